What follows belongs to an exercise in optimizing a design on an open flow for small area; a production flow would make more cautious choices. RTL that was checked went through simulation tests only; none was proved equivalent to the original. Order is by start time. A run may have started before the one above it ended, and the first run may already hold edits. Some runs may be left out. An edit can pass the tests and still lose a function that they never use. Function not checked in runs 22 to 24: the RTL went through the layout flow alone. Power figures rest on the tool's default switching activity, not on a simulated workload.

===== flow/config.mk =====
export PLATFORM = sky130hd
export DESIGN_NAME = TOP_MODULE
export DESIGN_NICKNAME = TOP_MODULE
export VERILOG_FILES = /design/flow/design.v
export SDC_FILE = /design/flow/constraint.sdc
export NUM_CORES = 4
export LEC_CHECK = 0
export CAP_MARGIN = 20
export CORE_MARGIN = 2
export CORE_UTILIZATION = 40
export SLEW_MARGIN = 20

===== flow/constraint.sdc =====
create_clock -name core_clock -period 10.0 [get_ports {CLK_100MHz}]
set_input_delay 2.0000 -clock core_clock [delete_from_list [all_inputs] [get_ports {CLK_100MHz}]]
set_output_delay 2.0000 -clock core_clock [all_outputs]
set_load 0.01 [all_outputs]

===== flow/design.v =====
module TOP_MODULE#(
    parameter NUM_DUT = 2,
    parameter UART_CNT_BAUDRATE = 216,
    parameter UART_FIFO_BYTE_SIZE = 3,
    parameter TEST_ENV_CMDS_BITWIDTH = 2,
    parameter TEST_ENV_ADR_WIDTH = 6,
    parameter TEST_ENV_DATA_BITWIDTH = 16
)(
    input wire          CLK_100MHz,
    input wire          RSTN,
    output wire [3:0]   LED,
    output wire         UART_TX,
    input wire          UART_RX
);
    localparam TEST_HEAD_BITWIDTH = 32;
    localparam UART_BITWIDTH = 8;
    wire uart_mod_rdy, uart_mod_start;
    wire [UART_BITWIDTH-'d1:0] data_uart_to_fifo, data_fifo_to_uart;
    wire uart_fifo_rdy;
    wire [UART_BITWIDTH*UART_FIFO_BYTE_SIZE -'d1:0] data_fifo_to_mid, data_mid_to_fifo;
    wire dut_start_flag, dut_rdy, dut_rnw;  
    wire [$clog2(NUM_DUT):0] dut_sel;
    wire [TEST_ENV_ADR_WIDTH-'d1:0] dut_adr;
    wire [TEST_ENV_DATA_BITWIDTH-'d1:0] dut_din, dut_dout;
    wire [TEST_HEAD_BITWIDTH-'d1:0] dut_header;
    assign LED[3:1] = {dut_rdy, dut_sel[0], dut_start_flag};
    TEST_ENVIRONMENT#(
        .NUM_DUT(NUM_DUT),
        .BITWIDTH_DATA(TEST_ENV_DATA_BITWIDTH), 
        .BITWIDTH_ADR(TEST_ENV_ADR_WIDTH),
        .NUM_BITS_HEADER(TEST_HEAD_BITWIDTH), 
        .UINT_DATATYPE(1'd1)
    ) DUT(
        .CLK(CLK_100MHz),
        .RSTN(RSTN),
        .START_FLAG(dut_start_flag),
        .SEL(dut_sel),
        .ADR(dut_adr),
        .RnW(dut_rnw),
        .DATA_IN(dut_din),
        .DATA_OUT(dut_dout),
        .HEAD_INFO(dut_header),
        .RDY_FLAG(dut_rdy)    
    );
    UART_COM#(
        .BITRATE(UART_CNT_BAUDRATE),
        .BITWIDTH(UART_BITWIDTH),
        .NSAMP(4)
    ) UART_MOD (
        .CLK_SYS(CLK_100MHz),
        .RSTN(RSTN),
        .RX(UART_RX),
        .TX(UART_TX),
        .UART_START_FLAG(uart_mod_start),
        .UART_DIN(data_fifo_to_uart),
        .UART_DOUT(data_uart_to_fifo),
        .UART_RDY(uart_mod_rdy)
    );
    UART_FIFO#(
        .FIFO_SIZE(UART_FIFO_BYTE_SIZE),
        .BITWIDTH(UART_BITWIDTH)
    ) UART_FIFO(
        .CLK_SYS(CLK_100MHz),
        .RSTN(RSTN),
        .START_FLAG(1'd0),
        .UART_START_FLAG(uart_mod_start),
        .UART_RDY_FLAG(uart_mod_rdy),
        .UART_DIN(data_uart_to_fifo),
        .UART_DOUT(data_fifo_to_uart),
        .FIFO_IN(data_mid_to_fifo),
        .FIFO_OUT(data_fifo_to_mid),
        .FIFO_RDY(uart_fifo_rdy)  
    );
    UART_MIDDLEWARE#(
        .FIFO_SIZE(UART_FIFO_BYTE_SIZE),
        .BITWIDTH(UART_BITWIDTH),
        .BITWIDTH_CMDS(TEST_ENV_CMDS_BITWIDTH),
        .BITWIDTH_DATA(TEST_ENV_DATA_BITWIDTH),
        .BITWIDTH_ADR(TEST_ENV_ADR_WIDTH),
        .BITWIDTH_HEAD(TEST_HEAD_BITWIDTH),
        .NUM_DUT(NUM_DUT)
    ) MIDDLEWARE(
        .CLK_SYS(CLK_100MHz),
        .RSTN(RSTN),
        .FIFO_RDY(uart_fifo_rdy),
        .FIFO_DIN(data_fifo_to_mid),
        .FIFO_DOUT(data_mid_to_fifo),
        .LED_CONTROL(LED[0]),
        .DUT_DO_TEST(dut_start_flag),
        .DUT_SEL(dut_sel),
        .DUT_DIN(dut_din),
        .DUT_DOUT(dut_dout),
        .DUT_ADR(dut_adr),
        .DUT_RnW(dut_rnw),
        .DUT_HEADER(dut_header)
    );
endmodule
module UART_COM#(
    parameter BITRATE = 'd26,
    parameter BITWIDTH = 'd8,
    parameter NSAMP = 'd4
)(
    input wire CLK_SYS,
    input wire RSTN,
    input wire RX,
    output reg TX,
    input wire UART_START_FLAG,
    input wire [BITWIDTH-'d1:0] UART_DIN,
    output reg [BITWIDTH-'d1:0] UART_DOUT,
    output wire UART_RDY
);
    localparam STATE_IDLE = 2'd0, STATE_START = 2'd1, STATE_RW = 2'd2, STATE_STOP = 2'd3;
    reg [1:0] state;
    reg [BITWIDTH-'d1:0] bufferUART;
    reg [$clog2(BITWIDTH)+'d1:0] bit_transfer;
    reg [$clog2(NSAMP)-'d1:0] valRX, cnt_ovs;
    reg [$clog2(BITRATE)-'d1:0] cnt_dt;
    wire ovs_done_flag, cnt_done_flag, uart_done_flag;
    assign UART_RDY = (state == STATE_IDLE);
    assign cnt_done_flag = (cnt_dt == BITRATE-'d1);
    assign ovs_done_flag = (cnt_ovs == NSAMP-'d1);
    assign uart_done_flag = (bit_transfer == BITWIDTH);
    always@(posedge CLK_SYS) begin
        if(!RSTN) begin
            bufferUART <= 'd0;
            UART_DOUT <= 'd0;
            state <= STATE_IDLE;
            cnt_dt <= 'd0;
            cnt_ovs <= 'd0;
            bit_transfer <= 'd0;
            TX <= 1'd1;
            valRX <= 'd0;
        end else begin
            case(state)
                STATE_IDLE: begin
                    state <= (UART_START_FLAG || !RX) ? STATE_START : STATE_IDLE;
                end
                STATE_START: begin
                    TX <= 1'd0;
                    bufferUART <= UART_DIN;
                    if(cnt_done_flag) begin
                        cnt_dt <= 'd0;
                        cnt_ovs <= (ovs_done_flag) ? 'd0 : cnt_ovs + 'd1;
                        state <= (ovs_done_flag) ? STATE_RW : STATE_START;
                        bit_transfer <= bit_transfer + ((ovs_done_flag) ? 'd1 : 'd0);
                    end else begin
                        cnt_dt <= cnt_dt + 'd1;
                        cnt_ovs <= cnt_ovs;
                        state <= STATE_START;
                        bit_transfer <= bit_transfer;
                    end
                end
                STATE_RW: begin
                    TX <= bufferUART[0];
                    if(cnt_done_flag) begin
                        cnt_dt <= 'd0;
                        cnt_ovs <= (ovs_done_flag) ? 'd0 : cnt_ovs + 'd1;
                        state <= (uart_done_flag && ovs_done_flag) ? STATE_STOP : STATE_RW; 
                        bit_transfer <= bit_transfer + ((ovs_done_flag) ? 'd1 : 'd0);
                        valRX <= (ovs_done_flag) ? 'd0 : valRX + RX;
                        bufferUART <= (ovs_done_flag) ? {valRX[1], bufferUART[BITWIDTH-'d1:1]} : bufferUART;
                    end else begin
                        cnt_dt <= cnt_dt + 'd1;
                        cnt_ovs <= cnt_ovs;
                        state <= state; 
                        bit_transfer <= bit_transfer;
                        valRX <= valRX;
                        bufferUART <= bufferUART;
                    end
                end
                STATE_STOP: begin
                    TX <= 1'd1;
                    if(cnt_done_flag) begin
                        cnt_dt <= 'd0;
                        cnt_ovs <= (ovs_done_flag) ? 'd0 : cnt_ovs + 'd1;
                        state <= (ovs_done_flag) ? STATE_IDLE : STATE_STOP;
                        UART_DOUT <= bufferUART;
                        bit_transfer <= 'd0;
                    end else begin
                        cnt_dt <= cnt_dt + 'd1;
                        cnt_ovs <= cnt_ovs;
                        state <= STATE_STOP;
                        UART_DOUT <= UART_DOUT;
                        bit_transfer <= bit_transfer;
                    end
                end  
            endcase
        end
    end
endmodule
module UART_FIFO#(
    parameter FIFO_SIZE = 'd4,
    parameter BITWIDTH = 'd8
)(
    input wire CLK_SYS,
    input wire RSTN,
    input wire UART_RDY_FLAG,
    input wire START_FLAG,
    input wire [BITWIDTH-'d1:0] UART_DIN,
    output wire [BITWIDTH-'d1:0] UART_DOUT,
    output wire UART_START_FLAG,
    input wire [BITWIDTH*FIFO_SIZE-'d1:0] FIFO_IN,
    output reg [BITWIDTH*FIFO_SIZE-'d1:0] FIFO_OUT,
    output wire FIFO_RDY
);
localparam STATE_IDLE = 2'd0, STATE_START = 2'd1, STATE_FIFO = 2'd2, STATE_STOP = 2'd3;
reg [1:0] state;
reg int_trigger;
reg [$clog2(FIFO_SIZE+'d1)-'d1:0] cnt_uart;
reg [2:0] shift_uart;
reg [1:0] shift_start;
wire do_flag_pos, do_flag_neg;
assign FIFO_RDY = (state == STATE_IDLE);
assign UART_START_FLAG = int_trigger && ((state == STATE_START) || (do_flag_pos && (cnt_uart < FIFO_SIZE-'d1)));
assign UART_DOUT = FIFO_OUT[(FIFO_SIZE-'d1)*BITWIDTH+:'d8];
assign do_flag_pos = (&shift_uart[1:0] && !shift_uart[2]);
assign do_flag_neg = (~&shift_uart[1:0] && shift_uart[1]);
assign do_start = (shift_start[0] && !shift_start[1]);
always@(posedge CLK_SYS) begin
    if(!RSTN) begin
        shift_uart <= 3'b111;
        shift_start <= 2'd0;
        state <= STATE_IDLE;
        cnt_uart <= 'd0;
        FIFO_OUT <= 'd0;
        int_trigger <= 1'd0;
    end else begin
        shift_uart <= {shift_uart[1:0], UART_RDY_FLAG};
        shift_start <= {shift_start[0], START_FLAG};
        case(state)
            STATE_IDLE: begin
                state <= (do_flag_neg ^ do_start) ? STATE_START : STATE_IDLE;
                int_trigger <= do_start;
            end
            STATE_START: begin
                state <= STATE_FIFO;
                FIFO_OUT <= FIFO_IN;
            end
            STATE_FIFO: begin
                if(cnt_uart == FIFO_SIZE) begin
                    state <= STATE_STOP;
                    cnt_uart <= 'd0;
                    FIFO_OUT <= FIFO_OUT;
                end else begin
                    state <= STATE_FIFO;
                    cnt_uart <= cnt_uart + ((do_flag_pos) ? 'd1 : 'd0);
                    FIFO_OUT <= (do_flag_pos) ? {FIFO_OUT[0+:(FIFO_SIZE-'d1)*BITWIDTH], UART_DIN} : FIFO_OUT;
                end
            end
            STATE_STOP: begin
                state <= STATE_IDLE;
            end
        endcase
    end
end
endmodule
module UART_MIDDLEWARE#(
    parameter NUM_DUT = 5,
    parameter FIFO_SIZE = 3,
    parameter BITWIDTH = 8,
    parameter BITWIDTH_CMDS = 2,
    parameter BITWIDTH_ADR = 6,
    parameter BITWIDTH_DATA = 16,
    parameter BITWIDTH_HEAD = 32
)(
    input wire                              CLK_SYS,
    input wire                              RSTN,
    input wire                              FIFO_RDY,
    input wire [BITWIDTH* FIFO_SIZE-'d1:0]  FIFO_DIN,
    output reg [BITWIDTH* FIFO_SIZE-'d1:0]  FIFO_DOUT,
    output reg                              LED_CONTROL,
    output wire                             DUT_DO_TEST,
    output reg [$clog2(NUM_DUT):0]          DUT_SEL,
    output reg [BITWIDTH_DATA-'d1:0]        DUT_DIN,
    input wire [BITWIDTH_DATA-'d1:0]        DUT_DOUT,
    output reg [BITWIDTH_ADR-'d1:0]         DUT_ADR,
    output reg                              DUT_RnW,
    input wire [BITWIDTH_HEAD-'d1:0]        DUT_HEADER
);
    localparam REG_DUT_CNTL = 2'd0, REG_DUT_WR = 2'd1, REG_DUT_RD = 2'd2, REG_HEADER = 2'd3;
    reg [1:0] shift_drdy;
    reg [1:0] shift_test;
    reg trigger_test;
    wire do_update_data;
    wire [BITWIDTH_CMDS-'d1:0] sel_cmds;
    wire [BITWIDTH_ADR-'d1:0] sel_adr;
    wire [BITWIDTH_DATA-'d1:0] sel_data;
    localparam NUM_HEAD_TRANSMISSION = 2**($clog2(BITWIDTH_HEAD) - $clog2(BITWIDTH_DATA));
    wire [BITWIDTH_DATA-'d1:0] data_head_send [NUM_HEAD_TRANSMISSION-'d1:0];
    genvar i1;
    for(i1 = 'd0; i1 < NUM_HEAD_TRANSMISSION; i1 = i1 + 'd1) begin
        assign data_head_send[i1] = DUT_HEADER[i1* BITWIDTH_DATA+:BITWIDTH_DATA];
    end
    assign do_update_data = shift_drdy[0] && ~shift_drdy[1];
    assign DUT_DO_TEST = shift_test[0] ^ shift_test[1];
    assign sel_cmds = (FIFO_RDY) ? FIFO_DIN[(BITWIDTH_DATA+BITWIDTH_ADR)+:BITWIDTH_CMDS] : 'd0;
    assign sel_adr = (FIFO_RDY) ? FIFO_DIN[BITWIDTH_DATA+:BITWIDTH_ADR] : 'd0;
    assign sel_data = (FIFO_RDY) ? FIFO_DIN[0+:BITWIDTH_DATA] : 'd0;
    always@(posedge CLK_SYS) begin
        if(~RSTN) begin
            shift_drdy <= 2'd3;
            shift_test <= 2'd0;
            FIFO_DOUT <= 'd0;
            LED_CONTROL <= 1'd0;
            trigger_test <= 1'd0;
            DUT_SEL <= 'd0;
            DUT_RnW <= 1'd1;
            DUT_ADR <= 'd0;
            DUT_DIN <= 'd0;
        end else begin
            shift_drdy <= {shift_drdy[0], FIFO_RDY};
            shift_test <= {shift_test[0], trigger_test};
            FIFO_DOUT <= (do_update_data) ? {sel_cmds, sel_adr, ((sel_cmds == REG_HEADER) ? data_head_send[sel_adr] : DUT_DOUT)} : FIFO_DOUT;
            LED_CONTROL     <= (do_update_data && sel_cmds == REG_DUT_CNTL && |sel_adr[3:2])    ? ((sel_adr[3]) ? ~LED_CONTROL : sel_data[0])  : LED_CONTROL;
            trigger_test    <= (do_update_data && sel_cmds == REG_DUT_CNTL && sel_adr[0])       ? ~trigger_test : trigger_test;
            DUT_SEL         <= (do_update_data && sel_cmds == REG_DUT_CNTL && sel_adr[1])       ? sel_data[$clog2(NUM_DUT)+'d1:1] : DUT_SEL;
            DUT_RnW         <= (do_update_data)                                                 ? ~(sel_cmds == REG_DUT_WR) : DUT_RnW;
            DUT_ADR         <= (do_update_data)                                                 ? sel_adr : DUT_ADR;
            DUT_DIN         <= (do_update_data && sel_cmds == REG_DUT_WR)                       ? sel_data : DUT_DIN;
        end
    end
endmodule
module TEST_ENVIRONMENT#(
    parameter BITWIDTH_DATA = 16,
    parameter BITWIDTH_ADR = 6,
    parameter NUM_DUT = 2,
    parameter NUM_BITS_HEADER = 32,
    parameter UINT_DATATYPE = 1
)(
    input wire CLK,
    input wire RSTN,
    input wire START_FLAG,
    input wire [$clog2(NUM_DUT):0] SEL,
    input wire [BITWIDTH_ADR-'d1:0] ADR,
    input wire RnW,
    input wire [BITWIDTH_DATA-'d1:0] DATA_IN,
    output wire [BITWIDTH_DATA-'d1:0] DATA_OUT,
    output wire [NUM_BITS_HEADER-'d1:0] HEAD_INFO, 
    output wire RDY_FLAG
);
    localparam BITWIDTH_HEAD = NUM_BITS_HEADER - 'd6;
    wire [BITWIDTH_DATA-'d1:0] dout [NUM_DUT:0];
    assign DATA_OUT = dout[SEL]; 
    wire [NUM_DUT:0] rdy_filt;
    assign RDY_FLAG = rdy_filt[SEL];
    wire [NUM_BITS_HEADER-'d7:0] head_array [NUM_DUT:0];
    assign HEAD_INFO = {NUM_DUT[5:0], head_array[SEL]};
    assign dout[0] = 'd0123;
    assign head_array[0] = {4'd0, 6'd0, 6'd1, 5'd0, BITWIDTH_DATA[4:0]};
    assign rdy_filt[0] = 1'd0; 
    SKELETON_ECHO#(
        .BITWIDTH_SYS(BITWIDTH_DATA),
        .BITWIDTH_HEAD(BITWIDTH_HEAD)
    ) DUT_01 (
        .CLK_SYS(CLK),
        .RSTN(RSTN),
        .EN(SEL == 'd1),
        .TRGG_START_CALC(START_FLAG),
        .DATA_IN(DATA_IN),
        .DATA_OUT(dout[1]),
        .DATA_HEAD(head_array[1]),
        .DATA_VALID(rdy_filt[1])
    );    
    SKELETON_RAM#(
        .BITWIDTH_IN('d16),
        .BITWIDTH_SYS(BITWIDTH_DATA),
        .BITWIDTH_HEAD(BITWIDTH_HEAD)
    ) DUT_02 (
        .CLK_SYS(CLK),
        .RSTN(RSTN),
		.EN(SEL == 'd2),
		.TRGG_START_CALC(START_FLAG),
		.RnW(RnW),
		.ADR(ADR),
		.DATA_IN(DATA_IN),
		.DATA_OUT(dout[2]),
		.DATA_HEAD(head_array[2]),
		.RDY(rdy_filt[2])
    );  
endmodule
module SKELETON_ECHO#(
    parameter BITWIDTH_SYS = 16,
    parameter BITWIDTH_HEAD = 26
)(
    input wire CLK_SYS,
    input wire RSTN,
    input wire EN,
    input wire TRGG_START_CALC,
    input wire [BITWIDTH_SYS-'d1:0] DATA_IN,
    output reg [BITWIDTH_SYS-'d1:0] DATA_OUT,
    output wire [BITWIDTH_HEAD-'d1:0] DATA_HEAD,
    output wire DATA_VALID
);
    reg first_run_done;
    assign DATA_HEAD = {4'd1, 6'd1, 6'd1, BITWIDTH_SYS[4:0], BITWIDTH_SYS[4:0]};
    assign DATA_VALID = first_run_done && !TRGG_START_CALC;
    always@(posedge CLK_SYS) begin
        if(~(RSTN && EN)) begin
            first_run_done <= 1'd0;
            DATA_OUT <= 'd0;
        end else begin
            first_run_done <= (TRGG_START_CALC) ? 1'd1 : first_run_done;
            DATA_OUT <= (TRGG_START_CALC) ? DATA_IN : DATA_OUT;
        end
    end
endmodule
module SKELETON_RAM#(
    parameter BITWIDTH_IN = 5'd12,
    parameter BITWIDTH_SYS = 5'd16,
    parameter BITWIDTH_HEAD = 6'd26,
	parameter BITWIDTH_ADR = 6'd6
)(
    input wire CLK_SYS,
    input wire RSTN,
    input wire EN,
    input wire TRGG_START_CALC,
    input wire RnW,
    input wire [BITWIDTH_ADR-'d1:0] ADR,
    input wire [BITWIDTH_SYS-'d1:0] DATA_IN,
    output wire [BITWIDTH_SYS-'d1:0] DATA_OUT,
    output wire [BITWIDTH_HEAD-'d1:0] DATA_HEAD,
    output wire RDY
);
localparam BITWIDTH_OFFSET = BITWIDTH_SYS - BITWIDTH_IN;
localparam NUM_POSITIONS = 2**BITWIDTH_ADR-'d4;
assign DATA_HEAD = {4'd3, NUM_POSITIONS[5:0], NUM_POSITIONS[5:0], BITWIDTH_IN[4:0], BITWIDTH_IN[4:0]};
wire en_module, we_module;
wire [BITWIDTH_IN-'d1:0] ram_din, ram_dout; 
assign en_module = EN && RSTN && ~TRGG_START_CALC;
assign we_module = ~RnW;
assign ram_din = DATA_IN[(BITWIDTH_SYS-'d1)-:BITWIDTH_IN];
assign DATA_OUT = {ram_dout, {BITWIDTH_OFFSET{1'd0}}};
assign RDY = 1'd1;
BRAM_SINGLE#(
    BITWIDTH_IN,
    NUM_POSITIONS,
    ""
) DUT (
    .CLK_RAM(CLK_SYS),
    .EN(en_module),
    .WE(we_module),
    .ADR(ADR),
    .DIN(ram_din),
    .DOUT(ram_dout)
);
endmodule
module BRAM_SINGLE#(
    parameter BITWIDTH = 12,
    parameter RAMWIDTH = 16,
    parameter DATAFILE = "bram_preload.mem"
)(
    input wire CLK_RAM,
    input wire EN,
    input wire WE,
    input wire [$clog2(RAMWIDTH)-'d1:'d0] ADR,
    input wire [BITWIDTH-'d1:'d0] DIN,
    output reg [BITWIDTH-'d1:'d0] DOUT
);
    (* ram_style = "block" *)
    reg [BITWIDTH-'d1:'d0] bram_block ['d0:RAMWIDTH-'d1];
    integer i0;
    always @(posedge CLK_RAM) begin
        if (EN) begin
            if (WE) begin
                bram_block[ADR] = DIN;
            end else begin
                DOUT = bram_block[ADR];
            end
        end
    end
endmodule

===== flow/run.sh =====
#!/bin/bash
# synth_recipe.tcl (not shown) runs the flow's synth.tcl, then flattens the netlist and writes it again
# the make line also repeats each setting of config.mk as NAME=value (left out here)
make -C /OpenROAD-flow-scripts/flow DESIGN_CONFIG=/design/flow/config.mk WORK_HOME=/design/flow/orfs CLKGATE_MAP_FILE= SYNTH_SCRIPT=/design/flow/synth_recipe.tcl finish

==> results of run 1 <==
layer usage:
metal | track usage [%] | vias up
li1 | - | 10900
met1 | 41.6 | 14400
met2 | 46.4 | 2438
met3 | 11.2 | 433
met4 | 16.1 | 6
met5 | 0 | -
worst max-delay path: cells and delay by family, from the launching register on:
| kind | cells | cell delay, ns |
|---|---|---|
| XOR/XNOR | 1 | 0.68 |
| AO/OA/AOI/OAI | 1 | 0.28 |
| flip-flops | 1 | 0.32 |
| buffers and inverters | 2 | 1.28 |
area by class of cell:
class / instances / area (um^2) / share of cell area [%]
flip-flops and latches: 1109 / 32000 / 66.5
diodes: 5 / 12.5 / 0.0260
repair buffers: 162 / 1230 / 2.55
inverters: 13 / 48.8 / 0.101
clock buffers: 133 / 2880 / 5.99
clock inverters: 75 / 696 / 1.45
well taps: 1380 / 1730 / 3.59
multi-input cells: 1394 / 9540 / 19.8
Yosys cell counts (all sizes together) (13+ instances only):
library cell,number,area (um^2)
nor3,66,330
nand2,219,825
a21boi,45,338
a21oi,44,224
o211a,34,340
ha,17,213
and3,37,231
nor2,125,528
a22o,18,158
a31oi,14,87.6
mux2i,46,460
nand4,56,357
nand2b,15,93.8
nor2b,13,81.3
buf,75,429
nand3,55,275
edfxtp,976,29300
dfxtp,133,2660
clkbuf,89,334
a2111oi,14,123
o21ai,21,105
nor4,26,163
a22oi,385,2900
cell families after synthesis:
logic type / Yosys count / synth area share (%)
adder cells (fa/ha/maj): 17 / 0.508
AND/OR/NAND/NOR: 666 / 8.01
buffers and inverters: 177 / 1.94
flip-flops: 1109 / 76.3
AO/OA/AOI/OAI: 641 / 11.5
XOR/XNOR: 12 / 0.269
multiplexers: 58 / 1.42
path summary, 6_finish.rpt:
path	from	end	slack [ns]
max	MIDDLEWARE.shift_test[1]$_SDFF_PN0_	LED[3]	4.77
min	DUT.DUT_01.DATA_OUT[6]$_SDFFE_PN0P_	DUT.DUT_01.DATA_OUT[6]$_SDFFE_PN0P_	0.45
max reg2reg	MIDDLEWARE.DUT_ADR[1]$_SDFFE_PN0P_	DUT.DUT_02.DUT.DOUT[1]$_DFFE_PP_	5.52
min reg2reg	DUT.DUT_01.DATA_OUT[6]$_SDFFE_PN0P_	DUT.DUT_01.DATA_OUT[6]$_SDFFE_PN0P_	0.45
through the flow:
| stage | cells | setup WS (ns) | util (%) |
|---|---|---|---|
| after floorplan | 2680 | 5.96 | - |
| after global placement | 4058 | 4.95 | 42.9 |
| after detailed placement | 4058 | 4.88 | 42.9 |
| after CTS | 4266 | 4.75 | 46.4 |
| after global routing | 4266 | 4.54 | 46.4 |
| final | 4271 | 4.77 | 46.4 |
flip-flops by register name, indices dropped and copies added, names as in the netlist, 3 cells and up:
register	flops
UART_MOD.UART_DOUT	8
DUT.DUT_02.DUT.DOUT	16
MIDDLEWARE.FIFO_DOUT	19
UART_MOD.cnt_dt	8
UART_MOD.bit_transfer	5
UART_FIFO.FIFO_OUT	24
DUT.DUT_02.DUT.bram_block	960
MIDDLEWARE.DUT_DIN	16
MIDDLEWARE.DUT_ADR	5
DUT.DUT_01.DATA_OUT	16
UART_FIFO.shift_uart	3
UART_MOD.bufferUART	8
==> impl_metrics.csv, run 1 <==
group,metric,value,unit
timing,drv_slew,0,
critical_path,cp_cell_sequence,"xnor2_2, clkinv_1, o22ai_1, clkdlybuf4s50_1",
logic_synthesis,syn_inst,2680,
critical_path,criticalPathCategory,"flop to output port",
critical_path,cp-end-kind,"output port",
placement,place_area,44500,um^2
critical_path,slowest_delay,0.71,ns
placement,gp_congestion,1.04,
timing,tns,0,ns
timing,clock.fmax,191,MHz
logic_synthesis,async_flop_share,0,%
critical_path,crit_fanout,19,
timing,min_period,5.23,ns
clock_network,cts-hold-fix-buffers,0,
detailed_routing,dr.pass1.iters,6,
die,rows,118,
logic_synthesis,netlist_area,41900,um^2
detailed_routing,routed_wl,172000,um
detailed_routing,avgViaCountPerCell,6.62,
die,core,104000,um^2
timing,hold-worst-slack,0.452,ns
detailed_routing,wl_per_cell,40.2,um
critical_path,reg2reg_depth,8,
detailed_routing,dr_wl_met2,73800,um
clock_network,clk_latency,0.73,ns
global_route,grt_pass1_vias,26200,
logic_synthesis,yosysWarnings,8,
logic_synthesis,ys_ff_latch,1109,
final_layout,nets,2811,
critical_path,worst_ep_required_time,8.00,ns
logic_synthesis,synth_area_per_cell,15.6,um^2
timing,finClkSkew,0.0645,ns
logic_synthesis,synth_edf_count,976,
hold_path,hold_depth,2,
clock_network,cts_resized,0,
timing,rsz0062_at_grt,"no",
critical_path,cp-start-kind,"flop",
clock_network,cts_tree,"done",
clock_network,htreeDepth,3,
status,status,"complete, no violations",
clock_network,cts_root_buf,"clkbuf_16",
detailed_routing,wl_met3,25200,um
global_route,grt_antenna_before_repair,9,
detailed_routing,drt-met1-wl,61800,um
clock_network,cts_buffers,111,
clock_network,cts.sinks,1109,
placement,dp_hpwl,109000,um
detailed_routing,routed-via-count,28300,
final_layout,n_fill_cell,8978,
logic_synthesis,syn_nets,2700,
timing,setup_viol,0,
detailed_routing,top_layer,"met5",
die,num_io_pins,8,
die,die_h,328,um
detailed_routing,antenna_left,0,
global_route,grt_remaining_overflow,0,
timing,worstMarginPinSlew,1.27,ns
critical_path,cp_data_arrival_time,3.23,ns
global_route,grt_max_degree,76,
final_layout,drive_gt1_share,15.5,%
final_layout,area_delta_synth_final,14.9,%
detailed_routing,first_iter_violations,5265,
final_layout,final_area,48100,um^2
timing,fin_crit_sh,52.3,%
detailed_routing,drc,0,
die,die_area,107000,um^2
job,drv_cap,0,
clock_network,post_cts_buffers,0,
timing,hold_viol_final,0,
critical_path,slowest_stage,"clkinv_1",
global_route,grt_pass1_wl,230000,um
die,initial_utilization,40.4,%
timing,slew_headroom,14.3,%
hold_path,hold_path.class,"flop to flop",
logic_synthesis,ys_seq_area_share,76.3,%
die,chipWidth,328,um
clock_network,clkTransAtPathRegs,0.06,ns
logic_synthesis,netlist-cell-type-count,74,
global_route,track_usage,31.7,%
final_layout,final_cell_mix,"edfxtp_1 (976), a22oi_1 (384), nand2_1 (218), buf_4 (155), dfxtp_1 (116)",
clock_network,clockBufferDepth,3,
logic_synthesis,synth_flop_cell,"edfxtp_1",
final_layout,layout_commonest_cell,"edfxtp_1",
placement,place.port_buffers,7,
Power of run 1 is not shown: the default activity estimate is doubtful for this run.
==> inputs of run 2 (changes only) <==
==> flow/design.v (replaced) <==
module TOP_MODULE#(
    parameter NUM_DUT = 2,
    parameter UART_CNT_BAUDRATE = 216,
    parameter UART_FIFO_BYTE_SIZE = 3,
    parameter TEST_ENV_CMDS_BITWIDTH = 2,
    parameter TEST_ENV_ADR_WIDTH = 6,
    parameter TEST_ENV_DATA_BITWIDTH = 16
)(
    input wire          CLK_100MHz,
    input wire          RSTN,
    output wire [3:0]   LED,
    output reg          UART_TX,
    input wire          UART_RX
);
    localparam BITLEN = 4 * UART_CNT_BAUDRATE;    
    reg [9:0]  cnt;      
    reg [3:0]  bst;      
    reg [1:0]  byte_i;   
    reg [23:0] sr;       
    reg        ans_ok;   
    wire idle     = (bst == 4'd0);
    wire bit_mid  = (cnt == BITLEN/2 - 1);
    wire bit_end  = (cnt == BITLEN - 1);
    wire last_bit = (bst == 4'd15);
    wire apply    = bit_end & last_bit & (byte_i == 2'd2);
    wire [5:0]  f_adr  = sr[5:0];
    wire [1:0]  f_cmd  = sr[7:6];
    wire [15:0] f_data = {sr[15:8], sr[23:16]};
    reg [1:0]  sel;
    reg        ledbit;
    reg [15:0] din;
    reg [15:0] rreg;     
    reg        evalid;
    wire is_ctl   = (f_cmd == 2'd0);
    wire start    = is_ctl & f_adr[0];
    wire [1:0] new_sel = (is_ctl & f_adr[1]) ? f_data[2:1] : sel;
    reg [15:0] head;
    always @(*) begin
        case ({sel[1], f_adr[0]})
            2'b00: head = sel[0] ? 16'h0610 : 16'h0410;
            2'b01: head = sel[0] ? 16'h0841 : 16'h0800;
            2'b10: head = 16'hF210;
            default: head = 16'h08FC;
        endcase
    end
    wire [15:0] rdata = (f_cmd == 2'd3) ? head : (sel == 2'd0) ? 16'd123 : rreg;
    reg [15:0] ring [0:59];
    reg [5:0]  pc;
    wire ram_go = idle & (byte_i == 2'd0) & (sel == 2'd2) & (pc == f_adr);
    wire ram_wr = ram_go & (f_cmd == 2'd1);
    wire ram_rd = ram_go & (f_cmd != 2'd1);
    integer i;
    always @(posedge CLK_100MHz) begin
        ring[0] <= ram_wr ? din : ring[59];
        for (i = 1; i < 60; i = i + 1)
            ring[i] <= ring[i-1];
    end
    always @(posedge CLK_100MHz) begin
        if (!RSTN)
            pc <= 6'd0;
        else
            pc <= (pc == 6'd59) ? 6'd0 : pc + 6'd1;
    end
    always @(posedge CLK_100MHz) begin
        cnt <= (idle | bit_end) ? 10'd0 : cnt + 10'd1;
        if (bit_mid & bst[3])
            sr <= {UART_RX, sr[23:1]};
        else if (apply) begin
            sr[15:8]  <= rdata[15:8];
            sr[23:16] <= rdata[7:0];
        end
    end
    always @(posedge CLK_100MHz) begin
        if (!RSTN) begin
            bst     <= 4'd0;
            byte_i  <= 2'd0;
            UART_TX <= 1'b1;
            ans_ok  <= 1'b0;
        end else begin
            if (idle) begin
                if (!UART_RX) begin
                    bst     <= 4'd7;
                    UART_TX <= 1'b0;
                end
            end else if (bit_end) begin
                bst     <= bst + 4'd1;
                UART_TX <= last_bit | (ans_ok & sr[0]);
                if (last_bit)
                    byte_i <= (byte_i == 2'd2) ? 2'd0 : byte_i + 2'd1;
            end
            if (apply)
                ans_ok <= 1'b1;
        end
    end
    always @(posedge CLK_100MHz) begin
        if (!RSTN) begin
            sel    <= 2'd0;
            ledbit <= 1'b0;
            din    <= 16'd0;
            evalid <= 1'b0;
        end else if (apply) begin
            sel <= new_sel;
            if (is_ctl & f_adr[3])
                ledbit <= ~ledbit;
            else if (is_ctl & f_adr[2])
                ledbit <= f_data[0];
            if (f_cmd == 2'd1)
                din <= f_data;
            evalid <= (new_sel == 2'd1) & (start | evalid);
        end
    end
    always @(posedge CLK_100MHz) begin
        if (apply) begin
            if (new_sel == 2'd1) begin
                if (start)
                    rreg <= din;
                else if (!evalid)
                    rreg <= 16'd0;
            end
        end else if (ram_rd)
            rreg <= ring[59];
    end
    assign LED[0] = ledbit;
    assign LED[1] = apply & start;
    assign LED[2] = sel[0];
    assign LED[3] = sel[1] | evalid;
endmodule
==> impl_metrics.csv, run 2 <==
group,metric,value,unit
critical_path,cp-startpoint,"bst[0]$_SDFFE_PN0P_",
logic_synthesis,async_flop_share,0,%
die,die_area,60300,um^2
logic_synthesis,synth_top_area_cell,"dfxtp_1",
global_route,met1_usage,14.0,%
status,status,"complete, no violations",
timing,clock.fmax,192,MHz
clock_network,clockBufferDepth,3,
die,core,57700,um^2
final_layout,diodes,0,
critical_path,cp_top_family,"simple AND/OR/NAND/NOR gates",
logic_synthesis,yosysWarnings,2,
detailed_routing,dr.pass1.iters,4,
die,chipWidth,245,um
critical_path,cp.buffers_inverters,1,
critical_path,crit_fanout,20,
timing,hold-worst-slack,0.315,ns
logic_synthesis,syn_nets,1391,
placement,gp_congestion,0.767,
critical_path,cp-start-kind,"flop",
pwr,power.density,284,nW/um^2
final_layout,n_fill_cell,4809,
clock_network,cts_root_buf,"clkbuf_16",
timing,worstMarginPinSlew,1.01,ns
timing,fin_crit_sh,52.2,%
timing,setup_slack,4.78,ns
placement,pre_cts_ws,5.42,ns
final_layout,largest_reg_flops,960,
clock_network,cts-hold-fix-buffers,0,
logic_synthesis,netlist-cell-type-count,52,
global_route,grt_antenna_before_repair,0,
logic_synthesis,synth_area_leaders,"dfxtp_1 (86%), edfxtp_1 (5.1%), nand2_1 (0.98%), o21ai_0 (0.86%), mux2_2 (0.77%)",
die,rows,88,
timing,hold_viol_final,0,
global_route,grt_max_degree,23,
clock_network,cts_buffers,93,
job,drv_cap,0,
die,die_h,245,um
timing,drv_slew,0,
global_route,track_usage,9.77,%
logic_synthesis,ys_seq_area_share,91.3,%
pwr,p_comb_share,0.4,%
critical_path,cp_data_arrival_time,3.22,ns
detailed_routing,routed_wl,28400,um
clock_network,clk_latency,0.63,ns
logic_synthesis,synth_flop_cell,"dfxtp_1",
final_layout,area_delta_synth_final,17.6,%
pwr,p_leak,10.8,nW
timing,tns,0,ns
critical_path,r2r_start,"bst[0]$_SDFFE_PN0P_",
detailed_routing,first_iter_violations,387,
final_layout,nets,1465,
clock_network,post_cts_buffers,0,
logic_synthesis,synth_area_per_cell,16.9,um^2
pwr,p_clk_share,45.8,%
critical_path,slowest_stage,"nand4_1",
placement,place.port_buffers,7,
timing,rsz0062_at_grt,"no",
global_route,busiest_layer,"met1",
timing,finClkSkew,0.0175,ns
global_route,met3_usage,2.97,%
clock_network,cts_tree,"done",
critical_path,cp-end-kind,"output port",
timing,setup_viol,0,
logic_synthesis,synth_edf_count,40,
clock_network,clkTransAtPathRegs,0.06,ns
detailed_routing,avgViaCountPerCell,4.01,
detailed_routing,routed-via-count,9228,
global_route,met2_usage,13.3,%
critical_path,worst_ep_required_time,8.00,ns
detailed_routing,wl_per_cell,12.3,um
logic_synthesis,synthTopCellsByCount,"dfxtp_1 (1004), nand2_1 (61), edfxtp_1 (40), o21ai_0 (40), a21oi_1 (34)",
critical_path,slowest_delay,0.70,ns
pwr,switching_share,19.2,%
die,num_io_pins,8,
final_layout,final_cell_mix,"dfxtp_1 (1004), clkbuf_16 (98), nand2_1 (61), o21ai_0 (40), edfxtp_1 (40)",
critical_path,cp_cell_sequence,"ha_1, and3_1, nand4_1, nor2_1, clkdlybuf4s50_1",
clock_network,cts.sinks,1044,
logic_synthesis,netlist_area,23300,um^2
clock_network,htreeDepth,3,
timing,min_period,5.22,ns
critical_path,criticalPathCategory,"flop to output port",
hold_path,hold_path.class,"flop to flop",
timing,slew_headroom,32.6,%
final_layout,layout_commonest_cell,"dfxtp_1",
global_route,grt_pass1_vias,9440,
logic_synthesis,synth_top_area_share,86.2,%
detailed_routing,drc,0,
final_layout,drive_gt1_share,11.8,%
clock_network,cts_resized,0,
logic_synthesis,ys_ff_latch,1044,
global_route,grt_pass1_wl,47700,um
pwr,seq_power_share,53.8,%
pwr,cell_internal_pwr,6.30,mW
logic_synthesis,syn_inst,1384,
placement,dp_hpwl,14100,um
global_route,grt_remaining_overflow,0,
detailed_routing,antenna_left,0,
pwr,power.switching,1.49,mW
hold_path,min_from,"ring[1][4]$_DFF_P_",
logic_synthesis,yosys.cell_count.top_type,"dfxtp_1",
pwr,irDropWorstVdd,0.212,mV
die,initial_utilization,40.4,%
-- run 2: cell type report --
class	count	area [um^2]	share of cell area (%)
Tap cell	765	957	3.49
Clock inverter	36	422	1.54
Inverter	9	33.8	0.123
Multi-Input combinational cell	302	1860	6.79
Clock buffer	139	2780	10.1
Timing Repair Buffer	8	77.6	0.283
Sequential cell	1044	21300	77.7
-- run 2: cell families (layout without fill, tap and decap cells) --
family	after synthesis	count (layout)	share of synthesized area, %
DFF	1044	1044	91.3
and+or+nand+nor	163	163	3.73
AOI/OAI and AO/OA	96	96	2.33
buffers and inverters	38	192	0.740
muxes	21	21	0.987
xor gates and xnor gates	18	18	0.676
adders and majority gates	4	4	0.215
-- run 2: power groups by stage --
stage	logic [mW]	registers (mW)	clock network, mW
finish	0.0311	4.20	3.57
floorplan	0.0233	4.29	0
global route	0.0356	4.19	3.83
CTS	0.0318	4.20	3.66
detailed placement	0.0319	4.29	0
global placement	0.0302	4.29	0
-- run 2: stage by stage --
| step | instance area (um^2) | instances | power [mW] | utilization, % |
|---|---|---|---|---|
| 6_report | 27400 | 2303 | 7.80 | 47.5 |
| 5_1_grt | 27400 | 2303 | 8.06 | 47.5 |
| 4_1_cts | 27400 | 2303 | 7.89 | 47.5 |
| 3_3_place_gp | 24200 | 2128 | 4.32 | 42.0 |
| 2_1_floorplan | 23300 | 1384 | 4.31 | - |
| 3_5_place_dp | 24200 | 2128 | 4.32 | 42.0 |
-- run 2: worst register-to-register path, stage by stage, from the launching register on --
cell     delay [ns]
dfxtp_1        0.40
ha_1           0.24
and3_1         0.28
nand4_1        0.70
a21oi_1        0.35
o21a_1         0.71
-- run 2: metal layers --
layer	vias to the layer above	part of all wire, %
li1	4652	-
met1	4373	53
met2	132	39
met3	71	4.6
met4	0	3.0
met5	-	0
-- run 2: worst paths after layout --
path	endpoint	slack, ns	depth (start not counted)
worst min-delay path	ring[2][4]$_DFF_P_	0.31	0
worst min register to register	ring[2][4]$_DFF_P_	0.31	0
worst max register to register	rreg[8]$_DFFE_PP_	6.94	5
worst max-delay path	LED[1]	4.78	5
==> inputs of run 3 (changes only) <==
--- a/flow/config.mk
+++ b/flow/config.mk
@@ -7,5 +7,7 @@
 export LEC_CHECK = 0
 export CAP_MARGIN = 20
 export CORE_MARGIN = 2
-export CORE_UTILIZATION = 40
+export CORE_UTILIZATION = 60
+export CTS_BUF_LIST = sky130_fd_sc_hd__clkbuf_4
+export CTS_CLUSTER_SIZE = 30
 export SLEW_MARGIN = 20
==> impl_metrics.csv, run 3 <==
group,metric,value,unit
timing,clock.fmax,182,MHz
detailed_routing,wl_per_cell,12.5,um
timing,tns,0,ns
logic_synthesis,async_flop_share,0,%
timing,drv_slew,0,
logic_synthesis,synth_top_area_cell,"dfxtp_1",
placement,gp_congestion,0.799,
timing,rsz0062_at_grt,"no",
timing,finClkSkew,0.0320,ns
die,die_h,201,um
logic_synthesis,synth_edf_count,40,
timing,setup_slack,4.50,ns
logic_synthesis,synth_top_area_share,86.2,%
detailed_routing,routed_wl,28600,um
logic_synthesis,syn_inst,1384,
logic_synthesis,yosysWarnings,2,
placement,pre_cts_ws,5.30,ns
hold_path,hold_path.class,"flop to flop",
final_layout,largest_reg_flops,960,
critical_path,r2r_start,"bst[0]$_SDFFE_PN0P_",
pwr,p_leak,10.9,nW
final_layout,area_delta_synth_final,15.2,%
timing,worstMarginPinSlew,0.893,ns
critical_path,cp-startpoint,"bst[0]$_SDFFE_PN0P_",
clock_network,cts_resized,0,
global_route,grt_pass1_vias,10500,
global_route,track_usage,15.4,%
detailed_routing,routed-via-count,9877,
final_layout,layout_commonest_cell,"dfxtp_1",
logic_synthesis,netlist_area,23300,um^2
clock_network,post_cts_buffers,0,
pwr,irDropWorstVdd,0.170,mV
clock_network,htreeDepth,4,
die,rows,72,
die,die_area,40500,um^2
placement,place_inst,1883,
pwr,power.density,273,nW/um^2
timing,slew_headroom,40.5,%
final_layout,layoutNonFillerInstCount,2280,
logic_synthesis,netlist-cell-type-count,52,
critical_path,cp-end-kind,"output port",
job,drv_cap,0,
clock_network,cts_buffers,225,
die,initial_utilization,60.6,%
logic_synthesis,synth_area_per_cell,16.9,um^2
critical_path,cp-start-kind,"flop",
logic_synthesis,ys_ff_latch,1044,
critical_path,slowest_delay,0.71,ns
die,num_io_pins,8,
final_layout,nets,1599,
die,core,38500,um^2
critical_path,cp_cell_sequence,"ha_1, and3_1, nand4_1, nor2_1, clkdlybuf4s50_1",
detailed_routing,avgViaCountPerCell,4.33,
logic_synthesis,synth_flop_cell,"dfxtp_1",
detailed_routing,dr.pass1.iters,4,
critical_path,worst_ep_required_time,8.00,ns
clock_network,clkTransAtPathRegs,0.07,ns
timing,hold-worst-slack,0.303,ns
clock_network,cts.sinks,1044,
pwr,p_total,7.34,mW
critical_path,slowest_stage,"nand4_1",
logic_synthesis,synth_area_leaders,"dfxtp_1 (86%), edfxtp_1 (5.1%), nand2_1 (0.98%), o21ai_0 (0.86%), mux2_2 (0.77%)",
detailed_routing,drc,0,
clock_network,clk_latency,0.86,ns
global_route,grt_antenna_before_repair,1,
detailed_routing,first_iter_violations,374,
hold_path,min_from,"ring[2][12]$_DFF_P_",
final_layout,drive_gt1_share,22.6,%
critical_path,criticalPathCategory,"flop to output port",
global_route,grt_remaining_overflow,0,
timing,fin_crit_sh,55.0,%
final_layout,n_fill_cell,2659,
timing,hold_viol_final,0,
final_layout,seq_area,21300,um^2
timing,min_period,5.50,ns
clock_network,cts_root_buf,"clkbuf_4",
die,chipWidth,201,um
final_layout,multi_input_area,1860,um^2
logic_synthesis,syn_nets,1391,
clock_network,cts-hold-fix-buffers,0,
placement,place.port_buffers,7,
logic_synthesis,yosys.cell_count.top_type,"dfxtp_1",
placement,dp_hpwl,13700,um
timing,setup_viol,0,
critical_path,cp_data_arrival_time,3.50,ns
detailed_routing,antenna_left,0,
clock_network,clockBufferDepth,3,
global_route,grt_max_degree,23,
critical_path,crit_fanout,20,
logic_synthesis,synthTopCellsByCount,"dfxtp_1 (1004), nand2_1 (61), edfxtp_1 (40), o21ai_0 (40), a21oi_1 (34)",
final_layout,final_cell_mix,"dfxtp_1 (1004), clkbuf_4 (348), nand2_1 (61), o21ai_0 (40), edfxtp_1 (40)",
clock_network,cts_tree,"done",
global_route,grt_pass1_wl,50000,um
status,status,"complete, no violations",
logic_synthesis,ys_seq_area_share,91.3,%
run 3: cell counts after synthesis:
Identical to the previous run, type by type.
run 3: routing by layer:
layer,vias to the layer above,share of wire (%),global-route usage (%)
li1,5052,-,-
met1,4612,53,21.6
met2,165,41,20.2
met3,48,4.4,6.14
met4,0,1.9,8.54
met5,-,0,0
run 3: through the flow:
stage	cell area [um^2]	utilization (%)
floorplan	23300	-
detailed placement	23900	62.2
global route	26900	69.8
CTS	26900	69.8
global placement	23900	62.2
finish	26900	69.8
run 3: cells by family (layout without fill, tap and decap cells):
family / count (synthesis) / in the layout / share of synthesized area [%]
multiplexers: 21 / 21 / 0.987
flip-flops: 1044 / 1044 / 91.3
other: 0 / 1 / 0
XOR/XNOR: 18 / 18 / 0.676
adder cells (fa/ha/maj): 4 / 4 / 0.215
AND/OR/NAND/NOR: 163 / 163 / 3.73
buffers and inverters: 38 / 415 / 0.740
AO/OA/AOI/OAI: 96 / 96 / 2.33
run 3: cell type report:
type                       instances  share of cell area, %
timing repair buffer              10                  0.345
clock inverter                    48                   1.18
tap                              518                   2.41
clock buffer                     348                   9.72
multi-input combinational        302                   6.91
sequential                      1044                   79.3
inverter                           9                  0.126
antenna                            1                0.00931
run 3: power by group:
| part | leakage [nW] | internal [mW] | switching, mW |
|---|---|---|---|
| Sequential | 8.49 | 4.19 | 0.00721 |
| Clock | 1.75 | 1.68 | 1.43 |
| Combinational | 0.692 | 0.0130 | 0.0181 |
| Total | 10.9 | 5.88 | 1.46 |
run 3: path summary, 6_finish.rpt:
kind / endpoint / slack [ns] / depth (start not counted)
worst min-delay path: ring[3][12]$_DFF_P_ / 0.30 / 0
worst min register to register: ring[3][12]$_DFF_P_ / 0.30 / 0
worst max register to register: rreg[11]$_DFFE_PP_ / 6.85 / 5
worst max-delay path: LED[1] / 4.50 / 5
run 3: critical path: cells and delay by family, from the launching register on:
family,cells,cell delay [ns]
simple gates,3,1.41
buf+inv,1,0.59
flops,1,0.40
fa+ha+maj,1,0.24
==> inputs of run 4 (changes only) <==
--- a/flow/config.mk
+++ b/flow/config.mk
@@ -7,7 +7,6 @@
 export LEC_CHECK = 0
 export CAP_MARGIN = 20
 export CORE_MARGIN = 2
-export CORE_UTILIZATION = 60
-export CTS_BUF_LIST = sky130_fd_sc_hd__clkbuf_4
-export CTS_CLUSTER_SIZE = 30
+export CORE_UTILIZATION = 70
+export CTS_BUF_LIST = sky130_fd_sc_hd__clkbuf_2 sky130_fd_sc_hd__clkbuf_4
 export SLEW_MARGIN = 20
==> impl_metrics.csv, run 4 <==
group,metric,value,unit
clock_network,clockBufferDepth,3,
timing,tns,0,ns
critical_path,reg2reg_depth,5,
critical_path,endpoint,"LED[1]",
logic_synthesis,synth_edf_count,40,
logic_synthesis,synthSimpleGateAreaFrac,3.73,%
detailed_routing,routed_wl,32100,um
critical_path,criticalPathCategory,"flop to output port",
pwr,power.density,273,nW/um^2
critical_path,r2r_slack,6.85,ns
detailed_routing,wl_per_cell,14.7,um
critical_path,cp_cell_sequence,"ha_1, and3_1, nand4_1, nor2_1, clkdlybuf4s50_1",
logic_synthesis,yosysWarnings,2,
logic_synthesis,yosys.area_share.adder,0.215,%
timing,drv_slew,0,
critical_path,cp-startpoint,"bst[0]$_SDFFE_PN0P_",
critical_path,worst_ep_required_time,8.00,ns
final_layout,layout_commonest_cell,"dfxtp_1",
final_layout,drive_gt1_share,21.6,%
logic_synthesis,synth_area_per_cell,16.9,um^2
die,chipWidth,187,um
clock_network,cts_buffers,217,
status,status,"complete, no violations",
final_layout,n_fill_cell,1671,
die,die_h,187,um
logic_synthesis,synth_top_family_by_area,"simple AND/OR/NAND/NOR gates",
pwr,p_comb_share,0.4,%
pwr,p_leak,10.8,nW
final_layout,area_delta_synth_final,14.1,%
clock_network,cts_tree,"done",
detailed_routing,first_iter_violations,520,
final_layout,largest_reg_flops,960,
placement,dp_hpwl,14500,um
logic_synthesis,synth_top_area_cell,"dfxtp_1",
final_layout,final_cell_mix,"dfxtp_1 (1004), clkbuf_4 (330), nand2_1 (61), o21ai_0 (40), edfxtp_1 (40)",
pwr,cell_internal_pwr,5.78,mW
clock_network,htreeDepth,4,
logic_synthesis,synthXorXnorAreaFrac,0.676,%
placement,place.port_buffers,7,
global_route,busiest_layer,"met2",
job,drv_cap,0,
logic_synthesis,synthTopCellsByCount,"dfxtp_1 (1004), nand2_1 (61), edfxtp_1 (40), o21ai_0 (40), a21oi_1 (34)",
critical_path,cp-start-kind,"flop",
logic_synthesis,synth_top_area_share,86.2,%
final_layout,nets,1591,
global_route,track_usage,19.5,%
critical_path,worstReg2RegEnd,"rreg[3]$_DFFE_PP_",
pwr,irDropWorstVdd,0.213,mV
logic_synthesis,synthMuxAreaShare,0.987,%
global_route,met2_usage,29.0,%
timing,finClkSkew,0.0437,ns
detailed_routing,avgViaCountPerCell,4.58,
critical_path,slowest_delay,0.74,ns
logic_synthesis,syn_nets,1391,
global_route,grt_max_degree,23,
timing,rsz0062_at_grt,"no",
logic_synthesis,syn_inst,1384,
critical_path,slowest_stage,"nand4_1",
die,core,32700,um^2
logic_synthesis,netlist_area,23300,um^2
global_route,met3_usage,6.70,%
clock_network,clkTransAtPathRegs,0.07,ns
global_route,grt_remaining_overflow,0,
detailed_routing,antenna_left,0,
logic_synthesis,ys_seq_area_share,91.3,%
die,num_io_pins,8,
final_layout,final_util,81.4,%
clock_network,clk_latency,0.88,ns
die,rows,66,
die,die_area,34800,um^2
detailed_routing,routed-via-count,10000,
clock_network,cts.sinks,1044,
logic_synthesis,synth_flop_cell,"dfxtp_1",
critical_path,crit_fanout,20,
logic_synthesis,netlist-cell-type-count,52,
critical_path,cp_data_arrival_time,3.47,ns
critical_path,r2r_start,"bst[0]$_SDFFE_PN0P_",
clock_network,cts_resized,0,
clock_network,cts-hold-fix-buffers,0,
clock_network,cts_root_buf,"clkbuf_4",
timing,worstMarginPinSlew,0.928,ns
placement,gp_congestion,0.829,
pwr,power.switching,1.50,mW
logic_synthesis,async_flop_share,0,%
critical_path,cp-end-kind,"output port",
pwr,switching_share,20.6,%
logic_synthesis,synth_area_leaders,"dfxtp_1 (86%), edfxtp_1 (5.1%), nand2_1 (0.98%), o21ai_0 (0.86%), mux2_2 (0.77%)",
hold_path,hold_path.class,"flop to flop",
pwr,p_clk_share,42.0,%
logic_synthesis,ys_ff_latch,1044,
logic_synthesis,synth_compound_area_share,2.33,%
timing,clock.fmax,183,MHz
timing,hold_viol_final,0,
global_route,grt_antenna_before_repair,3,
logic_synthesis,yosys.cell_count.top_type,"dfxtp_1",
die,initial_utilization,71.3,%
clock_network,post_cts_buffers,0,
global_route,met1_usage,25.9,%
detailed_routing,drc,0,
timing,fin_crit_sh,54.7,%
timing,slew_headroom,37.9,%
timing,setup_viol,0,
global_route,grt_pass1_vias,11000,
pwr,seq_power_share,57.6,%
global_route,grt_pass1_wl,53900,um
timing,min_period,5.47,ns
detailed_routing,dr.pass1.iters,6,
## run 4: worst max-delay path: cells and delay by family, from the launching register on
family,cells,cell delay [ns]
adder cells (fa/ha/maj),1,0.24
buffers and inverters,1,0.59
flip-flops,1,0.40
AND/OR/NAND/NOR,3,1.41
## run 4: power by group through the flow
stage	registers (mW)	clock network [mW]	logic, mW
after floorplan	4.29	0	0.0233
after global placement	4.29	0	0.0304
after detailed placement	4.29	0	0.0315
after CTS	4.19	3.16	0.0315
after global routing	4.19	3.35	0.0361
final	4.19	3.06	0.0311
## run 4: logic make-up (layout without fill, tap and decap cells)
family / Yosys count / count (layout)
compound gates: 96 / 96
xor+xnor: 18 / 18
fa+ha+maj: 4 / 4
buf+inv: 38 / 400
flops: 1044 / 1044
mux: 21 / 21
other cells: 0 / 1
simple gates: 163 / 163
## run 4: area by class of cell
class | count | area [um^2] | area share [%]
diodes | 1 | 2.50 | 0.00940
clock inverters | 51 | 298 | 1.12
clock buffers | 330 | 2480 | 9.31
repair buffers | 10 | 92.6 | 0.348
multi-input cells | 302 | 1860 | 6.98
inverters | 9 | 33.8 | 0.127
well taps | 442 | 553 | 2.08
flip-flops and latches | 1044 | 21300 | 80.0
## run 4: stage by stage
| step | setup slack [ns] | total power [mW] | hold slack (ns) | area, um^2 | std cells |
|---|---|---|---|---|---|
| 3_5_place_dp | 5.36 | 4.32 | 0.312 | 23800 | 1807 |
| 4_1_cts | 4.42 | 7.38 | 0.280 | 26600 | 2188 |
| 2_1_floorplan | 6.68 | 4.31 | 0.310 | 23300 | 1384 |
| 6_report | 4.53 | 7.28 | 0.298 | 26600 | 2189 |
| 3_3_place_gp | 5.43 | 4.32 | 0.310 | 23800 | 1807 |
| 5_1_grt | 4.16 | 7.58 | 0.295 | 26600 | 2189 |
## run 4: per-layer routing
layer	up-vias	share of wire (%)
li1	5029	-
met1	4745	48
met2	201	46
met3	51	4.4
met4	0	1.8
met5	-	0
## run 4: how the worst min path moves through the flow
stage          slack [ns]             endpoint  cells past startpoint           startpoint
5_1_grt              0.29   ring[9][3]$_DFF_P_                      0   ring[8][3]$_DFF_P_
3_3_place_gp         0.31  ring[41][7]$_DFF_P_                      0  ring[40][7]$_DFF_P_
2_1_floorplan        0.31  ring[10][0]$_DFF_P_                      0   ring[9][0]$_DFF_P_
3_5_place_dp         0.31  ring[10][6]$_DFF_P_                      0   ring[9][6]$_DFF_P_
6_report             0.30   ring[9][3]$_DFF_P_                      0   ring[8][3]$_DFF_P_
4_1_cts              0.28  ring[54][3]$_DFF_P_                      0  ring[53][3]$_DFF_P_
==> inputs of run 5 (changes only) <==
==> flow/design.v (replaced) <==
module TOP_MODULE#(
    parameter NUM_DUT = 2,
    parameter UART_CNT_BAUDRATE = 216,
    parameter UART_FIFO_BYTE_SIZE = 3,
    parameter TEST_ENV_CMDS_BITWIDTH = 2,
    parameter TEST_ENV_ADR_WIDTH = 6,
    parameter TEST_ENV_DATA_BITWIDTH = 16
)(
    input wire          CLK_100MHz,
    input wire          RSTN,
    output wire [3:0]   LED,
    output reg          UART_TX,
    input wire          UART_RX
);
    localparam BITLEN = 4 * UART_CNT_BAUDRATE;    
    localparam [5:0] DIN_SLOT = 6'd60;
    reg [9:0]  cnt;      
    reg [3:0]  bst;      
    reg [1:0]  byte_i;   
    reg [23:0] sr;       
    reg        ans_ok;   
    wire idle     = (bst == 4'd0);
    wire bit_mid  = (cnt == BITLEN/2 - 1);
    wire bit_end  = (cnt == BITLEN - 1);
    wire last_bit = (bst == 4'd15);
    wire fr_last  = last_bit & (byte_i == 2'd2);
    wire step_a   = fr_last & cnt[9];                
    wire step_b   = fr_last & bit_end;
    wire step_c   = idle & (byte_i == 2'd0);
    wire [5:0]  f_adr  = sr[5:0];
    wire [1:0]  f_cmd  = sr[7:6];
    wire [15:0] f_data = {sr[15:8], sr[23:16]};
    reg [1:0]  sel;
    reg        ledbit;
    reg        din_ok;   
    reg        evalid;   
    reg        eok;      
    reg [15:0] rreg;     
    wire is_ctl   = (f_cmd == 2'd0);
    wire is_wr    = (f_cmd == 2'd1);
    wire start    = is_ctl & f_adr[0];
    wire [1:0] new_sel = (is_ctl & f_adr[1]) ? f_data[2:1] : sel;
    reg [15:0] head;
    always @(*) begin
        case ({sel[1], f_adr[0]})
            2'b00: head = sel[0] ? 16'h0610 : 16'h0410;
            2'b01: head = sel[0] ? 16'h0841 : 16'h0800;
            2'b10: head = 16'hF210;
            default: head = 16'h08FC;
        endcase
    end
    wire rvis = sel[1] | (evalid & eok);
    wire [15:0] rdata = (f_cmd == 2'd3) ? head :
                        (sel == 2'd0)   ? 16'd123 : (rreg & {16{rvis}});
    reg [15:0] ring [0:60];
    reg [5:0]  pc;
    wire at_adr = (pc == f_adr);
    wire at_din = (pc == DIN_SLOT);
    wire ram_wr = step_a & is_wr & (at_din | (at_adr & (sel == 2'd2)));
    wire r_ld   = step_c & ((at_adr & (sel == 2'd2) & !is_wr) |
                            (at_din & (sel == 2'd1) & start));
    integer i;
    always @(posedge CLK_100MHz) begin
        ring[0] <= ram_wr ? f_data : ring[60];
        for (i = 1; i < 61; i = i + 1)
            ring[i] <= ring[i-1];
        if (r_ld)
            rreg <= ring[60];
    end
    always @(posedge CLK_100MHz) begin
        if (!RSTN)
            pc <= 6'd0;
        else
            pc <= (pc == DIN_SLOT) ? 6'd0 : pc + 6'd1;
    end
    always @(posedge CLK_100MHz) begin
        cnt <= (idle | bit_end) ? 10'd0 : cnt + 10'd1;
        if (bit_mid & bst[3])
            sr <= {UART_RX, sr[23:1]};
        else if (step_b) begin
            sr[15:8]  <= rdata[15:8];
            sr[23:16] <= rdata[7:0];
        end
    end
    always @(posedge CLK_100MHz) begin
        if (!RSTN) begin
            bst     <= 4'd0;
            byte_i  <= 2'd0;
            UART_TX <= 1'b1;
            ans_ok  <= 1'b0;
        end else begin
            if (idle) begin
                if (!UART_RX) begin
                    bst     <= 4'd7;
                    UART_TX <= 1'b0;
                end
            end else if (bit_end) begin
                bst     <= bst + 4'd1;
                UART_TX <= last_bit | (ans_ok & sr[0]);
                if (last_bit)
                    byte_i <= (byte_i == 2'd2) ? 2'd0 : byte_i + 2'd1;
            end
            if (step_b)
                ans_ok <= 1'b1;
        end
    end
    always @(posedge CLK_100MHz) begin
        if (!RSTN) begin
            sel    <= 2'd0;
            ledbit <= 1'b0;
            din_ok <= 1'b0;
            evalid <= 1'b0;
        end else if (step_b) begin
            sel <= new_sel;
            if (is_ctl & f_adr[3])
                ledbit <= ~ledbit;
            else if (is_ctl & f_adr[2])
                ledbit <= f_data[0];
            if (is_wr)
                din_ok <= 1'b1;
            evalid <= (new_sel == 2'd1) & (start | evalid);
        end
    end
    always @(posedge CLK_100MHz) begin
        if (step_b & start & (new_sel == 2'd1))
            eok <= din_ok;
    end
    assign LED[0] = ledbit;
    assign LED[1] = step_b & start;
    assign LED[2] = sel[0];
    assign LED[3] = sel[1] | evalid;
endmodule
--- a/flow/config.mk
+++ b/flow/config.mk
@@ -8,5 +8,7 @@
 export CAP_MARGIN = 20
 export CORE_MARGIN = 2
 export CORE_UTILIZATION = 70
-export CTS_BUF_LIST = sky130_fd_sc_hd__clkbuf_2 sky130_fd_sc_hd__clkbuf_4
+export CTS_BUF_LIST = sky130_fd_sc_hd__clkbuf_16
+export CTS_CLUSTER_DIAMETER = 80
+export CTS_CLUSTER_SIZE = 30
 export SLEW_MARGIN = 20
==> impl_metrics.csv, run 5 <==
group,metric,value,unit
status,status,"complete, no violations",
logic_synthesis,async_flop_share,0,%
critical_path,cp-start-kind,"flop",
pwr,p_total,6.18,mW
final_layout,multi_input_area,1840,um^2
logic_synthesis,syn_inst,1359,
final_layout,seq_area,21400,um^2
pwr,p_leak,9.71,nW
placement,place.port_buffers,7,
final_layout,nets,1393,
critical_path,cp_data_arrival_time,2.73,ns
logic_synthesis,syn_nets,1367,
placement,gp_congestion,0.806,
hold_path,hold_path.class,"flop to flop",
timing,setup_slack,5.27,ns
final_layout,area_delta_synth_final,7.14,%
timing,slew_headroom,30.9,%
global_route,track_usage,18.3,%
clock_network,cts_root_buf,"clkbuf_16",
clock_network,cts_resized,0,
final_layout,layout_commonest_cell,"dfxtp_1",
clock_network,clk_latency,0.58,ns
logic_synthesis,netlist-cell-type-count,58,
timing,fin_crit_sh,47.3,%
detailed_routing,wl_per_cell,16.8,um
detailed_routing,dr.pass1.iters,5,
logic_synthesis,synth_top_area_cell,"dfxtp_1",
logic_synthesis,netlist_area,23400,um^2
die,initial_utilization,71.4,%
detailed_routing,antenna_left,0,
timing,min_period,4.73,ns
clock_network,clockBufferDepth,3,
detailed_routing,routed_wl,30900,um
logic_synthesis,yosys.area_share.adder,0.268,%
clock_network,post_cts_buffers,0,
placement,dp_hpwl,14400,um
detailed_routing,drc,0,
clock_network,htreeDepth,2,
logic_synthesis,synth_flop_cell,"dfxtp_1",
die,die_h,187,um
pwr,irDropWorstVdd,0.253,mV
job,drv_cap,0,
detailed_routing,first_iter_violations,582,
clock_network,cts-hold-fix-buffers,0,
placement,pre_cts_ws,5.84,ns
clock_network,clkTransAtPathRegs,0.11,ns
die,num_io_pins,8,
logic_synthesis,synthMuxAreaShare,0.964,%
clock_network,cts_tree,"done",
logic_synthesis,yosysWarnings,2,
timing,drv_slew,0,
final_layout,final_util,76.5,%
final_layout,largest_reg_flops,976,
die,die_area,34800,um^2
global_route,grt_pass1_vias,9101,
logic_synthesis,synth_compound_area_share,2.09,%
critical_path,criticalPathCategory,"flop to output port",
die,chipWidth,187,um
logic_synthesis,synthTopCellsByCount,"dfxtp_1 (1005), edfxtp_1 (41), nand2_1 (28)",
clock_network,cts_buffers,41,
global_route,grt_remaining_overflow,0,
global_route,grt_max_degree,39,
global_route,grt_pass1_wl,50400,um
critical_path,worst_ep_required_time,8.00,ns
critical_path,crit_fanout,8,
clock_network,cts.sinks,1046,
logic_synthesis,synth_top_family_by_area,"simple AND/OR/NAND/NOR gates",
logic_synthesis,ys_ff_latch,1046,
die,core,32700,um^2
timing,tns,0,ns
timing,setup_viol,0,
logic_synthesis,yosys.cell_count.top_type,"dfxtp_1",
logic_synthesis,ys_seq_area_share,91.4,%
timing,hold_viol_final,0,
logic_synthesis,synth_area_leaders,"dfxtp_1 (86%), edfxtp_1 (5.3%), mux2i_1 (0.77%), and3_1 (0.64%), nand3_1 (0.56%)",
die,rows,66,
critical_path,cp-end-kind,"output port",
pwr,power.density,247,nW/um^2
timing,rsz0062_at_grt,"no",
detailed_routing,avgViaCountPerCell,4.87,
timing,finClkSkew,0.0242,ns
final_layout,final_cell_mix,"dfxtp_1 (1005), clkbuf_16 (42), edfxtp_1 (41), nand2_1 (28)",
timing,worstMarginPinSlew,1.03,ns
detailed_routing,routed-via-count,8934,
logic_synthesis,synth_area_per_cell,17.2,um^2
logic_synthesis,synthXorXnorAreaFrac,0.675,%
timing,clock.fmax,211,MHz
final_layout,n_fill_cell,1775,
logic_synthesis,synth_top_area_share,86.1,%
logic_synthesis,synthSimpleGateAreaFrac,3.87,%
logic_synthesis,synth_edf_count,41,
global_route,grt_antenna_before_repair,4,
final_layout,drive_gt1_share,4.52,%
run 5: changes by cell type after synthesis, sizes merged, moves of 6 or more:
cell    delta
mux2i     +13
nand4      -7
o21ai     -27
mux2      -12
nand2     -32
a31oi      +6
and3      +19
nand3     +21
o211ai    +17
a21oi     -21
run 5: layout make-up:
type | instances | share of cell area, %
well taps | 442 | 2.21
clock inverters | 9 | 0.395
flip-flops and latches | 1046 | 85.3
repair buffers | 10 | 0.370
diodes | 1 | 0.0100
multi-input cells | 278 | 7.37
inverters | 8 | 0.120
clock buffers | 42 | 4.20
run 5: final timing paths:
check / from / endpoint / slack (ns) / depth (start not counted)
setup / recovery: cnt[0]$_SDFF_PP0_ / LED[1] / 5.27 / 5
hold / removal: ring[27][15]$_DFF_P_ / ring[28][15]$_DFF_P_ / 0.32 / 0
setup reg to reg: pc[0]$_SDFF_PP0_ / rreg[10]$_DFFE_PP_ / 7.24 / 7
hold reg to reg: ring[27][15]$_DFF_P_ / ring[28][15]$_DFF_P_ / 0.32 / 0
run 5: critical path, cell delays in order (launching register included):
cell and delay [ns]:
dfxtp_1 0.39, ha_1 0.24, nand4b_1 0.17, nor4_2 0.61
and2_1 0.23, clkdlybuf4s50_1 0.54
run 5: where the power goes:
group          switching, mW  leakage [nW]  internal (mW)  total [mW]
clock network           1.18         0.575          0.780        1.96
registers            0.00838          8.36           4.19        4.20
logic                 0.0157         0.773         0.0123      0.0280
run 5: kinds of logic after synthesis:
group | Yosys count
AO/OA/AOI/OAI | 74
XOR/XNOR | 18
adder cells (fa/ha/maj) | 5
buffers and inverters | 35
flip-flops | 1046
multiplexers | 22
AND/OR/NAND/NOR | 159
run 5: routing by layer:
| layer | wire length, um | GRT usage [%] | vias to the layer above |
|---|---|---|---|
| met2 | 13500 | 27.5 | 166 |
| met4 | 511 | 4.55 | 0 |
| met1 | 15400 | 27.8 | 4287 |
| met3 | 1450 | 3.54 | 40 |
| met5 | 0 | 0 | - |
| li1 | - | - | 4441 |
run 5: stage by stage:
step | instances | instance area, um^2 | hold slack [ns]
finish | 1836 | 25000 | 0.325
global route | 1835 | 25000 | 0.324
CTS | 1835 | 25000 | 0.322
detailed placement | 1784 | 23900 | 0.312
global placement | 1784 | 23900 | 0.310
floorplan | 1359 | 23400 | 0.310
==> inputs of run 6 (changes only) <==
--- a/flow/config.mk
+++ b/flow/config.mk
@@ -8,7 +8,7 @@
 export CAP_MARGIN = 20
 export CORE_MARGIN = 2
 export CORE_UTILIZATION = 70
-export CTS_BUF_LIST = sky130_fd_sc_hd__clkbuf_16
-export CTS_CLUSTER_DIAMETER = 80
-export CTS_CLUSTER_SIZE = 30
+export CTS_BUF_LIST = sky130_fd_sc_hd__clkbuf_8
+export CTS_CLUSTER_DIAMETER = 60
+export CTS_CLUSTER_SIZE = 16
 export SLEW_MARGIN = 20
==> impl_metrics.csv, run 6 <==
group,metric,value,unit
logic_synthesis,yosys.cell_count.top_type,"dfxtp_1",
global_route,grt_antenna_before_repair,2,
critical_path,reg2reg_depth,7,
logic_synthesis,ys_seq_area_share,91.4,%
clock_network,post_cts_buffers,0,
detailed_routing,drc,0,
logic_synthesis,synth_area_per_cell,17.2,um^2
hold_path,hold_path.class,"flop to flop",
timing,setup_viol,0,
status,status,"complete, no violations",
critical_path,criticalPathCategory,"flop to output port",
detailed_routing,routed-via-count,8971,
die,initial_utilization,71.4,%
critical_path,cp-start-kind,"flop",
logic_synthesis,synth_top_area_cell,"dfxtp_1",
die,chipWidth,187,um
final_layout,drive_gt1_share,6.98,%
detailed_routing,dr.pass1.iters,4,
timing,slew_headroom,28.8,%
die,die_area,34800,um^2
final_layout,seq_area,21400,um^2
clock_network,cts-hold-fix-buffers,0,
logic_synthesis,async_flop_share,0,%
critical_path,cp_top_family,"simple AND/OR/NAND/NOR gates",
logic_synthesis,syn_inst,1359,
critical_path,worst_ep_required_time,8.00,ns
clock_network,cts_buffers,75,
hold_path,min_from,"ring[58][12]$_DFF_P_",
final_layout,multi_input_area,1840,um^2
placement,dp_hpwl,14400,um
global_route,grt_remaining_overflow,0,
logic_synthesis,synth_area_leaders,"dfxtp_1 (86%), edfxtp_1 (5.3%), mux2i_1 (0.77%), and3_1 (0.64%), nand3_1 (0.56%)",
timing,fin_crit_sh,48.1,%
logic_synthesis,synth_top_area_share,86.1,%
global_route,grt_max_degree,39,
clock_network,clockBufferDepth,3,
critical_path,slowest_delay,0.63,ns
timing,finClkSkew,0.0387,ns
placement,place.port_buffers,7,
pwr,p_leak,9.75,nW
logic_synthesis,netlist-cell-type-count,58,
logic_synthesis,synth_edf_count,41,
critical_path,cp-end-kind,"output port",
critical_path,crit_fanout,8,
critical_path,cp-startpoint,"cnt[0]$_SDFF_PP0_",
die,num_io_pins,8,
pwr,power.density,245,nW/um^2
detailed_routing,antenna_left,0,
final_layout,largest_reg_flops,976,
clock_network,cts_root_buf,"clkbuf_8",
logic_synthesis,syn_nets,1367,
global_route,grt_pass1_vias,9250,
global_route,track_usage,17.7,%
final_layout,area_delta_synth_final,7.11,%
final_layout,final_cell_mix,"dfxtp_1 (1005), clkbuf_8 (78), edfxtp_1 (41), nand2_1 (28)",
clock_network,clkTransAtPathRegs,0.11,ns
die,rows,66,
timing,tns,0,ns
placement,gp_congestion,0.806,
critical_path,cp_cell_sequence,"ha_1, nand4b_1, nor4_2, and2_1, clkdlybuf4s50_1",
timing,clock.fmax,208,MHz
critical_path,r2r_slack,7.22,ns
detailed_routing,avgViaCountPerCell,4.78,
die,core,32700,um^2
clock_network,htreeDepth,3,
die,die_h,187,um
logic_synthesis,synth_flop_cell,"dfxtp_1",
placement,place_inst,1784,
final_layout,nets,1427,
job,drv_cap,0,
detailed_routing,first_iter_violations,458,
global_route,grt_pass1_wl,48900,um
clock_network,cts.sinks,1046,
critical_path,path_depth,5,
detailed_routing,wl_per_cell,15.5,um
logic_synthesis,ys_ff_latch,1046,
final_layout,n_fill_cell,1812,
placement,place_area,23900,um^2
hold_path,hold_depth,0,
timing,hold_viol_final,0,
timing,min_period,4.81,ns
clock_network,clk_latency,0.64,ns
final_layout,layout_commonest_cell,"dfxtp_1",
critical_path,slowest_stage,"nor4_2",
critical_path,cp_data_arrival_time,2.81,ns
timing,drv_slew,0,
clock_network,cts_resized,0,
final_layout,layoutNonFillerInstCount,1875,
logic_synthesis,netlist_area,23400,um^2
critical_path,cp.buffers_inverters,1,
timing,worstMarginPinSlew,1.06,ns
timing,rsz0062_at_grt,"no",
clock_network,cts_tree,"done",
pwr,irDropWorstVdd,0.178,mV
final_layout,final_area,25000,um^2
logic_synthesis,synthTopCellsByCount,"dfxtp_1 (1005), edfxtp_1 (41), nand2_1 (28)",
detailed_routing,routed_wl,29000,um
critical_path,r2r_start,"pc[0]$_SDFF_PP0_",
logic_synthesis,yosysWarnings,2,
==> run 6: cell counts after synthesis <==
No cell type changed its count.
==> run 6: power breakdown <==
group | switching (mW) | total (mW) | internal (mW) | leakage (nW)
Sequential | 0.00837 | 4.20 | 4.19 | 8.36
Clock | 1.18 | 1.89 | 0.714 | 0.616
Combinational | 0.0157 | 0.0280 | 0.0123 | 0.773
==> run 6: layer usage <==
metal,share of wire (%),track usage (%),up-vias
li1,-,-,4506
met1,50,26.5,4246
met2,42,25.3,166
met3,4.5,3.87,53
met4,2.5,7.33,0
met5,0,0,-
==> run 6: area by class of cell <==
cell class                      instances  share of cell area (%)
Sequential cell                      1046                    85.3
Multi-Input combinational cell        278                    7.37
Clock buffer                           78                    4.29
Tap cell                              442                    2.21
Timing Repair Buffer                   10                   0.370
Clock inverter                         12                   0.280
Inverter                                8                   0.120
Antenna cell                            1                  0.0100
==> run 6: worst register-to-register path: stages, from the launching register on <==
cell	delay, ns
dfxtp_1	0.37
inv_1	0.08
ha_1	0.13
and4_1	0.58
nand2_4	0.27
or4b_1	0.58
a21oi_1	0.16
buf_4	0.28
==> run 6: worst paths after layout <==
kind	to
worst max-delay path	LED[1]
worst min-delay path	ring[59][12]$_DFF_P_
worst max register to register	rreg[9]$_DFFE_PP_
worst min register to register	ring[59][12]$_DFF_P_
==> run 6: per-stage QoR <==
stage	util [%]	setup WS, ns	power, mW	hold slack, ns
floorplan	-	6.63	4.32	0.310
global placement	73.0	5.92	4.32	0.310
detailed placement	73.0	5.84	4.33	0.312
CTS	76.5	5.14	6.19	0.310
global route	76.5	5.04	6.34	0.316
finish	76.5	5.19	6.12	0.298
==> run 6: kinds of logic after synthesis <==
logic type | synth area share [%]
multiplexers | 0.964
buffers and inverters | 0.713
AND/OR/NAND/NOR | 3.87
flip-flops | 91.4
XOR/XNOR | 0.675
adder cells (fa/ha/maj) | 0.268
AO/OA/AOI/OAI | 2.09
==> inputs of run 7 (changes only) <==
--- a/flow/design.v
+++ b/flow/design.v
@@ -12,19 +12,22 @@
     output reg          UART_TX,
     input wire          UART_RX
 );
-    localparam BITLEN = 4 * UART_CNT_BAUDRATE;    
+    localparam [9:0] T_SEED = 10'h3FF;
+    localparam [9:0] T_MID  = 10'h05F;
+    localparam [9:0] T_END  = 10'h329;
     localparam [5:0] DIN_SLOT = 6'd60;
-    reg [9:0]  cnt;      
+    reg [9:0]  tmr;
+    reg        late;     
     reg [3:0]  bst;      
     reg [1:0]  byte_i;   
     reg [23:0] sr;       
     reg        ans_ok;   
     wire idle     = (bst == 4'd0);
-    wire bit_mid  = (cnt == BITLEN/2 - 1);
-    wire bit_end  = (cnt == BITLEN - 1);
+    wire bit_mid  = (tmr == T_MID);
+    wire bit_end  = (tmr == T_END);
     wire last_bit = (bst == 4'd15);
     wire fr_last  = last_bit & (byte_i == 2'd2);
-    wire step_a   = fr_last & cnt[9];                
+    wire step_a   = fr_last & late;
     wire step_b   = fr_last & bit_end;
     wire step_c   = idle & (byte_i == 2'd0);
     wire [5:0]  f_adr  = sr[5:0];
@@ -34,7 +37,6 @@
     reg        ledbit;
     reg        din_ok;   
     reg        evalid;   
-    reg        eok;      
     reg [15:0] rreg;     
     wire is_ctl   = (f_cmd == 2'd0);
     wire is_wr    = (f_cmd == 2'd1);
@@ -49,32 +51,37 @@
             default: head = 16'h08FC;
         endcase
     end
-    wire rvis = sel[1] | (evalid & eok);
-    wire [15:0] rdata = (f_cmd == 2'd3) ? head :
-                        (sel == 2'd0)   ? 16'd123 : (rreg & {16{rvis}});
+    wire [15:0] rdata = (f_cmd == 2'd3) ? head : rreg;
     reg [15:0] ring [0:60];
     reg [5:0]  pc;
     wire at_adr = (pc == f_adr);
     wire at_din = (pc == DIN_SLOT);
     wire ram_wr = step_a & is_wr & (at_din | (at_adr & (sel == 2'd2)));
-    wire r_ld   = step_c & ((at_adr & (sel == 2'd2) & !is_wr) |
-                            (at_din & (sel == 2'd1) & start));
+    wire r_ring = step_c & ((at_adr & (sel == 2'd2) & !is_wr) |
+                            (at_din & (sel == 2'd1) & start & din_ok));
+    wire r_const = (step_c & (sel == 2'd0)) |
+                   (step_b & (new_sel == 2'd1) & (start ? !din_ok : !evalid));
+    wire [15:0] r_k = idle ? 16'd123 : 16'd0;
     integer i;
     always @(posedge CLK_100MHz) begin
         ring[0] <= ram_wr ? f_data : ring[60];
         for (i = 1; i < 61; i = i + 1)
             ring[i] <= ring[i-1];
-        if (r_ld)
+        if (r_ring)
             rreg <= ring[60];
+        else if (r_const)
+            rreg <= r_k;
     end
+    wire pc_jump = &pc[4:0];
     always @(posedge CLK_100MHz) begin
         if (!RSTN)
             pc <= 6'd0;
         else
-            pc <= (pc == DIN_SLOT) ? 6'd0 : pc + 6'd1;
+            pc <= {pc[4:2], pc[1] & !pc_jump, pc[0], ~(pc[5] ^ pc[4]) | pc_jump};
     end
     always @(posedge CLK_100MHz) begin
-        cnt <= (idle | bit_end) ? 10'd0 : cnt + 10'd1;
+        tmr  <= (idle | bit_end) ? T_SEED : {tmr[8:0], tmr[9] ^ tmr[6]};
+        late <= bit_mid | (late & !bit_end);
         if (bit_mid & bst[3])
             sr <= {UART_RX, sr[23:1]};
         else if (step_b) begin
@@ -121,10 +128,6 @@
             evalid <= (new_sel == 2'd1) & (start | evalid);
         end
     end
-    always @(posedge CLK_100MHz) begin
-        if (step_b & start & (new_sel == 2'd1))
-            eok <= din_ok;
-    end
     assign LED[0] = ledbit;
     assign LED[1] = step_b & start;
     assign LED[2] = sel[0];
--- a/flow/config.mk
+++ b/flow/config.mk
@@ -7,8 +7,8 @@
 export LEC_CHECK = 0
 export CAP_MARGIN = 20
 export CORE_MARGIN = 2
-export CORE_UTILIZATION = 70
-export CTS_BUF_LIST = sky130_fd_sc_hd__clkbuf_8
+export CORE_UTILIZATION = 80
+export CTS_BUF_LIST = sky130_fd_sc_hd__clkbuf_16
 export CTS_CLUSTER_DIAMETER = 60
-export CTS_CLUSTER_SIZE = 16
+export CTS_CLUSTER_SIZE = 36
 export SLEW_MARGIN = 20
==> impl_metrics.csv, run 7 <==
group,metric,value,unit
logic_synthesis,syn_inst,1277,
logic_synthesis,synthXorXnorAreaFrac,0.307,%
die,num_io_pins,8,
status,status,"did not finish",
logic_synthesis,synth_area_per_cell,17.9,um^2
status,first-error,"[ERROR DPL-0033] detailed placement checks failed during check placement.",
die,die_h,173,um
logic_synthesis,synth_top_area_share,88.2,%
logic_synthesis,syn_nets,1283,
logic_synthesis,yosys.cell_count.top_type,"dfxtp_1",
die,chipWidth,173,um
logic_synthesis,yosysWarnings,2,
logic_synthesis,ys_ff_latch,1046,
logic_synthesis,ys_seq_area_share,93.5,%
logic_synthesis,synthTopCellsByCount,"dfxtp_1 (1006), edfxtp_1 (40), a21oi_1 (32)",
placement,dp_hpwl,20700,um
logic_synthesis,async_flop_share,0,%
logic_synthesis,synth_top_family_by_area,"simple AND/OR/NAND/NOR gates",
logic_synthesis,synthSimpleGateAreaFrac,3.13,%
die,rows,61,
logic_synthesis,synthMuxAreaShare,0.970,%
logic_synthesis,synth_area_leaders,"dfxtp_1 (88%), edfxtp_1 (5.3%), mux2_2 (0.79%), a21oi_1 (0.70%), nor2_1 (0.48%)",
logic_synthesis,yosys.area_share.adder,0.164,%
logic_synthesis,synth_flop_cell,"dfxtp_1",
logic_synthesis,synth_edf_count,40,
placement,place.port_buffers,7,
logic_synthesis,netlist_area,22800,um^2
status,haltStage,"detailed placement (3_5_place_dp)",
placement,gp_congestion,0.838,
logic_synthesis,synth_compound_area_share,1.53,%
logic_synthesis,synth_top_area_cell,"dfxtp_1",
logic_synthesis,netlist-cell-type-count,54,
die,initial_utilization,81.7,%
==> run 7: kinds of logic after synthesis <==
kind of cell	count (synthesis)
fa+ha+maj	3
compound gates	57
flops	1046
simple gates	121
xor+xnor	8
buf+inv	22
mux	20
==> run 7: power groups by stage <==
stage / sequential [mW] / combinational [mW] / clock [mW]
floorplan: 4.31 / 0.0251 / 0
global placement: 4.31 / 0.0345 / 0
==> run 7: how the worst min path moves through the flow <==
stage,depth (start not counted),from,end,slack [ns]
floorplan,0,ring[9][0]$_DFF_P_,ring[10][0]$_DFF_P_,0.31
global placement,0,ring[40][5]$_DFF_P_,ring[41][5]$_DFF_P_,0.31
==> inputs of run 8 (changes only) <==
--- a/flow/config.mk
+++ b/flow/config.mk
@@ -8,7 +8,7 @@
 export CAP_MARGIN = 20
 export CORE_MARGIN = 2
 export CORE_UTILIZATION = 80
-export CTS_BUF_LIST = sky130_fd_sc_hd__clkbuf_16
-export CTS_CLUSTER_DIAMETER = 60
-export CTS_CLUSTER_SIZE = 36
+export CTS_BUF_LIST = sky130_fd_sc_hd__clkbuf_8
+export CTS_CLUSTER_DIAMETER = 50
+export CTS_CLUSTER_SIZE = 18
 export SLEW_MARGIN = 20
==> impl_metrics.csv, run 8 <==
group,metric,value,unit
placement,place.port_buffers,7,
logic_synthesis,syn_nets,1283,
logic_synthesis,netlist-cell-type-count,54,
logic_synthesis,synth_top_area_cell,"dfxtp_1",
logic_synthesis,synthTopCellsByCount,"dfxtp_1 (1006), edfxtp_1 (40), a21oi_1 (32)",
die,initial_utilization,81.7,%
logic_synthesis,ys_seq_area_share,93.5,%
logic_synthesis,synth_edf_count,40,
logic_synthesis,yosysWarnings,2,
die,num_io_pins,8,
status,haltStage,"detailed placement (3_5_place_dp)",
logic_synthesis,synth_top_area_share,88.2,%
logic_synthesis,yosys.cell_count.top_type,"dfxtp_1",
logic_synthesis,synth_flop_cell,"dfxtp_1",
die,chipWidth,173,um
logic_synthesis,syn_inst,1277,
die,die_h,173,um
status,status,"did not finish",
logic_synthesis,netlist_area,22800,um^2
logic_synthesis,synth_area_leaders,"dfxtp_1 (88%), edfxtp_1 (5.3%), mux2_2 (0.79%), a21oi_1 (0.70%), nor2_1 (0.48%)",
logic_synthesis,async_flop_share,0,%
status,first-error,"[ERROR DPL-0033] detailed placement checks failed during check placement.",
placement,dp_hpwl,20700,um
logic_synthesis,synth_area_per_cell,17.9,um^2
logic_synthesis,ys_ff_latch,1046,
die,rows,61,
placement,gp_congestion,0.838,
run 8: cell counts after synthesis:
Identical to the previous run, type by type.
run 8: per-stage QoR:
| step | worst slack [ns] | hold slack (ns) | instances | instance area [um^2] | power, mW |
|---|---|---|---|---|---|
| floorplan | 6.51 | 0.310 | 1277 | 22800 | 4.34 |
| global placement | 5.93 | 0.311 | 1646 | 23300 | 4.35 |
run 8: worst max-delay path by stage:
stage             slack (ns)     end           startpoint
floorplan               6.51  LED[1]  bst[0]$_SDFFE_PN0P_
global placement        5.93  LED[1]  bst[0]$_SDFFE_PN0P_
run 8: power by group through the flow:
stage / Combinational (mW) / Clock (mW) / Sequential [mW]
after global placement: 0.0345 / 0 / 4.31
after floorplan: 0.0251 / 0 / 4.31
run 8: logic make-up after synthesis:
group / after synthesis / share of synthesized area (%)
adder cells (fa/ha/maj): 3 / 0.164
flip-flops: 1046 / 93.5
XOR/XNOR: 8 / 0.307
multiplexers: 20 / 0.970
AO/OA/AOI/OAI: 57 / 1.53
AND/OR/NAND/NOR: 121 / 3.13
buffers and inverters: 22 / 0.438
==> inputs of run 9 (changes only) <==
==> flow/config.mk (replaced) <==
export PLATFORM = sky130hd
export DESIGN_NAME = TOP_MODULE
export DESIGN_NICKNAME = TOP_MODULE
export VERILOG_FILES = /design/flow/design.v
export SDC_FILE = /design/flow/constraint.sdc
export NUM_CORES = 4
export LEC_CHECK = 0
export CAP_MARGIN = 20
export CORE_MARGIN = 2
export CORE_UTILIZATION = 72
export CTS_BUF_LIST = sky130_fd_sc_hd__clkbuf_16
export CTS_CLUSTER_DIAMETER = 60
export CTS_CLUSTER_SIZE = 36
export SLEW_MARGIN = 20
==> impl_metrics.csv, run 9 <==
group,metric,value,unit
status,status,"complete, no violations",
detailed_routing,wl_per_cell,16.8,um
die,rows,65,
timing,drv_slew,0,
critical_path,worstReg2RegEnd,"rreg[4]$_DFFE_PP_",
hold_path,hold_path.class,"flop to flop",
final_layout,final_cell_mix,"dfxtp_1 (1006), clkbuf_16 (41), edfxtp_1 (40), a21oi_1 (32), nor2_1 (29)",
logic_synthesis,synthTopCellsByCount,"dfxtp_1 (1006), edfxtp_1 (40), a21oi_1 (32)",
global_route,grt_pass1_wl,46400,um
final_layout,nets,1315,
clock_network,cts_root_buf,"clkbuf_16",
pwr,p_total,6.31,mW
logic_synthesis,yosysWarnings,2,
clock_network,clk_latency,0.56,ns
pwr,irDropWorstVdd,0.187,mV
critical_path,cp_data_arrival_time,2.70,ns
logic_synthesis,synth_area_leaders,"dfxtp_1 (88%), edfxtp_1 (5.3%), mux2_2 (0.79%), a21oi_1 (0.70%), nor2_1 (0.48%)",
placement,place.port_buffers,7,
logic_synthesis,yosys.area_share.adder,0.164,%
critical_path,path_depth,5,
detailed_routing,routed_wl,29100,um
final_layout,area_delta_synth_final,7.73,%
clock_network,cts.sinks,1046,
clock_network,post_cts_buffers,0,
timing,setup_viol,0,
logic_synthesis,netlist_area,22800,um^2
die,die_h,182,um
timing,slew_headroom,33.5,%
timing,tns,0,ns
critical_path,cp.buffers_inverters,1,
critical_path,cp_cell_sequence,"ha_1, nand3_2, or3b_2, nor3_1, clkdlybuf4s50_1",
critical_path,r2r_slack,7.39,ns
logic_synthesis,syn_inst,1277,
logic_synthesis,async_flop_share,0,%
global_route,grt_max_degree,38,
clock_network,htreeDepth,2,
detailed_routing,dr.pass1.iters,4,
clock_network,cts-hold-fix-buffers,0,
critical_path,slowest_delay,0.59,ns
logic_synthesis,synth_top_area_share,88.2,%
clock_network,cts_buffers,39,
global_route,grt_remaining_overflow,0,
critical_path,cp-end-kind,"output port",
die,num_io_pins,8,
logic_synthesis,synthMuxAreaShare,0.970,%
detailed_routing,antenna_left,0,
global_route,grt_antenna_before_repair,0,
final_layout,largest_reg_flops,976,
final_layout,diodes,0,
pwr,p_leak,9.63,nW
logic_synthesis,synth_flop_cell,"dfxtp_1",
hold_path,hold_end,"ring[7][9]$_DFF_P_",
critical_path,worst_ep_required_time,8.00,ns
logic_synthesis,synth_top_family_by_area,"simple AND/OR/NAND/NOR gates",
logic_synthesis,synth_area_per_cell,17.9,um^2
critical_path,r2r_start,"bst[0]$_SDFFE_PN0P_",
logic_synthesis,netlist-cell-type-count,54,
clock_network,cts_tree,"done",
placement,dp_hpwl,13600,um
timing,worstMarginPinSlew,0.996,ns
detailed_routing,routed-via-count,8175,
timing,rsz0062_at_grt,"no",
logic_synthesis,syn_nets,1283,
final_layout,drive_gt1_share,6.25,%
timing,finClkSkew,0.0314,ns
detailed_routing,first_iter_violations,451,
logic_synthesis,synthXorXnorAreaFrac,0.307,%
hold_path,hold_depth,0,
die,die_area,33200,um^2
critical_path,criticalPathCategory,"flop to output port",
critical_path,cp_top_family,"simple AND/OR/NAND/NOR gates",
global_route,grt_pass1_vias,8372,
detailed_routing,drc,0,
logic_synthesis,synth_compound_area_share,1.53,%
critical_path,reg2reg_depth,4,
detailed_routing,avgViaCountPerCell,4.73,
final_layout,final_area,24600,um^2
critical_path,cp-start-kind,"flop",
placement,place_area,23300,um^2
global_route,track_usage,17.9,%
timing,fin_crit_sh,47.0,%
logic_synthesis,yosys.cell_count.top_type,"dfxtp_1",
logic_synthesis,ys_ff_latch,1046,
timing,clock.fmax,213,MHz
pwr,power.density,256,nW/um^2
final_layout,layout_commonest_cell,"dfxtp_1",
logic_synthesis,synth_edf_count,40,
logic_synthesis,synthSimpleGateAreaFrac,3.13,%
logic_synthesis,ys_seq_area_share,93.5,%
timing,hold-worst-slack,0.299,ns
clock_network,clkTransAtPathRegs,0.12,ns
die,chipWidth,182,um
clock_network,cts_resized,0,
timing,hold_viol_final,0,
placement,gp_congestion,0.835,
critical_path,slowest_stage,"clkdlybuf4s50_1",
hold_path,min_from,"ring[6][9]$_DFF_P_",
timing,min_period,4.70,ns
logic_synthesis,synth_top_area_cell,"dfxtp_1",
job,drv_cap,0,
die,initial_utilization,72.7,%
die,core,31400,um^2
critical_path,crit_fanout,6,
clock_network,clockBufferDepth,3,
## run 9: cell counts after synthesis
No cell type changed its count.
## run 9: area by class of cell
class	count	area [um^2]
multi-input combinational	209	1400
tap	402	503
timing repair buffer	7	70.1
fill	1603	6790
clock buffer	41	1030
clock inverter	18	239
sequential	1046	21300
inverter	6	22.5
## run 9: kinds of logic (layout without fill, tap and decap cells)
family	Yosys count	in the layout
flip-flops	1046	1046
AND/OR/NAND/NOR	121	121
AO/OA/AOI/OAI	57	57
buffers and inverters	22	72
multiplexers	20	20
XOR/XNOR	8	8
adder cells (fa/ha/maj)	3	3
## run 9: power by group
group          internal [mW]  leakage [nW]  switching (mW)
Sequential              4.21          8.45         0.00940
Combinational         0.0130         0.569          0.0235
Clock                  0.820         0.617            1.23
Total                   5.05          9.63            1.26
## run 9: worst reg2reg max path, delay by kind of cell (launching register included)
| kind | cells | cell delay (ns) |
|---|---|---|
| buffers and inverters | 1 | 0.10 |
| AOI/OAI and AO/OA | 1 | 0.83 |
| DFF | 1 | 0.36 |
| adders and majority gates | 1 | 0.16 |
| and+or+nand+nor | 1 | 0.79 |
## run 9: per-layer routing
layer / vias up / part of all wire [%] / global-route usage [%]
met2: 77 / 45 / 28.5
met5: - / 0 / 0
li1: 4131 / - / -
met3: 48 / 2.4 / 2.73
met4: 0 / 2.1 / 4.84
met1: 3919 / 50 / 26.2
## run 9: metrics by stage
step / setup slack, ns / util (%) / std cells
floorplan: 6.51 / - / 1277
global placement: 5.93 / 74.3 / 1670
detailed placement: 5.92 / 74.3 / 1670
CTS: 5.26 / 78.4 / 1729
global route: 5.15 / 78.4 / 1729
finish: 5.30 / 78.4 / 1729
## run 9: worst max-delay path by stage
| stage | from | to |
|---|---|---|
| after CTS | bst[0]$_SDFFE_PN0P_ | LED[1] |
| after detailed placement | bst[0]$_SDFFE_PN0P_ | LED[1] |
| final | bst[0]$_SDFFE_PN0P_ | LED[1] |
| after global placement | bst[0]$_SDFFE_PN0P_ | LED[1] |
| after floorplan | bst[0]$_SDFFE_PN0P_ | LED[1] |
| after global routing | bst[0]$_SDFFE_PN0P_ | LED[1] |
==> inputs of run 10 (changes only) <==
--- a/flow/config.mk
+++ b/flow/config.mk
@@ -8,7 +8,7 @@
 export CAP_MARGIN = 20
 export CORE_MARGIN = 2
 export CORE_UTILIZATION = 72
-export CTS_BUF_LIST = sky130_fd_sc_hd__clkbuf_16
-export CTS_CLUSTER_DIAMETER = 60
-export CTS_CLUSTER_SIZE = 36
+export CTS_BUF_LIST = sky130_fd_sc_hd__clkbuf_8
+export CTS_CLUSTER_DIAMETER = 50
+export CTS_CLUSTER_SIZE = 18
 export SLEW_MARGIN = 20
==> impl_metrics.csv, run 10 <==
group,metric,value,unit
critical_path,cp_cell_sequence,"ha_1, nand3_2, or3b_2, nor3_1, clkdlybuf4s50_1",
detailed_routing,wl_per_cell,14.7,um
final_layout,final_cell_mix,"dfxtp_1 (1006), clkbuf_8 (72), edfxtp_1 (40), a21oi_1 (32), nor2_1 (29)",
timing,slew_headroom,35.6,%
critical_path,worst_ep_required_time,8.00,ns
clock_network,clkTransAtPathRegs,0.10,ns
timing,rsz0062_at_grt,"no",
timing,hold_viol_final,0,
pwr,power.density,249,nW/um^2
critical_path,r2r_start,"sr[0]$_DFFE_PP_",
final_layout,diodes,0,
hold_path,min_from,"ring[47][2]$_DFF_P_",
global_route,grt_max_degree,31,
clock_network,cts-hold-fix-buffers,0,
logic_synthesis,yosysWarnings,2,
logic_synthesis,yosys.cell_count.top_type,"dfxtp_1",
timing,tns,0,ns
global_route,track_usage,16.1,%
timing,clock.fmax,213,MHz
logic_synthesis,ys_seq_area_share,93.5,%
hold_path,hold_path.class,"flop to flop",
global_route,met1_usage,24.7,%
die,die_h,182,um
global_route,met2_usage,22.3,%
clock_network,cts_tree,"done",
detailed_routing,routed-via-count,8163,
logic_synthesis,synth_area_leaders,"dfxtp_1 (88%), edfxtp_1 (5.3%), mux2_2 (0.79%), a21oi_1 (0.70%), nor2_1 (0.48%)",
critical_path,r2r_slack,7.40,ns
critical_path,slowest_stage,"clkdlybuf4s50_1",
detailed_routing,routed_wl,25800,um
logic_synthesis,synth_top_area_share,88.2,%
global_route,grt_antenna_before_repair,0,
critical_path,crit_fanout,6,
critical_path,cp_data_arrival_time,2.70,ns
logic_synthesis,syn_nets,1283,
logic_synthesis,synth_edf_count,40,
critical_path,cp-end-kind,"output port",
logic_synthesis,synth_top_area_cell,"dfxtp_1",
detailed_routing,dr.pass1.iters,4,
logic_synthesis,synthTopCellsByCount,"dfxtp_1 (1006), edfxtp_1 (40), a21oi_1 (32)",
critical_path,criticalPathCategory,"flop to output port",
logic_synthesis,synth_area_per_cell,17.9,um^2
global_route,met3_usage,3.49,%
logic_synthesis,ys_ff_latch,1046,
global_route,busiest_layer,"met1",
die,initial_utilization,72.7,%
placement,gp_congestion,0.835,
clock_network,cts_root_buf,"clkbuf_8",
critical_path,cp-startpoint,"bst[0]$_SDFFE_PN0P_",
timing,setup_viol,0,
clock_network,clockBufferDepth,3,
logic_synthesis,synth_flop_cell,"dfxtp_1",
placement,dp_hpwl,13600,um
final_layout,layout_commonest_cell,"dfxtp_1",
die,core,31400,um^2
die,num_io_pins,8,
timing,finClkSkew,0.0248,ns
detailed_routing,drc,0,
detailed_routing,avgViaCountPerCell,4.65,
logic_synthesis,netlist_area,22800,um^2
clock_network,cts_buffers,68,
global_route,grt_remaining_overflow,0,
pwr,p_leak,9.61,nW
final_layout,drive_gt1_share,7.83,%
final_layout,largest_reg_flops,976,
clock_network,clk_latency,0.62,ns
timing,min_period,4.70,ns
timing,drv_slew,0,
die,die_area,33200,um^2
placement,place.port_buffers,7,
clock_network,cts_resized,0,
timing,fin_crit_sh,47.0,%
final_layout,area_delta_synth_final,6.98,%
die,rows,65,
logic_synthesis,netlist-cell-type-count,54,
final_layout,nets,1344,
clock_network,post_cts_buffers,0,
die,chipWidth,182,um
timing,worstMarginPinSlew,0.964,ns
detailed_routing,first_iter_violations,454,
status,status,"complete, no violations",
global_route,grt_pass1_vias,8200,
logic_synthesis,syn_inst,1277,
job,drv_cap,0,
clock_network,htreeDepth,3,
clock_network,cts.sinks,1046,
critical_path,slowest_delay,0.59,ns
detailed_routing,antenna_left,0,
pwr,irDropWorstVdd,0.176,mV
global_route,grt_pass1_wl,42200,um
pwr,p_total,6.07,mW
logic_synthesis,async_flop_share,0,%
critical_path,cp-start-kind,"flop",
[run 10: changes by cell type in the layout (fill, tap and decap cells not counted), sizes merged]
cell	previous run	this run
clkinv	7	3
clkinvlp	1	0
inv	15	17
bufinv	1	0
clkbuf	41	72
[run 10: worst paths after layout]
| check | end | cells past startpoint |
|---|---|---|
| setup / recovery | LED[1] | 5 |
| hold / removal | ring[48][2]$_DFF_P_ | 0 |
| setup reg to reg | rreg[12]$_SDFFCE_PN0P_ | 5 |
| hold reg to reg | ring[48][2]$_DFF_P_ | 0 |
[run 10: routing by layer]
layer  vias to the layer above  routed length (um)  share of wire, %
li1                       4180                   -                 -
met1                      3806               13700                53
met2                       111               10500                41
met3                        66                 849               3.3
met4                         0                 767               3.0
met5                         -                   0                 0
[run 10: kinds of logic (layout without fill, tap and decap cells)]
group / after synthesis / in the layout / share of synthesized area (%)
DFF: 1046 / 1046 / 93.5
buffers and inverters: 22 / 99 / 0.438
adders and majority gates: 3 / 3 / 0.164
and+or+nand+nor: 121 / 121 / 3.13
AOI/OAI and AO/OA: 57 / 57 / 1.53
muxes: 20 / 20 / 0.970
xor gates and xnor gates: 8 / 8 / 0.307
[run 10: critical path: cells and delay by family (launching register included)]
kind / cells / cell delay, ns
simple gates: 3 / 0.90
buf+inv: 1 / 0.59
flops: 1 / 0.39
fa+ha+maj: 1 / 0.23
[run 10: final cells by class]
cell class	count	area (um^2)
multi-input cells	209	1400
fillers	1692	6970
well taps	402	503
inverters	6	22.5
flip-flops and latches	1046	21300
repair buffers	7	70.1
clock buffers	72	991
clock inverters	14	101
[run 10: per-stage QoR]
step,hold WS (ns),utilization (%),instance area [um^2],std cells,setup WS [ns]
after floorplan,0.310,-,22800,1277,6.51
after detailed placement,0.312,74.3,23300,1670,5.92
after global routing,0.325,77.8,24400,1756,5.12
after global placement,0.311,74.3,23300,1670,5.93
final,0.316,77.8,24400,1756,5.30
after CTS,0.318,77.8,24400,1756,5.24
[run 10: where the power goes]
group,internal (mW),switching [mW]
Sequential,4.21,0.00927
Combinational,0.0129,0.0226
Clock,0.669,1.15
Total,4.89,1.18
==> inputs of run 11 (changes only) <==
--- a/flow/config.mk
+++ b/flow/config.mk
@@ -9,6 +9,6 @@
 export CORE_MARGIN = 2
 export CORE_UTILIZATION = 72
 export CTS_BUF_LIST = sky130_fd_sc_hd__clkbuf_8
-export CTS_CLUSTER_DIAMETER = 50
-export CTS_CLUSTER_SIZE = 18
+export CTS_CLUSTER_DIAMETER = 45
+export CTS_CLUSTER_SIZE = 20
 export SLEW_MARGIN = 20
==> impl_metrics.csv, run 11 <==
group,metric,value,unit
critical_path,worstReg2RegEnd,"rreg[4]$_DFFE_PP_",
clock_network,cts_tree,"done",
global_route,grt_pass1_wl,43100,um
detailed_routing,avgViaCountPerCell,4.67,
placement,dp_hpwl,13600,um
logic_synthesis,synth_area_leaders,"dfxtp_1 (88%), edfxtp_1 (5.3%), mux2_2 (0.79%), a21oi_1 (0.70%), nor2_1 (0.48%)",
hold_path,min_from,"ring[58][12]$_DFF_P_",
timing,rsz0062_at_grt,"no",
logic_synthesis,ys_ff_latch,1046,
status,status,"complete, no violations",
critical_path,criticalPathCategory,"flop to output port",
clock_network,cts_resized,0,
logic_synthesis,synth_flop_cell,"dfxtp_1",
clock_network,cts_buffers,61,
critical_path,cp_data_arrival_time,2.72,ns
logic_synthesis,synth_edf_count,40,
clock_network,htreeDepth,2,
global_route,grt_remaining_overflow,0,
detailed_routing,wl_per_cell,15.2,um
timing,tns,0,ns
final_layout,seq_area,21300,um^2
die,num_io_pins,8,
timing,hold_viol_final,0,
detailed_routing,routed_wl,26500,um
detailed_routing,antenna_left,0,
critical_path,reg2reg_depth,5,
logic_synthesis,yosys.cell_count.top_type,"dfxtp_1",
final_layout,nets,1337,
critical_path,cp-end-kind,"output port",
timing,drv_slew,0,
logic_synthesis,synth_top_area_share,88.2,%
final_layout,final_area,24300,um^2
critical_path,cp-start-kind,"flop",
pwr,p_total,5.99,mW
logic_synthesis,netlist_area,22800,um^2
hold_path,hold_end,"ring[59][12]$_DFF_P_",
clock_network,cts_root_buf,"clkbuf_8",
critical_path,cp_cell_sequence,"ha_1, nand3_2, or3b_2, nor3_1, clkdlybuf4s50_1",
die,initial_utilization,72.7,%
clock_network,cts-hold-fix-buffers,0,
critical_path,crit_fanout,6,
die,rows,65,
hold_path,hold_path.class,"flop to flop",
final_layout,final_cell_mix,"dfxtp_1 (1006), clkbuf_8 (63), edfxtp_1 (40), a21oi_1 (32), nor2_1 (29)",
logic_synthesis,synthTopCellsByCount,"dfxtp_1 (1006), edfxtp_1 (40), a21oi_1 (32)",
logic_synthesis,synth_top_area_cell,"dfxtp_1",
logic_synthesis,synth_area_per_cell,17.9,um^2
final_layout,n_fill_cell,1695,
critical_path,r2r_slack,7.40,ns
clock_network,cts.sinks,1046,
logic_synthesis,async_flop_share,0,%
critical_path,cp.buffers_inverters,1,
detailed_routing,routed-via-count,8179,
clock_network,clkTransAtPathRegs,0.11,ns
logic_synthesis,syn_inst,1277,
final_layout,multi_input_area,1400,um^2
critical_path,slowest_delay,0.59,ns
detailed_routing,drc,0,
logic_synthesis,ys_seq_area_share,93.5,%
logic_synthesis,syn_nets,1283,
die,chipWidth,182,um
final_layout,largest_reg_flops,976,
pwr,p_leak,9.56,nW
timing,setup_viol,0,
global_route,track_usage,16.4,%
final_layout,area_delta_synth_final,6.54,%
final_layout,diodes,0,
timing,slew_headroom,34.6,%
hold_path,hold_depth,0,
die,die_h,182,um
timing,fin_crit_sh,47.2,%
die,core,31400,um^2
timing,clock.fmax,212,MHz
detailed_routing,dr.pass1.iters,4,
timing,finClkSkew,0.0242,ns
critical_path,cp_top_family,"simple AND/OR/NAND/NOR gates",
timing,min_period,4.72,ns
global_route,grt_pass1_vias,8187,
critical_path,worst_ep_required_time,8.00,ns
pwr,irDropWorstVdd,0.232,mV
critical_path,r2r_start,"sr[0]$_DFFE_PP_",
clock_network,clk_latency,0.63,ns
placement,gp_congestion,0.835,
timing,worstMarginPinSlew,0.978,ns
clock_network,clockBufferDepth,3,
critical_path,slowest_stage,"clkdlybuf4s50_1",
clock_network,post_cts_buffers,0,
global_route,grt_antenna_before_repair,0,
placement,place.port_buffers,7,
logic_synthesis,yosysWarnings,2,
final_layout,drive_gt1_share,7.41,%
placement,place_area,23300,um^2
global_route,grt_max_degree,31,
die,die_area,33200,um^2
job,drv_cap,0,
detailed_routing,first_iter_violations,418,
final_layout,layout_commonest_cell,"dfxtp_1",
pwr,power.density,246,nW/um^2
logic_synthesis,netlist-cell-type-count,54,
-- run 11: worst reg2reg max path, stage by stage, from the launching register on --
cell	delay, ns
edfxtp_1	0.57
xor2_1	0.21
nor3_1	0.23
nand4b_1	0.25
o21ai_0	0.26
a32o_1	0.72
-- run 11: cell type report --
type | instances | share of cell area [%]
clock buffer | 63 | 3.56
sequential | 1046 | 87.7
tap | 402 | 2.07
clock inverter | 18 | 0.519
timing repair buffer | 7 | 0.288
multi-input combinational | 209 | 5.75
inverter | 6 | 0.0926
-- run 11: stage by stage --
| step | hold WS, ns | util [%] | worst slack (ns) | std cells |
|---|---|---|---|---|
| finish | 0.317 | 77.5 | 5.28 | 1751 |
| global route | 0.325 | 77.5 | 5.10 | 1751 |
| CTS | 0.317 | 77.5 | 5.21 | 1751 |
| detailed placement | 0.312 | 74.3 | 5.92 | 1670 |
| global placement | 0.311 | 74.3 | 5.93 | 1670 |
| floorplan | 0.310 | - | 6.51 | 1277 |
-- run 11: power by group --
group          total, mW  internal [mW]  leakage, nW  switching, mW
logic             0.0356         0.0129        0.569         0.0227
clock network       1.74          0.592        0.544           1.14
registers           4.22           4.21         8.45        0.00939
-- run 11: how the worst max path moves through the flow --
| stage | start | end | slack, ns | depth (start not counted) |
|---|---|---|---|---|
| CTS | bst[0]$_SDFFE_PN0P_ | LED[1] | 5.21 | 5 |
| floorplan | bst[0]$_SDFFE_PN0P_ | LED[1] | 6.51 | 4 |
| global placement | bst[0]$_SDFFE_PN0P_ | LED[1] | 5.93 | 5 |
| detailed placement | bst[0]$_SDFFE_PN0P_ | LED[1] | 5.92 | 5 |
| finish | bst[0]$_SDFFE_PN0P_ | LED[1] | 5.28 | 5 |
| global route | bst[0]$_SDFFE_PN0P_ | LED[1] | 5.10 | 5 |
-- run 11: metal layers --
| metal | vias up | GRT usage, % | wire length, um |
|---|---|---|---|
| met3 | 60 | 3.05 | 912 |
| met2 | 122 | 24.0 | 11100 |
| met5 | - | 0 | 0 |
| met4 | 0 | 6.00 | 699 |
| li1 | 4169 | - | - |
| met1 | 3828 | 25.0 | 13800 |
-- run 11: kinds of logic after synthesis --
| family | Yosys count | synth area share (%) |
|---|---|---|
| buffers and inverters | 22 | 0.438 |
| DFF | 1046 | 93.5 |
| muxes | 20 | 0.970 |
| and+or+nand+nor | 121 | 3.13 |
| xor gates and xnor gates | 8 | 0.307 |
| adders and majority gates | 3 | 0.164 |
| AOI/OAI and AO/OA | 57 | 1.53 |
==> inputs of run 12 (changes only) <==
==> flow/flow/run.sh (new file) <==
#!/bin/bash
# Standard ORFS layout with custom clock-tree and port-buffer arguments.
set -euo pipefail
export CTS_ARGS="-sink_clustering_enable -repair_clock_nets -sink_clustering_size 34 -sink_clustering_max_diameter 45 -buf_list sky130_fd_sc_hd__clkbuf_16 -dont_use_dummy_load"
export BUFFER_PORTS_ARGS="-buffer_cell sky130_fd_sc_hd__buf_1"
bash standard.sh finish > orfs_make.log 2>&1
==> flow/standard.sh (new file) <==
#!/bin/bash
# synth_recipe.tcl (not shown) runs the flow's synth.tcl, then flattens the netlist and writes it again
# the make line also repeats each setting of config.mk as NAME=value (left out here)
make -C /OpenROAD-flow-scripts/flow DESIGN_CONFIG=/design/flow/config.mk WORK_HOME=/design/flow/orfs CLKGATE_MAP_FILE= SYNTH_SCRIPT=/design/flow/synth_recipe.tcl "${@:-finish}"
--- a/flow/config.mk
+++ b/flow/config.mk
@@ -8,7 +8,4 @@
 export CAP_MARGIN = 20
 export CORE_MARGIN = 2
 export CORE_UTILIZATION = 72
-export CTS_BUF_LIST = sky130_fd_sc_hd__clkbuf_8
-export CTS_CLUSTER_DIAMETER = 45
-export CTS_CLUSTER_SIZE = 20
 export SLEW_MARGIN = 20
removed: flow/run.sh
==> impl_metrics.csv, run 12 <==
group,metric,value,unit
timing,slew_headroom,33.2,%
placement,place.port_buffers,7,
critical_path,worst_ep_required_time,8.00,ns
placement,pre_cts_ws,6.37,ns
final_layout,n_fill_cell,1641,
final_layout,area_delta_synth_final,7.26,%
critical_path,cp-end-kind,"output port",
global_route,track_usage,17.8,%
clock_network,cts_resized,0,
clock_network,post_cts_buffers,0,
critical_path,cp_cell_sequence,"ha_1, nand3_2, or3b_2, nor3_1, buf_1",
clock_network,clkTransAtPathRegs,0.11,ns
global_route,grt_max_degree,35,
critical_path,worstReg2RegEnd,"rreg[8]$_SDFFCE_PN0P_",
timing,clock.fmax,238,MHz
critical_path,cp-startpoint,"bst[0]$_SDFFE_PN0P_",
final_layout,final_util,78.0,%
detailed_routing,wl_per_cell,16.4,um
detailed_routing,avgViaCountPerCell,4.78,
placement,gp_congestion,0.796,
detailed_routing,first_iter_violations,454,
critical_path,r2r_slack,7.39,ns
detailed_routing,antenna_left,0,
timing,hold-worst-slack,0.287,ns
critical_path,criticalPathCategory,"flop to output port",
pwr,power.density,255,nW/um^2
global_route,grt_pass1_vias,8629,
timing,hold_viol_final,0,
die,initial_utilization,72.7,%
clock_network,cts_root_buf,"clkbuf_16",
logic_synthesis,synthTopCellsByCount,"dfxtp_1 (1006), edfxtp_1 (40), a21oi_1 (32)",
critical_path,slowest_delay,0.49,ns
final_layout,diodes,0,
die,die_h,182,um
timing,setup_viol,0,
logic_synthesis,yosysWarnings,2,
clock_network,clk_latency,0.59,ns
logic_synthesis,synth_area_per_cell,17.9,um^2
final_layout,final_cell_mix,"dfxtp_1 (1006), clkbuf_16 (48), edfxtp_1 (40), a21oi_1 (32), nor2_1 (29)",
die,die_area,33200,um^2
die,rows,65,
detailed_routing,dr.pass1.iters,6,
timing,setup_slack,5.80,ns
clock_network,cts_buffers,48,
job,drv_cap,0,
timing,worstMarginPinSlew,1.00,ns
critical_path,slowest_stage,"or3b_2",
logic_synthesis,syn_inst,1277,
logic_synthesis,synth_edf_count,40,
hold_path,hold_end,"ring[34][13]$_DFF_P_",
logic_synthesis,netlist_area,22800,um^2
timing,fin_crit_sh,42.0,%
pwr,seq_power_share,67.5,%
timing,finClkSkew,0.0628,ns
placement,dp_hpwl,13300,um
detailed_routing,routed-via-count,8205,
critical_path,cp_data_arrival_time,2.20,ns
logic_synthesis,synth_top_area_share,88.2,%
timing,tns,0,ns
final_layout,largest_reg_flops,976,
critical_path,r2r_start,"sr[0]$_DFFE_PP_",
logic_synthesis,yosys.cell_count.top_type,"dfxtp_1",
clock_network,cts.sinks,1046,
clock_network,cts-hold-fix-buffers,0,
pwr,p_leak,9.59,nW
clock_network,htreeDepth,2,
logic_synthesis,synth_top_area_cell,"dfxtp_1",
logic_synthesis,synth_flop_cell,"dfxtp_1",
pwr,p_comb_share,0.6,%
critical_path,cp-start-kind,"flop",
pwr,p_clk_share,31.9,%
critical_path,reg2reg_depth,5,
status,status,"complete, no violations",
logic_synthesis,netlist-cell-type-count,54,
final_layout,nets,1324,
final_layout,final_area,24500,um^2
global_route,grt_remaining_overflow,0,
global_route,grt_antenna_before_repair,0,
critical_path,cp.buffers_inverters,1,
pwr,irDropWorstVdd,0.190,mV
pwr,cell_internal_pwr,5.08,mW
logic_synthesis,syn_nets,1283,
critical_path,cp_top_family,"simple AND/OR/NAND/NOR gates",
die,chipWidth,182,um
clock_network,clockBufferDepth,3,
hold_path,hold_depth,0,
final_layout,layout_commonest_cell,"dfxtp_1",
pwr,power.switching,1.17,mW
detailed_routing,drc,0,
timing,rsz0062_at_grt,"no",
critical_path,crit_fanout,6,
logic_synthesis,async_flop_share,0,%
timing,drv_slew,0,
detailed_routing,routed_wl,28300,um
timing,min_period,4.20,ns
logic_synthesis,synth_area_leaders,"dfxtp_1 (88%), edfxtp_1 (5.3%), mux2_2 (0.79%), a21oi_1 (0.70%), nor2_1 (0.48%)",
die,num_io_pins,8,
global_route,grt_pass1_wl,46200,um
final_layout,drive_gt1_share,5.70,%
clock_network,cts_tree,"done",
logic_synthesis,ys_ff_latch,1046,
logic_synthesis,ys_seq_area_share,93.5,%
hold_path,hold_path.class,"flop to flop",
placement,place_area,23300,um^2
pwr,switching_share,18.7,%
hold_path,min_from,"ring[33][13]$_DFF_P_",
die,core,31400,um^2
-- run 12: cell types whose count changed in the layout (fill, tap and decap cells not counted) --
| cell | change |
|---|---|
| clkbuf_8 | -63 |
| clkbuf_16 | +48 |
| inv_1 | -8 |
| buf_1 | +7 |
| clkdlybuf4s50_1 | -7 |
| inv_8 | -4 |
| clkinv_2 | -2 |
| inv_6 | -2 |
| clkinv_8 | -1 |
| clkinvlp_4 | -1 |
-- run 12: how the worst max path moves through the flow --
stage,endpoint,slack (ns),cells after the start
finish,LED[1],5.80,5
global route,LED[1],5.57,5
CTS,LED[1],5.76,5
detailed placement,LED[1],6.37,5
global placement,LED[1],6.36,5
floorplan,LED[1],6.51,4
-- run 12: metal layers --
layer  track usage (%)  part of all wire (%)
met3              3.09                   2.8
met5                 0                     0
met4              5.39                   2.4
met2              28.4                    46
met1              25.6                    49
-- run 12: kinds of logic (layout without fill, tap and decap cells) --
logic type / after synthesis / count (layout) / synth area share, %
mux: 20 / 20 / 0.970
buf+inv: 22 / 61 / 0.438
fa+ha+maj: 3 / 3 / 0.164
compound gates: 57 / 57 / 1.53
simple gates: 121 / 121 / 3.13
flops: 1046 / 1046 / 93.5
xor+xnor: 8 / 8 / 0.307
-- run 12: cell type report --
class                      count  area (um^2)  share of cell area (%)
multi-input combinational    209         1400                    5.71
inverter                       6         22.5                  0.0920
timing repair buffer           7         26.3                   0.107
sequential                  1046        21300                    87.1
clock buffer                  48         1200                    4.90
tap                          402          503                    2.05
-- run 12: power groups by stage --
stage                     logic, mW  registers [mW]  clock network [mW]
after floorplan              0.0251            4.31                   0
after global placement       0.0328            4.31                   0
after detailed placement     0.0347            4.32                   0
after CTS                    0.0358            4.22                2.05
after global routing         0.0386            4.22                2.18
final                        0.0352            4.22                1.99
-- run 12: metrics by stage --
stage | std cells | total power, mW
2_1_floorplan | 1277 | 4.34
3_3_place_gp | 1670 | 4.35
3_5_place_dp | 1670 | 4.35
4_1_cts | 1718 | 6.31
5_1_grt | 1718 | 6.44
6_report | 1718 | 6.25
==> inputs of run 13 (changes only) <==
==> flow/flow/run.sh (replaced) <==
#!/bin/bash
# Standard ORFS layout with custom clock-tree and port-buffer arguments.
set -euo pipefail
export CTS_ARGS="-sink_clustering_enable -repair_clock_nets -sink_clustering_size 23 -sink_clustering_max_diameter 45 -buf_list sky130_fd_sc_hd__clkbuf_8 -dont_use_dummy_load"
export BUFFER_PORTS_ARGS="-buffer_cell sky130_fd_sc_hd__buf_1"
bash standard.sh finish > orfs_make.log 2>&1
==> impl_metrics.csv, run 13 <==
group,metric,value,unit
hold_path,hold_path.class,"flop to flop",
logic_synthesis,synth_edf_count,40,
logic_synthesis,yosys.area_share.adder,0.164,%
final_layout,drive_gt1_share,6.27,%
global_route,grt_max_degree,31,
timing,finClkSkew,0.0750,ns
detailed_routing,first_iter_violations,446,
die,die_area,33200,um^2
pwr,cell_internal_pwr,4.73,mW
timing,hold_viol_final,0,
critical_path,slowest_stage,"or3b_2",
clock_network,cts_buffers,56,
status,status,"complete, no violations",
timing,drv_slew,0,
clock_network,cts-hold-fix-buffers,0,
final_layout,area_delta_synth_final,5.38,%
critical_path,endpoint,"LED[1]",
detailed_routing,antenna_left,0,
critical_path,reg2reg_depth,5,
critical_path,r2r_slack,7.41,ns
critical_path,cp_cell_sequence,"ha_1, nand3_2, or3b_2, nor3_1, buf_1",
clock_network,clkTransAtPathRegs,0.11,ns
logic_synthesis,async_flop_share,0,%
placement,dp_hpwl,13300,um
clock_network,cts_resized,0,
logic_synthesis,synth_area_leaders,"dfxtp_1 (88%), edfxtp_1 (5.3%), mux2_2 (0.79%), a21oi_1 (0.70%), nor2_1 (0.48%)",
critical_path,cp_top_family,"simple AND/OR/NAND/NOR gates",
timing,clock.fmax,236,MHz
critical_path,criticalPathCategory,"flop to output port",
global_route,grt_pass1_vias,8182,
logic_synthesis,synthSimpleGateAreaFrac,3.13,%
timing,rsz0062_at_grt,"no",
clock_network,cts_root_buf,"clkbuf_8",
timing,worstMarginPinSlew,1.00,ns
critical_path,cp.buffers_inverters,1,
clock_network,clockBufferDepth,3,
critical_path,cp_data_arrival_time,2.23,ns
global_route,grt_remaining_overflow,0,
logic_synthesis,netlist-cell-type-count,54,
timing,fin_crit_sh,42.3,%
detailed_routing,wl_per_cell,14.4,um
critical_path,cp-startpoint,"bst[0]$_SDFFE_PN0P_",
clock_network,cts.sinks,1046,
logic_synthesis,synth_top_area_cell,"dfxtp_1",
detailed_routing,routed-via-count,8109,
final_layout,nets,1332,
logic_synthesis,yosysWarnings,2,
critical_path,worst_ep_required_time,8.00,ns
final_layout,final_util,76.6,%
pwr,irDropWorstVdd,0.177,mV
critical_path,r2r_start,"sr[0]$_DFFE_PP_",
final_layout,final_cell_mix,"dfxtp_1 (1006), clkbuf_8 (56), edfxtp_1 (40), a21oi_1 (32), nor2_1 (29)",
timing,min_period,4.23,ns
timing,tns,0,ns
global_route,track_usage,15.4,%
timing,slew_headroom,33.1,%
pwr,p_leak,9.40,nW
detailed_routing,routed_wl,24900,um
logic_synthesis,yosys.cell_count.top_type,"dfxtp_1",
final_layout,diodes,0,
logic_synthesis,ys_ff_latch,1046,
die,core,31400,um^2
placement,place.port_buffers,7,
detailed_routing,avgViaCountPerCell,4.70,
critical_path,cp-start-kind,"flop",
die,num_io_pins,8,
die,initial_utilization,72.7,%
global_route,grt_antenna_before_repair,0,
logic_synthesis,synthMuxAreaShare,0.970,%
final_layout,multi_input_area,1400,um^2
die,die_h,182,um
pwr,switching_share,18.8,%
detailed_routing,drc,0,
final_layout,layout_commonest_cell,"dfxtp_1",
logic_synthesis,syn_nets,1283,
final_layout,n_fill_cell,1772,
final_layout,largest_reg_flops,976,
pwr,power.density,242,nW/um^2
job,drv_cap,0,
clock_network,cts_tree,"done",
detailed_routing,dr.pass1.iters,4,
pwr,p_clk_share,26.9,%
critical_path,worstReg2RegEnd,"rreg[1]$_DFFE_PP_",
die,chipWidth,182,um
critical_path,slowest_delay,0.49,ns
timing,setup_viol,0,
pwr,power.switching,1.09,mW
clock_network,clk_latency,0.62,ns
timing,hold-worst-slack,0.288,ns
critical_path,cp-end-kind,"output port",
global_route,grt_pass1_wl,41200,um
final_layout,seq_area,21300,um^2
logic_synthesis,synth_compound_area_share,1.53,%
logic_synthesis,netlist_area,22800,um^2
logic_synthesis,synth_top_family_by_area,"simple AND/OR/NAND/NOR gates",
logic_synthesis,synth_area_per_cell,17.9,um^2
die,rows,65,
logic_synthesis,synth_top_area_share,88.2,%
critical_path,crit_fanout,6,
logic_synthesis,ys_seq_area_share,93.5,%
critical_path,path_depth,5,
clock_network,htreeDepth,2,
placement,gp_congestion,0.796,
logic_synthesis,synth_flop_cell,"dfxtp_1",
logic_synthesis,synthXorXnorAreaFrac,0.307,%
clock_network,post_cts_buffers,0,
logic_synthesis,synthTopCellsByCount,"dfxtp_1 (1006), edfxtp_1 (40), a21oi_1 (32)",
pwr,p_comb_share,0.6,%
pwr,seq_power_share,72.5,%
logic_synthesis,syn_inst,1277,
run 13: worst min-delay path by stage:
stage	cells past startpoint	slack, ns	start	to
after global routing	0	0.30	ring[43][7]$_DFF_P_	ring[44][7]$_DFF_P_
final	0	0.29	ring[43][7]$_DFF_P_	ring[44][7]$_DFF_P_
after global placement	0	0.31	ring[30][8]$_DFF_P_	ring[31][8]$_DFF_P_
after CTS	0	0.29	ring[43][7]$_DFF_P_	ring[44][7]$_DFF_P_
after detailed placement	0	0.31	ring[23][2]$_DFF_P_	ring[24][2]$_DFF_P_
after floorplan	0	0.31	ring[9][0]$_DFF_P_	ring[10][0]$_DFF_P_
run 13: routing by layer:
| layer | share of wire (%) | vias up | global-route usage, % |
|---|---|---|---|
| li1 | - | 4142 | - |
| met1 | 53 | 3808 | 23.5 |
| met2 | 40 | 105 | 22.2 |
| met3 | 3.9 | 54 | 3.19 |
| met4 | 2.6 | 0 | 5.35 |
| met5 | 0 | - | 0 |
run 13: kinds of logic after synthesis:
kind of cell	after synthesis
compound gates	57
xor+xnor	8
fa+ha+maj	3
buf+inv	22
flops	1046
mux	20
simple gates	121
run 13: layout make-up:
| class | count | area share (%) |
|---|---|---|
| clock buffers | 56 | 3.20 |
| well taps | 402 | 2.09 |
| inverters | 6 | 0.0936 |
| repair buffers | 7 | 0.109 |
| flip-flops and latches | 1046 | 88.7 |
| multi-input cells | 209 | 5.81 |
run 13: metrics by stage:
| step | cells | instance area [um^2] | power, mW | worst slack, ns |
|---|---|---|---|---|
| 2_1_floorplan | 1277 | 22800 | 4.34 | 6.51 |
| 4_1_cts | 1726 | 24100 | 5.88 | 5.71 |
| 5_1_grt | 1726 | 24100 | 6.02 | 5.54 |
| 6_report | 1726 | 24100 | 5.82 | 5.77 |
| 3_5_place_dp | 1670 | 23300 | 4.35 | 6.37 |
| 3_3_place_gp | 1670 | 23300 | 4.35 | 6.36 |
run 13: power by group through the flow:
stage / Clock (mW) / Sequential [mW] / Combinational, mW
4_1_cts: 1.62 / 4.22 / 0.0349
2_1_floorplan: 0 / 4.31 / 0.0251
3_3_place_gp: 0 / 4.31 / 0.0328
6_report: 1.57 / 4.22 / 0.0344
5_1_grt: 1.76 / 4.22 / 0.0377
3_5_place_dp: 0 / 4.32 / 0.0347
==> inputs of run 14 (changes only) <==
==> flow/flow/run.sh (replaced) <==
#!/bin/bash
# Standard ORFS layout with custom clock-tree and port-buffer arguments.
set -euo pipefail
export CTS_ARGS="-sink_clustering_enable -repair_clock_nets -sink_clustering_size 20 -sink_clustering_max_diameter 45 -buf_list sky130_fd_sc_hd__clkbuf_8 -dont_use_dummy_load"
export BUFFER_PORTS_ARGS="-buffer_cell sky130_fd_sc_hd__buf_1"
bash standard.sh finish > orfs_make.log 2>&1
==> impl_metrics.csv, run 14 <==
group,metric,value,unit
status,status,"complete, no violations",
pwr,p_total,5.87,mW
clock_network,cts_tree,"done",
detailed_routing,wl_per_cell,14.6,um
placement,gp_congestion,0.796,
critical_path,worst_ep_required_time,8.00,ns
logic_synthesis,synth_top_area_share,88.2,%
logic_synthesis,synth_top_area_cell,"dfxtp_1",
logic_synthesis,yosysWarnings,2,
critical_path,cp_data_arrival_time,2.25,ns
detailed_routing,top_layer,"met4",
final_layout,area_delta_synth_final,5.62,%
final_layout,seq_area,21300,um^2
logic_synthesis,synth_flop_cell,"dfxtp_1",
critical_path,r2r_slack,7.32,ns
die,initial_utilization,72.7,%
logic_synthesis,synthTopCellsByCount,"dfxtp_1 (1006), edfxtp_1 (40), a21oi_1 (32)",
detailed_routing,drc,0,
logic_synthesis,ys_ff_latch,1046,
pwr,power.density,244,nW/um^2
detailed_routing,dr.pass1.iters,4,
timing,clock.fmax,235,MHz
detailed_routing,first_iter_violations,413,
final_layout,largest_reg_flops,976,
critical_path,crit_fanout,6,
detailed_routing,dr_wl_met2,10300,um
logic_synthesis,synth_edf_count,40,
final_layout,final_cell_mix,"dfxtp_1 (1006), clkbuf_8 (60), edfxtp_1 (40), a21oi_1 (32), nor2_1 (29)",
detailed_routing,wl_met3,934,um
global_route,grt_pass1_wl,41800,um
timing,worstMarginPinSlew,1.02,ns
timing,fin_crit_sh,42.5,%
clock_network,clkTransAtPathRegs,0.11,ns
pwr,irDropWorstVdd,0.193,mV
detailed_routing,drt-met1-wl,13300,um
logic_synthesis,yosys.cell_count.top_type,"dfxtp_1",
global_route,grt_remaining_overflow,0,
critical_path,cp-start-kind,"flop",
logic_synthesis,netlist-cell-type-count,54,
global_route,grt_pass1_vias,8272,
timing,drv_slew,0,
die,rows,65,
logic_synthesis,synth_area_per_cell,17.9,um^2
final_layout,nets,1336,
clock_network,cts_buffers,60,
logic_synthesis,netlist_area,22800,um^2
logic_synthesis,async_flop_share,0,%
clock_network,post_cts_buffers,0,
final_layout,drive_gt1_share,6.55,%
timing,hold_viol_final,0,
die,chipWidth,182,um
logic_synthesis,synth_area_leaders,"dfxtp_1 (88%), edfxtp_1 (5.3%), mux2_2 (0.79%), a21oi_1 (0.70%), nor2_1 (0.48%)",
timing,min_period,4.25,ns
clock_network,cts.sinks,1046,
final_layout,n_fill_cell,1765,
timing,finClkSkew,0.0490,ns
final_layout,multi_input_area,1400,um^2
global_route,grt_max_degree,31,
die,die_area,33200,um^2
clock_network,htreeDepth,2,
job,drv_cap,0,
timing,rsz0062_at_grt,"no",
clock_network,cts_resized,0,
placement,place.port_buffers,7,
die,die_h,182,um
clock_network,clockBufferDepth,3,
clock_network,cts-hold-fix-buffers,0,
pwr,p_leak,9.43,nW
critical_path,criticalPathCategory,"flop to output port",
global_route,grt_antenna_before_repair,0,
die,core,31400,um^2
final_layout,layout_commonest_cell,"dfxtp_1",
logic_synthesis,ys_seq_area_share,93.5,%
logic_synthesis,syn_inst,1277,
detailed_routing,avgViaCountPerCell,4.71,
logic_synthesis,syn_nets,1283,
timing,slew_headroom,31.9,%
timing,setup_viol,0,
die,num_io_pins,8,
critical_path,cp-end-kind,"output port",
hold_path,hold_path.class,"flop to flop",
detailed_routing,routed-via-count,8141,
detailed_routing,routed_wl,25200,um
detailed_routing,antenna_left,0,
global_route,track_usage,15.8,%
placement,dp_hpwl,13300,um
final_layout,diodes,0,
clock_network,clk_latency,0.63,ns
timing,tns,0,ns
clock_network,cts_root_buf,"clkbuf_8",
[run 14: cell counts after synthesis]
Identical to the previous run, type by type.
[run 14: power by group]
group          switching [mW]  internal (mW)  total [mW]
clock                    1.08          0.540        1.62
combinational          0.0226         0.0119      0.0345
sequential            0.00915           4.21        4.22
[run 14: logic make-up after synthesis]
logic type | count (synthesis) | synth area share, %
flip-flops | 1046 | 93.5
AO/OA/AOI/OAI | 57 | 1.53
multiplexers | 20 | 0.970
buffers and inverters | 22 | 0.438
AND/OR/NAND/NOR | 121 | 3.13
adder cells (fa/ha/maj) | 3 | 0.164
XOR/XNOR | 8 | 0.307
[run 14: path summary, 6_finish.rpt]
| kind | startpoint | endpoint | cells after the start |
|---|---|---|---|
| min reg2reg | ring[0][3]$_DFF_P_ | ring[1][3]$_DFF_P_ | 0 |
| max reg2reg | sr[0]$_DFFE_PP_ | rreg[0]$_DFFE_PP_ | 5 |
| min | ring[0][3]$_DFF_P_ | ring[1][3]$_DFF_P_ | 0 |
| max | bst[0]$_SDFFE_PN0P_ | LED[1] | 5 |
[run 14: area by class of cell]
class,instances,area share [%]
Sequential cell,1046,88.5
Multi-Input combinational cell,209,5.80
Clock buffer,60,3.42
Tap cell,402,2.09
Timing Repair Buffer,7,0.109
Inverter,6,0.0934
[run 14: critical path, stage by stage, from the launching register on]
cell,delay (ns)
dfxtp_1,0.37
ha_1,0.22
nand3_2,0.14
or3b_2,0.49
nor3_1,0.25
buf_1,0.18
[run 14: stage by stage]
stage	std cells	setup slack (ns)	util, %	instance area, um^2	hold slack, ns
2_1_floorplan	1277	6.51	-	22800	0.310
3_3_place_gp	1670	6.36	74.2	23300	0.310
3_5_place_dp	1670	6.37	74.2	23300	0.312
4_1_cts	1730	5.67	76.8	24100	0.277
5_1_grt	1730	5.50	76.8	24100	0.277
6_report	1730	5.75	76.8	24100	0.278
[run 14: metal layers]
metal  up-vias  global-route usage (%)
met5         -                       0
met4         0                    6.03
met1      3839                    23.7
met2       103                    22.7
met3        54                    3.57
li1       4145                       -
==> inputs of run 15 (changes only) <==
==> flow/flow/run.sh (replaced) <==
#!/bin/bash
# Standard ORFS layout with custom clock-tree and port-buffer arguments.
set -euo pipefail
export CTS_ARGS="-sink_clustering_enable -repair_clock_nets -sink_clustering_size 10 -sink_clustering_max_diameter 30 -buf_list sky130_fd_sc_hd__clkbuf_4 -dont_use_dummy_load"
export BUFFER_PORTS_ARGS="-buffer_cell sky130_fd_sc_hd__buf_1"
bash standard.sh finish > orfs_make.log 2>&1
==> impl_metrics.csv, run 15 <==
group,metric,value,unit
status,status,"complete, no violations",
critical_path,cp_data_arrival_time,2.43,ns
detailed_routing,drc,0,
clock_network,clk_latency,0.78,ns
detailed_routing,routed-via-count,8482,
final_layout,area_delta_synth_final,6.47,%
final_layout,layout_commonest_cell,"dfxtp_1",
final_layout,seq_area,21300,um^2
critical_path,criticalPathCategory,"flop to output port",
detailed_routing,top_layer,"met4",
clock_network,htreeDepth,4,
detailed_routing,first_iter_violations,440,
pwr,irDropWorstVdd,0.151,mV
timing,hold_viol_final,0,
detailed_routing,avgViaCountPerCell,4.69,
logic_synthesis,synth_edf_count,40,
clock_network,cts_root_buf,"clkbuf_4",
detailed_routing,dr_wl_met2,10600,um
global_route,grt_max_degree,31,
pwr,p_leak,9.62,nW
placement,gp_congestion,0.796,
global_route,track_usage,16.5,%
critical_path,cp-end-kind,"output port",
detailed_routing,wl_per_cell,14.1,um
timing,drv_slew,0,
pwr,power.density,247,nW/um^2
die,initial_utilization,72.7,%
timing,finClkSkew,0.0659,ns
detailed_routing,drt-met1-wl,13300,um
timing,slew_headroom,31.9,%
final_layout,nets,1411,
logic_synthesis,netlist_area,22800,um^2
clock_network,cts_resized,0,
logic_synthesis,syn_inst,1277,
logic_synthesis,syn_nets,1283,
logic_synthesis,async_flop_share,0,%
final_layout,final_util,77.4,%
timing,rsz0062_at_grt,"no",
die,rows,65,
clock_network,clkTransAtPathRegs,0.10,ns
logic_synthesis,ys_seq_area_share,93.5,%
detailed_routing,dr.pass1.iters,4,
detailed_routing,antenna_left,0,
clock_network,cts-hold-fix-buffers,0,
clock_network,cts.sinks,1046,
logic_synthesis,yosys.cell_count.top_type,"dfxtp_1",
timing,setup_viol,0,
final_layout,n_fill_cell,1786,
timing,clock.fmax,226,MHz
critical_path,cp-start-kind,"flop",
logic_synthesis,yosysWarnings,2,
timing,worstMarginPinSlew,1.02,ns
placement,place.port_buffers,7,
global_route,grt_pass1_vias,8951,
die,core,31400,um^2
clock_network,cts_buffers,135,
clock_network,post_cts_buffers,0,
placement,dp_hpwl,13300,um
critical_path,crit_fanout,6,
logic_synthesis,ys_ff_latch,1046,
job,drv_cap,0,
global_route,grt_remaining_overflow,0,
critical_path,worst_ep_required_time,8.00,ns
die,num_io_pins,8,
logic_synthesis,synth_flop_cell,"dfxtp_1",
global_route,grt_pass1_wl,43200,um
timing,fin_crit_sh,44.3,%
clock_network,clockBufferDepth,3,
die,die_area,33200,um^2
clock_network,cts_tree,"done",
logic_synthesis,synth_area_leaders,"dfxtp_1 (88%), edfxtp_1 (5.3%), mux2_2 (0.79%), a21oi_1 (0.70%), nor2_1 (0.48%)",
timing,hold-worst-slack,0.283,ns
logic_synthesis,netlist-cell-type-count,54,
die,die_h,182,um
die,chipWidth,182,um
final_layout,largest_reg_flops,976,
timing,tns,0,ns
final_layout,multi_input_area,1400,um^2
detailed_routing,wl_met3,1110,um
final_layout,final_cell_mix,"dfxtp_1 (1006), clkbuf_4 (135), edfxtp_1 (40), a21oi_1 (32), nor2_1 (29)",
final_layout,layoutNonFillerInstCount,1808,
placement,place_inst,1670,
final_layout,drive_gt1_share,11.5,%
hold_path,hold_path.class,"flop to flop",
logic_synthesis,synth_area_per_cell,17.9,um^2
logic_synthesis,synth_top_area_share,88.2,%
logic_synthesis,synthTopCellsByCount,"dfxtp_1 (1006), edfxtp_1 (40), a21oi_1 (32)",
timing,min_period,4.43,ns
detailed_routing,routed_wl,25400,um
global_route,grt_antenna_before_repair,2,
logic_synthesis,synth_top_area_cell,"dfxtp_1",
-- run 15: cell counts after synthesis --
No cell type changed its count.
-- run 15: cell type report --
type | instances | share of cell area (%)
Multi-Input combinational cell | 209 | 5.75
Antenna cell | 3 | 0.0309
Inverter | 6 | 0.0926
Tap cell | 402 | 2.07
Clock buffer | 135 | 4.17
Sequential cell | 1046 | 87.8
Timing Repair Buffer | 7 | 0.108
-- run 15: layer usage --
metal	global-route usage, %	up-vias
met4	8.45	0
li1	-	4338
met2	22.8	143
met1	23.6	3968
met3	5.29	33
met5	0	-
-- run 15: kinds of logic (layout without fill, tap and decap cells) --
logic type | count (synthesis) | in the layout | share of synthesized area [%]
muxes | 20 | 20 | 0.970
and+or+nand+nor | 121 | 121 | 3.13
buffers and inverters | 22 | 148 | 0.438
adders and majority gates | 3 | 3 | 0.164
xor gates and xnor gates | 8 | 8 | 0.307
DFF | 1046 | 1046 | 93.5
other | 0 | 3 | 0
AOI/OAI and AO/OA | 57 | 57 | 1.53
-- run 15: where the power goes --
group	switching (mW)	total, mW	internal [mW]
logic	0.0225	0.0344	0.0119
clock network	1.12	1.75	0.625
registers	0.00909	4.22	4.21
total	1.15	6.00	4.85
-- run 15: worst paths after layout --
path         cells past startpoint           startpoint                     end  slack, ns
min reg2reg                      0  ring[57][1]$_DFF_P_     ring[58][1]$_DFF_P_       0.28
max reg2reg                      5      sr[0]$_DFFE_PP_  rreg[15]$_SDFFCE_PN0P_       7.38
min                              0  ring[57][1]$_DFF_P_     ring[58][1]$_DFF_P_       0.28
max                              5  bst[0]$_SDFFE_PN0P_                  LED[1]       5.57
-- run 15: critical path: stages (launching register included) --
cell and delay (ns):
dfxtp_1 0.37, ha_1 0.22, nand3_2 0.14, or3b_2 0.50, nor3_1 0.25, buf_1 0.18
-- run 15: through the flow --
step           power, mW  setup WS [ns]  instance area (um^2)
2_1_floorplan       4.34           6.51                 22800
3_3_place_gp        4.35           6.36                 23300
3_5_place_dp        4.35           6.37                 23300
4_1_cts             6.08           5.47                 24300
5_1_grt             6.27           5.25                 24300
6_report            6.00           5.57                 24300
==> inputs of run 16 (changes only) <==
==> flow/flow/run.sh (replaced) <==
#!/bin/bash
# Standard ORFS layout with custom clock-tree and port-buffer arguments.
set -euo pipefail
export CTS_ARGS="-sink_clustering_enable -repair_clock_nets -sink_clustering_size 12 -sink_clustering_max_diameter 30 -buf_list sky130_fd_sc_hd__clkbuf_4 sky130_fd_sc_hd__clkbuf_8 -dont_use_dummy_load"
export BUFFER_PORTS_ARGS="-buffer_cell sky130_fd_sc_hd__buf_1"
bash standard.sh finish > orfs_make.log 2>&1
==> impl_metrics.csv, run 16 <==
group,metric,value,unit
status,status,"did not finish",
status,haltStage,"clock tree synthesis (4_1_cts)",
status,first-error,"[ERROR STA-0564] clock_tree_synthesis positional arguments not supported.",
logic_synthesis,synth_top_area_cell,"dfxtp_1",
placement,dp_hpwl,13300,um
logic_synthesis,netlist-cell-type-count,54,
placement,pre_cts_ws,6.37,ns
die,chipWidth,182,um
logic_synthesis,synth_edf_count,40,
die,die_h,182,um
logic_synthesis,syn_nets,1283,
logic_synthesis,yosys.cell_count.top_type,"dfxtp_1",
logic_synthesis,synth_flop_cell,"dfxtp_1",
placement,place.port_buffers,7,
logic_synthesis,yosysWarnings,2,
logic_synthesis,syn_inst,1277,
logic_synthesis,synthTopCellsByCount,"dfxtp_1 (1006), edfxtp_1 (40), a21oi_1 (32)",
logic_synthesis,netlist_area,22800,um^2
die,rows,65,
logic_synthesis,ys_ff_latch,1046,
logic_synthesis,synth_area_per_cell,17.9,um^2
placement,gp_congestion,0.796,
logic_synthesis,async_flop_share,0,%
logic_synthesis,synth_top_area_share,88.2,%
logic_synthesis,ys_seq_area_share,93.5,%
logic_synthesis,synth_area_leaders,"dfxtp_1 (88%), edfxtp_1 (5.3%), mux2_2 (0.79%), a21oi_1 (0.70%), nor2_1 (0.48%)",
die,initial_utilization,72.7,%
die,num_io_pins,8,
==> run 16: cell counts after synthesis <==
Identical to the previous run, type by type.
==> run 16: power groups by stage <==
stage | clock network, mW | logic (mW) | registers, mW
floorplan | 0 | 0.0251 | 4.31
global placement | 0 | 0.0328 | 4.31
detailed placement | 0 | 0.0347 | 4.32
==> run 16: how the worst max path moves through the flow <==
stage	start	to	slack (ns)	depth (start not counted)
2_1_floorplan	bst[0]$_SDFFE_PN0P_	LED[1]	6.51	4
3_3_place_gp	bst[0]$_SDFFE_PN0P_	LED[1]	6.36	5
3_5_place_dp	bst[0]$_SDFFE_PN0P_	LED[1]	6.37	5
==> run 16: stage by stage <==
step	area (um^2)	util, %	hold slack [ns]	power, mW	instances
2_1_floorplan	22800	-	0.310	4.34	1277
3_3_place_gp	23300	74.2	0.310	4.35	1670
3_5_place_dp	23300	74.2	0.312	4.35	1670
==> run 16: cells by family after synthesis <==
family	share of synthesized area, %
DFF	93.5
and+or+nand+nor	3.13
AOI/OAI and AO/OA	1.53
buffers and inverters	0.438
muxes	0.970
xor gates and xnor gates	0.307
adders and majority gates	0.164
==> inputs of run 17 (changes only) <==
==> flow/flow/run.sh (replaced) <==
#!/bin/bash
# Standard ORFS layout with custom clock-tree and port-buffer arguments.
set -euo pipefail
export CTS_ARGS="-sink_clustering_enable -repair_clock_nets -sink_clustering_size 21 -sink_clustering_max_diameter 45 -buf_list sky130_fd_sc_hd__clkbuf_8 -dont_use_dummy_load"
export BUFFER_PORTS_ARGS="-buffer_cell sky130_fd_sc_hd__buf_1"
bash standard.sh finish > orfs_make.log 2>&1
==> impl_metrics.csv, run 17 <==
group,metric,value,unit
die,die_h,182,um
detailed_routing,wl_per_cell,14.6,um
clock_network,cts_resized,0,
logic_synthesis,ys_seq_area_share,93.5,%
clock_network,clk_latency,0.64,ns
timing,hold-worst-slack,0.232,ns
critical_path,cp-end-kind,"output port",
clock_network,post_cts_buffers,0,
die,initial_utilization,72.7,%
detailed_routing,avgViaCountPerCell,4.68,
logic_synthesis,synthTopCellsByCount,"dfxtp_1 (1006), edfxtp_1 (40), a21oi_1 (32)",
pwr,p_comb_share,0.6,%
pwr,p_leak,9.42,nW
detailed_routing,first_iter_violations,567,
global_route,grt_pass1_wl,41800,um
final_layout,nets,1335,
final_layout,final_cell_mix,"dfxtp_1 (1006), clkbuf_8 (59), edfxtp_1 (40), a21oi_1 (32), nor2_1 (29)",
die,chipWidth,182,um
timing,drv_slew,0,
final_layout,final_util,76.8,%
die,die_area,33200,um^2
pwr,p_clk_share,27.4,%
die,core,31400,um^2
timing,finClkSkew,0.0895,ns
detailed_routing,antenna_left,0,
pwr,p_total,5.86,mW
logic_synthesis,synth_area_per_cell,17.9,um^2
logic_synthesis,netlist-cell-type-count,54,
detailed_routing,dr.pass1.iters,4,
pwr,switching_share,18.9,%
global_route,grt_max_degree,31,
timing,min_period,4.25,ns
placement,place.port_buffers,7,
clock_network,clkTransAtPathRegs,0.11,ns
global_route,grt_pass1_vias,8286,
timing,tns,0,ns
logic_synthesis,yosysWarnings,2,
logic_synthesis,netlist_area,22800,um^2
die,rows,65,
timing,fin_crit_sh,42.5,%
final_layout,n_fill_cell,1763,
pwr,cell_internal_pwr,4.75,mW
die,num_io_pins,8,
critical_path,cp_data_arrival_time,2.25,ns
detailed_routing,routed_wl,25300,um
logic_synthesis,synth_top_area_share,88.2,%
clock_network,htreeDepth,2,
critical_path,cp-start-kind,"flop",
timing,slew_headroom,34.2,%
final_layout,drive_gt1_share,6.48,%
pwr,power.density,243,nW/um^2
global_route,grt_remaining_overflow,0,
logic_synthesis,synth_flop_cell,"dfxtp_1",
timing,setup_viol,0,
logic_synthesis,ys_ff_latch,1046,
critical_path,worstReg2RegEnd,"rreg[0]$_DFFE_PP_",
critical_path,criticalPathCategory,"flop to output port",
final_layout,layout_commonest_cell,"dfxtp_1",
pwr,irDropWorstVdd,0.172,mV
critical_path,endpoint,"LED[1]",
global_route,track_usage,15.7,%
clock_network,cts_tree,"done",
timing,worstMarginPinSlew,0.982,ns
final_layout,area_delta_synth_final,5.56,%
placement,place_inst,1670,
hold_path,hold_path.class,"flop to flop",
placement,dp_hpwl,13300,um
timing,hold_viol_final,0,
timing,clock.fmax,236,MHz
final_layout,layoutNonFillerInstCount,1729,
critical_path,r2r_slack,7.37,ns
critical_path,r2r_start,"sr[0]$_DFFE_PP_",
logic_synthesis,yosys.cell_count.top_type,"dfxtp_1",
clock_network,clockBufferDepth,3,
logic_synthesis,synth_edf_count,40,
placement,pre_cts_ws,6.37,ns
logic_synthesis,synth_area_leaders,"dfxtp_1 (88%), edfxtp_1 (5.3%), mux2_2 (0.79%), a21oi_1 (0.70%), nor2_1 (0.48%)",
job,drv_cap,0,
pwr,seq_power_share,72.0,%
final_layout,final_area,24100,um^2
clock_network,cts_root_buf,"clkbuf_8",
detailed_routing,routed-via-count,8094,
global_route,grt_antenna_before_repair,0,
critical_path,reg2reg_depth,5,
final_layout,diodes,0,
pwr,power.switching,1.11,mW
placement,place_area,23300,um^2
final_layout,largest_reg_flops,976,
timing,rsz0062_at_grt,"no",
placement,gp_congestion,0.796,
clock_network,cts.sinks,1046,
logic_synthesis,syn_inst,1277,
critical_path,cp-startpoint,"bst[0]$_SDFFE_PN0P_",
detailed_routing,drc,0,
critical_path,worst_ep_required_time,8.00,ns
logic_synthesis,async_flop_share,0,%
clock_network,cts_buffers,59,
status,status,"complete, no violations",
logic_synthesis,syn_nets,1283,
critical_path,crit_fanout,6,
logic_synthesis,synth_top_area_cell,"dfxtp_1",
timing,setup_slack,5.75,ns
clock_network,cts-hold-fix-buffers,0,
run 17: cell families (layout without fill, tap and decap cells):
| family | count (synthesis) | after routing | synth area share, % |
|---|---|---|---|
| mux | 20 | 20 | 0.970 |
| fa+ha+maj | 3 | 3 | 0.164 |
| simple gates | 121 | 121 | 3.13 |
| compound gates | 57 | 57 | 1.53 |
| xor+xnor | 8 | 8 | 0.307 |
| buf+inv | 22 | 72 | 0.438 |
| flops | 1046 | 1046 | 93.5 |
run 17: power by group through the flow:
stage	combinational, mW	sequential (mW)	clock (mW)
3_5_place_dp	0.0347	4.32	0
3_3_place_gp	0.0328	4.31	0
5_1_grt	0.0377	4.22	1.80
2_1_floorplan	0.0251	4.31	0
4_1_cts	0.0349	4.22	1.66
6_report	0.0343	4.22	1.61
run 17: how the worst min path moves through the flow:
stage	start	cells past startpoint	slack, ns	end
6_report	ring[0][6]$_DFF_P_	0	0.23	ring[1][6]$_DFF_P_
2_1_floorplan	ring[9][0]$_DFF_P_	0	0.31	ring[10][0]$_DFF_P_
3_5_place_dp	ring[23][2]$_DFF_P_	0	0.31	ring[24][2]$_DFF_P_
4_1_cts	ring[0][6]$_DFF_P_	0	0.19	ring[1][6]$_DFF_P_
3_3_place_gp	ring[30][8]$_DFF_P_	0	0.31	ring[31][8]$_DFF_P_
5_1_grt	ring[0][6]$_DFF_P_	0	0.22	ring[1][6]$_DFF_P_
run 17: cell type report:
| class | count | area [um^2] | area share (%) |
|---|---|---|---|
| tap | 402 | 503 | 2.09 |
| sequential | 1046 | 21300 | 88.5 |
| multi-input combinational | 209 | 1400 | 5.80 |
| timing repair buffer | 7 | 26.3 | 0.109 |
| inverter | 6 | 22.5 | 0.0934 |
| clock buffer | 59 | 812 | 3.37 |
run 17: layer usage:
metal,GRT usage (%),vias to the layer above,part of all wire [%]
li1,-,4147,-
met1,23.5,3781,53
met3,3.59,53,3.8
met2,23.0,113,41
met5,0,-,0
met4,5.26,0,2.3
run 17: worst max-delay path, cell delays in order (launching register included):
cell     delay (ns)
dfxtp_1        0.37
ha_1           0.22
nand3_2        0.14
or3b_2         0.49
nor3_1         0.25
buf_1          0.18
==> inputs of run 18 (changes only) <==
==> flow/flow/run.sh (replaced) <==
#!/bin/bash
# Standard ORFS layout with custom clock-tree and port-buffer arguments.
set -euo pipefail
export CTS_ARGS="-sink_clustering_enable -repair_clock_nets -sink_clustering_size 22 -sink_clustering_max_diameter 50 -buf_list sky130_fd_sc_hd__clkbuf_8 -dont_use_dummy_load"
export BUFFER_PORTS_ARGS="-buffer_cell sky130_fd_sc_hd__buf_1"
bash standard.sh finish > orfs_make.log 2>&1
==> impl_metrics.csv, run 18 <==
group,metric,value,unit
final_layout,layout_commonest_cell,"dfxtp_1",
hold_path,hold_path.class,"flop to flop",
die,initial_utilization,72.7,%
logic_synthesis,yosys.area_share.adder,0.164,%
final_layout,area_delta_synth_final,5.32,%
die,rows,65,
global_route,grt_antenna_before_repair,0,
timing,min_period,4.28,ns
final_layout,multi_input_area,1400,um^2
clock_network,cts_root_buf,"clkbuf_8",
critical_path,worst_ep_required_time,8.00,ns
logic_synthesis,synth_top_area_share,88.2,%
timing,hold_viol_final,0,
timing,setup_viol,0,
status,status,"complete, no violations",
final_layout,nets,1331,
global_route,grt_remaining_overflow,0,
pwr,p_leak,9.39,nW
final_layout,layoutNonFillerInstCount,1725,
timing,worstMarginPinSlew,1.01,ns
detailed_routing,routed-via-count,8108,
logic_synthesis,yosys.cell_count.top_type,"dfxtp_1",
detailed_routing,drc,0,
logic_synthesis,netlist-cell-type-count,54,
global_route,track_usage,15.5,%
logic_synthesis,synthSimpleGateAreaFrac,3.13,%
placement,place.port_buffers,7,
final_layout,final_cell_mix,"dfxtp_1 (1006), clkbuf_8 (55), edfxtp_1 (40), a21oi_1 (32), nor2_1 (29)",
timing,setup_slack,5.72,ns
die,chipWidth,182,um
logic_synthesis,synth_top_area_cell,"dfxtp_1",
placement,pre_cts_ws,6.37,ns
die,die_area,33200,um^2
timing,finClkSkew,0.0635,ns
critical_path,criticalPathCategory,"flop to output port",
critical_path,cp-end-kind,"output port",
placement,place_inst,1670,
job,drv_cap,0,
detailed_routing,wl_per_cell,14.5,um
clock_network,clkTransAtPathRegs,0.11,ns
timing,rsz0062_at_grt,"no",
global_route,grt_pass1_wl,41200,um
pwr,power.density,242,nW/um^2
logic_synthesis,netlist_area,22800,um^2
critical_path,cp-start-kind,"flop",
logic_synthesis,synthTopCellsByCount,"dfxtp_1 (1006), edfxtp_1 (40), a21oi_1 (32)",
clock_network,cts.sinks,1046,
logic_synthesis,async_flop_share,0,%
placement,dp_hpwl,13300,um
clock_network,cts-hold-fix-buffers,0,
logic_synthesis,syn_nets,1283,
die,core,31400,um^2
final_layout,diodes,0,
final_layout,drive_gt1_share,6.20,%
logic_synthesis,synth_area_per_cell,17.9,um^2
timing,slew_headroom,32.4,%
logic_synthesis,synth_compound_area_share,1.53,%
die,num_io_pins,8,
final_layout,n_fill_cell,1780,
final_layout,largest_reg_flops,976,
critical_path,cp_data_arrival_time,2.28,ns
logic_synthesis,ys_ff_latch,1046,
clock_network,post_cts_buffers,0,
clock_network,cts_resized,0,
detailed_routing,routed_wl,25000,um
logic_synthesis,synthXorXnorAreaFrac,0.307,%
logic_synthesis,synth_flop_cell,"dfxtp_1",
clock_network,clockBufferDepth,3,
clock_network,cts_tree,"done",
logic_synthesis,synth_area_leaders,"dfxtp_1 (88%), edfxtp_1 (5.3%), mux2_2 (0.79%), a21oi_1 (0.70%), nor2_1 (0.48%)",
logic_synthesis,synth_edf_count,40,
logic_synthesis,synth_top_family_by_area,"simple AND/OR/NAND/NOR gates",
logic_synthesis,syn_inst,1277,
die,die_h,182,um
logic_synthesis,yosysWarnings,2,
pwr,irDropWorstVdd,0.188,mV
clock_network,cts_buffers,55,
critical_path,crit_fanout,6,
logic_synthesis,ys_seq_area_share,93.5,%
timing,drv_slew,0,
logic_synthesis,synthMuxAreaShare,0.970,%
global_route,grt_pass1_vias,8171,
placement,gp_congestion,0.796,
clock_network,clk_latency,0.61,ns
detailed_routing,dr.pass1.iters,4,
global_route,grt_max_degree,31,
detailed_routing,first_iter_violations,464,
timing,tns,0,ns
detailed_routing,antenna_left,0,
final_layout,seq_area,21300,um^2
detailed_routing,avgViaCountPerCell,4.70,
timing,clock.fmax,233,MHz
timing,fin_crit_sh,42.8,%
clock_network,htreeDepth,2,
==> run 18: cell families (layout without fill, tap and decap cells) <==
family          after synthesis  in the layout
simple gates                121            121
buf+inv                      22             68
flops                      1046           1046
mux                          20             20
compound gates               57             57
xor+xnor                      8              8
fa+ha+maj                     3              3
==> run 18: metal layers <==
layer  vias up  GRT usage [%]  wire [um]
met2       100           22.3      10200
li1       4141              -          -
met4         0           5.06        610
met1      3810           23.7      13200
met5         -              0          0
met3        57           3.41        936
==> run 18: worst paths after layout <==
kind / from / endpoint / slack [ns] / cells after the start
hold reg to reg: ring[24][9]$_DFF_P_ / ring[25][9]$_DFF_P_ / 0.29 / 0
hold / removal: ring[24][9]$_DFF_P_ / ring[25][9]$_DFF_P_ / 0.29 / 0
setup reg to reg: bst[0]$_SDFFE_PN0P_ / rreg[1]$_DFFE_PP_ / 7.36 / 4
setup / recovery: bst[0]$_SDFFE_PN0P_ / LED[1] / 5.72 / 5
==> run 18: layout make-up <==
class | count | share of cell area [%]
multi-input cells | 209 | 5.82
inverters | 6 | 0.0937
repair buffers | 7 | 0.109
clock buffers | 55 | 3.15
well taps | 402 | 2.09
flip-flops and latches | 1046 | 88.7
==> run 18: stage by stage <==
stage	util [%]	power [mW]	instance area [um^2]	hold WS, ns
after floorplan	-	4.34	22800	0.310
after global placement	74.2	4.35	23300	0.310
after detailed placement	74.2	4.35	23300	0.312
after CTS	76.6	5.87	24000	0.294
after global routing	76.6	6.02	24000	0.284
final	76.6	5.82	24000	0.287
==> run 18: worst max-delay path: stages, from the launching register on <==
cell and delay (ns):
dfxtp_1 0.39, ha_1 0.22, nand3_2 0.14, or3b_2 0.49, nor3_1 0.25, buf_1 0.18
==> run 18: report_power, final <==
group / leakage, nW / switching [mW] / total, mW / internal, mW
Clock: 0.395 / 1.06 / 1.56 / 0.498
Combinational: 0.552 / 0.0226 / 0.0344 / 0.0119
Sequential: 8.45 / 0.00913 / 4.22 / 4.21
Total: 9.39 / 1.09 / 5.82 / 4.72
==> inputs of run 19 (changes only) <==
--- a/flow/design.v
+++ b/flow/design.v
@@ -15,19 +15,17 @@
     localparam [9:0] T_SEED = 10'h3FF;
     localparam [9:0] T_MID  = 10'h05F;
     localparam [9:0] T_END  = 10'h329;
-    localparam [5:0] DIN_SLOT = 6'd60;
     reg [9:0]  tmr;
-    reg        late;     
-    reg [3:0]  bst;      
+    reg [3:0]  bst;
     reg [1:0]  byte_i;   
     reg [23:0] sr;       
     reg        ans_ok;   
-    wire idle     = (bst == 4'd0);
+    wire idle     = (bst == 4'd1);
     wire bit_mid  = (tmr == T_MID);
     wire bit_end  = (tmr == T_END);
-    wire last_bit = (bst == 4'd15);
+    wire last_bit = (bst == 4'd0);
     wire fr_last  = last_bit & (byte_i == 2'd2);
-    wire step_a   = fr_last & late;
+    wire step_a   = fr_last;
     wire step_b   = fr_last & bit_end;
     wire step_c   = idle & (byte_i == 2'd0);
     wire [5:0]  f_adr  = sr[5:0];
@@ -55,7 +53,7 @@
     reg [15:0] ring [0:60];
     reg [5:0]  pc;
     wire at_adr = (pc == f_adr);
-    wire at_din = (pc == DIN_SLOT);
+    wire at_din = &pc[5:2];    
     wire ram_wr = step_a & is_wr & (at_din | (at_adr & (sel == 2'd2)));
     wire r_ring = step_c & ((at_adr & (sel == 2'd2) & !is_wr) |
                             (at_din & (sel == 2'd1) & start & din_ok));
@@ -81,7 +79,6 @@
     end
     always @(posedge CLK_100MHz) begin
         tmr  <= (idle | bit_end) ? T_SEED : {tmr[8:0], tmr[9] ^ tmr[6]};
-        late <= bit_mid | (late & !bit_end);
         if (bit_mid & bst[3])
             sr <= {UART_RX, sr[23:1]};
         else if (step_b) begin
@@ -91,7 +88,7 @@
     end
     always @(posedge CLK_100MHz) begin
         if (!RSTN) begin
-            bst     <= 4'd0;
+            bst     <= 4'd1;
             byte_i  <= 2'd0;
             UART_TX <= 1'b1;
             ans_ok  <= 1'b0;
@@ -101,11 +98,14 @@
                     bst     <= 4'd7;
                     UART_TX <= 1'b0;
                 end
-            end else if (bit_end) begin
-                bst     <= bst + 4'd1;
-                UART_TX <= last_bit | (ans_ok & sr[0]);
-                if (last_bit)
-                    byte_i <= (byte_i == 2'd2) ? 2'd0 : byte_i + 2'd1;
+            end else begin
+                if ((bit_mid & !last_bit) | (bit_end & last_bit))
+                    bst <= bst + 4'd1;
+                if (bit_end) begin
+                    UART_TX <= last_bit | (ans_ok & sr[0]);
+                    if (last_bit)
+                        byte_i <= (byte_i == 2'd2) ? 2'd0 : byte_i + 2'd1;
+                end
             end
             if (step_b)
                 ans_ok <= 1'b1;
==> impl_metrics.csv, run 19 <==
group,metric,value,unit
timing,fin_crit_sh,42.2,%
detailed_routing,dr.pass1.iters,4,
die,chipWidth,182,um
pwr,p_total,5.86,mW
logic_synthesis,synth_area_per_cell,18.0,um^2
logic_synthesis,netlist_area,22900,um^2
critical_path,cp-startpoint,"bst[0]$_SDFFE_PN1P_",
placement,place.port_buffers,7,
clock_network,cts_buffers,54,
clock_network,clockBufferDepth,3,
global_route,grt_antenna_before_repair,0,
critical_path,crit_fanout,6,
logic_synthesis,yosys.cell_count.top_type,"dfxtp_1",
hold_path,hold_path.class,"flop to flop",
die,core,31400,um^2
logic_synthesis,synth_top_area_share,88.0,%
timing,drv_slew,0,
critical_path,worst_ep_required_time,8.00,ns
final_layout,diodes,0,
clock_network,cts.sinks,1045,
logic_synthesis,synth_area_leaders,"dfxtp_1 (88%), edfxtp_1 (5.3%), mux2_4 (0.72%), a21oi_1 (0.66%), nor2_1 (0.43%)",
timing,worstMarginPinSlew,0.974,ns
logic_synthesis,ys_seq_area_share,93.3,%
detailed_routing,antenna_left,0,
final_layout,nets,1324,
final_layout,drive_gt1_share,6.31,%
critical_path,reg2reg_depth,5,
clock_network,htreeDepth,2,
clock_network,cts_tree,"done",
critical_path,cp-start-kind,"flop",
placement,gp_congestion,0.801,
clock_network,cts-hold-fix-buffers,0,
global_route,met2_usage,22.4,%
global_route,grt_remaining_overflow,0,
critical_path,cp_data_arrival_time,2.22,ns
critical_path,endpoint,"LED[1]",
final_layout,final_cell_mix,"dfxtp_1 (1005), clkbuf_8 (54), edfxtp_1 (40), a21oi_1 (30), nor2_1 (26)",
final_layout,layout_commonest_cell,"dfxtp_1",
timing,finClkSkew,0.0533,ns
global_route,grt_max_degree,30,
timing,tns,0,ns
detailed_routing,routed-via-count,7981,
pwr,power.density,244,nW/um^2
logic_synthesis,synth_edf_count,40,
final_layout,area_delta_synth_final,5.12,%
critical_path,r2r_slack,7.62,ns
critical_path,criticalPathCategory,"flop to output port",
logic_synthesis,ys_ff_latch,1045,
logic_synthesis,async_flop_share,0,%
die,initial_utilization,72.8,%
logic_synthesis,syn_inst,1270,
final_layout,final_util,76.5,%
detailed_routing,first_iter_violations,432,
job,drv_cap,0,
critical_path,worstReg2RegEnd,"ring[0][0]$_DFF_P_",
logic_synthesis,synth_top_area_cell,"dfxtp_1",
clock_network,clk_latency,0.62,ns
timing,hold_viol_final,0,
clock_network,cts_root_buf,"clkbuf_8",
detailed_routing,avgViaCountPerCell,4.65,
critical_path,r2r_start,"sr[0]$_DFFE_PP_",
placement,dp_hpwl,13000,um
pwr,p_leak,9.46,nW
die,die_h,182,um
die,die_area,33200,um^2
global_route,busiest_layer,"met1",
critical_path,cp-end-kind,"output port",
logic_synthesis,syn_nets,1277,
final_layout,n_fill_cell,1747,
clock_network,cts_resized,0,
pwr,irDropWorstVdd,0.173,mV
detailed_routing,routed_wl,25000,um
die,num_io_pins,8,
logic_synthesis,netlist-cell-type-count,57,
clock_network,clkTransAtPathRegs,0.12,ns
detailed_routing,drc,0,
global_route,grt_pass1_vias,8105,
clock_network,post_cts_buffers,0,
logic_synthesis,synthTopCellsByCount,"dfxtp_1 (1005), edfxtp_1 (40), a21oi_1 (30)",
detailed_routing,wl_per_cell,14.6,um
timing,slew_headroom,35.0,%
timing,setup_viol,0,
final_layout,largest_reg_flops,976,
logic_synthesis,synth_flop_cell,"dfxtp_1",
timing,min_period,4.22,ns
global_route,grt_pass1_wl,41500,um
global_route,met3_usage,3.19,%
status,status,"complete, no violations",
timing,rsz0062_at_grt,"no",
die,rows,65,
global_route,met1_usage,24.0,%
logic_synthesis,yosysWarnings,2,
timing,clock.fmax,237,MHz
global_route,track_usage,15.5,%
==> run 19: worst min-delay path by stage <==
| stage | from | to | depth (start not counted) |
|---|---|---|---|
| global placement | ring[59][0]$_DFF_P_ | ring[60][0]$_DFF_P_ | 0 |
| floorplan | ring[9][0]$_DFF_P_ | ring[10][0]$_DFF_P_ | 0 |
| finish | ring[13][6]$_DFF_P_ | ring[14][6]$_DFF_P_ | 0 |
| global route | ring[4][10]$_DFF_P_ | ring[5][10]$_DFF_P_ | 0 |
| detailed placement | ring[16][15]$_DFF_P_ | ring[17][15]$_DFF_P_ | 0 |
| CTS | ring[4][10]$_DFF_P_ | ring[5][10]$_DFF_P_ | 0 |
==> run 19: power by group <==
group | switching (mW) | internal (mW)
clock | 1.07 | 0.490
sequential | 0.0118 | 4.22
combinational | 0.0403 | 0.0275
==> run 19: logic make-up after synthesis <==
family                   Yosys count  synth area share, %
flip-flops                      1045                 93.3
AND/OR/NAND/NOR                  110                 2.70
AO/OA/AOI/OAI                     61                 1.73
buffers and inverters             23                0.624
multiplexers                      20                 1.15
XOR/XNOR                           7                0.268
adder cells (fa/ha/maj)            4                0.219
==> run 19: final cells by class <==
class | count | area, um^2 | area share (%)
tap | 402 | 503 | 2.09
clock buffer | 54 | 743 | 3.09
multi-input combinational | 202 | 1390 | 5.80
inverter | 5 | 18.8 | 0.0781
timing repair buffer | 9 | 41.3 | 0.172
sequential | 1045 | 21300 | 88.8
==> run 19: critical path, stage by stage, from the launching register on <==
cell,delay (ns)
dfxtp_1,0.37
inv_1,0.09
ha_1,0.20
and4b_1,0.35
nand4_1,0.23
nor2_1,0.22
buf_1,0.17
==> run 19: routing by layer <==
layer / wire length [um] / share of wire [%]
met1: 13300 / 53
met5: 0 / 0
met2: 10100 / 41
met4: 570 / 2.3
met3: 971 / 3.9
==> run 19: per-stage QoR <==
| stage | setup WS, ns | cell area [um^2] | std cells | hold WS (ns) |
|---|---|---|---|---|
| floorplan | 6.77 | 22900 | 1270 | 0.310 |
| global placement | 6.45 | 23300 | 1663 | 0.311 |
| detailed placement | 6.41 | 23300 | 1663 | 0.312 |
| CTS | 5.73 | 24000 | 1717 | 0.305 |
| global route | 5.52 | 24000 | 1717 | 0.310 |
| finish | 5.78 | 24000 | 1717 | 0.312 |
==> inputs of run 20 (changes only) <==
--- a/flow/config.mk
+++ b/flow/config.mk
@@ -7,5 +7,5 @@
 export LEC_CHECK = 0
 export CAP_MARGIN = 20
 export CORE_MARGIN = 2
-export CORE_UTILIZATION = 72
+export CORE_UTILIZATION = 70
 export SLEW_MARGIN = 20
==> impl_metrics.csv, run 20 <==
group,metric,value,unit
critical_path,r2r_slack,7.61,ns
final_layout,n_fill_cell,1907,
critical_path,crit_fanout,6,
timing,tns,0,ns
timing,worstMarginPinSlew,0.964,ns
logic_synthesis,ys_seq_area_share,93.3,%
clock_network,clkTransAtPathRegs,0.11,ns
timing,rsz0062_at_grt,"no",
logic_synthesis,synthTopCellsByCount,"dfxtp_1 (1005), edfxtp_1 (40), a21oi_1 (30)",
timing,setup_viol,0,
die,die_area,34100,um^2
logic_synthesis,synth_flop_cell,"dfxtp_1",
logic_synthesis,async_flop_share,0,%
die,num_io_pins,8,
critical_path,cp_data_arrival_time,2.19,ns
timing,slew_headroom,35.7,%
global_route,grt_remaining_overflow,0,
detailed_routing,routed_wl,25100,um
critical_path,criticalPathCategory,"flop to output port",
pwr,power.density,244,nW/um^2
critical_path,slowest_stage,"dfxtp_1",
final_layout,multi_input_area,1390,um^2
placement,place.port_buffers,7,
timing,drv_slew,0,
logic_synthesis,syn_nets,1277,
die,chipWidth,185,um
global_route,grt_max_degree,30,
final_layout,final_util,74.4,%
final_layout,final_cell_mix,"dfxtp_1 (1005), clkbuf_8 (56), edfxtp_1 (40), a21oi_1 (30), nor2_1 (26)",
timing,setup_slack,5.81,ns
critical_path,cp_cell_sequence,"inv_1, ha_1, and4b_1, nand4_1, nor2_1, buf_1",
logic_synthesis,synth_top_area_share,88.0,%
detailed_routing,avgViaCountPerCell,4.54,
die,rows,66,
timing,min_period,4.19,ns
critical_path,worst_ep_required_time,8.00,ns
detailed_routing,drc,0,
timing,finClkSkew,0.0726,ns
pwr,p_leak,9.47,nW
placement,pre_cts_ws,6.39,ns
hold_path,min_from,"ring[13][0]$_DFF_P_",
clock_network,clockBufferDepth,3,
logic_synthesis,synth_area_leaders,"dfxtp_1 (88%), edfxtp_1 (5.3%), mux2_4 (0.72%), a21oi_1 (0.66%), nor2_1 (0.43%)",
final_layout,layoutNonFillerInstCount,1759,
clock_network,cts_resized,0,
critical_path,r2r_start,"sr[0]$_DFFE_PP_",
die,die_h,185,um
critical_path,worstReg2RegEnd,"ring[0][1]$_DFF_P_",
detailed_routing,first_iter_violations,432,
logic_synthesis,synth_top_area_cell,"dfxtp_1",
timing,fin_crit_sh,41.9,%
timing,hold_viol_final,0,
logic_synthesis,synth_edf_count,40,
critical_path,path_depth,6,
hold_path,hold_depth,0,
clock_network,clk_latency,0.63,ns
final_layout,largest_reg_flops,976,
critical_path,cp-end-kind,"output port",
hold_path,hold_path.class,"flop to flop",
pwr,irDropWorstVdd,0.204,mV
die,initial_utilization,70.6,%
detailed_routing,dr.pass1.iters,4,
global_route,grt_pass1_vias,8058,
clock_network,cts_root_buf,"clkbuf_8",
clock_network,cts_buffers,56,
hold_path,hold_end,"ring[14][0]$_DFF_P_",
logic_synthesis,netlist-cell-type-count,57,
final_layout,layout_commonest_cell,"dfxtp_1",
critical_path,cp_top_family,"simple AND/OR/NAND/NOR gates",
clock_network,post_cts_buffers,0,
pwr,p_total,5.88,mW
logic_synthesis,netlist_area,22900,um^2
detailed_routing,routed-via-count,7988,
clock_network,cts_tree,"done",
die,core,32400,um^2
placement,gp_congestion,0.816,
logic_synthesis,yosys.cell_count.top_type,"dfxtp_1",
global_route,grt_pass1_wl,41300,um
placement,dp_hpwl,12900,um
critical_path,reg2reg_depth,5,
clock_network,htreeDepth,2,
global_route,track_usage,15.4,%
final_layout,nets,1326,
job,drv_cap,0,
final_layout,area_delta_synth_final,5.46,%
timing,clock.fmax,239,MHz
logic_synthesis,ys_ff_latch,1045,
clock_network,cts.sinks,1045,
final_layout,diodes,0,
logic_synthesis,synth_area_per_cell,18.0,um^2
logic_synthesis,yosysWarnings,2,
global_route,grt_antenna_before_repair,0,
logic_synthesis,syn_inst,1270,
final_layout,drive_gt1_share,6.45,%
placement,place_inst,1703,
critical_path,slowest_delay,0.35,ns
status,status,"complete, no violations",
final_layout,seq_area,21300,um^2
clock_network,cts-hold-fix-buffers,0,
detailed_routing,antenna_left,0,
critical_path,cp-start-kind,"flop",
detailed_routing,wl_per_cell,14.3,um
critical_path,cp.buffers_inverters,2,
==> run 20: cell counts after synthesis <==
Identical to the previous run, type by type.
==> run 20: per-layer routing <==
| layer | share of wire [%] | global-route usage, % | vias to the layer above |
|---|---|---|---|
| li1 | - | - | 4099 |
| met1 | 54 | 23.7 | 3741 |
| met2 | 40 | 21.9 | 91 |
| met3 | 3.5 | 3.08 | 57 |
| met4 | 2.7 | 5.87 | 0 |
| met5 | 0 | 0 | - |
==> run 20: worst max-delay path by stage <==
stage / start / end / slack [ns]
2_1_floorplan: bst[0]$_SDFFE_PN1P_ / LED[1] / 6.77
3_3_place_gp: bst[0]$_SDFFE_PN1P_ / LED[1] / 6.41
3_5_place_dp: bst[0]$_SDFFE_PN1P_ / LED[1] / 6.39
4_1_cts: bst[0]$_SDFFE_PN1P_ / LED[1] / 5.75
5_1_grt: bst[1]$_SDFFE_PN0P_ / LED[1] / 5.58
6_report: bst[0]$_SDFFE_PN1P_ / LED[1] / 5.81
==> run 20: final cells by class <==
class	count	share of cell area, %
Inverter	5	0.0779
Clock buffer	56	3.20
Multi-Input combinational cell	202	5.78
Sequential cell	1045	88.5
Tap cell	442	2.29
Timing Repair Buffer	9	0.171
==> run 20: stage by stage <==
step	hold WS, ns	instance area [um^2]
global route	0.252	24100
global placement	0.311	23300
finish	0.252	24100
CTS	0.254	24100
detailed placement	0.312	23300
floorplan	0.310	22900
==> run 20: where the power goes <==
group / switching [mW] / internal, mW / total, mW
sequential: 0.0116 / 4.22 / 4.23
combinational: 0.0405 / 0.0275 / 0.0680
clock: 1.07 / 0.506 / 1.58
total: 1.13 / 4.76 / 5.88
==> run 20: cell families after synthesis <==
| kind of cell | share of synthesized area (%) |
|---|---|
| compound gates | 1.73 |
| fa+ha+maj | 0.219 |
| mux | 1.15 |
| simple gates | 2.70 |
| xor+xnor | 0.268 |
| flops | 93.3 |
| buf+inv | 0.624 |
==> run 20: worst register-to-register path, cell delays in order, from the launching register on <==
cell	delay (ns)
edfxtp_1	0.62
xnor2_1	0.23
nand3_1	0.14
nor2_1	0.14
o211a_1	0.76
mux2_2	0.41
==> inputs of run 21 (changes only) <==
==> flow/flow/run.sh (replaced) <==
#!/bin/bash
# Standard ORFS layout with custom clock-tree and port-buffer arguments.
set -euo pipefail
export CTS_ARGS="-sink_clustering_enable -repair_clock_nets -sink_clustering_size 23 -sink_clustering_max_diameter 50 -buf_list sky130_fd_sc_hd__clkbuf_8 -dont_use_dummy_load"
export BUFFER_PORTS_ARGS="-buffer_cell sky130_fd_sc_hd__buf_1"
bash standard.sh finish > orfs_make.log 2>&1
--- a/flow/config.mk
+++ b/flow/config.mk
@@ -7,5 +7,5 @@
 export LEC_CHECK = 0
 export CAP_MARGIN = 20
 export CORE_MARGIN = 2
-export CORE_UTILIZATION = 70
+export CORE_UTILIZATION = 72
 export SLEW_MARGIN = 20
==> impl_metrics.csv, run 21 <==
group,metric,value,unit
critical_path,r2r_slack,7.61,ns
pwr,p_leak,9.45,nW
logic_synthesis,syn_nets,1277,
placement,pre_cts_ws,6.41,ns
hold_path,hold_path.class,"flop to flop",
logic_synthesis,synth_edf_count,40,
timing,finClkSkew,0.0876,ns
logic_synthesis,synth_top_area_cell,"dfxtp_1",
critical_path,worstReg2RegEnd,"ring[0][0]$_DFF_P_",
critical_path,cp-end-kind,"output port",
timing,hold-worst-slack,0.307,ns
placement,place_inst,1663,
logic_synthesis,synth_top_area_share,88.0,%
clock_network,cts_resized,0,
clock_network,cts.sinks,1045,
clock_network,clk_latency,0.63,ns
global_route,grt_pass1_wl,41100,um
critical_path,crit_fanout,6,
logic_synthesis,yosys.cell_count.top_type,"dfxtp_1",
critical_path,criticalPathCategory,"flop to output port",
timing,setup_viol,0,
die,rows,65,
critical_path,worst_ep_required_time,8.00,ns
critical_path,cp_data_arrival_time,2.22,ns
logic_synthesis,netlist_area,22900,um^2
placement,gp_congestion,0.801,
detailed_routing,avgViaCountPerCell,4.64,
die,num_io_pins,8,
detailed_routing,first_iter_violations,443,
final_layout,drive_gt1_share,6.24,%
global_route,grt_remaining_overflow,0,
final_layout,diodes,0,
clock_network,clkTransAtPathRegs,0.12,ns
timing,tns,0,ns
placement,place_area,23300,um^2
global_route,grt_pass1_vias,8042,
critical_path,endpoint,"LED[1]",
detailed_routing,wl_per_cell,14.4,um
timing,setup_slack,5.78,ns
logic_synthesis,synth_flop_cell,"dfxtp_1",
logic_synthesis,synthTopCellsByCount,"dfxtp_1 (1005), edfxtp_1 (40), a21oi_1 (30)",
logic_synthesis,yosysWarnings,2,
logic_synthesis,netlist-cell-type-count,57,
detailed_routing,routed_wl,24600,um
placement,dp_hpwl,13000,um
logic_synthesis,synth_area_per_cell,18.0,um^2
die,core,31400,um^2
clock_network,htreeDepth,2,
clock_network,cts-hold-fix-buffers,0,
final_layout,final_area,24000,um^2
logic_synthesis,ys_seq_area_share,93.3,%
timing,min_period,4.22,ns
critical_path,r2r_start,"sr[0]$_DFFE_PP_",
final_layout,final_cell_mix,"dfxtp_1 (1005), clkbuf_8 (53), edfxtp_1 (40), a21oi_1 (30), nor2_1 (26)",
final_layout,area_delta_synth_final,5.06,%
critical_path,reg2reg_depth,5,
clock_network,post_cts_buffers,0,
detailed_routing,routed-via-count,7962,
die,die_h,182,um
timing,clock.fmax,237,MHz
timing,slew_headroom,35.4,%
die,die_area,33200,um^2
die,chipWidth,182,um
pwr,p_total,5.84,mW
timing,fin_crit_sh,42.2,%
clock_network,cts_root_buf,"clkbuf_8",
clock_network,cts_buffers,53,
timing,worstMarginPinSlew,0.969,ns
clock_network,clockBufferDepth,3,
clock_network,cts_tree,"done",
global_route,grt_antenna_before_repair,0,
pwr,irDropWorstVdd,0.176,mV
final_layout,nets,1323,
status,status,"complete, no violations",
final_layout,layoutNonFillerInstCount,1716,
final_layout,layout_commonest_cell,"dfxtp_1",
pwr,power.density,243,nW/um^2
critical_path,cp-startpoint,"bst[0]$_SDFFE_PN1P_",
logic_synthesis,ys_ff_latch,1045,
final_layout,n_fill_cell,1749,
placement,place.port_buffers,7,
global_route,grt_max_degree,30,
detailed_routing,antenna_left,0,
final_layout,final_util,76.5,%
job,drv_cap,0,
logic_synthesis,async_flop_share,0,%
detailed_routing,drc,0,
final_layout,largest_reg_flops,976,
logic_synthesis,synth_area_leaders,"dfxtp_1 (88%), edfxtp_1 (5.3%), mux2_4 (0.72%), a21oi_1 (0.66%), nor2_1 (0.43%)",
timing,drv_slew,0,
die,initial_utilization,72.8,%
global_route,track_usage,15.4,%
timing,rsz0062_at_grt,"no",
logic_synthesis,syn_inst,1270,
detailed_routing,dr.pass1.iters,4,
timing,hold_viol_final,0,
critical_path,cp-start-kind,"flop",
==> run 21: cell counts after synthesis <==
Identical to the previous run, type by type.
==> run 21: layer usage <==
layer  routed length, um  global-route usage, %  up-vias
li1                    -                      -     4098
met1               13200                   23.9     3690
met2                9830                   21.8      118
met3                 916                   3.01       56
met4                 651                   5.35        0
met5                   0                      0        -
==> run 21: worst min path at each step <==
stage	slack, ns	cells past startpoint	end	startpoint
after floorplan	0.31	0	ring[10][0]$_DFF_P_	ring[9][0]$_DFF_P_
after global placement	0.31	0	ring[60][0]$_DFF_P_	ring[59][0]$_DFF_P_
after detailed placement	0.31	0	ring[17][15]$_DFF_P_	ring[16][15]$_DFF_P_
after CTS	0.30	0	ring[5][7]$_DFF_P_	ring[4][7]$_DFF_P_
after global routing	0.31	0	ring[28][0]$_DFF_P_	ring[27][0]$_DFF_P_
final	0.31	0	ring[42][6]$_DFF_P_	ring[41][6]$_DFF_P_
==> run 21: cells by family (layout without fill, tap and decap cells) <==
kind of cell,Yosys count,in the layout,synth area share (%)
simple gates,110,110,2.70
mux,20,20,1.15
buf+inv,23,67,0.624
flops,1045,1045,93.3
fa+ha+maj,4,4,0.219
xor+xnor,7,7,0.268
compound gates,61,61,1.73
==> run 21: cell type report <==
class | instances | area [um^2] | area share [%]
flip-flops and latches | 1045 | 21300 | 88.8
multi-input cells | 202 | 1390 | 5.81
clock buffers | 53 | 729 | 3.04
well taps | 402 | 503 | 2.10
repair buffers | 9 | 41.3 | 0.172
inverters | 5 | 18.8 | 0.0782
==> run 21: worst max-delay path, stage by stage, from the launching register on <==
cell,delay [ns]
dfxtp_1,0.37
inv_1,0.09
ha_1,0.20
and4b_1,0.35
nand4_1,0.23
nor2_1,0.22
buf_1,0.17
==> run 21: power breakdown <==
group	switching, mW	leakage [nW]	internal, mW
clock	1.06	0.381	0.481
sequential	0.0116	8.47	4.22
combinational	0.0404	0.598	0.0275
==> inputs of run 22 (changes only) <==
--- a/flow/design.v
+++ b/flow/design.v
@@ -49,7 +49,7 @@
             default: head = 16'h08FC;
         endcase
     end
-    wire [15:0] rdata = (f_cmd == 2'd3) ? head : rreg;
+    wire [15:0] rdata = (f_cmd == 2'd3) ? head : (sel == 2'd0) ? 16'd123 : rreg;
     reg [15:0] ring [0:60];
     reg [5:0]  pc;
     wire at_adr = (pc == f_adr);
@@ -57,9 +57,7 @@
     wire ram_wr = step_a & is_wr & (at_din | (at_adr & (sel == 2'd2)));
     wire r_ring = step_c & ((at_adr & (sel == 2'd2) & !is_wr) |
                             (at_din & (sel == 2'd1) & start & din_ok));
-    wire r_const = (step_c & (sel == 2'd0)) |
-                   (step_b & (new_sel == 2'd1) & (start ? !din_ok : !evalid));
-    wire [15:0] r_k = idle ? 16'd123 : 16'd0;
+    wire r_const = step_b & (new_sel == 2'd1) & (start ? !din_ok : !evalid);
     integer i;
     always @(posedge CLK_100MHz) begin
         ring[0] <= ram_wr ? f_data : ring[60];
@@ -68,7 +66,7 @@
         if (r_ring)
             rreg <= ring[60];
         else if (r_const)
-            rreg <= r_k;
+            rreg <= 16'd0;
     end
     wire pc_jump = &pc[4:0];
     always @(posedge CLK_100MHz) begin
==> flow/flow/run.sh (replaced) <==
#!/bin/bash
# Standard ORFS layout with custom clock-tree and port-buffer arguments.
set -euo pipefail
export CTS_ARGS="-sink_clustering_enable -repair_clock_nets -sink_clustering_size 21 -sink_clustering_max_diameter 45 -buf_list sky130_fd_sc_hd__clkbuf_8 -dont_use_dummy_load"
export BUFFER_PORTS_ARGS="-buffer_cell sky130_fd_sc_hd__buf_1"
bash standard.sh finish > orfs_make.log 2>&1
==> impl_metrics.csv, run 22 <==
group,metric,value,unit
logic_synthesis,synthMuxAreaShare,1.02,%
critical_path,slowest_delay,0.56,ns
final_layout,largest_reg_flops,976,
global_route,grt_antenna_before_repair,0,
detailed_routing,drc,0,
detailed_routing,dr.pass1.iters,4,
timing,tns,0,ns
die,die_h,182,um
critical_path,cp_data_arrival_time,2.52,ns
logic_synthesis,yosysWarnings,2,
clock_network,cts.sinks,1045,
die,rows,65,
final_layout,drive_gt1_share,7.02,%
final_layout,layoutNonFillerInstCount,1727,
pwr,p_leak,9.53,nW
global_route,grt_max_degree,22,
clock_network,clkTransAtPathRegs,0.12,ns
logic_synthesis,synth_area_leaders,"dfxtp_1 (88%), edfxtp_1 (5.3%), mux2_2 (0.84%), and2_1 (0.63%), nor2_1 (0.41%)",
timing,fin_crit_sh,45.2,%
timing,hold-worst-slack,0.257,ns
logic_synthesis,synthTopCellsByCount,"dfxtp_1 (1005), edfxtp_1 (40), nor2_1 (25)",
clock_network,post_cts_buffers,0,
global_route,grt_pass1_vias,8252,
timing,min_period,4.52,ns
die,chipWidth,182,um
final_layout,final_util,76.7,%
global_route,grt_pass1_wl,42400,um
critical_path,cp-end-kind,"output port",
status,status,"complete, no violations",
logic_synthesis,yosys.cell_count.top_type,"dfxtp_1",
logic_synthesis,syn_nets,1278,
global_route,track_usage,16.3,%
pwr,p_total,5.90,mW
critical_path,slowest_stage,"or4b_4",
detailed_routing,wl_per_cell,15.0,um
clock_network,clockBufferDepth,3,
pwr,power.density,245,nW/um^2
logic_synthesis,synth_flop_cell,"dfxtp_1",
logic_synthesis,ys_seq_area_share,93.6,%
placement,dp_hpwl,13300,um
logic_synthesis,synth_top_area_share,88.3,%
timing,setup_viol,0,
final_layout,area_delta_synth_final,5.75,%
timing,hold_viol_final,0,
die,num_io_pins,8,
critical_path,cp-start-kind,"flop",
detailed_routing,avgViaCountPerCell,4.70,
final_layout,layout_commonest_cell,"dfxtp_1",
clock_network,cts_tree,"done",
logic_synthesis,synthSimpleGateAreaFrac,3.13,%
logic_synthesis,ys_ff_latch,1045,
logic_synthesis,syn_inst,1271,
timing,rsz0062_at_grt,"no",
timing,slew_headroom,41.8,%
placement,place_inst,1667,
detailed_routing,routed-via-count,8110,
logic_synthesis,netlist-cell-type-count,54,
final_layout,diodes,0,
pwr,irDropWorstVdd,0.203,mV
logic_synthesis,yosys.area_share.adder,0.220,%
logic_synthesis,synth_area_per_cell,17.9,um^2
critical_path,cp_cell_sequence,"or4b_4, nor4_4, nand2b_1, nor2_1, buf_1",
clock_network,cts_root_buf,"clkbuf_8",
critical_path,criticalPathCategory,"flop to output port",
critical_path,cp.buffers_inverters,1,
timing,drv_slew,0,
clock_network,clk_latency,0.65,ns
detailed_routing,antenna_left,0,
timing,worstMarginPinSlew,0.873,ns
logic_synthesis,synth_edf_count,40,
logic_synthesis,netlist_area,22800,um^2
final_layout,final_cell_mix,"dfxtp_1 (1005), clkbuf_8 (60), edfxtp_1 (40), nor2_1 (25), and2_1 (23)",
final_layout,nets,1334,
die,initial_utilization,72.6,%
clock_network,htreeDepth,2,
placement,place.port_buffers,7,
critical_path,crit_fanout,9,
detailed_routing,first_iter_violations,391,
timing,clock.fmax,221,MHz
logic_synthesis,synthXorXnorAreaFrac,0.308,%
job,drv_cap,0,
critical_path,worst_ep_required_time,8.00,ns
hold_path,hold_path.class,"flop to flop",
clock_network,cts-hold-fix-buffers,0,
global_route,grt_remaining_overflow,0,
logic_synthesis,async_flop_share,0,%
logic_synthesis,synth_top_area_cell,"dfxtp_1",
die,core,31400,um^2
critical_path,cp_top_family,"simple AND/OR/NAND/NOR gates",
logic_synthesis,synth_top_family_by_area,"simple AND/OR/NAND/NOR gates",
clock_network,cts_resized,0,
clock_network,cts_buffers,60,
timing,finClkSkew,0.0971,ns
logic_synthesis,synth_compound_area_share,1.40,%
detailed_routing,routed_wl,26000,um
die,die_area,33100,um^2
placement,gp_congestion,0.814,
[run 22: cell types whose count changed after synthesis, sizes merged, moves of 4 or more]
cell and delta:
xor2 +4, nand2b -5, o21a -4, buf -7, nand2 +8, a21oi -12, and2 +8, or2 +4
[run 22: path summary, 6_finish.rpt]
kind / endpoint / cells after the start / slack [ns] / start
worst min register to register: ring[14][8]$_DFF_P_ / 0 / 0.26 / ring[13][8]$_DFF_P_
worst max-delay path: LED[1] / 5 / 5.48 / tmr[1]$_SDFF_PP1_
worst min-delay path: ring[14][8]$_DFF_P_ / 0 / 0.26 / ring[13][8]$_DFF_P_
worst max register to register: rreg[10]$_SDFFCE_PN0P_ / 6 / 7.07 / bst[1]$_SDFFE_PN0P_
[run 22: where the power goes]
| group | switching, mW | internal [mW] | total, mW |
|---|---|---|---|
| clock network | 1.09 | 0.540 | 1.63 |
| registers | 0.0100 | 4.19 | 4.20 |
| logic | 0.0382 | 0.0267 | 0.0649 |
| total | 1.14 | 4.76 | 5.90 |
[run 22: layout make-up]
class                           instances  area [um^2]
Fill cell                            1668         7300
Tap cell                              402          503
Clock buffer                           60          826
Inverter                                5         18.8
Timing Repair Buffer                    7         26.3
Sequential cell                      1045        21300
Multi-Input combinational cell        208         1400
[run 22: metrics by stage]
stage               setup WS [ns]  cell area [um^2]
floorplan                    6.46             22800
global placement             6.18             23300
detailed placement           6.17             23300
CTS                          5.44             24100
global route                 5.28             24100
finish                       5.48             24100
[run 22: layer usage]
layer	part of all wire [%]	routed length [um]	GRT usage, %
met3	4.0	1040	3.45
met1	52	13600	24.9
met5	0	0	0
met2	41	10700	23.4
met4	2.3	610	5.71
[run 22: cell families after synthesis]
logic type      count (synthesis)
simple gates                  125
compound gates                 50
xor+xnor                        8
buf+inv                        18
mux                            21
fa+ha+maj                       4
flops                        1045
==> inputs of run 23 (changes only) <==
==> flow/flow/run.sh (replaced) <==
#!/bin/bash
# Standard ORFS layout with custom clock-tree and port-buffer arguments.
set -euo pipefail
export CTS_ARGS="-sink_clustering_enable -repair_clock_nets -sink_clustering_size 22 -sink_clustering_max_diameter 50 -buf_list sky130_fd_sc_hd__clkbuf_8 -dont_use_dummy_load"
export BUFFER_PORTS_ARGS="-buffer_cell sky130_fd_sc_hd__buf_1"
bash standard.sh finish > orfs_make.log 2>&1
==> impl_metrics.csv, run 23 <==
group,metric,value,unit
critical_path,slowest_stage,"or4b_4",
logic_synthesis,ys_ff_latch,1045,
die,num_io_pins,8,
logic_synthesis,synth_flop_cell,"dfxtp_1",
detailed_routing,routed-via-count,8037,
critical_path,slowest_delay,0.56,ns
critical_path,crit_fanout,9,
timing,rsz0062_at_grt,"no",
timing,setup_viol,0,
final_layout,final_area,24000,um^2
final_layout,diodes,0,
placement,pre_cts_ws,6.17,ns
die,core,31400,um^2
logic_synthesis,synth_top_area_cell,"dfxtp_1",
final_layout,largest_reg_flops,976,
global_route,grt_pass1_wl,40000,um
global_route,grt_pass1_vias,7985,
die,die_area,33100,um^2
timing,setup_slack,5.55,ns
detailed_routing,drc,0,
pwr,seq_power_share,72.1,%
critical_path,path_depth,5,
timing,worstMarginPinSlew,0.885,ns
pwr,p_clk_share,26.8,%
logic_synthesis,netlist-cell-type-count,54,
logic_synthesis,ys_seq_area_share,93.6,%
logic_synthesis,synth_area_per_cell,17.9,um^2
pwr,p_leak,9.49,nW
global_route,grt_max_degree,23,
job,drv_cap,0,
logic_synthesis,synth_top_area_share,88.3,%
clock_network,cts_buffers,55,
pwr,p_comb_share,1.1,%
hold_path,hold_depth,0,
logic_synthesis,synth_area_leaders,"dfxtp_1 (88%), edfxtp_1 (5.3%), mux2_2 (0.84%), and2_1 (0.63%), nor2_1 (0.41%)",
logic_synthesis,yosysWarnings,2,
timing,fin_crit_sh,44.5,%
placement,place.port_buffers,7,
critical_path,criticalPathCategory,"flop to output port",
timing,tns,0,ns
die,rows,65,
final_layout,n_fill_cell,1733,
timing,hold_viol_final,0,
clock_network,cts_resized,0,
pwr,switching_share,19.0,%
clock_network,clk_latency,0.63,ns
logic_synthesis,syn_nets,1278,
placement,dp_hpwl,13300,um
detailed_routing,dr.pass1.iters,4,
logic_synthesis,syn_inst,1271,
detailed_routing,wl_per_cell,14.1,um
timing,drv_slew,0,
die,chipWidth,182,um
global_route,grt_antenna_before_repair,0,
hold_path,hold_path.class,"flop to flop",
placement,place_area,23300,um^2
final_layout,layout_commonest_cell,"dfxtp_1",
die,initial_utilization,72.6,%
global_route,track_usage,15.1,%
detailed_routing,routed_wl,24300,um
clock_network,cts_root_buf,"clkbuf_8",
logic_synthesis,async_flop_share,0,%
clock_network,cts-hold-fix-buffers,0,
critical_path,cp-start-kind,"flop",
clock_network,htreeDepth,2,
detailed_routing,avgViaCountPerCell,4.67,
logic_synthesis,yosys.cell_count.top_type,"dfxtp_1",
final_layout,area_delta_synth_final,5.45,%
critical_path,worst_ep_required_time,8.00,ns
logic_synthesis,synth_edf_count,40,
logic_synthesis,netlist_area,22800,um^2
detailed_routing,antenna_left,0,
timing,slew_headroom,41.0,%
critical_path,cp_cell_sequence,"or4b_4, nor4_4, nand2b_1, nor2_1, buf_1",
clock_network,clockBufferDepth,3,
critical_path,cp-end-kind,"output port",
critical_path,cp.buffers_inverters,1,
clock_network,post_cts_buffers,0,
critical_path,reg2reg_depth,6,
status,status,"complete, no violations",
final_layout,nets,1329,
clock_network,cts.sinks,1045,
clock_network,cts_tree,"done",
final_layout,drive_gt1_share,6.67,%
timing,clock.fmax,224,MHz
pwr,irDropWorstVdd,0.194,mV
pwr,power.density,243,nW/um^2
global_route,grt_remaining_overflow,0,
logic_synthesis,synthTopCellsByCount,"dfxtp_1 (1005), edfxtp_1 (40), nor2_1 (25)",
critical_path,cp_data_arrival_time,2.45,ns
pwr,power.switching,1.11,mW
pwr,p_total,5.83,mW
placement,gp_congestion,0.814,
timing,finClkSkew,0.0847,ns
final_layout,final_cell_mix,"dfxtp_1 (1005), clkbuf_8 (55), edfxtp_1 (40), nor2_1 (25), and2_1 (23)",
timing,min_period,4.45,ns
pwr,cell_internal_pwr,4.72,mW
die,die_h,182,um
detailed_routing,first_iter_violations,382,
clock_network,clkTransAtPathRegs,0.11,ns
critical_path,cp_top_family,"simple AND/OR/NAND/NOR gates",
run 23: cell count changes in the layout (fill, tap and decap cells not counted), sizes merged:
| cell | previous run | this run |
|---|---|---|
| clkbuf | 60 | 55 |
run 23: kinds of logic after synthesis:
family / Yosys count / share of synthesized area [%]
buffers and inverters: 18 / 0.335
adder cells (fa/ha/maj): 4 / 0.220
AND/OR/NAND/NOR: 125 / 3.13
AO/OA/AOI/OAI: 50 / 1.40
multiplexers: 21 / 1.02
XOR/XNOR: 8 / 0.308
flip-flops: 1045 / 93.6
run 23: power groups by stage:
stage	registers (mW)	clock network, mW	logic (mW)
floorplan	4.30	0	0.0497
global placement	4.30	0	0.0609
detailed placement	4.30	0	0.0629
CTS	4.20	1.61	0.0633
global route	4.21	1.75	0.0721
finish	4.20	1.56	0.0648
run 23: metal layers:
| layer | track usage, % | routed length [um] |
|---|---|---|
| met1 | 24.1 | 13300 |
| met4 | 5.42 | 660 |
| met2 | 20.7 | 9380 |
| met5 | 0 | 0 |
| met3 | 3.15 | 973 |
run 23: worst reg2reg max path, stage by stage, from the launching register on:
cell,delay (ns)
dfxtp_1,0.33
inv_1,0.09
ha_1,0.21
nor3b_2,0.60
nand2_1,0.14
a21oi_2,0.51
a41o_1,0.64
run 23: worst paths after layout:
| kind | endpoint | from | slack [ns] |
|---|---|---|---|
| worst min register to register | ring[5][14]$_DFF_P_ | ring[4][14]$_DFF_P_ | 0.31 |
| worst max-delay path | LED[1] | tmr[1]$_SDFF_PP1_ | 5.55 |
| worst max register to register | rreg[7]$_SDFFCE_PN0P_ | bst[1]$_SDFFE_PN0P_ | 7.11 |
| worst min-delay path | ring[5][14]$_DFF_P_ | ring[4][14]$_DFF_P_ | 0.31 |
run 23: area by class of cell:
type	instances	area, um^2	area share, %
Sequential cell	1045	21300	88.8
Clock buffer	55	757	3.15
Inverter	5	18.8	0.0781
Timing Repair Buffer	7	26.3	0.109
Multi-Input combinational cell	208	1400	5.81
Tap cell	402	503	2.09
run 23: per-stage QoR:
| stage | util, % | std cells | hold WS, ns |
|---|---|---|---|
| after detailed placement | 74.1 | 1667 | 0.312 |
| final | 76.5 | 1722 | 0.308 |
| after CTS | 76.5 | 1722 | 0.298 |
| after global routing | 76.5 | 1722 | 0.311 |
| after global placement | 74.1 | 1667 | 0.310 |
| after floorplan | - | 1271 | 0.310 |
==> inputs of run 24 (changes only) <==
==> flow/flow/run.sh (replaced) <==
#!/bin/bash
# Standard ORFS layout with custom clock-tree and port-buffer arguments.
set -euo pipefail
export CTS_ARGS="-sink_clustering_enable -repair_clock_nets -sink_clustering_size 23 -sink_clustering_max_diameter 50 -buf_list sky130_fd_sc_hd__clkbuf_8 -dont_use_dummy_load"
export BUFFER_PORTS_ARGS="-buffer_cell sky130_fd_sc_hd__buf_1"
bash standard.sh finish > orfs_make.log 2>&1
--- a/flow/config.mk
+++ b/flow/config.mk
@@ -7,5 +7,5 @@
 export LEC_CHECK = 0
 export CAP_MARGIN = 20
 export CORE_MARGIN = 2
-export CORE_UTILIZATION = 72
+export CORE_UTILIZATION = 70
 export SLEW_MARGIN = 20
==> impl_metrics.csv, run 24 <==
group,metric,value,unit
placement,pre_cts_ws,6.10,ns
clock_network,cts_resized,0,
die,core,32300,um^2
logic_synthesis,netlist-cell-type-count,54,
final_layout,final_cell_mix,"dfxtp_1 (1005), clkbuf_8 (54), edfxtp_1 (40), nor2_1 (25), and2_1 (23)",
timing,setup_viol,0,
critical_path,worst_ep_required_time,8.00,ns
clock_network,cts_tree,"done",
placement,place_inst,1710,
critical_path,crit_fanout,9,
detailed_routing,drc,0,
global_route,grt_pass1_vias,7820,
clock_network,clkTransAtPathRegs,0.12,ns
final_layout,multi_input_area,1380,um^2
logic_synthesis,ys_seq_area_share,93.6,%
hold_path,hold_path.class,"flop to flop",
final_layout,nets,1331,
job,drv_cap,0,
logic_synthesis,yosysWarnings,2,
global_route,met2_usage,20.3,%
detailed_routing,first_iter_violations,381,
final_layout,largest_reg_flops,976,
logic_synthesis,synth_edf_count,40,
global_route,busiest_layer,"met1",
logic_synthesis,async_flop_share,0,%
detailed_routing,avgViaCountPerCell,4.52,
critical_path,cp_cell_sequence,"or4b_4, nor4_4, nand2b_1, nor2_1, buf_1",
final_layout,area_delta_synth_final,5.65,%
global_route,grt_max_degree,24,
clock_network,htreeDepth,2,
timing,drv_slew,0,
global_route,track_usage,15.4,%
global_route,grt_antenna_before_repair,0,
final_layout,layoutNonFillerInstCount,1764,
die,chipWidth,184,um
clock_network,post_cts_buffers,0,
timing,rsz0062_at_grt,"no",
logic_synthesis,synth_area_per_cell,17.9,um^2
status,status,"complete, no violations",
critical_path,cp-end-kind,"output port",
logic_synthesis,synth_top_area_cell,"dfxtp_1",
logic_synthesis,synth_area_leaders,"dfxtp_1 (88%), edfxtp_1 (5.3%), mux2_2 (0.84%), and2_1 (0.63%), nor2_1 (0.41%)",
global_route,grt_pass1_wl,41100,um
critical_path,slowest_stage,"or4b_4",
final_layout,seq_area,21300,um^2
logic_synthesis,yosys.cell_count.top_type,"dfxtp_1",
logic_synthesis,ys_ff_latch,1045,
logic_synthesis,synthTopCellsByCount,"dfxtp_1 (1005), edfxtp_1 (40), nor2_1 (25)",
detailed_routing,dr.pass1.iters,4,
final_layout,diodes,0,
pwr,p_leak,9.50,nW
timing,fin_crit_sh,45.4,%
detailed_routing,routed-via-count,7966,
die,initial_utilization,70.6,%
timing,worstMarginPinSlew,0.773,ns
clock_network,cts_buffers,54,
final_layout,drive_gt1_share,6.58,%
final_layout,layout_commonest_cell,"dfxtp_1",
logic_synthesis,syn_inst,1271,
clock_network,cts_root_buf,"clkbuf_8",
timing,tns,0,ns
logic_synthesis,synth_flop_cell,"dfxtp_1",
timing,slew_headroom,48.3,%
timing,finClkSkew,0.0864,ns
placement,gp_congestion,0.816,
critical_path,criticalPathCategory,"flop to output port",
die,rows,66,
critical_path,slowest_delay,0.53,ns
final_layout,n_fill_cell,1813,
placement,dp_hpwl,13400,um
timing,hold_viol_final,0,
detailed_routing,wl_per_cell,14.0,um
clock_network,cts-hold-fix-buffers,0,
global_route,grt_remaining_overflow,0,
critical_path,cp-start-kind,"flop",
logic_synthesis,netlist_area,22800,um^2
timing,min_period,4.54,ns
clock_network,clockBufferDepth,3,
clock_network,clk_latency,0.64,ns
pwr,irDropWorstVdd,0.193,mV
timing,setup_slack,5.46,ns
die,die_h,184,um
global_route,met3_usage,3.34,%
die,num_io_pins,8,
logic_synthesis,syn_nets,1278,
critical_path,cp_data_arrival_time,2.54,ns
placement,place.port_buffers,7,
detailed_routing,routed_wl,24700,um
logic_synthesis,synth_top_area_share,88.3,%
final_layout,final_util,74.5,%
clock_network,cts.sinks,1045,
global_route,met1_usage,24.9,%
pwr,power.density,242,nW/um^2
timing,clock.fmax,220,MHz
detailed_routing,antenna_left,0,
die,die_area,34000,um^2
run 24: power by group:
group,switching [mW],internal (mW)
Clock,1.07,0.489
Sequential,0.00977,4.20
Combinational,0.0405,0.0297
Total,1.12,4.71
run 24: kinds of logic after synthesis:
group	synth area share, %
buffers and inverters	0.335
flip-flops	93.6
adder cells (fa/ha/maj)	0.220
AO/OA/AOI/OAI	1.40
AND/OR/NAND/NOR	3.13
multiplexers	1.02
XOR/XNOR	0.308
run 24: stage by stage:
step	power [mW]	instance area, um^2	hold slack [ns]
detailed placement	4.37	23300	0.312
global route	6.04	24100	0.302
finish	5.83	24100	0.292
floorplan	4.35	22800	0.310
CTS	5.88	24100	0.296
global placement	4.37	23300	0.310
run 24: final timing paths:
| check | start | slack [ns] | end | cells past startpoint |
|---|---|---|---|---|
| setup / recovery | tmr[2]$_SDFF_PP1_ | 5.46 | LED[1] | 5 |
| hold / removal | ring[2][7]$_DFF_P_ | 0.29 | ring[3][7]$_DFF_P_ | 0 |
| setup reg to reg | sr[0]$_DFFE_PP_ | 7.03 | rreg[7]$_SDFFCE_PN0P_ | 6 |
| hold reg to reg | ring[2][7]$_DFF_P_ | 0.29 | ring[3][7]$_DFF_P_ | 0 |
run 24: critical path: cells and delay by family (launching register included):
family	cells	cell delay (ns)
buffers and inverters	1	0.18
DFF	1	0.34
and+or+nand+nor	4	1.42
run 24: per-layer routing:
layer	share of wire, %	routed length [um]
met1	55	13600
met2	39	9550
met3	3.7	919
met4	2.6	649
met5	0	0
run 24: cell type report:
type / count / share of cell area (%)
Sequential cell: 1045 / 88.6
Inverter: 5 / 0.0780
Timing Repair Buffer: 10 / 0.203
Clock buffer: 54 / 3.09
Multi-Input combinational cell: 208 / 5.75
Tap cell: 442 / 2.30

-- port drivers added, routing unchanged --
Ports are ideal in the flow. The routed layouts listed here were re-timed in OpenROAD. Step 1: set_driving_cell puts a clkbuf_16 on CLK_100MHz and a buf_2 on each other input, an assumption about the parent block. Step 2 times the ports against the registers' clock, not the clock port: input delays grow and output delays shrink by t, the midpoint of the rising clock arrivals with the driver on. Slacks: ideal ports / drivers / drivers and shift; pairs: ideal ports / drivers.
run	t, ns	setup WS [ns]	worst hold slack (ns)	worst setup path after step 2
run 1	0.760	4.769 / 4.702 / 4.884	0.452 / 0.452 / 0.452	input to register
run 2	0.670	4.784 / 4.731 / 5.401	0.315 / 0.315 / 0.315	register to output
run 3	0.894	4.500 / 4.453 / 5.347	0.303 / 0.303 / 0.303	register to output
run 4	0.890	4.533 / 4.485 / 5.375	0.298 / 0.298 / 0.298	register to output
run 5	0.615	5.268 / 5.217 / 5.832	0.325 / 0.325 / 0.325	register to output
run 6	0.663	5.190 / 5.144 / 5.807	0.298 / 0.298 / 0.298	register to output
run 9	0.601	5.296 / 5.245 / 5.846	0.299 / 0.299 / 0.299	register to output
run 10	0.651	5.303 / 5.256 / 5.907	0.316 / 0.316 / 0.316	register to output
run 11	0.667	5.282 / 5.234 / 5.902	0.317 / 0.317 / 0.317	register to output
run 12	0.610	5.798 / 5.745 / 6.355	0.287 / 0.287 / 0.287	register to output
run 13	0.635	5.768 / 5.720 / 6.354	0.288 / 0.288 / 0.288	register to output
run 14	0.663	5.746 / 5.698 / 6.361	0.278 / 0.278 / 0.278	register to output
run 15	0.800	5.566 / 5.516 / 6.316	0.283 / 0.283 / 0.283	register to output
run 17	0.644	5.755 / 5.706 / 6.350	0.232 / 0.232 / 0.232	register to output
run 18	0.632	5.716 / 5.669 / 6.301	0.287 / 0.287 / 0.287	register to output
run 19	0.643	5.781 / 5.732 / 6.374	0.312 / 0.312 / 0.312	register to output
run 20	0.647	5.808 / 5.760 / 6.407	0.252 / 0.252 / 0.252	register to output
run 21	0.635	5.782 / 5.735 / 6.370	0.307 / 0.307 / 0.307	register to output
run 22	0.648	5.476 / 5.432 / 6.081	0.257 / 0.257 / 0.257	register to output
run 23	0.638	5.545 / 5.499 / 6.137	0.308 / 0.308 / 0.308	register to output
run 24	0.643	5.465 / 5.416 / 6.059	0.292 / 0.292 / 0.292	register to output
After both steps setup and hold are still met in every run listed.
